This design comes from an exercise in tuning for small area on the open sky130 flow, not from production work. RTL that was checked went through simulation tests only; none was proved equivalent to the original. The runs stand in the order in which they began. Some may have run side by side, so a run need not build on the results above it, and the first need not be the original design. Some runs may be left out. An edit can pass the tests and still lose a function that they never use. Function not checked in runs 2, 3, 9, 11, 17, 22, 24, 28, 30 and 31: the RTL went through the layout flow alone. The clock cells of runs 12 to 31 come from the design's own scripts or RTL, not from TritonCTS. The flow treats the clock pin as an ideal source. Dropping or thinning the clock tree relies on that and would not hold on a real chip.

$ cat flow/design.v
module Adder1(a_in, b_in, c_in, s_out, c_out);
  input   a_in, b_in, c_in;
  output  s_out, c_out;
  assign s_out = a_in ^ b_in ^ c_in;
  assign c_out = (a_in & b_in) | (b_in & c_in) | (c_in & a_in);
endmodule
module Adder6(a_in, b_in, s_out);
  input  [5:0] a_in, b_in;
  output [5:0] s_out;
  wire   [5:0] c_in;
  Adder1 add0(a_in[0], b_in[0], 1'b0, s_out[0], c_in[1]);
  Adder1 add1(a_in[1], b_in[1], c_in[1], s_out[1], c_in[2]);
  Adder1 add2(a_in[2], b_in[2], c_in[2], s_out[2], c_in[3]);
  Adder1 add3(a_in[3], b_in[3], c_in[3], s_out[3], c_in[4]);
  Adder1 add4(a_in[4], b_in[4], c_in[4], s_out[4], c_in[5]);
  Adder1 add5(a_in[5], b_in[5], c_in[5], s_out[5],   c_in[0]);
endmodule
module TwosCompliment(a_in, a_out);
  input  [5:0] a_in;
  output [5:0] a_out;
  Adder6 add(
    .a_in(~a_in),
    .b_in(6'b000001),
    .s_out(a_out)
  );
endmodule
module Multiplier(a_in, b_in, c_out);
  input  [5:0] a_in, b_in;
  output [11:0] c_out;
  reg [5:0] t;
  reg [11:0] accum;
  reg [11:0] sum;
  integer i;
  assign c_out = sum;
  always@(*) begin
    if (a_in[5] == 1) begin
      t = (~a_in) + 1;
    end
    else begin
      t = a_in;
    end
    accum = {{6{b_in[5]}}, b_in};
    sum = 0;
    for (i = 0; i < 6; i = i + 1) begin
      if (t[0] == 1) begin
        sum = sum + accum;
      end
      accum = accum << 1;
      t = t >> 1;
    end
	 if (a_in[5] == 1) begin
		sum = 1 + ~sum;
	 end
  end
endmodule
module Divider(a_in, b_in, c_out);
  input  [5:0] a_in, b_in;
  output [11:0] c_out;
  reg [5:0] quotient, remainder;
  assign c_out = {remainder, quotient};
  reg [5:0] accum;
  integer msb, i;
  always@(*) begin
    msb = 0;
    accum = 6'b0;
    if (a_in[5] | b_in[5] | b_in == 6'b0) begin
      remainder = 6'b0;
      quotient = 6'b0;
    end
    else begin
      if (b_in[4]) msb = 0;
      else if (b_in[3]) msb = 1;
      else if (b_in[2]) msb = 2;
      else if (b_in[1]) msb = 3;
      else if (b_in[0]) msb = 4;
      else msb = 0;
      accum = b_in << msb;
      remainder = a_in;
      quotient = 6'b0;
      for (i = 4; i >= 0; i = i - 1) begin
        if (i <= msb) begin
          if (remainder >= accum) begin
            remainder = remainder - accum;
            quotient = quotient + (1 << i);
          end
          accum = accum >> 1;
        end
      end
    end
  end
endmodule
module Mux1(a_in, b_in, s_in, s_out);
  parameter WIDTH = 1;
  input  [WIDTH-1:0] a_in, b_in;
  input  s_in;
  output [WIDTH-1:0] s_out;
  assign s_out = s_in ? b_in : a_in;
endmodule
module Mux2(a_in, b_in, c_in, d_in, s_in, s_out);
  parameter WIDTH = 1;
  input  [WIDTH-1:0] a_in, b_in, c_in, d_in;
  input  [1:0] s_in;
  output [WIDTH-1:0] s_out;
  wire   [WIDTH-1:0] mux00_out, mux01_out;
  Mux1 #(WIDTH) mux00 (
    .a_in(a_in),
    .b_in(b_in),
    .s_in(s_in[0]),
    .s_out(mux00_out)
  );
  Mux1 #(WIDTH) mux01 (
    .a_in(c_in),
    .b_in(d_in),
    .s_in(s_in[0]),
    .s_out(mux01_out)
  );
  Mux1 #(WIDTH) mux10 (
    .a_in(mux00_out),
    .b_in(mux01_out),
    .s_in(s_in[1]),
    .s_out(s_out)
  );
endmodule
module ALU(a_in, b_in, op_in, c_out, overflow);
  input  [5:0] a_in, b_in;
  input  [1:0] op_in;
  output [11:0] c_out;
  output overflow;
  wire  [5:0]  adder_out, suber_out;
  wire  [11:0] muler_out, diver_out;
  Adder6 adder(
    .a_in(a_in),
    .b_in(b_in),
    .s_out(adder_out)
  );
  wire  [5:0] tc_a_out;
  TwosCompliment tc(
    .a_in(b_in),
    .a_out(tc_a_out)
  );
  Adder6 suber(
    .a_in(a_in),
    .b_in(tc_a_out),
    .s_out(suber_out)
  );
  Multiplier muler(
    .a_in(a_in),
    .b_in(b_in),
    .c_out(muler_out)
  );
  Divider diver(
    .a_in(a_in),
    .b_in(b_in),
    .c_out(diver_out)
  );
  Mux2 #(12) muxResult (
    .a_in({6'b0, adder_out}),
    .b_in({6'b0, suber_out}),
    .c_in(muler_out),
    .d_in(diver_out),
    .s_in(op_in),
    .s_out(c_out)
  );
  Mux2 #(1) muxOverflow (
    .a_in((a_in[5] & b_in[5] & ~c_out[5])
        | (~a_in[5] & ~b_in[5] & c_out[5])),
    .b_in((a_in[5] & tc_a_out[5] & ~c_out[5])
        | (~a_in[5] & ~tc_a_out[5] & c_out[5])),
    .c_in(1'b0),
    .d_in(1'b0),
    .s_in(op_in),
    .s_out(overflow)
  );
endmodule
module Bin2dec(a_in , c_out);
  input [11:0] a_in;
  output [16:0] c_out;  
  reg [11:0] decnum;
  reg [16:0] result;
  assign c_out = result;
  always@(*) begin
    result = 17'b0;
    decnum = a_in;
    if (a_in[11]) begin
    	result[16] = 1;
    	decnum = 1 + ~decnum;
    end
    else begin
    	result[16] = 0;
    end
    result[3:0] = decnum % 10; decnum = decnum / 10;
    result[7:4] = decnum % 10; decnum = decnum / 10;
    result[11:8] = decnum % 10; decnum = decnum / 10;
    result[15:12] = decnum % 10; decnum = decnum / 10;
  end
endmodule
module Display7seg(a_in , s_out);
  input [11:0] a_in;
  output [39:0] s_out;  
  wire [16:0] c_out;
  Bin2dec bin2dec(
  	.a_in(a_in),
  	.c_out(c_out)
  );
  Seg7 seg7(
  	.c_in(c_out),
  	.s_out(s_out)
  );
endmodule
module Seg7_integer(a_in , s_out);
  input [3:0] a_in;
  output [7:0] s_out;
  reg [7:0] temp;
  assign s_out = temp;
  always @(*) begin
  	case (a_in)
  	  4'b0000: temp = 8'b00111111;
  	  4'b0001: temp = 8'b00000110;
  	  4'b0010: temp = 8'b01011011;
  	  4'b0011: temp = 8'b01001111;
  	  4'b0100: temp = 8'b01100110;
  	  4'b0101: temp = 8'b01101101;
  	  4'b0110: temp = 8'b01111101;
  	  4'b0111: temp = 8'b00100111;
  	  4'b1000: temp = 8'b01111111;
  	  4'b1001: temp = 8'b01101111;
  	  default: temp = 8'b00000000;
  	endcase
  end
endmodule
module Seg7_sign(a_in , s_out);
  input a_in;
  output [7:0] s_out;
  reg [7:0] temp;
  assign s_out = temp;
  always @(*) begin
  	if(a_in == 1) begin
  	    temp = 8'b01000000;
  	end
  	else begin
  		temp = 8'b00000000;
  	end
  end
endmodule
module Seg7(c_in , s_out);
  input [16:0] c_in;
  output [39:0] s_out;
  Seg7_sign seg7_1(
  	.a_in(c_in[16]),
  	.s_out(s_out[39:32])
  );
  Seg7_integer seg7_2(
  	.a_in(c_in[15:12]),
  	.s_out(s_out[31:24])
  );
  Seg7_integer seg7_3(
  	.a_in(c_in[11:8]),
  	.s_out(s_out[23:16])
  );
  Seg7_integer seg7_4(
  	.a_in(c_in[7:4]),
  	.s_out(s_out[15:8])
  );
  Seg7_integer seg7_5(
  	.a_in(c_in[3:0]),
  	.s_out(s_out[7:0])
  );
endmodule
module TopLevel(sw, ledr, ledg, seg7_out);
  input  [17:0] sw;
  output [17:0] ledr;
  output [8:0]  ledg;
  wire [5:0] a_in, b_in;
  wire [1:0] op_in;
  wire led_in;
  assign a_in = sw[17:12];
  assign b_in = sw[11: 6];
  assign op_in = sw[1:0];
  assign led_in = sw[2];
  wire [11:0] c_out;
  wire overflow_out;
  output wire [39:0] seg7_out;
  assign ledg[8] = overflow_out;
  assign ledg[7:0] = 8'b0;
  assign ledr[5:0] = 6'b0;
  ALU alu(
    .a_in(a_in),
    .b_in(b_in),
    .c_out(c_out),
    .op_in(op_in),
    .overflow(overflow_out)
  );
  Mux1 #(12) mux(
    .a_in({a_in, b_in}),
    .b_in(c_out),
    .s_in(led_in),
    .s_out(ledr[17:6])
  );
  wire [39:0] display7seg_out;
  assign  seg7_out = ~display7seg_out;
  wire [11:0] display7seg_in;
  assign display7seg_in = op_in[1] ? c_out : {{6{c_out[5]}}, c_out[5:0]};
  Display7seg display7seg(
    .a_in(display7seg_in),
    .s_out(display7seg_out)
  );
endmodule
module Lab1Top(clk, sw, ledr, ledg, seg7_out);
  input         clk;
  input  [17:0] sw;
  output reg [17:0] ledr;
  output reg [8:0]  ledg;
  output reg [39:0] seg7_out;
  reg  [17:0] sw_q;
  wire [17:0] ledr_d;
  wire [8:0]  ledg_d;
  wire [39:0] seg7_d;
  TopLevel core(
    .sw(sw_q),
    .ledr(ledr_d),
    .ledg(ledg_d),
    .seg7_out(seg7_d)
  );
  always @(posedge clk) begin
    sw_q     <= sw;
    ledr     <= ledr_d;
    ledg     <= ledg_d;
    seg7_out <= seg7_d;
  end
endmodule
$ cat flow/run.sh
#!/bin/bash
# synth_recipe.tcl (not shown) runs the flow's synth.tcl, then flattens the netlist and writes it again
# the make line also repeats each setting of config.mk as NAME=value (left out here)
make -C /OpenROAD-flow-scripts/flow DESIGN_CONFIG=/design/flow/config.mk WORK_HOME=/design/flow/orfs CLKGATE_MAP_FILE= SYNTH_SCRIPT=/design/flow/synth_recipe.tcl finish
$ cat flow/config.mk
export PLATFORM = sky130hd
export DESIGN_NAME = Lab1Top
export DESIGN_NICKNAME = Lab1Top
export VERILOG_FILES = /design/flow/design.v
export SDC_FILE = /design/flow/constraint.sdc
export NUM_CORES = 4
export LEC_CHECK = 0
export CAP_MARGIN = 20
export CORE_MARGIN = 2
export CORE_UTILIZATION = 40
export SLEW_MARGIN = 20
$ cat flow/constraint.sdc
create_clock -name core_clock -period 18.0 [get_ports {clk}]
set_input_delay 3.6000 -clock core_clock [delete_from_list [all_inputs] [get_ports {clk}]]
set_output_delay 3.6000 -clock core_clock [all_outputs]
set_load 0.01 [all_outputs]
==> flow_summary.yaml, run 1 <==
timing:
  clock_skew_ns: 0.0137
  fin_crit_ns: 17.01
  min_period_over_period: 0.945
  holdWs_ns: 0.758
  finalSetupTns_ns: 0
  setup_slack_ns: 0.995
  setup_viol: 0
  max_slew_margin: 0.269
  tightest_slew_ns: 1.09
  hold_viol: 0
  fmax_mhz: 58.8
  final_max_slew_viol_count: 0
critical_path:
  crit_end: "seg7_out[22]"
  critPathKind: "register to register"
  r2r_slack_ns: 0.99
  required_ns: 18.24
  slowest_stage: "dfxtp_1"
  cp-startpoint: "sw_q[9]"
  r2r-end: "seg7_out[22]"
  crit_arrival_ns: 17.25
  crit_top_cell: "ha_1"
  rr_startpoint: "sw_q[9]"
  endpoint_kind: "register"
  reg2regPathDepth: 70
  crit_path_max_incr_delay_ns: 0.49
  critical_path_peak_fanout: 17
  start_kind: "register"
routing:
  drt-total-wl_um: 31100
  num_vias: 10400
  viasPerCell: 5.83
  first_pass_iters: 5
  wire_per_inst_um: 17.4
  drtIter0Drc: 803
  drc: 0
  final_antenna_net_count: 0
synth:
  seq_area_frac_synth: 0.109
  netlist_area_um2: 10500
  ys_seq_elements: 57
  synth.avg_cell_area_um2: 7.60
  synth-main-ff-cell: "dfxtp_1"
  async_flop_share: 0
  synth_cells: 1378
  synth_edf_count: 0
  synth_cell_types: 133
  yosys_warnings: 6
clock_network:
  clk_latency_ns: 0.35
  cts_tree: "yes"
  cts_num_sinks: 57
  cts_buffers: 9
  path_clk_slew_ns: 0.07
  root_buffer: "clkbuf_16"
  clock_path_buffers: 2
  htreeDepth: 3
die:
  num_io_pins: 86
  die_w_um: 166
  initial_core_util: 0.404
  die_y_um: 166
  dieArea_um2: 27500
  core_um2: 25900
  num_rows: 59
placement:
  post-dp-hpwl_um: 24600
  portBuffers: 57
  pre_cts_ws_ns: 0.666
  place_congestion: 0.904
  dp_cells: 1769
flow_run:
  maxCapViolCount: 0
finish:
  stdcell_count: 1790
  area_growth_pct: 13.4
  drive_above_1_share: 0.127
  nNetsFinal: 1592
  diodes: 0
grt:
  grt_overflow: 0
  grt_start_max_net_pins: 30
  grt_pass1_vias: 9723
  grt_pass1_wl_um: 50300
  track_usage: 0.221
  antenna_found_initial: 0
worst_hold_path:
  min_path_type: "register to register"
status:
  status: "no timing/DRC/antenna violations"
worst min path at each step:
stage                       start       end  slack (ns)  cells after the start
after floorplan           sw_q[2]  ledr[17]        0.49                      1
after global placement    sw_q[8]   ledr[8]        0.76                      3
after detailed placement  sw_q[8]   ledr[8]        0.77                      3
after CTS                 sw_q[8]   ledr[8]        0.77                      3
after global routing      sw_q[8]   ledr[8]        0.79                      3
final                     sw_q[8]   ledr[8]        0.76                      3
flip-flops by register name (all words and copies together), names as in the netlist:
signal,count
seg7_out,29
sw_q,15
ledr,12
ledg,1
synthesized netlist by cell type (5+ instances only):
library cell	number	area, um2
nor3_1	31	155
xor2_1	18	158
and2_1	12	75.1
a32oi_1	6	52.6
o21ai_0	60	300
o21a_1	20	150
and3_1	15	93.8
xnor2_2	5	81.3
o31ai_1	20	150
ha_1	106	1330
inv_2	7	26.3
nor4_1	6	37.5
and4_1	6	52.6
xnor2_1	38	333
dfxtp_1	57	1140
nand4_1	15	93.8
a221oi_1	7	61.3
nand2b_1	15	93.8
nand3_1	33	165
fa_1	17	340
a21oi_1	98	490
nor2_1	147	552
nand2_1	117	439
inv_1	76	285
o211ai_1	12	90.1
o21ai_1	16	80.1
clkbuf_1	26	97.6
nor2b_1	17	106
mux2i_1	26	260
a311oi_1	5	43.8
o31a_1	7	61.3
o22ai_1	12	75.1
a211o_1	9	78.8
buf_4	29	218
or3_1	18	113
a221o_1	7	70.1
a21o_1	27	203
or2_2	10	62.6
a31oi_1	19	119
mux2_2	9	101
buf_2	13	65.1
a22oi_1	6	45.0
a211oi_1	21	158
placed cells by master, fill, tap and decap left out, types with 20 or more instances in the layout:
master / count
clkdlybuf4s50_1: 57
mux2i_1: 25
nor3_1: 31
a21o_1: 27
nand2_1: 117
dfxtp_1: 57
ha_1: 106
o21a_1: 20
nor2_1: 146
o21ai_0: 59
a21oi_1: 97
xnor2_1: 38
inv_1: 76
a211oi_1: 21
buf_4: 52
conb_1: 25
nand3_1: 33
critical path: cells and delay by family, from the launching register on:
| kind | cells | cell delay (ns) |
|---|---|---|
| adders and majority gates | 8 | 2.63 |
| and+or+nand+nor | 24 | 5.54 |
| AOI/OAI and AO/OA | 27 | 6.42 |
| muxes | 1 | 0.38 |
| buffers and inverters | 10 | 1.37 |
| DFF | 1 | 0.49 |
cell type report:
cell class	instances	area, um2
Fill cell	2593	14000
Multi-Input combinational cell	1187	8720
Sequential cell	57	1140
Timing Repair Buffer	110	966
Tap cell	335	419
Inverter	85	324
Clock buffer	9	225
Clock inverter	7	70.1
repair_timing:
action | CTS | global route
resized for setup | 0 | 12
endpoints found under the setup margin | 0 | 25
buffers inserted | 0 | 5
hold buffers | 0 | 0
kinds of logic (layout without fill, tap and decap cells):
group / count (synthesis) / after routing / synth area share
multiplexers: 40 / 40 / 0.0435
AO/OA/AOI/OAI: 449 / 449 / 0.318
other: 2 / 25 / 0.000717
buffers and inverters: 157 / 211 / 0.0709
adder cells (fa/ha/maj): 123 / 123 / 0.159
XOR/XNOR: 62 / 62 / 0.0572
AND/OR/NAND/NOR: 488 / 488 / 0.241
flip-flops: 57 / 57 / 0.109
routing by layer:
metal | vias to the layer above | routed length (um) | global-route usage
li1 | 5225 | - | -
met1 | 4912 | 14800 | 0.303
met2 | 266 | 14600 | 0.371
met3 | 36 | 1190 | 0.0222
met4 | 0 | 552 | 0.0582
met5 | - | 0 | 0
metrics by stage:
stage	util	cell area, um2
after global placement	0.443	11500
after CTS	0.455	11800
after detailed placement	0.443	11500
after floorplan	-	10600
final	0.458	11900
after global routing	0.458	11900
Power of run 1 is not shown: default switching activity piles up to over one toggle a cycle in this logic, so the estimate is an artifact.
==> run 2, diff against run 1 <==
==> flow/design.v (replaced) <==
module Lab1Top(clk, sw, ledr, ledg, seg7_out);
  input         clk;
  input  [17:0] sw;
  output [17:0] ledr;
  output [8:0]  ledg;
  output [39:0] seg7_out;
  reg [14:0] s1, s2;
  always @(posedge clk) begin
    s1 <= {sw[17:6], sw[2:0]};
    s2 <= s1;
  end
  wire [5:0] a = s2[14:9];
  wire [5:0] b = s2[8:3];
  wire show = s2[2];
  wire [1:0] op = s2[1:0];
  wire [5:0] bx = b ^ {6{op[0]}};
  wire [5:0] s = a + bx + op[0];
  wire bs = b[5] ^ (op[0] & (|b[4:0]));
  wire ovf = ~op[1] & (a[5] == bs) & (s[5] != a[5]);
  wire signed [11:0] p = $signed(a) * $signed(b);
  reg [4:0] q, r;
  reg [5:0] t;
  integer i;
  always @(*) begin
    r = 5'd0;
    q = 5'd0;
    for (i = 4; i >= 0; i = i - 1) begin
      t = {r, a[i]} - {1'b0, b[4:0]};
      q[i] = ~t[5];
      r = t[5] ? {r[3:0], a[i]} : t[4:0];
    end
  end
  wire dv = ~a[5] & ~b[5] & (|b[4:0]);
  wire [11:0] d = dv ? {1'b0, r, 1'b0, q} : 12'd0;
  reg [11:0] c;
  always @(*)
    case (op)
      2'b00, 2'b01: c = {6'd0, s};
      2'b10: c = p;
      default: c = d;
    endcase
  wire neg = op[1] ? (~op[0] & p[11]) : s[5];
  wire [11:0] v = op[1] ? c : {{6{s[5]}}, s};
  wire [10:0] m = neg ? -v[10:0] : v[10:0];
  reg [14:0] bcd;
  integer k;
  always @(*) begin
    bcd = 15'd0;
    for (k = 10; k >= 0; k = k - 1) begin
      if (bcd[3:0] >= 5) bcd[3:0] = bcd[3:0] + 3;
      if (bcd[7:4] >= 5) bcd[7:4] = bcd[7:4] + 3;
      if (bcd[11:8] >= 5) bcd[11:8] = bcd[11:8] + 3;
      bcd = {bcd[13:0], m[k]};
    end
  end
  function [6:0] seg;
    input [3:0] x;
    case (x)
      4'd0: seg = 7'h3f; 4'd1: seg = 7'h06; 4'd2: seg = 7'h5b; 4'd3: seg = 7'h4f;
      4'd4: seg = 7'h66; 4'd5: seg = 7'h6d; 4'd6: seg = 7'h7d; 4'd7: seg = 7'h27;
      4'd8: seg = 7'h7f; 4'd9: seg = 7'h6f; default: seg = 7'h00;
    endcase
  endfunction
  assign ledr = {show ? c : {a, b}, 6'd0};
  assign ledg = {ovf, 8'd0};
  assign seg7_out = ~{1'b0, neg, 6'd0,
                      1'b0, seg(bcd[15-3 +: 4] & 4'b0001),
                      1'b0, seg(bcd[11:8]),
                      1'b0, seg(bcd[7:4]),
                      1'b0, seg(bcd[3:0])};
endmodule
==> run 2 against run 1 <==
  * Maximum frequency decreased by 17%
  * Register-to-register slack improved by 17 ns
  * Critical path type is now register to output pin
  * First-iteration DRC count decreased by 59%
  * Clock skew decreased by 0.013 ns
  * Global-route usage increased by 0.62 points
  * Now fails the layout checks on negative setup slack
  * Cell count decreased by 8.8%
==> flow_summary.yaml, run 2 <==
status:
  status: "complete, but fails checks"
  violations: "negative setup slack"
synth:
  yosys_warnings: 2
  seq_area_frac_synth: 0.0776
  synth-main-ff-cell: "dfxtp_1"
  ys_top_cells_by_count: "ha_1, inv_1, nor2_1"
  synth_cell_types: 127
  synth_edf_count: 0
  synth.avg_cell_area_um2: 8.00
  netlist_area_um2: 7740
  yosysTopAreaCellShare: 0.142
  async_flop_share: 0
  yosysMostFrequentCell: "ha_1"
  synth_cells: 968
  ys_top_cells_by_area: "ha_1, fa_1, dfxtp_1, inv_1, nor2_1"
  ys_seq_elements: 30
  synth_top_area_cell: "ha_1"
clock_network:
  cts_num_sinks: 30
  path_clk_slew_ns: 0.04
  clock_path_buffers: 2
  clk_latency_ns: 0.26
  hold_buffers: 0
  htreeDepth: 2
  cts_tree: "yes"
  cts_buffers: 5
  root_buffer: "clkbuf_16"
timing:
  tightest_slew_ns: 0.871
  fmax_mhz: 49.0
  fin_crit_ns: 20.41
  clock_skew_ns: 0.000922
  rsz0062_at_grt: "true"
  max_slew_margin: 0.415
  final_max_slew_viol_count: 0
  setup_viol: 25
  min_period_over_period: 1.13
  setup_slack_ns: -2.41
  hold_viol: 0
critical_path:
  start_kind: "register"
  crit_path_max_incr_delay_ns: 0.54
  endpoint_kind: "output pin"
  critical_path_peak_fanout: 5
  crit_top_cell: "ha_4"
  crit_arrival_ns: 16.81
  required_ns: 14.40
  slowest_stage: "or4_4"
  reg2regPathDepth: 0
  path_delay_family: "simple AND/OR/NAND/NOR gates"
  cp.buffers_inverters: 14
  crit_cells: 94
  critPathKind: "register to output pin"
routing:
  drtIter0Drc: 328
  first_pass_iters: 5
  viasPerCell: 5.15
  final_antenna_net_count: 0
  num_vias: 8407
  drt-total-wl_um: 23600
  wire_per_inst_um: 14.5
  drc: 0
placement:
  portBuffers: 54
  place_congestion: 0.896
  postPlaceCellArea_um2: 11200
  post-dp-hpwl_um: 18300
die:
  initial_core_util: 0.411
  num_io_pins: 86
  num_rows: 50
  die_y_um: 143
  dieArea_um2: 20500
  die_w_um: 143
  core_um2: 18800
finish:
  area_growth_pct: 58.1
  multi_input_area_um2: 7580
  layout_commonest_cell: "buf_4"
  fin_area_um2: 12200
  nNetsFinal: 1510
  reg_top3: "s1 x15, s2 x15"
  drive_above_1_share: 0.471
  final_cell_mix: "buf_4, inv_1, nor2_1, ha_1, nand2_1"
  fillers: 1595
  diodes: 0
  ff_latch_area_um2: 604
worst_hold_path:
  min_path_type: "register to register"
  min_path_cells: 0
flow_run:
  maxCapViolCount: 0
grt:
  antenna_found_initial: 0
  track_usage: 0.227
  grt_pass1_wl_um: 38600
  grt_overflow: 0
  grt_start_max_net_pins: 23
  grt_pass1_vias: 8336
-- run 2: changes by cell type after synthesis, moves of 11 or more --
| cell | delta |
|---|---|
| nand3_1 | -15 |
| fa_1 | +14 |
| o21ai_1 | -11 |
| a21o_1 | -15 |
| nor2_1 | -64 |
| nand2_1 | -53 |
| o21ai_0 | -25 |
| clkbuf_1 | -20 |
| dfxtp_1 | -27 |
| ha_1 | -18 |
| a21oi_1 | -44 |
| a31oi_1 | -11 |
| buf_2 | -11 |
-- run 2: final timing paths --
kind	startpoint	slack (ns)	endpoint
setup / recovery	s2[6]	-2.41	seg7_out[9]
hold / removal	s1[11]	0.32	s2[11]
setup reg to reg	s1[0]	17.59	s2[0]
hold reg to reg	s1[11]	0.32	s2[11]
-- run 2: through the flow --
stage | setup slack, ns | cells | utilization | TNS (ns) | hold slack [ns]
2_1_floorplan | -2.47 | 995 | - | -45.10 | 0.310
3_3_place_gp | -2.67 | 1565 | 0.592 | -56.12 | 0.311
3_5_place_dp | -2.88 | 1565 | 0.592 | -61.91 | 0.312
4_1_cts | -2.36 | 1614 | 0.633 | -50.38 | 0.323
5_1_grt | -3.14 | 1632 | 0.650 | -69.07 | 0.330
6_report | -2.41 | 1632 | 0.650 | -50.79 | 0.322
-- run 2: area by class of cell --
type                            instances  share of cell area
Timing Repair Buffer                  423               0.265
Inverter                               90              0.0286
Clock buffer                            7              0.0108
Multi-Input combinational cell        822               0.619
Tap cell                              260              0.0266
Sequential cell                        30              0.0494
-- run 2: routing by layer --
metal  up-vias  share of wire  global-route usage  wire (um)
met1      3990           0.47               0.307      11200
met2       145           0.48               0.394      11400
li1       4242              -                   -          -
met4         0          0.015              0.0521        350
met5         -              0                   0          0
met3        30          0.030              0.0171        698
-- run 2: cells by family after synthesis --
family / count (synthesis) / share of synthesized area
AOI/OAI and AO/OA: 266 / 0.261
xor gates and xnor gates: 53 / 0.0619
adders and majority gates: 119 / 0.222
buffers and inverters: 143 / 0.0942
DFF: 30 / 0.0776
muxes: 37 / 0.0541
other: 2 / 0.000970
and+or+nand+nor: 318 / 0.228
-- run 2: timing repair --
item / CTS / global route
pin swaps: 72 / 55
gates resized for setup: 186 / 36
setup endpoints to repair: 25 / 25
setup buffers: 42 / 18
Power of run 2 is left out for the same reason.
==> run 3, diff against run 2 <==
--- a/flow/design.v
+++ b/flow/design.v
@@ -5,13 +5,10 @@
   output [8:0]  ledg;
   output [39:0] seg7_out;
-  reg [14:0] s1, s2;
-  always @(posedge clk) begin
-    s1 <= {sw[17:6], sw[2:0]};
-    s2 <= s1;
-  end
-  wire [5:0] a = s2[14:9];
-  wire [5:0] b = s2[8:3];
-  wire show = s2[2];
-  wire [1:0] op = s2[1:0];
+  reg [14:0] s1;
+  always @(posedge clk) s1 <= {sw[17:6], sw[2:0]};
+  wire [5:0] a = s1[14:9];
+  wire [5:0] b = s1[8:3];
+  wire show = s1[2];
+  wire [1:0] op = s1[1:0];
   wire [5:0] bx = b ^ {6{op[0]}};
   wire [5:0] s = a + bx + op[0];
@@ -43,4 +40,13 @@
   wire [11:0] v = op[1] ? c : {{6{s[5]}}, s};
   wire [10:0] m = neg ? -v[10:0] : v[10:0];
+  reg [11:0] ledr_q;
+  reg ovf_q, neg_q;
+  reg [10:0] m_q;
+  always @(posedge clk) begin
+    ledr_q <= show ? c : {a, b};
+    ovf_q <= ovf;
+    neg_q <= neg;
+    m_q <= m;
+  end
   reg [14:0] bcd;
   integer k;
@@ -51,5 +57,5 @@
       if (bcd[7:4] >= 5) bcd[7:4] = bcd[7:4] + 3;
       if (bcd[11:8] >= 5) bcd[11:8] = bcd[11:8] + 3;
-      bcd = {bcd[13:0], m[k]};
+      bcd = {bcd[13:0], m_q[k]};
     end
   end
@@ -62,8 +68,8 @@
     endcase
   endfunction
-  assign ledr = {show ? c : {a, b}, 6'd0};
-  assign ledg = {ovf, 8'd0};
-  assign seg7_out = ~{1'b0, neg, 6'd0,
-                      1'b0, seg(bcd[15-3 +: 4] & 4'b0001),
+  assign ledr = {ledr_q, 6'd0};
+  assign ledg = {ovf_q, 8'd0};
+  assign seg7_out = ~{1'b0, neg_q, 6'd0,
+                      1'b0, seg({3'd0, bcd[12]}),
                       1'b0, seg(bcd[11:8]),
                       1'b0, seg(bcd[7:4]),
==> run 3 against run 2 <==
  * Worst hold slack gained 0.30 ns
  * Cell count shrank 35%
  * Sequential share of layout area grew 5.9 points
  * Routed wire length shrank 44%
  * The run now finishes clean
  * Highest routed layer unchanged
  * Register-to-register slack lost 10 ns
  * Critical path depth shrank 52
  * Non-clock buffer count shrank 369
  * Design area shrank 40%
  * First-iteration DRC count shrank 46%
==> flow_summary.yaml, run 3 <==
status:
  status: "no timing/DRC/antenna violations"
grt:
  antenna_found_initial: 0
  grt_pass1_wl_um: 22400
  track_usage: 0.151
  grt_pass1_vias: 4942
  grt_overflow: 0
  grt_start_max_net_pins: 22
critical_path:
  slowest_stage: "clkdlybuf4s50_1"
  critPathKind: "register to output pin"
  critical_path_peak_fanout: 7
  crit_arrival_ns: 10.12
  start_kind: "register"
  crit_path_max_incr_delay_ns: 0.54
  endpoint_kind: "output pin"
  required_ns: 14.40
  crit_top_cell: "ha_1"
timing:
  fin_crit_ns: 13.72
  clock_skew_ns: 0.00748
  setup_viol: 0
  setup_slack_ns: 4.28
  min_period_over_period: 0.762
  finalSetupTns_ns: 0
  fmax_mhz: 72.9
  tightest_slew_ns: 0.766
  holdWs_ns: 0.621
  final_max_slew_viol_count: 0
  max_slew_margin: 0.489
  hold_viol: 0
  rsz0062_at_grt: "false"
synth:
  synthMuxAreaShare: 0.0981
  synth.avg_cell_area_um2: 8.37
  yosys.area_share.simple: 0.152
  yosysTopAreaCellShare: 0.185
  synth-main-ff-cell: "dfxtp_1"
  ys_top_cells_by_area: "ha_1, dfxtp_1, fa_1, inv_1, mux2i_1"
  seq_area_frac_synth: 0.121
  ys_top_cells_by_count: "ha_1, inv_1, nor2_1"
  netlist_area_um2: 6620
  synth_edf_count: 0
  yosys_warnings: 1
  synth-compound-area-share: 0.175
  synth_top_area_cell: "ha_1"
  synthAdderAreaFrac: 0.279
  yosysMostFrequentCell: "ha_1"
  synth_cell_types: 77
  synthXorXnorAreaFrac: 0.0743
  synth_top_family_by_area: "adder cells"
  async_flop_share: 0
  ys_seq_elements: 40
  synth_cells: 791
routing:
  drc: 0
  drt-total-wl_um: 13200
  wire_per_inst_um: 12.5
  final_antenna_net_count: 0
  viasPerCell: 4.91
  first_pass_iters: 4
  num_vias: 5191
  drtIter0Drc: 178
clock_network:
  cts_resized: 0
  clk_latency_ns: 0.29
  cts_tree: "yes"
  path_clk_slew_ns: 0.05
  htreeDepth: 2
  cts_setup_buffers: 0
  hold_buffers: 0
  cts_num_sinks: 40
  root_buffer: "clkbuf_16"
  clock_path_buffers: 2
  cts_buffers: 5
die:
  num_io_pins: 86
  die_w_um: 133
  num_rows: 47
  dieArea_um2: 17600
  die_y_um: 133
  core_um2: 16300
  initial_core_util: 0.405
finish:
  largest-register: "s1"
  layout_commonest_cell: "ha_1"
  final_cell_mix: "ha_1, inv_1, nor2_1, nand2_1, clkdlybuf4s50_1"
  reg_top3: "s1 x15, ledr_q x12, m_q x11"
  area_growth_pct: 11.7
  drive_above_1_share: 0.0741
  fin_area_um2: 7390
  diodes: 0
  ff_latch_area_um2: 801
  largest_register_ffs: 15
  multi_input_area_um2: 5260
  fillers: 1684
  nNetsFinal: 984
placement:
  portBuffers: 54
  post-dp-hpwl_um: 11100
  pre_cts_ws_ns: 4.57
  postPlaceCellArea_um2: 7250
  place_congestion: 0.832
worst_hold_path:
  min_path_type: "register to register"
flow_run:
  maxCapViolCount: 0
run 3: cell types whose count changed in the layout (fill, tap and decap cells not counted), moves of 11 or more:
| cell | delta |
|---|---|
| inv_1 | +18 |
| a21oi_2 | -14 |
| clkdlybuf4s50_1 | +25 |
| buf_4 | -356 |
| buf_6 | -15 |
| o21ai_0 | +11 |
| nor2b_1 | +15 |
| buf_2 | -23 |
| dfxtp_1 | +13 |
| ha_1 | +37 |
| nand3_1 | -12 |
| ha_4 | -24 |
| a21oi_1 | +11 |
run 3: cell families (layout without fill, tap and decap cells):
| group | count (synthesis) | count (layout) |
|---|---|---|
| compound gates | 170 | 170 |
| xor+xnor | 51 | 51 |
| fa+ha+maj | 129 | 129 |
| buf+inv | 141 | 160 |
| flops | 40 | 40 |
| mux | 55 | 55 |
| other cells | 2 | 29 |
| simple gates | 203 | 203 |
run 3: worst paths after layout:
kind | slack (ns) | from | depth (start not counted) | end
worst max-delay path | 4.28 | m_q[8] | 42 | seg7_out[5]
worst min-delay path | 0.62 | s1[6] | 2 | ledr_q[3]
worst max register to register | 7.33 | s1[4] | 47 | m_q[9]
worst min register to register | 0.62 | s1[6] | 2 | ledr_q[3]
run 3: area by class of cell:
| class | count | area share |
|---|---|---|
| timing repair buffer | 54 | 0.0731 |
| clock buffer | 8 | 0.0198 |
| sequential | 40 | 0.108 |
| inverter | 98 | 0.0498 |
| tap | 220 | 0.0372 |
| multi-input combinational | 637 | 0.712 |
run 3: metrics by stage:
stage	cells	utilization
finish	1057	0.452
global route	1057	0.452
CTS	1057	0.452
detailed placement	1049	0.443
global placement	1049	0.443
floorplan	818	-
run 3: metal layers:
layer	global-route usage	wire, um
met1	0.187	6010
met4	0.0341	189
met5	0	0
met2	0.284	6660
met3	0.0134	304
run 3: worst max-delay path, delay by kind of cell (launching register included):
family / cells / cell delay (ns)
buffers and inverters: 5 / 0.99
adder cells (fa/ha/maj): 10 / 2.49
AO/OA/AOI/OAI: 9 / 2.27
flip-flops: 1 / 0.34
AND/OR/NAND/NOR: 11 / 2.09
XOR/XNOR: 7 / 1.66
Power of run 3 is left out for the same reason.
==> run 4, diff against run 3 <==
==> flow/design.v (replaced) <==
module Lab1Top(clk, sw, ledr, ledg, seg7_out);
  input         clk;
  input  [17:0] sw;
  output [17:0] ledr;
  output [8:0]  ledg;
  output [39:0] seg7_out;
  reg [14:0] s1;
  always @(posedge clk) s1 <= {sw[17:6], sw[2:0]};
  wire [5:0] a = s1[14:9];
  wire [5:0] b = s1[8:3];
  wire show = s1[2];
  wire [1:0] op = s1[1:0];
  wire n170 = b[0] ^ op[0];
  wire n171 = a[0] ^ n170 ^ op[0];
  wire n172 = (a[0] & n170) | (a[0] & op[0]) | (n170 & op[0]);
  wire n173 = b[1] ^ op[0];
  wire n174 = a[1] ^ n173 ^ n172;
  wire n175 = (a[1] & n173) | (a[1] & n172) | (n173 & n172);
  wire n176 = b[2] ^ op[0];
  wire n177 = a[2] ^ n176 ^ n175;
  wire n178 = (a[2] & n176) | (a[2] & n175) | (n176 & n175);
  wire n179 = b[3] ^ op[0];
  wire n180 = a[3] ^ n179 ^ n178;
  wire n181 = (a[3] & n179) | (a[3] & n178) | (n179 & n178);
  wire n182 = b[4] ^ op[0];
  wire n183 = a[4] ^ n182 ^ n181;
  wire n184 = (a[4] & n182) | (a[4] & n181) | (n182 & n181);
  wire n185 = b[5] ^ op[0];
  wire n186 = a[5] ^ n185 ^ n184;
  wire [5:0] s = {n186, n183, n180, n177, n174, n171};
  wire bs = b[5] ^ (op[0] & (|b[4:0]));
  wire ovf = ~op[1] & ~(a[5] ^ bs) & (s[5] ^ a[5]);
  wire n1 = a[0] & b[0];
  wire n2 = a[1] & b[0];
  wire n3 = a[2] & b[0];
  wire n4 = a[3] & b[0];
  wire n5 = a[4] & b[0];
  wire n6 = ~(a[5] & b[0]);
  wire n7 = a[0] & b[1];
  wire n8 = a[1] & b[1];
  wire n9 = a[2] & b[1];
  wire n10 = a[3] & b[1];
  wire n11 = a[4] & b[1];
  wire n12 = ~(a[5] & b[1]);
  wire n13 = a[0] & b[2];
  wire n14 = a[1] & b[2];
  wire n15 = a[2] & b[2];
  wire n16 = a[3] & b[2];
  wire n17 = a[4] & b[2];
  wire n18 = ~(a[5] & b[2]);
  wire n19 = a[0] & b[3];
  wire n20 = a[1] & b[3];
  wire n21 = a[2] & b[3];
  wire n22 = a[3] & b[3];
  wire n23 = a[4] & b[3];
  wire n24 = ~(a[5] & b[3]);
  wire n25 = a[0] & b[4];
  wire n26 = a[1] & b[4];
  wire n27 = a[2] & b[4];
  wire n28 = a[3] & b[4];
  wire n29 = a[4] & b[4];
  wire n30 = ~(a[5] & b[4]);
  wire n31 = ~(a[0] & b[5]);
  wire n32 = ~(a[1] & b[5]);
  wire n33 = ~(a[2] & b[5]);
  wire n34 = ~(a[3] & b[5]);
  wire n35 = ~(a[4] & b[5]);
  wire n36 = a[5] & b[5];
  wire n37 = n2 ^ n7;
  wire n38 = n2 & n7;
  wire n39 = n3 ^ n8 ^ n13;
  wire n40 = (n3 & n8) | (n3 & n13) | (n8 & n13);
  wire n41 = n38 ^ n39;
  wire n42 = n38 & n39;
  wire n43 = n4 ^ n9 ^ n14;
  wire n44 = (n4 & n9) | (n4 & n14) | (n9 & n14);
  wire n45 = n19 ^ n40 ^ n43;
  wire n46 = (n19 & n40) | (n19 & n43) | (n40 & n43);
  wire n47 = n42 ^ n45;
  wire n48 = n42 & n45;
  wire n49 = n5 ^ n10 ^ n15;
  wire n50 = (n5 & n10) | (n5 & n15) | (n10 & n15);
  wire n51 = n20 ^ n25 ^ n44;
  wire n52 = (n20 & n25) | (n20 & n44) | (n25 & n44);
  wire n53 = n49 ^ n46 ^ n51;
  wire n54 = (n49 & n46) | (n49 & n51) | (n46 & n51);
  wire n55 = n48 ^ n53;
  wire n56 = n48 & n53;
  wire n57 = n6 ^ n11 ^ n16;
  wire n58 = (n6 & n11) | (n6 & n16) | (n11 & n16);
  wire n59 = n21 ^ n26 ^ n31;
  wire n60 = (n21 & n26) | (n21 & n31) | (n26 & n31);
  wire n61 = n50 ^ n57 ^ n59;
  wire n62 = (n50 & n57) | (n50 & n59) | (n57 & n59);
  wire n63 = n52 ^ n61 ^ n54;
  wire n64 = (n52 & n61) | (n52 & n54) | (n61 & n54);
  wire n65 = n56 ^ n63;
  wire n66 = n56 & n63;
  wire n67 = ~(n12 ^ n17);
  wire n68 = n12 | n17;
  wire n69 = n22 ^ n27 ^ n32;
  wire n70 = (n22 & n27) | (n22 & n32) | (n27 & n32);
  wire n71 = n58 ^ n60 ^ n67;
  wire n72 = (n58 & n60) | (n58 & n67) | (n60 & n67);
  wire n73 = n69 ^ n62 ^ n71;
  wire n74 = (n69 & n62) | (n69 & n71) | (n62 & n71);
  wire n75 = n73 ^ n64 ^ n66;
  wire n76 = (n73 & n64) | (n73 & n66) | (n64 & n66);
  wire n77 = n18 ^ n23 ^ n28;
  wire n78 = (n18 & n23) | (n18 & n28) | (n23 & n28);
  wire n79 = n33 ^ n68 ^ n70;
  wire n80 = (n33 & n68) | (n33 & n70) | (n68 & n70);
  wire n81 = n77 ^ n72 ^ n79;
  wire n82 = (n77 & n72) | (n77 & n79) | (n72 & n79);
  wire n83 = n74 ^ n81 ^ n76;
  wire n84 = (n74 & n81) | (n74 & n76) | (n81 & n76);
  wire n85 = n24 ^ n29 ^ n34;
  wire n86 = (n24 & n29) | (n24 & n34) | (n29 & n34);
  wire n87 = n78 ^ n85 ^ n80;
  wire n88 = (n78 & n85) | (n78 & n80) | (n85 & n80);
  wire n89 = n82 ^ n87 ^ n84;
  wire n90 = (n82 & n87) | (n82 & n84) | (n87 & n84);
  wire n91 = n30 ^ n35 ^ n86;
  wire n92 = (n30 & n35) | (n30 & n86) | (n35 & n86);
  wire n93 = n91 ^ n88 ^ n90;
  wire n94 = (n91 & n88) | (n91 & n90) | (n88 & n90);
  wire n95 = n36 ^ n92 ^ n94;
  wire n96 = (n36 & n92) | (n36 & n94) | (n92 & n94);
  wire n97 = ~n96;
  wire [11:0] p = {n97, n95, n93, n89, n83, n75, n65, n55, n47, n41, n37, n1};
  wire dv = ~a[5] & ~b[5] & (|b[4:0]);
  wire n99 = a[0] & dv;
  wire n100 = a[1] & dv;
  wire n101 = a[2] & dv;
  wire n102 = a[3] & dv;
  wire n103 = a[4] & dv;
  wire n104 = b[0] | ~dv;
  wire n105 = ~n104;
  wire n106 = ~(n103 ^ n105);
  wire n107 = n103 | n105;
  wire n108 = n107 & ~(b[1] | b[2] | b[3] | b[4]);
  wire n109 = n108 ? n106 : n103;
  wire n110 = ~n104;
  wire n111 = ~(n102 ^ n110);
  wire n112 = n102 | n110;
  wire n113 = ~b[1];
  wire n114 = n109 ^ n113 ^ n112;
  wire n115 = (n109 & n113) | (n109 & n112) | (n113 & n112);
  wire n116 = n115 & ~(b[2] | b[3] | b[4]);
  wire n117 = n116 ? n111 : n102;
  wire n118 = n116 ? n114 : n109;
  wire n119 = ~n104;
  wire n120 = ~(n101 ^ n119);
  wire n121 = n101 | n119;
  wire n122 = ~b[1];
  wire n123 = n117 ^ n122 ^ n121;
  wire n124 = (n117 & n122) | (n117 & n121) | (n122 & n121);
  wire n125 = ~b[2];
  wire n126 = n118 ^ n125 ^ n124;
  wire n127 = (n118 & n125) | (n118 & n124) | (n125 & n124);
  wire n128 = n127 & ~(b[3] | b[4]);
  wire n129 = n128 ? n120 : n101;
  wire n130 = n128 ? n123 : n117;
  wire n131 = n128 ? n126 : n118;
  wire n132 = ~n104;
  wire n133 = ~(n100 ^ n132);
  wire n134 = n100 | n132;
  wire n135 = ~b[1];
  wire n136 = n129 ^ n135 ^ n134;
  wire n137 = (n129 & n135) | (n129 & n134) | (n135 & n134);
  wire n138 = ~b[2];
  wire n139 = n130 ^ n138 ^ n137;
  wire n140 = (n130 & n138) | (n130 & n137) | (n138 & n137);
  wire n141 = ~b[3];
  wire n142 = n131 ^ n141 ^ n140;
  wire n143 = (n131 & n141) | (n131 & n140) | (n141 & n140);
  wire n144 = n143 & ~(b[4]);
  wire n145 = n144 ? n133 : n100;
  wire n146 = n144 ? n136 : n129;
  wire n147 = n144 ? n139 : n130;
  wire n148 = n144 ? n142 : n131;
  wire n149 = ~n104;
  wire n150 = ~(n99 ^ n149);
  wire n151 = n99 | n149;
  wire n152 = ~b[1];
  wire n153 = n145 ^ n152 ^ n151;
  wire n154 = (n145 & n152) | (n145 & n151) | (n152 & n151);
  wire n155 = ~b[2];
  wire n156 = n146 ^ n155 ^ n154;
  wire n157 = (n146 & n155) | (n146 & n154) | (n155 & n154);
  wire n158 = ~b[3];
  wire n159 = n147 ^ n158 ^ n157;
  wire n160 = (n147 & n158) | (n147 & n157) | (n158 & n157);
  wire n161 = ~b[4];
  wire n162 = n148 ^ n161 ^ n160;
  wire n163 = (n148 & n161) | (n148 & n160) | (n161 & n160);
  wire n164 = n163;
  wire n165 = n164 ? n150 : n99;
  wire n166 = n164 ? n153 : n145;
  wire n167 = n164 ? n156 : n146;
  wire n168 = n164 ? n159 : n147;
  wire n169 = n164 ? n162 : n148;
  wire [4:0] q = {n108, n116, n128, n144, n164};
  wire [4:0] r = {n169, n168, n167, n166, n165};
  wire [11:0] c = op[1] ? (op[0] ? {1'b0, r, 1'b0, q} : p) : {6'd0, s};
  wire [10:0] v = op[1] ? c[10:0] : {{5{s[5]}}, s};
  wire neg = op[1] ? (~op[0] & p[11]) : s[5];
  reg [10:0] m;
  reg nz;
  integer i;
  always @(*) begin
    nz = 1'b0;
    for (i = 0; i < 11; i = i + 1) begin
      m[i] = v[i] ^ (neg & nz);
      nz = nz | v[i];
    end
  end
  reg [11:0] ledr_q;
  reg ovf_q, neg_q;
  reg [10:0] m_q;
  always @(posedge clk) begin
    ledr_q <= show ? c : {a, b};
    ovf_q <= ovf;
    neg_q <= neg;
    m_q <= m;
  end
  function [3:0] add3;
    input [3:0] x;
    begin
      add3[3] = x[3] | (x[2] & x[0]) | (x[2] & x[1]);
      add3[2] = (x[2] & ~x[1] & ~x[0]) | (x[3] & x[0]);
      add3[1] = (~x[2] & x[1]) | (x[1] & x[0]) | (x[3] & ~x[0]);
      add3[0] = (~x[3] & ~x[2] & x[0]) | (x[2] & x[1] & ~x[0]) | (x[3] & ~x[0]);
    end
  endfunction
  reg [12:0] bcd;
  integer k;
  always @(*) begin
    bcd = 13'd0;
    for (k = 10; k >= 0; k = k - 1) begin
      bcd[3:0] = add3(bcd[3:0]);
      bcd[7:4] = add3(bcd[7:4]);
      bcd[11:8] = add3(bcd[11:8]);
      bcd = {bcd[11:0], m_q[k]};
    end
  end
  function [6:0] seg;
    input [3:0] x;
    begin
      seg[0] = x[3] | x[1] | (x[2] ~^ x[0]);
      seg[1] = ~x[2] | (x[1] ~^ x[0]);
      seg[2] = x[2] | ~x[1] | x[0];
      seg[3] = x[3] | (~x[2] & ~x[0]) | (x[1] & ~x[0]) | (~x[2] & x[1]) | (x[2] & ~x[1] & x[0]);
      seg[4] = ~x[0] & (~x[2] | x[1]);
      seg[5] = x[3] | x[2] | (~x[1] & ~x[0]);
      seg[6] = x[3] | (x[2] ^ x[1]) | (x[1] & ~x[0]);
    end
  endfunction
  assign ledr = {ledr_q, 6'd0};
  assign ledg = {ovf_q, 8'd0};
  assign seg7_out = ~{1'b0, neg_q, 6'd0,
                      1'b0, seg({3'd0, bcd[12]}),
                      1'b0, seg(bcd[11:8]),
                      1'b0, seg(bcd[7:4]),
                      1'b0, seg(bcd[3:0])};
endmodule
==> run 4 against run 3 <==
  * Utilization rose by 0.24 points
  * Die area fell by 17%
  * Critical path depth fell by 5
  * Critical path type is now register to register
  * Largest cell class unchanged
==> flow_summary.yaml, run 4 <==
timing:
  tightest_slew_ns: 1.04
  final_max_slew_viol_count: 0
  fmax_mhz: 93.0
  setup_slack_ns: 7.25
  setup_viol: 0
  clock_skew_ns: 0.00653
  min_period_over_period: 0.597
  rsz0062_at_grt: "false"
  finalSetupTns_ns: 0
  fin_crit_ns: 10.75
  hold_viol: 0
  max_slew_margin: 0.306
die:
  num_rows: 42
  die_y_um: 121
  die_w_um: 121
  initial_core_util: 0.412
  core_um2: 13300
  dieArea_um2: 14600
  num_io_pins: 86
critical_path:
  crit_arrival_ns: 10.90
  reg2regPathDepth: 37
  r2r_slack_ns: 7.25
  endpoint_kind: "register"
  r2r-end: "m_q[10]"
  path_delay_family: "adder cells"
  slowest_stage: "dfxtp_1"
  critPathKind: "register to register"
  cp-startpoint: "s1[4]"
  cp.buffers_inverters: 3
  start_kind: "register"
  rr_startpoint: "s1[4]"
  crit_top_cell: "fa_1"
  critical_path_peak_fanout: 13
  crit_path_max_incr_delay_ns: 0.82
  required_ns: 18.15
grt:
  grt_start_max_net_pins: 30
  antenna_found_initial: 0
  grt_pass1_wl_um: 22600
  grt_overflow: 0
  track_usage: 0.186
  grt_pass1_vias: 4685
finish:
  nNetsFinal: 773
  reg_top3: "s1 x15, ledr_q x12, m_q x11"
  layout_commonest_cell: "nand2_1"
  drive_above_1_share: 0.0710
  area_growth_pct: 10.3
  largest_register_ffs: 15
  fillers: 1314
  diodes: 0
  largest-register: "s1"
  ff_latch_area_um2: 801
  final_cell_mix: "nand2_1, clkdlybuf4s50_1, nor2_1, inv_1, dfxtp_1"
  stdcell_count: 866
  multi_input_area_um2: 4160
  fin_area_um2: 6040
clock_network:
  hold_buffers: 0
  cts_setup_buffers: 0
  cts_tree: "yes"
  clock_path_buffers: 2
  clk_latency_ns: 0.28
  cts_buffers: 5
  path_clk_slew_ns: 0.06
  cts_num_sinks: 40
  root_buffer: "clkbuf_16"
  htreeDepth: 2
  cts_resized: 0
routing:
  num_vias: 4831
  drtIter0Drc: 366
  first_pass_iters: 5
  final_antenna_net_count: 0
  drc: 0
  viasPerCell: 5.58
  wire_per_inst_um: 15.6
  drt-total-wl_um: 13500
placement:
  dp_cells: 858
  place_congestion: 0.887
  postPlaceCellArea_um2: 5900
  post-dp-hpwl_um: 10100
  portBuffers: 54
  pre_cts_ws_ns: 7.35
synth:
  synth_edf_count: 0
  ys_seq_elements: 40
  yosysMostFrequentCell: "nand2_1"
  synth.avg_cell_area_um2: 8.08
  async_flop_share: 0
  synth_cells: 678
  yosys_warnings: 1
  ys_top_cells_by_area: "dfxtp_1, fa_1, ha_1, buf_4, nand2_1"
  ys_top_cells_by_count: "nand2_1, nor2_1, inv_1"
  seq_area_frac_synth: 0.146
  yosysTopAreaCellShare: 0.146
  synth_top_area_cell: "dfxtp_1"
  synth-main-ff-cell: "dfxtp_1"
  netlist_area_um2: 5480
  synth_cell_types: 87
worst_hold_path:
  hold_end: "ledr_q[5]"
  min_path_type: "register to register"
  min_path_cells: 2
  hp-start: "s1[8]"
status:
  status: "no timing/DRC/antenna violations"
flow_run:
  maxCapViolCount: 0
==> run 4: changes by cell type in the layout (fill, tap and decap cells not counted), moves of 10 or more <==
| cell | delta |
|---|---|
| inv_1 | -50 |
| a21oi_1 | -20 |
| nor2_1 | -22 |
| ha_1 | -71 |
| o31ai_1 | +10 |
| mux2i_1 | -24 |
| xnor2_1 | -13 |
| and2_1 | +19 |
==> run 4: final cells by class <==
class / count / area share
clock buffers: 6 / 0.0230
clock inverters: 2 / 0.00166
inverters: 43 / 0.0267
multi-input cells: 543 / 0.688
flip-flops and latches: 40 / 0.132
well taps: 176 / 0.0364
repair buffers: 56 / 0.0919
==> run 4: worst register-to-register path, delay by kind of cell (launching register included) <==
family / cells / cell delay, ns
multiplexers: 3 / 0.79
AO/OA/AOI/OAI: 6 / 1.49
XOR/XNOR: 1 / 0.16
buffers and inverters: 3 / 0.22
adder cells (fa/ha/maj): 11 / 4.32
flip-flops: 1 / 0.82
AND/OR/NAND/NOR: 13 / 2.82
==> run 4: per-layer routing <==
metal,GRT usage,wire (um)
met1,0.239,5900
met2,0.331,6890
met3,0.0160,491
met4,0.0574,208
met5,0,0
==> run 4: kinds of logic after synthesis <==
logic type,after synthesis,synth area share
flip-flops,40,0.146
multiplexers,17,0.0336
AND/OR/NAND/NOR,245,0.244
other,2,0.00137
buffers and inverters,121,0.113
XOR/XNOR,26,0.0429
AO/OA/AOI/OAI,162,0.219
adder cells (fa/ha/maj),65,0.201
==> run 4: worst max-delay path by stage <==
stage,end,depth (start not counted)
after global routing,m_q[10],37
after detailed placement,m_q[10],37
after global placement,m_q[10],37
final,m_q[10],37
after CTS,m_q[10],37
after floorplan,m_q[10],40
==> run 4: metrics by stage <==
| step | hold WS (ns) | utilization |
|---|---|---|
| after detailed placement | 0.687 | 0.443 |
| after global routing | 0.752 | 0.455 |
| after global placement | 0.689 | 0.443 |
| after CTS | 0.692 | 0.455 |
| after floorplan | 0.538 | - |
| final | 0.689 | 0.455 |
Power of run 4 is left out for the same reason.
==> run 5, diff against run 4 <==
==> flow/flow/run.sh (new file) <==
#!/bin/bash
# Standard ORFS layout, with three changes to how the layout is made:
# port buffers are buf_1 cells, the clock tree uses small clock buffers
# without dummy loads, and constant outputs share the synthesized tie cells.
set -euo pipefail
export BUFFER_PORTS_ARGS="-buffer_cell sky130_fd_sc_hd__buf_1"
export CTS_ARGS="-sink_clustering_enable -repair_clock_nets -buf_list {sky130_fd_sc_hd__clkbuf_2 sky130_fd_sc_hd__clkbuf_4 sky130_fd_sc_hd__clkbuf_8} -dont_use_dummy_load"
export SKIP_REPAIR_TIE_FANOUT=1
bash standard.sh > make_flow.log 2>&1
==> flow/standard.sh (new file) <==
#!/bin/bash
# synth_recipe.tcl (not shown) runs the flow's synth.tcl, then flattens the netlist and writes it again
# the make line also repeats each setting of config.mk as NAME=value (left out here)
make -C /OpenROAD-flow-scripts/flow DESIGN_CONFIG=/design/flow/config.mk WORK_HOME=/design/flow/orfs CLKGATE_MAP_FILE= SYNTH_SCRIPT=/design/flow/synth_recipe.tcl "${@:-finish}"
removed: flow/run.sh
==> run 5 against run 4 <==
  * Clock-buffer cell count fell by 1
  * Sequential share of layout area rose by 1.2 points
  * Critical path depth did not move
  * First-iteration DRC count rose by 1.4%
  * Cell count fell by 3.3%
  * Routed wire length fell by 1.8%
  * Synthesized cell count did not move
  * Design area fell by 8.5%
  * Worst setup slack improved by 0.12 ns
  * Maximum frequency rose by 1.2%
  * Die area did not move
==> flow_summary.yaml, run 5 <==
status:
  status: "no timing/DRC/antenna violations"
timing:
  min_period_over_period: 0.590
  fin_crit_ns: 10.63
  fmax_mhz: 94.1
  rsz0062_at_grt: "false"
  finalSetupTns_ns: 0
  max_slew_margin: 0.315
  clock_skew_ns: 0.0197
  hold_viol: 0
  final_max_slew_viol_count: 0
  setup_viol: 0
  tightest_slew_ns: 1.03
finish:
  ff_latch_area_um2: 801
  nNetsFinal: 747
  diodes: 0
  drive_above_1_share: 0.0696
  area_growth_pct: 0.936
  largest_register_ffs: 15
  final_cell_mix: "nand2_1, buf_1, nor2_1, inv_1, dfxtp_1"
  layout_commonest_cell: "nand2_1"
  largest-register: "s1"
  fillers: 1380
  multi_input_area_um2: 4060
  reg_top3: "s1 x15, ledr_q x12, m_q x11"
clock_network:
  path_clk_slew_ns: 0.08
  cts_buffers: 5
  clock_path_buffers: 2
  htreeDepth: 2
  cts_setup_buffers: 0
  hold_buffers: 0
  cts_num_sinks: 40
  cts_resized: 0
  cts_tree: "yes"
  root_buffer: "clkbuf_8"
  clk_latency_ns: 0.30
synth:
  yosysTopAreaCellShare: 0.146
  yosysMostFrequentCell: "nand2_1"
  synth-main-ff-cell: "dfxtp_1"
  seq_area_frac_synth: 0.146
  async_flop_share: 0
  netlist_area_um2: 5480
  synth_top_area_cell: "dfxtp_1"
  ys_seq_elements: 40
  synth_edf_count: 0
  ys_top_cells_by_area: "dfxtp_1, fa_1, ha_1, buf_4, nand2_1"
  synth_cells: 678
  synth.avg_cell_area_um2: 8.08
  ys_top_cells_by_count: "nand2_1, nor2_1, inv_1"
  synth_cell_types: 87
  yosys_warnings: 1
grt:
  grt_overflow: 0
  track_usage: 0.185
  grt_start_max_net_pins: 30
  grt_pass1_wl_um: 22500
  antenna_found_initial: 0
  grt_pass1_vias: 4576
routing:
  drt-total-wl_um: 13300
  num_vias: 4797
  viasPerCell: 5.73
  first_pass_iters: 5
  drc: 0
  drtIter0Drc: 371
  final_antenna_net_count: 0
  wire_per_inst_um: 15.8
flow_run:
  maxCapViolCount: 0
placement:
  post-dp-hpwl_um: 9930
  portBuffers: 54
  place_congestion: 0.906
critical_path:
  critPathKind: "register to register"
  start_kind: "register"
  crit_arrival_ns: 10.80
  crit_top_cell: "fa_1"
  endpoint_kind: "register"
  slowest_stage: "dfxtp_1"
  cp-startpoint: "s1[5]"
  rr_startpoint: "s1[5]"
  critical_path_peak_fanout: 13
  required_ns: 18.17
  crit_path_max_incr_delay_ns: 0.83
die:
  num_io_pins: 86
  initial_core_util: 0.412
  core_um2: 13300
  die_w_um: 121
  dieArea_um2: 14600
  die_y_um: 121
  num_rows: 42
worst_hold_path:
  min_path_type: "register to register"
  hp-start: "s1[13]"
run 5: routing by layer:
metal	GRT usage	routed length [um]	up-vias
met3	0.0164	479	20
met5	0	0	-
li1	-	-	2330
met2	0.340	6880	130
met1	0.237	5790	2317
met4	0.0291	101	0
run 5: cell families after synthesis:
kind of cell | count (synthesis) | share of synthesized area
xor+xnor | 26 | 0.0429
buf+inv | 121 | 0.113
flops | 40 | 0.146
compound gates | 162 | 0.219
simple gates | 245 | 0.244
other cells | 2 | 0.00137
mux | 17 | 0.0336
fa+ha+maj | 65 | 0.201
run 5: worst max-delay path, delay by kind of cell, from the launching register on:
kind / cells / cell delay (ns)
multiplexers: 3 / 0.78
flip-flops: 1 / 0.83
adder cells (fa/ha/maj): 11 / 4.22
AND/OR/NAND/NOR: 13 / 2.77
XOR/XNOR: 1 / 0.14
AO/OA/AOI/OAI: 6 / 1.54
buffers and inverters: 3 / 0.22
run 5: worst paths after layout:
kind | depth (start not counted) | end | slack [ns]
setup reg to reg | 37 | m_q[10] | 7.37
hold / removal | 2 | ledr_q[10] | 0.72
setup / recovery | 37 | m_q[10] | 7.37
hold reg to reg | 2 | ledr_q[10] | 0.72
run 5: stage by stage:
| step | std cells | worst slack (ns) | utilization | cell area [um2] | hold slack [ns] |
|---|---|---|---|---|---|
| after detailed placement | 832 | 7.45 | 0.411 | 5460 | 0.683 |
| after CTS | 837 | 7.46 | 0.416 | 5530 | 0.682 |
| after global routing | 837 | 6.74 | 0.416 | 5530 | 0.731 |
| after floorplan | 678 | 8.58 | - | 5480 | 0.538 |
| final | 837 | 7.37 | 0.416 | 5530 | 0.715 |
| after global placement | 832 | 7.61 | 0.411 | 5460 | 0.674 |
run 5: area by class of cell:
type / count / share of cell area
Timing Repair Buffer: 56 / 0.0394
Inverter: 43 / 0.0292
Sequential cell: 40 / 0.145
Tap cell: 176 / 0.0398
Clock buffer: 5 / 0.0124
Multi-Input combinational cell: 517 / 0.734
Power of run 5 is left out for the same reason.
==> run 6, diff against run 5 <==
==> flow/flow/run.sh (replaced) <==
#!/bin/bash
# The standard ORFS layout (standard.sh) with these changes to how the
# layout is made:
# - synthesis runs the standard synthesis script, but Yosys's abc step uses
#   the area-oriented ABC script flow/area.abc, and half adders are left to
#   abc (the ha cells are added to DONT_USE_CELLS);
# - port buffers are buf_1 cells;
# - the clock tree uses small clock buffers and no dummy loads;
# - constant outputs share the synthesized tie cells.
# make's output goes to make_flow.log here; each step's log is in orfs/logs/.
set -euo pipefail
W=$PWD
sed "s#@ABC@#$W/flow/area.abc#; s#@FLOW_SYNTH@#$W/synth_recipe.tcl#" flow/synth.tcl.in > my_synth.tcl
sed "s#SYNTH_SCRIPT=[^ ]*#SYNTH_SCRIPT=$W/my_synth.tcl#" standard.sh > my_standard.sh
grep -q "SYNTH_SCRIPT=$W/my_synth.tcl" my_standard.sh
PLATFORM_DONT_USE=$(make -s -C "$FLOW_HOME" DESIGN_CONFIG="$W/config.mk" print-DONT_USE_CELLS | sed -n 's/^DONT_USE_CELLS: *//p')
echo "$PLATFORM_DONT_USE" | grep -q probe_p_8
export BUFFER_PORTS_ARGS="-buffer_cell sky130_fd_sc_hd__buf_1"
export CTS_ARGS="-sink_clustering_enable -repair_clock_nets -buf_list {sky130_fd_sc_hd__clkbuf_2 sky130_fd_sc_hd__clkbuf_4 sky130_fd_sc_hd__clkbuf_8} -dont_use_dummy_load"
export SKIP_REPAIR_TIE_FANOUT=1
bash my_standard.sh "DONT_USE_CELLS=$PLATFORM_DONT_USE sky130_fd_sc_hd__ha_1 sky130_fd_sc_hd__ha_2 sky130_fd_sc_hd__ha_4" finish > make_flow.log 2>&1
==> flow/flow/area.abc (new file) <==
strash
&get -n
&deepsyn -T 30
&put
dch -f
amap
topo
==> flow/flow/synth.tcl.in (new file) <==
# The standard synthesis (synth_recipe.tcl), with Yosys's abc step given the
# area-oriented script @ABC@ in place of the one ORFS picks.
proc abc {args} {
  set i [lsearch -exact $args -script]
  if { $i >= 0 } { lset args [expr { $i + 1 }] @ABC@ }
  yosys abc {*}$args
}
source @FLOW_SYNTH@
==> run 6 against run 5 <==
  * Critical path depth grew 14
  * Clock-buffer cell count is the same
  * Critical endpoint unchanged
  * Design area shrank 31%
  * Via count shrank 29%
  * Non-clock buffer count shrank 2
  * Critical path type unchanged
  * Die area shrank 32%
  * Worst hold slack lost 0.11 ns
  * Synthesized cell count shrank 27%
  * Global-route usage grew 0.85 points
  * Utilization grew 1.8 points
==> flow_summary.yaml, run 6 <==
synth:
  synth-main-ff-cell: "dfxtp_1"
  async_flop_share: 0
  ys_seq_elements: 40
  ys_top_cells_by_area: "dfxtp_1, fa_1, nor2_1, clkinv_1, buf_4"
  ys_top_cells_by_count: "nor2_1, clkinv_1, nand2_1"
  yosysMostFrequentCell: "nor2_1"
  synthXorXnorAreaFrac: 0.00240
  synth_edf_count: 0
  synth_top_family_by_area: "compound AO/OA/AOI/OAI gates"
  synth-compound-area-share: 0.225
  yosys.area_share.simple: 0.197
  seq_area_frac_synth: 0.220
  synth.avg_cell_area_um2: 7.39
  synth_cells: 493
  yosysTopAreaCellShare: 0.220
  synth_cell_types: 36
  netlist_area_um2: 3640
  synth_top_area_cell: "dfxtp_1"
  yosys_warnings: 1
  synthAdderAreaFrac: 0.209
  synthMuxAreaShare: 0
finish:
  final_cell_mix: "nor2_1, clkinv_1, buf_1, nand2_1, dfxtp_1"
  largest_register_ffs: 15
  stdcell_count: 627
  diodes: 0
  drive_above_1_share: 0.00963
  layout_commonest_cell: "nor2_1"
  reg_top3: "s1 x15, ledr_q x12, m_q x11"
  nNetsFinal: 578
  area_growth_pct: 4.36
  largest-register: "s1"
die:
  dieArea_um2: 9890
  num_rows: 34
  initial_core_util: 0.416
  die_w_um: 99.4
  core_um2: 8760
  num_io_pins: 86
  die_y_um: 99.4
timing:
  rsz0062_at_grt: "false"
  fmax_mhz: 86.3
  hold_viol: 0
  setup_viol: 0
  finalSetupTns_ns: 0
  fin_crit_ns: 11.59
  clock_skew_ns: 0.0125
  setup_slack_ns: 6.41
  final_max_slew_viol_count: 0
  tightest_slew_ns: 0.783
  max_slew_margin: 0.478
  min_period_over_period: 0.644
routing:
  viasPerCell: 5.44
  num_vias: 3408
  wire_per_inst_um: 14.7
  final_antenna_net_count: 0
  drt-total-wl_um: 9200
  drc: 0
  drtIter0Drc: 183
  first_pass_iters: 4
clock_network:
  htreeDepth: 2
  cts_tree: "yes"
  hold_buffers: 0
  cts_buffers: 5
  cts_num_sinks: 40
  path_clk_slew_ns: 0.06
  clock_path_buffers: 2
  root_buffer: "clkbuf_8"
  clk_latency_ns: 0.29
  cts_setup_buffers: 0
  cts_resized: 0
critical_path:
  critPathKind: "register to register"
  critical_path_peak_fanout: 8
  crit_path_max_incr_delay_ns: 0.64
  slowest_stage: "dfxtp_1"
  cp-startpoint: "s1[5]"
  endpoint_kind: "register"
  required_ns: 18.21
  start_kind: "register"
  rr_startpoint: "s1[5]"
  crit_top_cell: "nor2_1"
  crit_arrival_ns: 11.80
placement:
  post-dp-hpwl_um: 7480
  place_congestion: 0.947
  dp_cells: 622
  portBuffers: 54
  pre_cts_ws_ns: 6.51
grt:
  grt_pass1_wl_um: 15300
  grt_start_max_net_pins: 17
  grt_pass1_vias: 3344
  track_usage: 0.193
  antenna_found_initial: 0
  grt_overflow: 0
worst_hold_path:
  hp-start: "s1[1]"
  min_path_type: "register to register"
flow_run:
  maxCapViolCount: 0
status:
  status: "no timing/DRC/antenna violations"
## run 6: area by class of cell
class | count | area (um2)
tap | 108 | 135
sequential | 40 | 801
multi-input combinational | 346 | 2320
timing repair buffer | 54 | 203
clock buffer | 5 | 68.8
inverter | 74 | 278
fill | 948 | 4960
## run 6: critical path: cells and delay by family (launching register included)
| family | cells | cell delay [ns] |
|---|---|---|
| and+or+nand+nor | 26 | 4.59 |
| adders and majority gates | 10 | 3.83 |
| AOI/OAI and AO/OA | 8 | 1.26 |
| buffers and inverters | 6 | 1.07 |
| DFF | 1 | 0.64 |
| xor gates and xnor gates | 1 | 0.12 |
## run 6: metrics by stage
stage | hold slack (ns) | util | instance area (um2)
finish | 0.605 | 0.434 | 3800
CTS | 0.611 | 0.434 | 3800
floorplan | 0.503 | - | 3640
global route | 0.645 | 0.434 | 3800
global placement | 0.590 | 0.426 | 3730
detailed placement | 0.596 | 0.426 | 3730
## run 6: final timing paths
kind / cells past startpoint / endpoint / slack, ns
max reg2reg: 51 / m_q[10] / 6.41
min: 2 / ledr_q[9] / 0.60
max: 51 / m_q[10] / 6.41
min reg2reg: 2 / ledr_q[9] / 0.60
## run 6: layer usage
layer | up-vias | track usage | routed length, um | part of all wire
met5 | - | 0 | 0 | 0
met4 | 0 | 0.0706 | 254 | 0.028
met3 | 15 | 0.0295 | 514 | 0.056
met2 | 82 | 0.348 | 4670 | 0.51
met1 | 1613 | 0.232 | 3760 | 0.41
li1 | 1698 | - | - | -
## run 6: cells by family after synthesis
kind of cell               count (synthesis)
buffers and inverters                    107
xor gates and xnor gates                   1
DFF                                       40
adders and majority gates                 38
other                                      2
AOI/OAI and AO/OA                        132
and+or+nand+nor                          173
Power of run 6 is not shown: the default activity estimate is doubtful for this run.
==> run 7, diff against run 6 <==
--- a/flow/flow/run.sh
+++ b/flow/flow/run.sh
@@ -17,5 +17,5 @@
 echo "$PLATFORM_DONT_USE" | grep -q probe_p_8
 export BUFFER_PORTS_ARGS="-buffer_cell sky130_fd_sc_hd__buf_1"
-export CTS_ARGS="-sink_clustering_enable -repair_clock_nets -buf_list {sky130_fd_sc_hd__clkbuf_2 sky130_fd_sc_hd__clkbuf_4 sky130_fd_sc_hd__clkbuf_8} -dont_use_dummy_load"
+export CTS_ARGS="-repair_clock_nets -buf_list {sky130_fd_sc_hd__clkbuf_4} -dont_use_dummy_load"
 export SKIP_REPAIR_TIE_FANOUT=1
 bash my_standard.sh "DONT_USE_CELLS=$PLATFORM_DONT_USE sky130_fd_sc_hd__ha_1 sky130_fd_sc_hd__ha_2 sky130_fd_sc_hd__ha_4" finish > make_flow.log 2>&1
==> run 7 against run 6 <==
  * Still clean on timing, DRC and antenna
  * Non-clock buffer count is the same
  * Flip-flop and latch count unchanged
  * Cell count stayed put
  * Critical path type unchanged
  * Largest cell class unchanged
  * Highest routed layer unchanged
==> flow_summary.yaml, run 7 <==
die:
  initial_core_util: 0.416
  core_um2: 8760
  num_io_pins: 86
  dieArea_um2: 9890
  num_rows: 34
  die_y_um: 99.4
  die_w_um: 99.4
synth:
  synth-main-ff-cell: "dfxtp_1"
  synth_cells: 493
  synth_edf_count: 0
  ys_top_cells_by_count: "nor2_1, clkinv_1, nand2_1"
  yosysMostFrequentCell: "nor2_1"
  synth_cell_types: 36
  async_flop_share: 0
  seq_area_frac_synth: 0.220
  synth_top_area_cell: "dfxtp_1"
  synth.avg_cell_area_um2: 7.39
  netlist_area_um2: 3640
  ys_seq_elements: 40
  yosysTopAreaCellShare: 0.220
  yosys_warnings: 1
  ys_top_cells_by_area: "dfxtp_1, fa_1, nor2_1, clkinv_1, buf_4"
timing:
  clock_skew_ns: 0.0258
  setup_viol: 0
  max_slew_margin: 0.475
  min_period_over_period: 0.641
  fin_crit_ns: 11.53
  hold_viol: 0
  tightest_slew_ns: 0.787
  finalSetupTns_ns: 0
  rsz0062_at_grt: "false"
  final_max_slew_viol_count: 0
  fmax_mhz: 86.7
critical_path:
  crit_arrival_ns: 11.79
  endpoint_kind: "register"
  slowest_stage: "dfxtp_1"
  start_kind: "register"
  critical_path_peak_fanout: 8
  required_ns: 18.26
  rr_startpoint: "s1[5]"
  crit_path_max_incr_delay_ns: 0.64
  crit_top_cell: "nor2_1"
  cp-startpoint: "s1[5]"
  crit_end: "m_q[10]"
  critPathKind: "register to register"
  reg2regPathDepth: 51
  r2r-end: "m_q[10]"
  r2r_slack_ns: 6.47
routing:
  first_pass_iters: 5
  final_antenna_net_count: 0
  viasPerCell: 5.45
  drc: 0
  drtIter0Drc: 161
  wire_per_inst_um: 14.7
  drt-total-wl_um: 9200
  num_vias: 3418
grt:
  track_usage: 0.192
  grt_pass1_wl_um: 15300
  grt_overflow: 0
  grt_pass1_vias: 3345
  antenna_found_initial: 0
  grt_start_max_net_pins: 17
finish:
  area_growth_pct: 3.50
  reg_top3: "s1 x15, ledr_q x12, m_q x11"
  drive_above_1_share: 0.00963
  fillers: 954
  final_cell_mix: "nor2_1, clkinv_1, buf_1, nand2_1, dfxtp_1"
  nNetsFinal: 578
  layout_commonest_cell: "nor2_1"
  largest_register_ffs: 15
  diodes: 0
  largest-register: "s1"
clock_network:
  cts_num_sinks: 40
  cts_setup_buffers: 0
  cts_resized: 0
  hold_buffers: 0
  cts_buffers: 5
  path_clk_slew_ns: 0.09
  htreeDepth: 2
  root_buffer: "clkbuf_4"
  cts_tree: "yes"
  clock_path_buffers: 2
  clk_latency_ns: 0.35
placement:
  post-dp-hpwl_um: 7480
  place_congestion: 0.947
  portBuffers: 54
worst_hold_path:
  min_path_type: "register to register"
flow_run:
  maxCapViolCount: 0
status:
  status: "no timing/DRC/antenna violations"
==> run 7: cell counts after synthesis <==
No cell type changed its count.
==> run 7: kinds of logic (layout without fill, tap and decap cells) <==
family                     after synthesis  after routing  share of synthesized area
and+or+nand+nor                        173            173                      0.197
AOI/OAI and AO/OA                      132            132                      0.225
buffers and inverters                  107            133                      0.144
DFF                                     40             40                      0.220
adders and majority gates               38             38                      0.209
other                                    2              2                    0.00206
xor gates and xnor gates                 1              1                    0.00240
==> run 7: worst min-delay path by stage <==
| stage | slack [ns] | endpoint | start | depth (start not counted) |
|---|---|---|---|---|
| 2_1_floorplan | 0.50 | ledr_q[9] | s1[1] | 2 |
| 3_3_place_gp | 0.59 | ledr_q[9] | s1[1] | 2 |
| 3_5_place_dp | 0.60 | ledr_q[9] | s1[1] | 2 |
| 4_1_cts | 0.62 | ledr_q[9] | s1[1] | 2 |
| 5_1_grt | 0.65 | ledr_q[9] | s1[1] | 2 |
| 6_report | 0.61 | ledr_q[9] | s1[1] | 2 |
==> run 7: layer usage <==
| layer | GRT usage | part of all wire | wire length, um | vias to the layer above |
|---|---|---|---|---|
| li1 | - | - | - | 1701 |
| met1 | 0.232 | 0.42 | 3870 | 1620 |
| met2 | 0.348 | 0.51 | 4680 | 82 |
| met3 | 0.0295 | 0.044 | 404 | 15 |
| met4 | 0.0674 | 0.027 | 250 | 0 |
| met5 | 0 | 0 | 0 | - |
==> run 7: worst max-delay path: cells and delay by family (launching register included) <==
kind | cells | cell delay, ns
xor+xnor | 1 | 0.12
buf+inv | 6 | 1.06
fa+ha+maj | 10 | 3.83
simple gates | 26 | 4.56
flops | 1 | 0.64
compound gates | 8 | 1.24
==> run 7: final cells by class <==
| cell class | count | area, um2 | share of cell area |
|---|---|---|---|
| sequential | 40 | 801 | 0.212 |
| clock buffer | 5 | 37.5 | 0.00995 |
| inverter | 74 | 278 | 0.0737 |
| multi-input combinational | 346 | 2320 | 0.614 |
| timing repair buffer | 54 | 203 | 0.0537 |
| tap | 108 | 135 | 0.0358 |
==> run 7: per-stage QoR <==
stage,instance area [um2],util,std cells,setup WS (ns),hold WS (ns)
4_1_cts,3770,0.430,627,6.46,0.616
3_3_place_gp,3730,0.426,622,6.73,0.590
5_1_grt,3770,0.430,627,5.27,0.651
2_1_floorplan,3640,-,493,8.34,0.503
6_report,3770,0.430,627,6.47,0.613
3_5_place_dp,3730,0.426,622,6.51,0.596
Power of run 7 is not shown: the default activity estimate is doubtful for this run.
==> run 8, diff against run 7 <==
--- a/flow/flow/run.sh
+++ b/flow/flow/run.sh
@@ -17,5 +17,5 @@
 echo "$PLATFORM_DONT_USE" | grep -q probe_p_8
 export BUFFER_PORTS_ARGS="-buffer_cell sky130_fd_sc_hd__buf_1"
-export CTS_ARGS="-repair_clock_nets -buf_list {sky130_fd_sc_hd__clkbuf_4} -dont_use_dummy_load"
+export CTS_ARGS="-sink_clustering_enable -sink_clustering_size 40 -sink_clustering_max_diameter 200 -repair_clock_nets -buf_list {sky130_fd_sc_hd__clkbuf_4 sky130_fd_sc_hd__clkbuf_8} -dont_use_dummy_load"
 export SKIP_REPAIR_TIE_FANOUT=1
 bash my_standard.sh "DONT_USE_CELLS=$PLATFORM_DONT_USE sky130_fd_sc_hd__ha_1 sky130_fd_sc_hd__ha_2 sky130_fd_sc_hd__ha_4" finish > make_flow.log 2>&1
==> run 8 against run 7 <==
  * Still clean on timing, DRC and antenna
  * Die area unchanged
  * Global-route usage is 0.059 points higher
  * Sequential share of layout area shrank 0.17 points
  * Cell count did not move
  * Area after synthesis did not move
  * Via count shrank 0.29%
  * Maximum frequency decreased by 0.54%
  * Clock-buffer cell count is the same
  * Non-clock buffer count stayed put
  * First-iteration DRC count up 14%
  * Clock skew fell by 0.013 ns
  * Critical endpoint unchanged
==> flow_summary.yaml, run 8 <==
critical_path:
  start_kind: "register"
  endpoint_kind: "register"
  critPathKind: "register to register"
  crit_arrival_ns: 11.80
  r2r-end: "m_q[10]"
  crit_top_cell: "nor2_1"
  required_ns: 18.21
  reg2regPathDepth: 51
  slowest_stage: "dfxtp_1"
  r2r_slack_ns: 6.41
  rr_startpoint: "s1[5]"
  critical_path_peak_fanout: 8
  path_delay_family: "simple AND/OR/NAND/NOR gates"
  crit_path_max_incr_delay_ns: 0.64
  cp.buffers_inverters: 6
clock_network:
  cts_num_sinks: 40
  htreeDepth: 2
  path_clk_slew_ns: 0.06
  clk_latency_ns: 0.29
  cts_setup_buffers: 0
  cts_resized: 0
  root_buffer: "clkbuf_8"
  cts_tree: "yes"
  cts_buffers: 5
  clock_path_buffers: 2
  hold_buffers: 0
grt:
  grt_pass1_wl_um: 15300
  grt_start_max_net_pins: 17
  grt_pass1_vias: 3344
  grt_overflow: 0
  antenna_found_initial: 0
  track_usage: 0.193
synth:
  async_flop_share: 0
  netlist_area_um2: 3640
  ys_seq_elements: 40
  yosys_warnings: 1
  synth-main-ff-cell: "dfxtp_1"
  yosysTopAreaCellShare: 0.220
  ys_top_cells_by_area: "dfxtp_1, fa_1, nor2_1, clkinv_1, buf_4"
  yosysMostFrequentCell: "nor2_1"
  synth_cell_types: 36
  synth.avg_cell_area_um2: 7.39
  synth_edf_count: 0
  synth_cells: 493
  synth_top_area_cell: "dfxtp_1"
  ys_top_cells_by_count: "nor2_1, clkinv_1, nand2_1"
  seq_area_frac_synth: 0.220
routing:
  viasPerCell: 5.44
  drc: 0
  drtIter0Drc: 183
  num_vias: 3408
  drt-total-wl_um: 9200
  wire_per_inst_um: 14.7
  final_antenna_net_count: 0
  first_pass_iters: 4
die:
  core_um2: 8760
  die_y_um: 99.4
  num_io_pins: 86
  num_rows: 34
  initial_core_util: 0.416
  dieArea_um2: 9890
  die_w_um: 99.4
finish:
  ff_latch_area_um2: 801
  largest-register: "s1"
  final_cell_mix: "nor2_1, clkinv_1, buf_1, nand2_1, dfxtp_1"
  reg_top3: "s1 x15, ledr_q x12, m_q x11"
  multi_input_area_um2: 2320
  diodes: 0
  drive_above_1_share: 0.00963
  area_growth_pct: 4.36
  layout_commonest_cell: "nor2_1"
  fillers: 948
  nNetsFinal: 578
  largest_register_ffs: 15
status:
  status: "no timing/DRC/antenna violations"
timing:
  finalSetupTns_ns: 0
  fmax_mhz: 86.3
  min_period_over_period: 0.644
  final_max_slew_viol_count: 0
  setup_viol: 0
  hold_viol: 0
  tightest_slew_ns: 0.783
  rsz0062_at_grt: "false"
  max_slew_margin: 0.478
  clock_skew_ns: 0.0125
  fin_crit_ns: 11.59
placement:
  place_congestion: 0.947
  portBuffers: 54
  post-dp-hpwl_um: 7480
worst_hold_path:
  min_path_type: "register to register"
  hp-start: "s1[1]"
  hold_end: "ledr_q[9]"
  min_path_cells: 2
flow_run:
  maxCapViolCount: 0
## run 8: cell counts after synthesis
No cell type changed its count.
## run 8: logic make-up after synthesis
family / after synthesis / share of synthesized area
AND/OR/NAND/NOR: 173 / 0.197
other: 2 / 0.00206
AO/OA/AOI/OAI: 132 / 0.225
XOR/XNOR: 1 / 0.00240
flip-flops: 40 / 0.220
buffers and inverters: 107 / 0.144
adder cells (fa/ha/maj): 38 / 0.209
## run 8: cell type report
class                   instances  share of cell area
clock buffers                   5              0.0181
inverters                      74              0.0731
multi-input cells             346               0.609
flip-flops and latches         40               0.211
well taps                     108              0.0355
repair buffers                 54              0.0533
## run 8: routing by layer
metal | up-vias | wire [um] | GRT usage
met2 | 82 | 4670 | 0.348
li1 | 1698 | - | -
met4 | 0 | 254 | 0.0706
met1 | 1613 | 3760 | 0.232
met5 | - | 0 | 0
met3 | 15 | 514 | 0.0295
## run 8: worst max-delay path by stage
stage / startpoint / to / slack (ns) / cells past startpoint
floorplan: s1[5] / m_q[10] / 8.34 / 51
global route: s1[5] / m_q[10] / 5.27 / 51
detailed placement: s1[5] / m_q[10] / 6.51 / 51
finish: s1[5] / m_q[10] / 6.41 / 51
CTS: s1[5] / m_q[10] / 6.46 / 51
global placement: s1[5] / m_q[10] / 6.73 / 51
## run 8: worst register-to-register path, delay by kind of cell, from the launching register on
kind | cells | cell delay [ns]
flip-flops | 1 | 0.64
adder cells (fa/ha/maj) | 10 | 3.84
AND/OR/NAND/NOR | 26 | 4.59
XOR/XNOR | 1 | 0.12
AO/OA/AOI/OAI | 8 | 1.26
buffers and inverters | 6 | 1.07
## run 8: metrics by stage
stage                     cells  hold WS [ns]  worst slack [ns]  instance area, um2   util
after CTS                   627         0.611              6.46                3800  0.434
after global placement      622         0.590              6.73                3730  0.426
after floorplan             493         0.503              8.34                3640      -
after global routing        627         0.645              5.27                3800  0.434
after detailed placement    622         0.596              6.51                3730  0.426
final                       627         0.605              6.41                3800  0.434
Power of run 8 is not shown: the default activity estimate is doubtful for this run.
==> run 9, diff against run 8 <==
--- a/flow/design.v
+++ b/flow/design.v
@@ -11,24 +11,4 @@
   wire show = s1[2];
   wire [1:0] op = s1[1:0];
-  wire n170 = b[0] ^ op[0];
-  wire n171 = a[0] ^ n170 ^ op[0];
-  wire n172 = (a[0] & n170) | (a[0] & op[0]) | (n170 & op[0]);
-  wire n173 = b[1] ^ op[0];
-  wire n174 = a[1] ^ n173 ^ n172;
-  wire n175 = (a[1] & n173) | (a[1] & n172) | (n173 & n172);
-  wire n176 = b[2] ^ op[0];
-  wire n177 = a[2] ^ n176 ^ n175;
-  wire n178 = (a[2] & n176) | (a[2] & n175) | (n176 & n175);
-  wire n179 = b[3] ^ op[0];
-  wire n180 = a[3] ^ n179 ^ n178;
-  wire n181 = (a[3] & n179) | (a[3] & n178) | (n179 & n178);
-  wire n182 = b[4] ^ op[0];
-  wire n183 = a[4] ^ n182 ^ n181;
-  wire n184 = (a[4] & n182) | (a[4] & n181) | (n182 & n181);
-  wire n185 = b[5] ^ op[0];
-  wire n186 = a[5] ^ n185 ^ n184;
-  wire [5:0] s = {n186, n183, n180, n177, n174, n171};
-  wire bs = b[5] ^ (op[0] & (|b[4:0]));
-  wire ovf = ~op[1] & ~(a[5] ^ bs) & (s[5] ^ a[5]);
   wire n1 = a[0] & b[0];
   wire n2 = a[1] & b[0];
@@ -180,27 +160,36 @@
   wire n147 = n144 ? n139 : n130;
   wire n148 = n144 ? n142 : n131;
-  wire n149 = ~n104;
-  wire n150 = ~(n99 ^ n149);
-  wire n151 = n99 | n149;
-  wire n152 = ~b[1];
-  wire n153 = n145 ^ n152 ^ n151;
-  wire n154 = (n145 & n152) | (n145 & n151) | (n152 & n151);
-  wire n155 = ~b[2];
-  wire n156 = n146 ^ n155 ^ n154;
-  wire n157 = (n146 & n155) | (n146 & n154) | (n155 & n154);
-  wire n158 = ~b[3];
-  wire n159 = n147 ^ n158 ^ n157;
-  wire n160 = (n147 & n158) | (n147 & n157) | (n158 & n157);
-  wire n161 = ~b[4];
-  wire n162 = n148 ^ n161 ^ n160;
-  wire n163 = (n148 & n161) | (n148 & n160) | (n161 & n160);
-  wire n164 = n163;
-  wire n165 = n164 ? n150 : n99;
-  wire n166 = n164 ? n153 : n145;
-  wire n167 = n164 ? n156 : n146;
-  wire n168 = n164 ? n159 : n147;
-  wire n169 = n164 ? n162 : n148;
-  wire [4:0] q = {n108, n116, n128, n144, n164};
-  wire [4:0] r = {n169, n168, n167, n166, n165};
+  wire n149 = op[1] ? n99 : a[0];
+  wire n150 = op[1] ? n145 : a[1];
+  wire n151 = op[1] ? n146 : a[2];
+  wire n152 = op[1] ? n147 : a[3];
+  wire n153 = op[1] ? n148 : a[4];
+  wire n154 = op[1] ? (~b[0] & dv) : (b[0] ^ op[0]);
+  wire n155 = b[1] ^ op[0];
+  wire n156 = b[2] ^ op[0];
+  wire n157 = b[3] ^ op[0];
+  wire n158 = b[4] ^ op[0];
+  wire n159 = b[5] ^ op[0];
+  wire n160 = n149 ^ n154 ^ op[0];
+  wire n161 = (n149 & n154) | (n149 & op[0]) | (n154 & op[0]);
+  wire n162 = n150 ^ n155 ^ n161;
+  wire n163 = (n150 & n155) | (n150 & n161) | (n155 & n161);
+  wire n164 = n151 ^ n156 ^ n163;
+  wire n165 = (n151 & n156) | (n151 & n163) | (n156 & n163);
+  wire n166 = n152 ^ n157 ^ n165;
+  wire n167 = (n152 & n157) | (n152 & n165) | (n157 & n165);
+  wire n168 = n153 ^ n158 ^ n167;
+  wire n169 = (n153 & n158) | (n153 & n167) | (n158 & n167);
+  wire n170 = a[5] ^ n159 ^ n169;
+  wire n171 = n169 ? n160 : n99;
+  wire n172 = n169 ? n162 : n145;
+  wire n173 = n169 ? n164 : n146;
+  wire n174 = n169 ? n166 : n147;
+  wire n175 = n169 ? n168 : n148;
+  wire [4:0] q = {n108, n116, n128, n144, n169};
+  wire [4:0] r = {n175, n174, n173, n172, n171};
+  wire [5:0] s = {n170, n168, n166, n164, n162, n160};
+  wire bs = b[5] ^ (op[0] & (|b[4:0]));
+  wire ovf = ~op[1] & ~(a[5] ^ bs) & (s[5] ^ a[5]);
   wire [11:0] c = op[1] ? (op[0] ? {1'b0, r, 1'b0, q} : p) : {6'd0, s};
   wire [10:0] v = op[1] ? c[10:0] : {{5{s[5]}}, s};
@@ -225,22 +214,28 @@
     m_q <= m;
   end
-  function [3:0] add3;
-    input [3:0] x;
+  function [3:0] dd;
+    input [3:0] d;
+    reg c;
     begin
-      add3[3] = x[3] | (x[2] & x[0]) | (x[2] & x[1]);
-      add3[2] = (x[2] & ~x[1] & ~x[0]) | (x[3] & x[0]);
-      add3[1] = (~x[2] & x[1]) | (x[1] & x[0]) | (x[3] & ~x[0]);
-      add3[0] = (~x[3] & ~x[2] & x[0]) | (x[2] & x[1] & ~x[0]) | (x[3] & ~x[0]);
+      c = d[3] | (d[2] & d[1]) | (d[2] & d[0]);
+      dd[3] = c;
+      dd[0] = d[0] ^ c;
+      dd[1] = c ? ((d[1] & d[0]) | (d[3] & ~d[0])) : d[1];
+      dd[2] = (d[2] & ~d[1] & ~d[0]) | (d[3] & d[0]);
     end
   endfunction
-  reg [12:0] bcd;
+  reg [3:0] du, dt, dh, cu, ct, ch;
+  reg th;
   integer k;
   always @(*) begin
-    bcd = 13'd0;
+    du = 4'd0; dt = 4'd0; dh = 4'd0; th = 1'b0;
     for (k = 10; k >= 0; k = k - 1) begin
-      bcd[3:0] = add3(bcd[3:0]);
-      bcd[7:4] = add3(bcd[7:4]);
-      bcd[11:8] = add3(bcd[11:8]);
-      bcd = {bcd[11:0], m_q[k]};
+      cu = dd(du);
+      ct = dd(dt);
+      ch = dd(dh);
+      du = {cu[2:0], m_q[k]};
+      dt = {ct[2:0], cu[3]};
+      dh = {ch[2:0], ct[3]};
+      th = th | ch[3];
     end
   end
@@ -260,7 +255,7 @@
   assign ledg = {ovf_q, 8'd0};
   assign seg7_out = ~{1'b0, neg_q, 6'd0,
-                      1'b0, seg({3'd0, bcd[12]}),
-                      1'b0, seg(bcd[11:8]),
-                      1'b0, seg(bcd[7:4]),
-                      1'b0, seg(bcd[3:0])};
+                      1'b0, seg({3'd0, th}),
+                      1'b0, seg(dh),
+                      1'b0, seg(dt),
+                      1'b0, seg(du)};
 endmodule
--- a/flow/flow/run.sh
+++ b/flow/flow/run.sh
@@ -17,5 +17,5 @@
 echo "$PLATFORM_DONT_USE" | grep -q probe_p_8
 export BUFFER_PORTS_ARGS="-buffer_cell sky130_fd_sc_hd__buf_1"
-export CTS_ARGS="-sink_clustering_enable -sink_clustering_size 40 -sink_clustering_max_diameter 200 -repair_clock_nets -buf_list {sky130_fd_sc_hd__clkbuf_4 sky130_fd_sc_hd__clkbuf_8} -dont_use_dummy_load"
+export CTS_ARGS="-sink_clustering_enable -repair_clock_nets -buf_list {sky130_fd_sc_hd__clkbuf_2 sky130_fd_sc_hd__clkbuf_4 sky130_fd_sc_hd__clkbuf_8} -dont_use_dummy_load"
 export SKIP_REPAIR_TIE_FANOUT=1
 bash my_standard.sh "DONT_USE_CELLS=$PLATFORM_DONT_USE sky130_fd_sc_hd__ha_1 sky130_fd_sc_hd__ha_2 sky130_fd_sc_hd__ha_4" finish > make_flow.log 2>&1
==> run 9 against run 8 <==
  * Still clean on timing, DRC and antenna
  * Design area shrank 0.46%
  * Utilization shrank 0.20 points
  * Register-to-register slack lost 1.8 ns
  * Global-route usage shrank 0.33 points
  * Worst hold slack lost 0.0076 ns
  * Die area shrank 0.46%
==> flow_summary.yaml, run 9 <==
die:
  die_y_um: 99.2
  dieArea_um2: 9840
  initial_core_util: 0.414
  die_w_um: 99.2
  core_um2: 8760
  num_rows: 34
  num_io_pins: 86
synth:
  yosysMostFrequentCell: "nor2_1"
  yosys_warnings: 1
  ys_top_cells_by_count: "nor2_1, clkinv_1, dfxtp_1"
  synth_cells: 510
  ys_seq_elements: 40
  synth_edf_count: 0
  yosysTopAreaCellShare: 0.221
  synthAdderAreaFrac: 0.188
  netlist_area_um2: 3630
  ys_top_cells_by_area: "dfxtp_1, fa_1, nor2_1, clkinv_1, buf_4"
  async_flop_share: 0
  synthXorXnorAreaFrac: 0.00242
  synth_cell_types: 35
  synthMuxAreaShare: 0
  synth_top_area_cell: "dfxtp_1"
  seq_area_frac_synth: 0.221
  yosys.area_share.simple: 0.244
  synth-compound-area-share: 0.202
  synth.avg_cell_area_um2: 7.11
  synth_top_family_by_area: "simple AND/OR/NAND/NOR gates"
  synth-main-ff-cell: "dfxtp_1"
critical_path:
  critical_path_peak_fanout: 9
  endpoint_kind: "register"
  start_kind: "register"
  crit_path_max_incr_delay_ns: 0.77
  required_ns: 18.17
  crit_top_cell: "nor2_1"
  slowest_stage: "a211oi_1"
  crit_arrival_ns: 13.59
  reg2regPathDepth: 62
  critPathKind: "register to register"
clock_network:
  cts_resized: 0
  cts_tree: "yes"
  hold_buffers: 0
  clock_path_buffers: 2
  root_buffer: "clkbuf_8"
  cts_buffers: 5
  cts_num_sinks: 40
  path_clk_slew_ns: 0.08
  clk_latency_ns: 0.29
  cts_setup_buffers: 0
  htreeDepth: 2
finish:
  largest-register: "s1"
  final_cell_mix: "nor2_1, clkinv_1, buf_1, dfxtp_1, nand2_1"
  fin_util: 0.432
  largest_register_ffs: 15
  reg_top3: "s1 x15, ledr_q x12, m_q x11"
  diodes: 0
  stdcell_count: 644
  nNetsFinal: 591
  drive_above_1_share: 0.00933
  area_growth_pct: 4.38
  layout_commonest_cell: "nor2_1"
grt:
  track_usage: 0.190
  antenna_found_initial: 0
  grtUsageMet1: 0.262
  grt_overflow: 0
  grt_start_max_net_pins: 19
  top_usage_layer: "met2"
  met2_usage: 0.319
  grt_pass1_vias: 3341
  met3_usage: 0.0288
  grt_pass1_wl_um: 15400
routing:
  drt-total-wl_um: 8670
  first_pass_iters: 4
  viasPerCell: 5.26
  drtIter0Drc: 171
  num_vias: 3390
  drc: 0
  wire_per_inst_um: 13.5
  final_antenna_net_count: 0
timing:
  fin_crit_ns: 13.42
  finalSetupTns_ns: 0
  rsz0062_at_grt: "false"
  setup_slack_ns: 4.58
  fmax_mhz: 74.5
  setup_viol: 0
  hold_viol: 0
  final_max_slew_viol_count: 0
  min_period_over_period: 0.746
  clock_skew_ns: 0.0246
  tightest_slew_ns: 0.909
  max_slew_margin: 0.390
worst_hold_path:
  min_path_type: "register to register"
  min_path_cells: 1
flow_run:
  maxCapViolCount: 0
placement:
  post-dp-hpwl_um: 7120
  place_congestion: 0.916
  portBuffers: 54
  pre_cts_ws_ns: 4.69
  dp_cells: 639
status:
  status: "no timing/DRC/antenna violations"
-- run 9: layout make-up --
cell class                 instances  area [um2]
sequential                        40         801
multi-input combinational        367        2310
inverter                          70         263
tap                              108         135
fill                             959        4980
clock buffer                       5        68.8
timing repair buffer              54         203
-- run 9: metal layers --
| metal | vias up | wire [um] |
|---|---|---|
| met3 | 10 | 448 |
| met2 | 82 | 4100 |
| met1 | 1579 | 4030 |
| met4 | 0 | 99 |
| li1 | 1719 | - |
| met5 | - | 0 |
-- run 9: path summary, 6_finish.rpt --
kind	from	end	slack, ns
setup reg to reg	s1[5]	m_q[10]	4.58
hold / removal	s1[2]	ledr_q[2]	0.60
setup / recovery	s1[5]	m_q[10]	4.58
hold reg to reg	s1[2]	ledr_q[2]	0.60
-- run 9: metrics by stage --
| stage | instance area (um2) | hold slack [ns] |
|---|---|---|
| after floorplan | 3630 | 0.500 |
| after global placement | 3720 | 0.583 |
| after detailed placement | 3720 | 0.584 |
| after CTS | 3780 | 0.602 |
| after global routing | 3780 | 0.635 |
| final | 3780 | 0.597 |
-- run 9: cells by family after synthesis --
logic type | Yosys count
simple gates | 212
compound gates | 118
buf+inv | 103
flops | 40
fa+ha+maj | 34
other cells | 2
xor+xnor | 1
-- run 9: worst max-delay path, delay by kind of cell (launching register included) --
family                     cells  cell delay (ns)
AOI/OAI and AO/OA              9             2.06
xor gates and xnor gates       1             0.11
adders and majority gates      8             2.93
buffers and inverters          9             1.55
DFF                            1             0.56
and+or+nand+nor               35             6.08
Power of run 9 is not shown: default switching activity piles up to over one toggle a cycle in this logic, so the estimate is an artifact.
==> run 10, diff against run 9 <==
==> flow/design.v: back to that of run 4 <==
--- a/flow/flow/run.sh
+++ b/flow/flow/run.sh
@@ -17,5 +17,5 @@
 echo "$PLATFORM_DONT_USE" | grep -q probe_p_8
 export BUFFER_PORTS_ARGS="-buffer_cell sky130_fd_sc_hd__buf_1"
-export CTS_ARGS="-sink_clustering_enable -repair_clock_nets -buf_list {sky130_fd_sc_hd__clkbuf_2 sky130_fd_sc_hd__clkbuf_4 sky130_fd_sc_hd__clkbuf_8} -dont_use_dummy_load"
+export CTS_ARGS="-sink_clustering_enable -sink_clustering_size 40 -sink_clustering_max_diameter 300 -sink_buffer_max_cap_derate 1.0 -repair_clock_nets -buf_list {sky130_fd_sc_hd__clkbuf_4 sky130_fd_sc_hd__clkbuf_8} -dont_use_dummy_load"
 export SKIP_REPAIR_TIE_FANOUT=1
 bash my_standard.sh "DONT_USE_CELLS=$PLATFORM_DONT_USE sky130_fd_sc_hd__ha_1 sky130_fd_sc_hd__ha_2 sky130_fd_sc_hd__ha_4" finish > make_flow.log 2>&1
==> run 10 against run 9 <==
  * Non-clock buffer count did not move
  * Still clean
  * Die area rose by 0.46%
  * Worst hold slack improved by 0.015 ns
  * Register-to-register slack improved by 1.9 ns
  * Global-route usage rose by 0.27 points
  * Via count increased by 0.83%
  * Worst setup slack improved by 1.9 ns
  * Routed wire length is 6.1% higher
==> flow_summary.yaml, run 10 <==
flow_run:
  maxCapViolCount: 0
grt:
  grt_pass1_wl_um: 15300
  track_usage: 0.192
  top_usage_layer: "met2"
  grt_start_max_net_pins: 17
  grt_overflow: 0
  met3_usage: 0.0295
  met2_usage: 0.348
  grtUsageMet1: 0.232
  grt_pass1_vias: 3345
  antenna_found_initial: 0
critical_path:
  critPathKind: "register to register"
  reg2regPathDepth: 51
  crit_top_cell: "nor2_1"
  start_kind: "register"
  critical_path_peak_fanout: 8
  endpoint_kind: "register"
  cp-startpoint: "s1[5]"
  r2r_slack_ns: 6.47
  crit_end: "m_q[10]"
  crit_path_max_incr_delay_ns: 0.64
  required_ns: 18.26
  slowest_stage: "dfxtp_1"
  crit_arrival_ns: 11.79
  rr_startpoint: "s1[5]"
  r2r-end: "m_q[10]"
clock_network:
  root_buffer: "clkbuf_4"
  htreeDepth: 2
  cts_resized: 0
  clk_latency_ns: 0.35
  cts_num_sinks: 40
  clock_path_buffers: 2
  cts_buffers: 5
  hold_buffers: 0
  cts_tree: "yes"
  path_clk_slew_ns: 0.09
  cts_setup_buffers: 0
synth:
  netlist_area_um2: 3640
  ys_top_cells_by_area: "dfxtp_1, fa_1, nor2_1, clkinv_1, buf_4"
  synth.avg_cell_area_um2: 7.39
  synth_cells: 493
  seq_area_frac_synth: 0.220
  yosysMostFrequentCell: "nor2_1"
  synth_top_area_cell: "dfxtp_1"
  synth_edf_count: 0
  synth_cell_types: 36
  ys_top_cells_by_count: "nor2_1, clkinv_1, nand2_1"
  synth-main-ff-cell: "dfxtp_1"
  yosysTopAreaCellShare: 0.220
  ys_seq_elements: 40
  yosys_warnings: 1
  async_flop_share: 0
routing:
  wire_per_inst_um: 14.7
  viasPerCell: 5.45
  first_pass_iters: 5
  drtIter0Drc: 161
  drt-total-wl_um: 9200
  num_vias: 3418
  final_antenna_net_count: 0
  drc: 0
timing:
  final_max_slew_viol_count: 0
  rsz0062_at_grt: "false"
  setup_viol: 0
  finalSetupTns_ns: 0
  hold_viol: 0
  fmax_mhz: 86.7
  clock_skew_ns: 0.0258
  tightest_slew_ns: 0.787
  min_period_over_period: 0.641
  max_slew_margin: 0.475
  fin_crit_ns: 11.53
finish:
  diodes: 0
  final_cell_mix: "nor2_1, clkinv_1, buf_1, nand2_1, dfxtp_1"
  layout_commonest_cell: "nor2_1"
  largest_register_ffs: 15
  nNetsFinal: 578
  area_growth_pct: 3.50
  drive_above_1_share: 0.00963
  reg_top3: "s1 x15, ledr_q x12, m_q x11"
  largest-register: "s1"
die:
  core_um2: 8760
  die_y_um: 99.4
  num_rows: 34
  dieArea_um2: 9890
  initial_core_util: 0.416
  die_w_um: 99.4
  num_io_pins: 86
worst_hold_path:
  min_path_type: "register to register"
  hp-start: "s1[1]"
  min_path_cells: 2
placement:
  portBuffers: 54
  post-dp-hpwl_um: 7480
  place_congestion: 0.947
status:
  status: "no timing/DRC/antenna violations"
run 10: worst min path at each step:
stage	end	slack [ns]
4_1_cts	ledr_q[9]	0.62
2_1_floorplan	ledr_q[9]	0.50
5_1_grt	ledr_q[9]	0.65
6_report	ledr_q[9]	0.61
3_5_place_dp	ledr_q[9]	0.60
3_3_place_gp	ledr_q[9]	0.59
run 10: cells by family (layout without fill, tap and decap cells):
logic type               count (synthesis)  count (layout)  share of synthesized area
AO/OA/AOI/OAI                          132             132                      0.225
XOR/XNOR                                 1               1                    0.00240
adder cells (fa/ha/maj)                 38              38                      0.209
buffers and inverters                  107             133                      0.144
flip-flops                              40              40                      0.220
other                                    2               2                    0.00206
AND/OR/NAND/NOR                        173             173                      0.197
run 10: per-stage QoR:
step	setup WS, ns	utilization	hold WS (ns)	instance area, um2	std cells
4_1_cts	6.46	0.430	0.616	3770	627
5_1_grt	5.27	0.430	0.651	3770	627
6_report	6.47	0.430	0.613	3770	627
3_3_place_gp	6.73	0.426	0.590	3730	622
3_5_place_dp	6.51	0.426	0.596	3730	622
2_1_floorplan	8.34	-	0.503	3640	493
run 10: cell type report:
type / count / area (um2)
Inverter: 74 / 278
Multi-Input combinational cell: 346 / 2320
Timing Repair Buffer: 54 / 203
Tap cell: 108 / 135
Fill cell: 954 / 4990
Sequential cell: 40 / 801
Clock buffer: 5 / 37.5
run 10: per-layer routing:
layer	up-vias	wire, um
met5	-	0
met3	15	404
li1	1701	-
met1	1620	3870
met4	0	250
met2	82	4680
run 10: critical path, delay by kind of cell, from the launching register on:
kind / cells / cell delay, ns
simple gates: 26 / 4.56
buf+inv: 6 / 1.06
fa+ha+maj: 10 / 3.83
compound gates: 8 / 1.24
xor+xnor: 1 / 0.12
flops: 1 / 0.64
Power of run 10 is not shown: the default activity estimate is doubtful for this run.
==> run 11, diff against run 10 <==
==> flow/design.v: back to that of run 9 <==
--- a/flow/flow/run.sh
+++ b/flow/flow/run.sh
@@ -3,6 +3,6 @@
 # layout is made:
 # - synthesis runs the standard synthesis script, but Yosys's abc step uses
-#   the area-oriented ABC script flow/area.abc, and half adders are left to
-#   abc (the ha cells are added to DONT_USE_CELLS);
+#   the area-oriented ABC script flow/area.abc, and half and full adders are left to
+#   abc (the ha and fa cells are added to DONT_USE_CELLS);
 # - port buffers are buf_1 cells;
 # - the clock tree uses small clock buffers and no dummy loads;
@@ -17,5 +17,5 @@
 echo "$PLATFORM_DONT_USE" | grep -q probe_p_8
 export BUFFER_PORTS_ARGS="-buffer_cell sky130_fd_sc_hd__buf_1"
-export CTS_ARGS="-sink_clustering_enable -sink_clustering_size 40 -sink_clustering_max_diameter 300 -sink_buffer_max_cap_derate 1.0 -repair_clock_nets -buf_list {sky130_fd_sc_hd__clkbuf_4 sky130_fd_sc_hd__clkbuf_8} -dont_use_dummy_load"
+export CTS_ARGS="-sink_clustering_enable -repair_clock_nets -buf_list {sky130_fd_sc_hd__clkbuf_2 sky130_fd_sc_hd__clkbuf_4 sky130_fd_sc_hd__clkbuf_8} -dont_use_dummy_load"
 export SKIP_REPAIR_TIE_FANOUT=1
-bash my_standard.sh "DONT_USE_CELLS=$PLATFORM_DONT_USE sky130_fd_sc_hd__ha_1 sky130_fd_sc_hd__ha_2 sky130_fd_sc_hd__ha_4" finish > make_flow.log 2>&1
+bash my_standard.sh "DONT_USE_CELLS=$PLATFORM_DONT_USE sky130_fd_sc_hd__ha_1 sky130_fd_sc_hd__ha_2 sky130_fd_sc_hd__ha_4 sky130_fd_sc_hd__fa_1 sky130_fd_sc_hd__fa_2 sky130_fd_sc_hd__fa_4" finish > make_flow.log 2>&1
==> run 11 against run 10 <==
  * Die area is 2.2% lower
  * Global-route usage up 0.15 points
  * Design area is 1.2% lower
  * Clock-buffer cell count unchanged
  * Routed wire length is 1.0% higher
  * Area after synthesis down 2.3%
  * Register-to-register slack gained 1.3 ns
  * Utilization shrank 0.11 points
  * Sequential share of layout area up 0.26 points
  * Via count grew 14%
  * First-iteration DRC count is 48% higher
  * Flip-flop and latch count did not move
  * Critical endpoint is now seg7_out[14]
==> flow_summary.yaml, run 11 <==
routing:
  drt-total-wl_um: 9290
  num_vias: 3906
  viasPerCell: 5.28
  drc: 0
  first_pass_iters: 6
  wire_per_inst_um: 12.6
  final_antenna_net_count: 0
  drtIter0Drc: 238
critical_path:
  reg2regPathDepth: 60
  crit_cells: 45
  crit_path_max_incr_delay_ns: 0.52
  critical_path_peak_fanout: 6
  crit_top_cell: "clkinv_1"
  rr_startpoint: "s1[7]"
  r2r_slack_ns: 7.75
  start_kind: "register"
  r2r-end: "m_q[9]"
  endpoint_kind: "output pin"
  cp-startpoint: "m_q[8]"
  crit_end: "seg7_out[14]"
  path_delay_family: "compound AO/OA/AOI/OAI gates"
  crit_arrival_ns: 8.50
  critPathKind: "register to output pin"
  slowest_stage: "o21ai_0"
  required_ns: 14.40
  cp.buffers_inverters: 12
die:
  dieArea_um2: 9670
  core_um2: 8680
  initial_core_util: 0.410
  num_rows: 34
  die_w_um: 98.3
  num_io_pins: 86
  die_y_um: 98.3
timing:
  hold_viol: 0
  tightest_slew_ns: 0.682
  final_max_slew_viol_count: 0
  fmax_mhz: 82.6
  min_period_over_period: 0.672
  max_slew_margin: 0.544
  rsz0062_at_grt: "false"
  clock_skew_ns: 0.0122
  setup_viol: 0
  fin_crit_ns: 12.10
  finalSetupTns_ns: 0
synth:
  synth_cell_types: 33
  synth.avg_cell_area_um2: 5.88
  synth_edf_count: 0
  seq_area_frac_synth: 0.225
  async_flop_share: 0
  yosysMostFrequentCell: "nor2_1"
  ys_top_cells_by_area: "dfxtp_1, nor2_1, o21ai_0, nand2_1, a21oi_1"
  synth_top_area_cell: "dfxtp_1"
  yosys_warnings: 1
  ys_seq_elements: 40
  netlist_area_um2: 3560
  ys_top_cells_by_count: "nor2_1, nand2_1, o21ai_0"
  synth_cells: 605
  synth-main-ff-cell: "dfxtp_1"
  yosysTopAreaCellShare: 0.225
finish:
  nNetsFinal: 653
  final_cell_mix: "nor2_1, nand2_1, o21ai_0, clkinv_1, a21oi_1"
  reg_top3: "s1 x15, ledr_q x12, m_q x11"
  largest_register_ffs: 15
  diodes: 0
  drive_above_1_share: 0.00949
  area_growth_pct: 4.68
  fillers: 967
  largest-register: "s1"
  layout_commonest_cell: "nor2_1"
grt:
  grt_pass1_vias: 3479
  track_usage: 0.194
  antenna_found_initial: 0
  grt_overflow: 0
  grt_start_max_net_pins: 21
  grt_pass1_wl_um: 15600
clock_network:
  cts_tree: "yes"
  cts_num_sinks: 40
  root_buffer: "clkbuf_8"
  cts_resized: 0
  cts_setup_buffers: 0
  path_clk_slew_ns: 0.07
  cts_buffers: 5
  clk_latency_ns: 0.30
  hold_buffers: 0
  htreeDepth: 2
  clock_path_buffers: 2
flow_run:
  maxCapViolCount: 0
placement:
  place_congestion: 0.925
  portBuffers: 54
  post-dp-hpwl_um: 7420
status:
  status: "no timing/DRC/antenna violations"
worst_hold_path:
  min_path_type: "register to register"
==> run 11: cell types whose count changed after synthesis, sizes merged, moves of 5 or more <==
cell / delta
a211oi: -5
a21oi: +27
clkinv: -11
fa: -38
nand2: +41
nor2: +40
o21a: +7
o21ai: +44
or2: +8
==> run 11: how the worst min path moves through the flow <==
stage                start        end  slack, ns  cells past startpoint
floorplan           s1[12]  ledr_q[9]       0.51                      2
detailed placement   s1[2]  ledr_q[2]       0.61                      1
global route         s1[2]  ledr_q[2]       0.67                      1
CTS                  s1[2]  ledr_q[2]       0.63                      1
finish               s1[2]  ledr_q[2]       0.62                      1
global placement     s1[2]  ledr_q[0]       0.60                      1
==> run 11: through the flow <==
step	worst slack, ns	hold slack (ns)	cell area [um2]	utilization	instances
after floorplan	7.22	0.510	3560	-	605
after global placement	6.50	0.602	3660	0.421	735
after detailed placement	6.28	0.607	3660	0.421	735
after CTS	5.94	0.626	3720	0.429	740
after global routing	4.61	0.665	3720	0.429	740
final	5.90	0.625	3720	0.429	740
==> run 11: area by class of cell <==
| type | instances | area (um2) | area share |
|---|---|---|---|
| Multi-Input combinational cell | 469 | 2270 | 0.610 |
| Sequential cell | 40 | 801 | 0.215 |
| Inverter | 63 | 236 | 0.0635 |
| Timing Repair Buffer | 55 | 210 | 0.0564 |
| Tap cell | 108 | 135 | 0.0363 |
| Clock buffer | 5 | 68.8 | 0.0185 |
==> run 11: worst reg2reg max path, delay by kind of cell, from the launching register on <==
family	cells	cell delay, ns
compound gates	22	3.81
xor+xnor	2	0.36
buf+inv	7	1.10
flops	1	0.39
simple gates	29	4.49
==> run 11: cell families (layout without fill, tap and decap cells) <==
group / count (synthesis) / in the layout / synth area share
AOI/OAI and AO/OA: 203 / 203 / 0.329
xor gates and xnor gates: 2 / 2 / 0.00492
buffers and inverters: 96 / 123 / 0.136
DFF: 40 / 40 / 0.225
other: 2 / 2 / 0.00211
and+or+nand+nor: 262 / 262 / 0.303
==> run 11: layer usage <==
metal,vias up,wire [um],part of all wire,track usage
li1,2113,-,-,-
met3,12,474,0.051,0.0279
met1,1672,4630,0.50,0.276
met2,109,4060,0.44,0.309
met5,-,0,0,0
met4,0,129,0.014,0.0495
Power of run 11 is not shown: the default activity estimate is doubtful for this run.
==> run 12, diff against run 11 <==
--- a/flow/design.v
+++ b/flow/design.v
@@ -222,5 +222,5 @@
       dd[0] = d[0] ^ c;
       dd[1] = c ? ((d[1] & d[0]) | (d[3] & ~d[0])) : d[1];
-      dd[2] = (d[2] & ~d[1] & ~d[0]) | (d[3] & d[0]);
+      dd[2] = (~c & d[2]) | (d[3] & d[0]);
     end
   endfunction
--- a/flow/flow/run.sh
+++ b/flow/flow/run.sh
@@ -6,5 +6,7 @@
 #   abc (the ha and fa cells are added to DONT_USE_CELLS);
 # - port buffers are buf_1 cells;
-# - the clock tree uses small clock buffers and no dummy loads;
+# - the clock tree is one level of clock buffers, one per group of nearby
+#   registers
+#   (flow/pre_cts.tcl, run before the CTS step, which it then skips);
 # - constant outputs share the synthesized tie cells.
 # make's output goes to make_flow.log here; each step's log is in orfs/logs/.
@@ -17,5 +19,7 @@
 echo "$PLATFORM_DONT_USE" | grep -q probe_p_8
 export BUFFER_PORTS_ARGS="-buffer_cell sky130_fd_sc_hd__buf_1"
-export CTS_ARGS="-sink_clustering_enable -repair_clock_nets -buf_list {sky130_fd_sc_hd__clkbuf_2 sky130_fd_sc_hd__clkbuf_4 sky130_fd_sc_hd__clkbuf_8} -dont_use_dummy_load"
+export PRE_CTS_TCL=$W/flow/pre_cts.tcl
+export CLOCK_BUFFER_CELL=${CLOCK_BUFFER_CELL:-sky130_fd_sc_hd__clkbuf_4}
+export CLOCK_CLUSTERS=${CLOCK_CLUSTERS:-4}
 export SKIP_REPAIR_TIE_FANOUT=1
 bash my_standard.sh "DONT_USE_CELLS=$PLATFORM_DONT_USE sky130_fd_sc_hd__ha_1 sky130_fd_sc_hd__ha_2 sky130_fd_sc_hd__ha_4 sky130_fd_sc_hd__fa_1 sky130_fd_sc_hd__fa_2 sky130_fd_sc_hd__fa_4" finish > make_flow.log 2>&1
==> flow/flow/pre_cts.tcl (new file) <==
# Clock tree: the registers are split into CLOCK_CLUSTERS groups by position
# (k-means); one clock buffer (CLOCK_BUFFER_CELL), placed at the centre of its
# group, drives each group, and the clock port drives only these buffers.
# The standard CTS command is then skipped.
set block [ord::get_db_block]
set k $::env(CLOCK_CLUSTERS)
set regs {}
foreach inst [$block getInsts] {
  if { [string match "*dfxtp*" [[$inst getMaster] getName]] } {
    set box [$inst getBBox]
    lappend regs [list $inst [expr { ([$box xMin] + [$box xMax]) / 2.0 }] \
      [expr { ([$box yMin] + [$box yMax]) / 2.0 }]]
  }
}
# k-means, started from registers spread along the sorted x order
set sorted [lsort -real -index 1 $regs]
set n [llength $sorted]
set centres {}
for { set i 0 } { $i < $k } { incr i } {
  set r [lindex $sorted [expr { int(($i + 0.5) * $n / $k) }]]
  lappend centres [list [lindex $r 1] [lindex $r 2]]
}
for { set iter 0 } { $iter < 50 } { incr iter } {
  set groups [lrepeat $k {}]
  foreach r $regs {
    set best 0
    set bd 1e30
    for { set i 0 } { $i < $k } { incr i } {
      lassign [lindex $centres $i] cx cy
      set d [expr { abs([lindex $r 1] - $cx) + abs([lindex $r 2] - $cy) }]
      if { $d < $bd } { set bd $d; set best $i }
    }
    lset groups $best [concat [lindex $groups $best] [list $r]]
  }
  set new {}
  for { set i 0 } { $i < $k } { incr i } {
    set g [lindex $groups $i]
    if { [llength $g] == 0 } { lappend new [lindex $centres $i]; continue }
    set sx 0.0
    set sy 0.0
    foreach r $g { set sx [expr { $sx + [lindex $r 1] }]; set sy [expr { $sy + [lindex $r 2] }] }
    lappend new [list [expr { $sx / [llength $g] }] [expr { $sy / [llength $g] }]]
  }
  set centres $new
}
set dbu [$block getDefUnits]
set clk [$block findNet clk]
for { set i 0 } { $i < $k } { incr i } {
  set g [lindex $groups $i]
  if { [llength $g] == 0 } { continue }
  set pins {}
  foreach r $g { lappend pins [get_pins -of_objects [get_cells [[lindex $r 0] getName]] -filter "name == CLK"] }
  lassign [lindex $centres $i] cx cy
  puts "Clock buffer $i for [llength $g] registers at ([expr { $cx / $dbu }], [expr { $cy / $dbu }])"
  insert_buffer -buffer_cell $::env(CLOCK_BUFFER_CELL) -net clk -load_pins $pins \
    -buffer_name clkbuf_regs_$i -net_name clk_regs_$i \
    -location [list [expr { $cx / $dbu }] [expr { $cy / $dbu }]]
}
foreach inst [$block getInsts] {
  if { [string match "clkbuf_regs_*" [$inst getName]] } {
    foreach it [$inst getITerms] {
      if { [$it getNet] != "NULL" && [[$it getNet] getName] ni {VPWR VGND} } {
        [$it getNet] setSigType CLOCK
      }
    }
  }
}
proc clock_tree_synthesis { args } {
  puts "clock_tree_synthesis skipped: the clock buffers are already in place"
}
==> run 12 against run 11 <==
  * Critical path type unchanged
  * Register-to-register slack better by 0.02 ns
  * Flip-flop and latch count unchanged
  * Clock skew increased by 0.0097 ns
  * Sequential share of layout area up 0.43 points
  * Worst setup slack better by 0.56 ns
  * Critical endpoint is now seg7_out[4]
  * Largest cell class unchanged
  * Via count is 0.87% lower
  * Utilization is 0.63 points lower
  * Still clean
==> flow_summary.yaml, run 12 <==
placement:
  post-dp-hpwl_um: 7240
  portBuffers: 54
  dp_cells: 734
  place_congestion: 0.864
  postPlaceCellArea_um2: 3620
finish:
  multi_input_area_um2: 2270
  fillers: 967
  fin_area_um2: 3650
  nNetsFinal: 651
  reg_top3: "s1 x15, ledr_q x12, m_q x11"
  largest_register_ffs: 15
  stdcell_count: 739
  final_cell_mix: "nor2_1, nand2_1, o21ai_0, a21oi_1, clkinv_1"
  fin_util: 0.423
  layout_commonest_cell: "nor2_1"
  largest-register: "s1"
  ff_latch_area_um2: 801
  area_growth_pct: 3.69
  drive_above_1_share: 0.00794
timing:
  clock_skew_ns: 0.0219
  min_period_over_period: 0.642
  max_slew_margin: 0.536
  hold_viol: 0
  setup_viol: 0
  rsz0062_at_grt: "false"
  fmax_mhz: 86.6
  finalSetupTns_ns: 0
  fin_crit_ns: 11.55
  tightest_slew_ns: 0.688
  final_max_slew_viol_count: 0
synth:
  synth-main-ff-cell: "dfxtp_1"
  yosys_warnings: 1
  async_flop_share: 0
  ys_seq_elements: 40
  netlist_area_um2: 3520
  synth_cell_types: 34
  yosysMostFrequentCell: "nor2_1"
  seq_area_frac_synth: 0.227
  synth_edf_count: 0
  synth_cells: 604
  synth_top_area_cell: "dfxtp_1"
  yosysTopAreaCellShare: 0.227
  ys_top_cells_by_count: "nor2_1, nand2_1, o21ai_0"
  synth.avg_cell_area_um2: 5.83
  ys_top_cells_by_area: "dfxtp_1, nor2_1, o21ai_0, nand2_1, a21oi_1"
die:
  die_y_um: 97.8
  dieArea_um2: 9570
  num_io_pins: 86
  num_rows: 34
  initial_core_util: 0.408
  die_w_um: 97.8
  core_um2: 8640
grt:
  grt_pass1_wl_um: 15300
  track_usage: 0.184
  grt_overflow: 0
  grt_start_max_net_pins: 20
  antenna_found_initial: 1
  grt_pass1_vias: 3409
routing:
  drc: 0
  drtIter0Drc: 180
  viasPerCell: 5.24
  final_antenna_net_count: 0
  num_vias: 3872
  drt-total-wl_um: 9010
  wire_per_inst_um: 12.2
  first_pass_iters: 5
status:
  status: "no timing/DRC/antenna violations"
critical_path:
  critPathKind: "register to output pin"
  start_kind: "register"
  endpoint_kind: "output pin"
  required_ns: 14.40
  critical_path_peak_fanout: 6
  crit_arrival_ns: 7.95
  r2r_slack_ns: 7.77
  crit_path_max_incr_delay_ns: 0.45
  slowest_stage: "o21ai_0"
worst_hold_path:
  min_path_type: "register to register"
clock_network:
  clk_latency_ns: 0.17
  hold_buffers: 0
  path_clk_slew_ns: 0.11
  cts_setup_buffers: 0
  cts_resized: 0
flow_run:
  maxCapViolCount: 0
==> run 12: path summary, 6_finish.rpt <==
kind                start     endpoint  depth (start not counted)
hold reg to reg     s1[2]    ledr_q[2]                          1
setup / recovery  m_q[10]  seg7_out[4]                         41
setup reg to reg    s1[5]       m_q[9]                         58
hold / removal      s1[2]    ledr_q[2]                          1
==> run 12: cells by family after synthesis <==
kind of cell	count (synthesis)	share of synthesized area
xor+xnor	2	0.00497
simple gates	275	0.317
buf+inv	88	0.129
other cells	2	0.00213
flops	40	0.227
compound gates	197	0.320
==> run 12: metrics by stage <==
stage               worst slack (ns)  hold slack [ns]
floorplan                       7.75            0.480
global placement                7.00            0.558
detailed placement              6.73            0.548
CTS                             6.67            0.548
global route                    5.11            0.587
finish                          6.45            0.565
==> run 12: metal layers <==
layer / routed length, um / track usage / up-vias
met5: 0 / 0 / -
met4: 187 / 0.0342 / 0
met3: 441 / 0.0115 / 16
met2: 4030 / 0.315 / 106
met1: 4360 / 0.258 / 1650
li1: - / - / 2100
==> run 12: worst max-delay path: cells and delay by family, from the launching register on <==
family	cells	cell delay [ns]
compound gates	16	3.48
simple gates	14	2.20
buf+inv	11	1.69
flops	1	0.41
==> run 12: cell type report, clock buffers not listed <==
cell class | instances | share of cell area
flip-flops and latches | 40 | 0.219
repair buffers | 55 | 0.0576
well taps | 108 | 0.0370
multi-input cells | 476 | 0.621
inverters | 55 | 0.0565
diodes | 1 | 0.000685
Power of run 12 is not shown: the default activity estimate is doubtful for this run.
==> run 13, diff against run 12 <==
--- a/flow/flow/run.sh
+++ b/flow/flow/run.sh
@@ -20,6 +20,6 @@
 export BUFFER_PORTS_ARGS="-buffer_cell sky130_fd_sc_hd__buf_1"
 export PRE_CTS_TCL=$W/flow/pre_cts.tcl
-export CLOCK_BUFFER_CELL=${CLOCK_BUFFER_CELL:-sky130_fd_sc_hd__clkbuf_4}
-export CLOCK_CLUSTERS=${CLOCK_CLUSTERS:-4}
+export CLOCK_BUFFER_CELL=${CLOCK_BUFFER_CELL:-sky130_fd_sc_hd__clkbuf_8}
+export CLOCK_CLUSTERS=${CLOCK_CLUSTERS:-3}
 export SKIP_REPAIR_TIE_FANOUT=1
 bash my_standard.sh "DONT_USE_CELLS=$PLATFORM_DONT_USE sky130_fd_sc_hd__ha_1 sky130_fd_sc_hd__ha_2 sky130_fd_sc_hd__ha_4 sky130_fd_sc_hd__fa_1 sky130_fd_sc_hd__fa_2 sky130_fd_sc_hd__fa_4" finish > make_flow.log 2>&1
==> run 13 against run 12 <==
  * Synthesized cell count did not move
  * Via count grew 0.49%
  * Design area is 0.24% higher
  * Still clean
==> flow_summary.yaml, run 13 <==
finish:
  fin_util: 0.424
  final_cell_mix: "nor2_1, nand2_1, o21ai_0, a21oi_1, clkinv_1"
  drive_above_1_share: 0.00636
  nNetsFinal: 650
  diodes: 0
  largest_register_ffs: 15
  area_growth_pct: 3.94
  layout_commonest_cell: "nor2_1"
  largest-register: "s1"
  reg_top3: "s1 x15, ledr_q x12, m_q x11"
  fillers: 967
grt:
  antenna_found_initial: 0
  track_usage: 0.184
  grt_start_max_net_pins: 20
  grt_pass1_vias: 3390
  grt_overflow: 0
  grt_pass1_wl_um: 15300
placement:
  portBuffers: 54
  place_congestion: 0.864
  pre_cts_ws_ns: 6.73
  post-dp-hpwl_um: 7240
synth:
  yosysTopAreaCellShare: 0.227
  yosys_warnings: 1
  synth-main-ff-cell: "dfxtp_1"
  netlist_area_um2: 3520
  ys_top_cells_by_count: "nor2_1, nand2_1, o21ai_0"
  async_flop_share: 0
  ys_top_cells_by_area: "dfxtp_1, nor2_1, o21ai_0, nand2_1, a21oi_1"
  ys_seq_elements: 40
  synth.avg_cell_area_um2: 5.83
  yosysMostFrequentCell: "nor2_1"
  synth_cells: 604
  synth_edf_count: 0
  seq_area_frac_synth: 0.227
  synth_cell_types: 34
  synth_top_area_cell: "dfxtp_1"
critical_path:
  slowest_stage: "o21ai_0"
  start_kind: "register"
  r2r-end: "m_q[9]"
  endpoint_kind: "output pin"
  reg2regPathDepth: 55
  crit_arrival_ns: 7.93
  critPathKind: "register to output pin"
  r2r_slack_ns: 7.80
  crit_path_max_incr_delay_ns: 0.45
  crit_end: "seg7_out[4]"
  cp-startpoint: "m_q[10]"
  critical_path_peak_fanout: 6
  rr_startpoint: "s1[5]"
  required_ns: 14.40
flow_run:
  maxCapViolCount: 0
die:
  die_y_um: 97.8
  num_io_pins: 86
  initial_core_util: 0.408
  dieArea_um2: 9570
  num_rows: 34
  core_um2: 8640
  die_w_um: 97.8
timing:
  min_period_over_period: 0.640
  fin_crit_ns: 11.53
  clock_skew_ns: 0.0230
  fmax_mhz: 86.8
  finalSetupTns_ns: 0
  holdWs_ns: 0.577
  tightest_slew_ns: 0.699
  rsz0062_at_grt: "false"
  hold_viol: 0
  setup_slack_ns: 6.47
  setup_viol: 0
  max_slew_margin: 0.529
  final_max_slew_viol_count: 0
worst_hold_path:
  hp-start: "s1[2]"
  min_path_type: "register to register"
routing:
  drt-total-wl_um: 9070
  viasPerCell: 5.28
  first_pass_iters: 5
  wire_per_inst_um: 12.3
  drtIter0Drc: 164
  num_vias: 3891
  drc: 0
  final_antenna_net_count: 0
clock_network:
  clk_latency_ns: 0.15
  cts_setup_buffers: 0
  hold_buffers: 0
  path_clk_slew_ns: 0.09
  cts_resized: 0
status:
  status: "no timing/DRC/antenna violations"
## run 13: changes by cell type in the layout (fill, tap and decap cells not counted), sizes merged
cell    before  now
clkbuf       4    3
diode        1    0
## run 13: worst min-delay path by stage
stage,depth (start not counted),slack [ns],end
2_1_floorplan,1,0.48,ledr_q[1]
3_3_place_gp,1,0.56,ledr_q[1]
3_5_place_dp,1,0.55,ledr_q[1]
4_1_cts,1,0.55,ledr_q[1]
5_1_grt,1,0.59,ledr_q[1]
6_report,1,0.58,ledr_q[1]
## run 13: cell families after synthesis
logic type,count (synthesis),synth area share
AO/OA/AOI/OAI,197,0.320
flip-flops,40,0.227
XOR/XNOR,2,0.00497
other,2,0.00213
AND/OR/NAND/NOR,275,0.317
buffers and inverters,88,0.129
## run 13: cell type report, clock buffers not listed
type	count	area, um2	area share
timing repair buffer	55	210	0.0574
tap	108	135	0.0369
sequential	40	801	0.219
multi-input combinational	476	2270	0.619
inverter	55	206	0.0564
## run 13: metrics by stage
| step | cell area, um2 | cells |
|---|---|---|
| after floorplan | 3520 | 604 |
| after global placement | 3620 | 734 |
| after detailed placement | 3620 | 734 |
| after CTS | 3660 | 737 |
| after global routing | 3660 | 737 |
| final | 3660 | 737 |
## run 13: routing by layer
layer | GRT usage | wire, um | up-vias
met2 | 0.318 | 4070 | 117
met4 | 0.0353 | 189 | 0
met3 | 0.0107 | 430 | 13
met5 | 0 | 0 | -
met1 | 0.256 | 4380 | 1664
li1 | - | - | 2097
## run 13: worst max-delay path: cells and delay by family (launching register included)
kind,cells,cell delay (ns)
compound gates,16,3.48
simple gates,14,2.20
buf+inv,11,1.69
flops,1,0.40
Power of run 13 is not shown: the default activity estimate is doubtful for this run.
==> run 14, diff against run 13 <==
==> flow/flow/area.abc (replaced) <==
strash
dc2
&get -n
&deepsyn -T 30
&put
dch -f
amap
topo
==> run 14 against run 13 <==
  * Critical endpoint is now seg7_out[6]
  * Worst hold slack better by 0.057 ns
  * Via count is 1.6% lower
  * Synthesized cell count shrank 0.50%
  * Register-to-register slack improved by 0.19 ns
  * Still clean
  * Utilization down 0.23 points
  * Die area is 0.82% lower
  * Area after synthesis is 0.85% lower
  * Maximum frequency up 6.5%
==> flow_summary.yaml, run 14 <==
status:
  status: "no timing/DRC/antenna violations"
routing:
  num_vias: 3830
  wire_per_inst_um: 12.5
  first_pass_iters: 5
  final_antenna_net_count: 0
  dr_wl_met2_um: 3990
  viasPerCell: 5.23
  met3_length_um: 525
  top_layer: "met4"
  met1_length_um: 4560
  drtIter0Drc: 220
  drc: 0
  drt-total-wl_um: 9170
worst_hold_path:
  min_path_type: "register to register"
grt:
  track_usage: 0.190
  grt_pass1_wl_um: 15600
  grt_overflow: 0
  antenna_found_initial: 0
  grt_start_max_net_pins: 19
  grt_pass1_vias: 3330
clock_network:
  cts_resized: 0
  clk_latency_ns: 0.15
  cts_setup_buffers: 0
  path_clk_slew_ns: 0.09
  hold_buffers: 0
timing:
  setup_slack_ns: 7.18
  max_slew_margin: 0.503
  holdWs_ns: 0.634
  final_max_slew_viol_count: 0
  fin_crit_ns: 10.82
  finalSetupTns_ns: 0
  hold_viol: 0
  min_period_over_period: 0.601
  setup_viol: 0
  tightest_slew_ns: 0.738
  clock_skew_ns: 0.0258
  rsz0062_at_grt: "false"
  fmax_mhz: 92.4
die:
  die_w_um: 97.4
  num_rows: 34
  num_io_pins: 86
  dieArea_um2: 9490
  core_um2: 8590
  initial_core_util: 0.406
  die_y_um: 97.4
synth:
  synth_top_area_cell: "dfxtp_1"
  synth_cell_types: 30
  async_flop_share: 0
  yosys_warnings: 1
  yosysTopAreaCellShare: 0.229
  synth_edf_count: 0
  synthAdderAreaFrac: 0
  yosys.area_share.simple: 0.311
  synth-main-ff-cell: "dfxtp_1"
  synth_top_family_by_area: "compound AO/OA/AOI/OAI gates"
  synthXorXnorAreaFrac: 0
  synth.avg_cell_area_um2: 5.81
  synth-compound-area-share: 0.325
  ys_seq_elements: 40
  netlist_area_um2: 3490
  ys_top_cells_by_area: "dfxtp_1, nor2_1, o21ai_0, a21oi_1, nand2_1"
  yosysMostFrequentCell: "nor2_1"
  synthMuxAreaShare: 0
  synth_cells: 601
  seq_area_frac_synth: 0.229
  ys_top_cells_by_count: "nor2_1, o21ai_0, nand2_1"
critical_path:
  critPathKind: "register to output pin"
  critical_path_peak_fanout: 6
  required_ns: 14.40
  start_kind: "register"
  crit_path_max_incr_delay_ns: 0.49
  slowest_stage: "o21ai_0"
  endpoint_kind: "output pin"
  crit_top_cell: "nor2_1"
  crit_arrival_ns: 7.22
finish:
  final_cell_mix: "nor2_1, o21ai_0, nand2_1, a21oi_1, clkinv_1"
  diodes: 0
  nNetsFinal: 646
  fin_area_um2: 3620
  area_growth_pct: 3.76
  largest-register: "s1"
  drive_above_1_share: 0.00480
  reg_top3: "s1 x15, ledr_q x12, m_q x11"
  largest_register_ffs: 15
  fillers: 950
  layout_commonest_cell: "nor2_1"
placement:
  portBuffers: 54
  pre_cts_ws_ns: 7.46
  place_congestion: 0.892
  post-dp-hpwl_um: 7510
  postPlaceCellArea_um2: 3580
flow_run:
  maxCapViolCount: 0
[run 14: changes by cell type in the layout (fill, tap and decap cells not counted), moves of 4 or more]
cell,change
nor2_1,+4
or2_0,-4
nand2_1,-6
o32ai_1,+6
nor3_1,+7
[run 14: cell families after synthesis]
kind of cell / after synthesis
compound gates: 198
buf+inv: 91
flops: 40
other cells: 2
simple gates: 270
[run 14: path summary, 6_finish.rpt]
path | from | depth (start not counted) | to | slack [ns]
min | s1[14] | 2 | ledr_q[11] | 0.63
min reg2reg | s1[14] | 2 | ledr_q[11] | 0.63
max reg2reg | s1[7] | 62 | m_q[9] | 7.99
max | m_q[10] | 39 | seg7_out[6] | 7.18
[run 14: critical path: cells and delay by family (launching register included)]
family | cells | cell delay [ns]
AO/OA/AOI/OAI | 16 | 3.28
flip-flops | 1 | 0.45
buffers and inverters | 8 | 1.36
AND/OR/NAND/NOR | 15 | 2.01
[run 14: final cells by class, clock buffers not listed]
class / instances / area [um2] / area share
well taps: 108 / 135 / 0.0373
repair buffers: 54 / 203 / 0.0559
multi-input cells: 470 / 2230 / 0.614
flip-flops and latches: 40 / 801 / 0.221
inverters: 58 / 218 / 0.0601
[run 14: metal layers]
metal  vias to the layer above  global-route usage
li1                       2073                   -
met1                      1631               0.285
met2                       117               0.309
met3                         9             0.00935
met4                         0              0.0267
met5                         -                   0
[run 14: stage by stage]
step	instances	util
floorplan	601	-
global placement	730	0.417
detailed placement	730	0.417
CTS	733	0.422
global route	733	0.422
finish	733	0.422
Power of run 14 is not shown: the default activity estimate is doubtful for this run.
==> run 15, diff against run 14 <==
==> flow/design.v (replaced) <==
module Lab1Top(clk, sw, ledr, ledg, seg7_out);
  input         clk;
  input  [17:0] sw;
  output [17:0] ledr;
  output [8:0]  ledg;
  output [39:0] seg7_out;
  reg [14:0] s1;
  always @(posedge clk) s1 <= {sw[17:6], sw[2:0]};
  wire [5:0] a = s1[14:9];
  wire [5:0] b = s1[8:3];
  wire show = s1[2];
  wire [1:0] op = s1[1:0];
  wire n1 = b[0] ^ 1'b0;
  wire n2 = (b[1] & ~b[0] & ~1'b0) | (~b[1] & b[0] & 1'b0);
  wire n3 = ((n1 & a[0]) | (n2 & 1'b0)) ^ b[1];
  wire n4 = ((n1 & a[1]) | (n2 & a[0])) ^ b[1];
  wire n5 = ((n1 & a[2]) | (n2 & a[1])) ^ b[1];
  wire n6 = ((n1 & a[3]) | (n2 & a[2])) ^ b[1];
  wire n7 = ((n1 & a[4]) | (n2 & a[3])) ^ b[1];
  wire n8 = ((n1 & a[5]) | (n2 & a[4])) ^ b[1];
  wire n9 = ((n1 & a[5]) | (n2 & a[5])) ^ b[1];
  wire n10 = ~n9;
  wire n11 = b[2] ^ b[1];
  wire n12 = (b[3] & ~b[2] & ~b[1]) | (~b[3] & b[2] & b[1]);
  wire n13 = ((n11 & a[0]) | (n12 & 1'b0)) ^ b[3];
  wire n14 = ((n11 & a[1]) | (n12 & a[0])) ^ b[3];
  wire n15 = ((n11 & a[2]) | (n12 & a[1])) ^ b[3];
  wire n16 = ((n11 & a[3]) | (n12 & a[2])) ^ b[3];
  wire n17 = ((n11 & a[4]) | (n12 & a[3])) ^ b[3];
  wire n18 = ((n11 & a[5]) | (n12 & a[4])) ^ b[3];
  wire n19 = ((n11 & a[5]) | (n12 & a[5])) ^ b[3];
  wire n20 = ~n19;
  wire n21 = b[4] ^ b[3];
  wire n22 = (b[5] & ~b[4] & ~b[3]) | (~b[5] & b[4] & b[3]);
  wire n23 = ((n21 & a[0]) | (n22 & 1'b0)) ^ b[5];
  wire n24 = ((n21 & a[1]) | (n22 & a[0])) ^ b[5];
  wire n25 = ((n21 & a[2]) | (n22 & a[1])) ^ b[5];
  wire n26 = ((n21 & a[3]) | (n22 & a[2])) ^ b[5];
  wire n27 = ((n21 & a[4]) | (n22 & a[3])) ^ b[5];
  wire n28 = ((n21 & a[5]) | (n22 & a[4])) ^ b[5];
  wire n29 = ((n21 & a[5]) | (n22 & a[5])) ^ b[5];
  wire n30 = ~n29;
  wire n31 = b[1] ^ n3;
  wire n32 = b[1] & n3;
  wire n33 = n4 ^ n32;
  wire n34 = n4 & n32;
  wire n35 = b[3] ^ n5 ^ n13;
  wire n36 = (b[3] & n5) | (b[3] & n13) | (n5 & n13);
  wire n37 = n35 ^ n34;
  wire n38 = n35 & n34;
  wire n39 = n6 ^ n14 ^ n36;
  wire n40 = (n6 & n14) | (n6 & n36) | (n14 & n36);
  wire n41 = n39 ^ n38;
  wire n42 = n39 & n38;
  wire n43 = b[5] ^ n7 ^ n15;
  wire n44 = (b[5] & n7) | (b[5] & n15) | (n7 & n15);
  wire n45 = n23 ^ n43 ^ n40;
  wire n46 = (n23 & n43) | (n23 & n40) | (n43 & n40);
  wire n47 = n45 ^ n42;
  wire n48 = n45 & n42;
  wire n49 = n8 ^ n16 ^ n24;
  wire n50 = (n8 & n16) | (n8 & n24) | (n16 & n24);
  wire n51 = n44 ^ n49 ^ n46;
  wire n52 = (n44 & n49) | (n44 & n46) | (n49 & n46);
  wire n53 = n51 ^ n48;
  wire n54 = n51 & n48;
  wire n55 = ~(n10 ^ n17);
  wire n56 = n10 | n17;
  wire n57 = n25 ^ n50 ^ n55;
  wire n58 = (n25 & n50) | (n25 & n55) | (n50 & n55);
  wire n59 = n57 ^ n52 ^ n54;
  wire n60 = (n57 & n52) | (n57 & n54) | (n52 & n54);
  wire n61 = ~(n18 ^ n26);
  wire n62 = n18 | n26;
  wire n63 = n56 ^ n61 ^ n58;
  wire n64 = (n56 & n61) | (n56 & n58) | (n61 & n58);
  wire n65 = n63 ^ n60;
  wire n66 = n63 & n60;
  wire n67 = n20 ^ n27 ^ n62;
  wire n68 = (n20 & n27) | (n20 & n62) | (n27 & n62);
  wire n69 = n67 ^ n64 ^ n66;
  wire n70 = (n67 & n64) | (n67 & n66) | (n64 & n66);
  wire n71 = ~(n28 ^ n68);
  wire n72 = n28 | n68;
  wire n73 = n71 ^ n70;
  wire n74 = n71 & n70;
  wire n75 = n30 ^ n72 ^ n74;
  wire n76 = (n30 & n72) | (n30 & n74) | (n72 & n74);
  wire n77 = ~n76;
  wire [11:0] p = {n77, n75, n73, n69, n65, n59, n53, n47, n41, n37, n33, n31};
  wire dv = ~a[5] & ~b[5] & (|b[4:0]);
  wire n79 = a[0] & dv;
  wire n80 = a[1] & dv;
  wire n81 = a[2] & dv;
  wire n82 = a[3] & dv;
  wire n83 = a[4] & dv;
  wire n84 = b[0] | ~dv;
  wire n85 = ~n84;
  wire n86 = ~(n83 ^ n85);
  wire n87 = n83 | n85;
  wire n88 = n87 & ~(b[1] | b[2] | b[3] | b[4]);
  wire n89 = n88 ? n86 : n83;
  wire n90 = ~n84;
  wire n91 = ~(n82 ^ n90);
  wire n92 = n82 | n90;
  wire n93 = ~b[1];
  wire n94 = n89 ^ n93 ^ n92;
  wire n95 = (n89 & n93) | (n89 & n92) | (n93 & n92);
  wire n96 = n95 & ~(b[2] | b[3] | b[4]);
  wire n97 = n96 ? n91 : n82;
  wire n98 = n96 ? n94 : n89;
  wire n99 = ~n84;
  wire n100 = ~(n81 ^ n99);
  wire n101 = n81 | n99;
  wire n102 = ~b[1];
  wire n103 = n97 ^ n102 ^ n101;
  wire n104 = (n97 & n102) | (n97 & n101) | (n102 & n101);
  wire n105 = ~b[2];
  wire n106 = n98 ^ n105 ^ n104;
  wire n107 = (n98 & n105) | (n98 & n104) | (n105 & n104);
  wire n108 = n107 & ~(b[3] | b[4]);
  wire n109 = n108 ? n100 : n81;
  wire n110 = n108 ? n103 : n97;
  wire n111 = n108 ? n106 : n98;
  wire n112 = ~n84;
  wire n113 = ~(n80 ^ n112);
  wire n114 = n80 | n112;
  wire n115 = ~b[1];
  wire n116 = n109 ^ n115 ^ n114;
  wire n117 = (n109 & n115) | (n109 & n114) | (n115 & n114);
  wire n118 = ~b[2];
  wire n119 = n110 ^ n118 ^ n117;
  wire n120 = (n110 & n118) | (n110 & n117) | (n118 & n117);
  wire n121 = ~b[3];
  wire n122 = n111 ^ n121 ^ n120;
  wire n123 = (n111 & n121) | (n111 & n120) | (n121 & n120);
  wire n124 = n123 & ~(b[4]);
  wire n125 = n124 ? n113 : n80;
  wire n126 = n124 ? n116 : n109;
  wire n127 = n124 ? n119 : n110;
  wire n128 = n124 ? n122 : n111;
  wire n129 = op[1] ? n79 : a[0];
  wire n130 = op[1] ? n125 : a[1];
  wire n131 = op[1] ? n126 : a[2];
  wire n132 = op[1] ? n127 : a[3];
  wire n133 = op[1] ? n128 : a[4];
  wire n134 = op[1] ? (~b[0] & dv) : (b[0] ^ op[0]);
  wire n135 = b[1] ^ op[0];
  wire n136 = b[2] ^ op[0];
  wire n137 = b[3] ^ op[0];
  wire n138 = b[4] ^ op[0];
  wire n139 = b[5] ^ op[0];
  wire n140 = n129 ^ n134 ^ op[0];
  wire n141 = (n129 & n134) | (n129 & op[0]) | (n134 & op[0]);
  wire n142 = n130 ^ n135 ^ n141;
  wire n143 = (n130 & n135) | (n130 & n141) | (n135 & n141);
  wire n144 = n131 ^ n136 ^ n143;
  wire n145 = (n131 & n136) | (n131 & n143) | (n136 & n143);
  wire n146 = n132 ^ n137 ^ n145;
  wire n147 = (n132 & n137) | (n132 & n145) | (n137 & n145);
  wire n148 = n133 ^ n138 ^ n147;
  wire n149 = (n133 & n138) | (n133 & n147) | (n138 & n147);
  wire n150 = a[5] ^ n139 ^ n149;
  wire n151 = n149 ? n140 : n79;
  wire n152 = n149 ? n142 : n125;
  wire n153 = n149 ? n144 : n126;
  wire n154 = n149 ? n146 : n127;
  wire n155 = n149 ? n148 : n128;
  wire [4:0] q = {n88, n96, n108, n124, n149};
  wire [4:0] r = {n155, n154, n153, n152, n151};
  wire [5:0] s = {n150, n148, n146, n144, n142, n140};
  wire bs = b[5] ^ (op[0] & (|b[4:0]));
  wire ovf = ~op[1] & ~(a[5] ^ bs) & (s[5] ^ a[5]);
  wire [11:0] c = op[1] ? (op[0] ? {1'b0, r, 1'b0, q} : p) : {6'd0, s};
  wire [10:0] v = op[1] ? c[10:0] : {{5{s[5]}}, s};
  wire neg = op[1] ? (~op[0] & p[11]) : s[5];
  reg [10:0] m;
  reg nz;
  integer i;
  always @(*) begin
    nz = 1'b0;
    for (i = 0; i < 11; i = i + 1) begin
      m[i] = v[i] ^ (neg & nz);
      nz = nz | v[i];
    end
  end
  reg [11:0] ledr_q;
  reg ovf_q, neg_q;
  reg [10:0] m_q;
  always @(posedge clk) begin
    ledr_q <= show ? c : {a, b};
    ovf_q <= ovf;
    neg_q <= neg;
    m_q <= m;
  end
  function [3:0] dd;
    input [3:0] d;
    reg c;
    begin
      c = d[3] | (d[2] & d[1]) | (d[2] & d[0]);
      dd[3] = c;
      dd[0] = d[0] ^ c;
      dd[1] = c ? ((d[1] & d[0]) | (d[3] & ~d[0])) : d[1];
      dd[2] = (~c & d[2]) | (d[3] & d[0]);
    end
  endfunction
  reg [3:0] du, dt, dh, cu, ct, ch;
  reg th;
  integer k;
  always @(*) begin
    du = 4'd0; dt = 4'd0; dh = 4'd0; th = 1'b0;
    for (k = 10; k >= 0; k = k - 1) begin
      cu = dd(du);
      ct = dd(dt);
      ch = dd(dh);
      du = {cu[2:0], m_q[k]};
      dt = {ct[2:0], cu[3]};
      dh = {ch[2:0], ct[3]};
      th = th | ch[3];
    end
  end
  function [6:0] seg;
    input [3:0] x;
    begin
      seg[0] = x[3] | x[1] | (x[2] ~^ x[0]);
      seg[1] = ~x[2] | (x[1] ~^ x[0]);
      seg[2] = x[2] | ~x[1] | x[0];
      seg[3] = x[3] | (~x[2] & ~x[0]) | (x[1] & ~x[0]) | (~x[2] & x[1]) | (x[2] & ~x[1] & x[0]);
      seg[4] = ~x[0] & (~x[2] | x[1]);
      seg[5] = x[3] | x[2] | (~x[1] & ~x[0]);
      seg[6] = x[3] | (x[2] ^ x[1]) | (x[1] & ~x[0]);
    end
  endfunction
  assign ledr = {ledr_q, 6'd0};
  assign ledg = {ovf_q, 8'd0};
  assign seg7_out = ~{1'b0, neg_q, 6'd0,
                      1'b0, seg({3'd0, th}),
                      1'b0, seg(dh),
                      1'b0, seg(dt),
                      1'b0, seg(du)};
endmodule
==> run 15 against run 14 <==
  * Synthesized cell count down 4.2%
  * Clock skew shrank 0.012 ns
  * Via count increased by 0.42%
  * Global-route usage increased by 0.31 points
  * Flip-flop and latch count did not move
  * Routed wire length is 3.0% higher
  * Area after synthesis decreased by 1.1%
  * Critical path depth decreased by 1
==> flow_summary.yaml, run 15 <==
status:
  status: "no timing/DRC/antenna violations"
routing:
  viasPerCell: 5.46
  wire_per_inst_um: 13.4
  final_antenna_net_count: 0
  first_pass_iters: 5
  num_vias: 3846
  drtIter0Drc: 285
  drt-total-wl_um: 9440
  drc: 0
timing:
  setup_slack_ns: 6.84
  rsz0062_at_grt: "false"
  max_slew_margin: 0.424
  min_period_over_period: 0.620
  hold_viol: 0
  clock_skew_ns: 0.0136
  tightest_slew_ns: 0.855
  finalSetupTns_ns: 0
  fin_crit_ns: 11.16
  final_max_slew_viol_count: 0
  fmax_mhz: 89.6
  setup_viol: 0
synth:
  synth_edf_count: 0
  async_flop_share: 0
  synth_cells: 576
  seq_area_frac_synth: 0.232
  ys_top_cells_by_area: "dfxtp_1, nor2_1, a21oi_1, o21ai_0, buf_4"
  synth_top_area_cell: "dfxtp_1"
  synth-main-ff-cell: "dfxtp_1"
  yosysTopAreaCellShare: 0.232
  netlist_area_um2: 3450
  yosys_warnings: 1
  synth_cell_types: 32
  yosysMostFrequentCell: "nor2_1"
  synth.avg_cell_area_um2: 6.00
  ys_top_cells_by_count: "nor2_1, a21oi_1, clkinv_1"
  ys_seq_elements: 40
placement:
  place_congestion: 0.957
  pre_cts_ws_ns: 7.16
  portBuffers: 54
  post-dp-hpwl_um: 7560
  postPlaceCellArea_um2: 3540
critical_path:
  r2r-end: "m_q[9]"
  critPathKind: "register to output pin"
  crit_path_max_incr_delay_ns: 0.68
  start_kind: "register"
  reg2regPathDepth: 56
  endpoint_kind: "output pin"
  r2r_slack_ns: 7.64
  rr_startpoint: "s1[4]"
  slowest_stage: "o21ai_0"
  critical_path_peak_fanout: 9
  required_ns: 14.40
  crit_top_cell: "clkinv_1"
  crit_arrival_ns: 7.56
clock_network:
  path_clk_slew_ns: 0.09
  clk_latency_ns: 0.15
  hold_buffers: 0
  cts_setup_buffers: 0
  cts_resized: 0
finish:
  drive_above_1_share: 0.00500
  nNetsFinal: 621
  largest_register_ffs: 15
  final_cell_mix: "nor2_1, a21oi_1, clkinv_1, o21ai_0, buf_1"
  ff_latch_area_um2: 801
  reg_top3: "s1 x15, ledr_q x12, m_q x11"
  layout_commonest_cell: "nor2_1"
  area_growth_pct: 3.70
  multi_input_area_um2: 2190
  largest-register: "s1"
  diodes: 0
  fin_area_um2: 3580
  fillers: 911
worst_hold_path:
  hold_end: "ledr_q[4]"
  hp-start: "s1[7]"
  min_path_cells: 2
  min_path_type: "register to register"
die:
  dieArea_um2: 9390
  die_y_um: 96.9
  core_um2: 8300
  num_rows: 33
  initial_core_util: 0.416
  num_io_pins: 86
  die_w_um: 96.9
grt:
  grt_overflow: 0
  grt_pass1_vias: 3215
  grt_start_max_net_pins: 19
  antenna_found_initial: 0
  track_usage: 0.193
  grt_pass1_wl_um: 15700
flow_run:
  maxCapViolCount: 0
-- run 15: cell count changes in the layout (fill, tap and decap cells not counted), moves of 6 or more --
cell,previous run,this run
o22ai_1,19,39
o21ai_0,77,55
nand2_1,74,52
or2_0,6,12
nor2_1,159,148
-- run 15: area by class of cell, clock buffers not listed --
cell class / count / area share
inverters: 56 / 0.0587
repair buffers: 54 / 0.0566
well taps: 105 / 0.0367
multi-input cells: 447 / 0.613
flip-flops and latches: 40 / 0.224
-- run 15: logic make-up (layout without fill, tap and decap cells) --
logic type             Yosys count  count (layout)  share of synthesized area
and+or+nand+nor                241             241                      0.287
AOI/OAI and AO/OA              204             204                      0.347
buffers and inverters           89             113                      0.133
DFF                             40              40                      0.232
other                            2               2                    0.00217
-- run 15: metrics by stage --
step / instances / utilization / hold WS (ns)
detailed placement: 702 / 0.427 / 0.586
CTS: 705 / 0.431 / 0.585
global route: 705 / 0.431 / 0.594
floorplan: 576 / - / 0.479
finish: 705 / 0.431 / 0.585
global placement: 702 / 0.427 / 0.583
-- run 15: metal layers --
| layer | vias to the layer above | routed length [um] | global-route usage |
|---|---|---|---|
| met2 | 145 | 4000 | 0.307 |
| met3 | 13 | 669 | 0.0166 |
| li1 | 2039 | - | - |
| met4 | 0 | 105 | 0.0184 |
| met1 | 1649 | 4660 | 0.295 |
| met5 | - | 0 | 0 |
-- run 15: worst max path at each step --
| stage | startpoint | to | slack [ns] |
|---|---|---|---|
| global route | m_q[10] | seg7_out[6] | 5.76 |
| CTS | m_q[10] | seg7_out[6] | 7.10 |
| detailed placement | m_q[10] | seg7_out[6] | 7.16 |
| global placement | m_q[10] | seg7_out[6] | 7.33 |
| finish | m_q[10] | seg7_out[6] | 6.84 |
| floorplan | m_q[10] | seg7_out[6] | 8.15 |
-- run 15: worst max-delay path: cells and delay by family, from the launching register on --
| family | cells | cell delay (ns) |
|---|---|---|
| AO/OA/AOI/OAI | 16 | 4.21 |
| flip-flops | 1 | 0.39 |
| AND/OR/NAND/NOR | 13 | 1.48 |
| buffers and inverters | 9 | 1.36 |
Power of run 15 is left out: the tool's default activity adds up to more than one toggle a clock period on the data nets, which glitch-free logic cannot reach.
==> run 16, diff against run 15 <==
--- a/flow/design.v
+++ b/flow/design.v
@@ -5,10 +5,13 @@
   output [8:0]  ledg;
   output [39:0] seg7_out;
-  reg [14:0] s1;
-  always @(posedge clk) s1 <= {sw[17:6], sw[2:0]};
-  wire [5:0] a = s1[14:9];
-  wire [5:0] b = s1[8:3];
-  wire show = s1[2];
-  wire [1:0] op = s1[1:0];
+  reg [14:0] s1, s2;
+  always @(posedge clk) begin
+    s1 <= {sw[17:6], sw[2:0]};
+    s2 <= s1;
+  end
+  wire [5:0] a = s2[14:9];
+  wire [5:0] b = s2[8:3];
+  wire show = s2[2];
+  wire [1:0] op = s2[1:0];
   wire n1 = b[0] ^ 1'b0;
   wire n2 = (b[1] & ~b[0] & ~1'b0) | (~b[1] & b[0] & 1'b0);
@@ -185,13 +188,8 @@
     end
   end
-  reg [11:0] ledr_q;
-  reg ovf_q, neg_q;
-  reg [10:0] m_q;
-  always @(posedge clk) begin
-    ledr_q <= show ? c : {a, b};
-    ovf_q <= ovf;
-    neg_q <= neg;
-    m_q <= m;
-  end
+  wire [11:0] ledr_q = show ? c : {a, b};
+  wire ovf_q = ovf;
+  wire neg_q = neg;
+  wire [10:0] m_q = m;
   function [3:0] dd;
     input [3:0] d;
==> run 16 against run 15 <==
  * Global-route usage rose by 2.3 points
  * Area after synthesis fell by 4.8%
  * Cell count rose by 2.0%
  * Utilization rose by 2.2 points
  * Design area rose by 2.5%
  * Critical endpoint is now seg7_out[10]
  * Maximum frequency fell by 32%
  * Synthesized cell count fell by 0.17%
  * Flip-flop and latch count fell by 10
  * Still clean
  * Via count rose by 3.5%
  * Die area fell by 4.6%
  * Highest routed layer unchanged
==> flow_summary.yaml, run 16 <==
clock_network:
  path_clk_slew_ns: 0.07
  hold_buffers: 0
  clk_latency_ns: 0.13
die:
  num_rows: 33
  die_y_um: 94.7
  initial_core_util: 0.406
  core_um2: 8090
  dieArea_um2: 8960
  num_io_pins: 86
  die_w_um: 94.7
finish:
  final_cell_mix: "nor2_1, clkinv_1, a21oi_1, o21ai_0"
  reg_top3: "s1 x15, s2 x15"
  drive_above_1_share: 0.0782
  area_growth_pct: 11.7
  stdcell_count: 719
  nNetsFinal: 635
  diodes: 0
  layout_commonest_cell: "nor2_1"
placement:
  dp_cells: 712
  pre_cts_ws_ns: 0.570
  post-dp-hpwl_um: 7670
  place_congestion: 0.928
  portBuffers: 54
timing:
  fin_crit_ns: 16.34
  setup_slack_ns: 1.66
  rsz0062_at_grt: "false"
  tightest_slew_ns: 0.719
  max_slew_margin: 0.515
  fmax_mhz: 61.2
  setup_viol: 0
  hold_viol: 0
  clock_skew_ns: 0.00458
  min_period_over_period: 0.908
  finalSetupTns_ns: 0
  final_max_slew_viol_count: 0
grt:
  grt_overflow: 0
  track_usage: 0.216
  grt_start_max_net_pins: 17
  antenna_found_initial: 0
  grt_pass1_wl_um: 16100
  grt_pass1_vias: 3548
worst_hold_path:
  min_path_cells: 0
  min_path_type: "register to register"
synth:
  yosys_warnings: 1
  synth_cell_types: 37
  async_flop_share: 0
  synth_top_area_cell: "dfxtp_1"
  ys_top_cells_by_count: "nor2_1, clkinv_1, a21oi_1"
  yosysTopAreaCellShare: 0.183
  ys_top_cells_by_area: "dfxtp_1, nor2_1, a21oi_1, o21ai_0, clkinv_1"
  yosysMostFrequentCell: "nor2_1"
  synth-main-ff-cell: "dfxtp_1"
  synth_edf_count: 0
  ys_seq_elements: 30
  synth.avg_cell_area_um2: 5.72
  synth_cells: 575
  seq_area_frac_synth: 0.183
  netlist_area_um2: 3290
flow_run:
  maxCapViolCount: 0
status:
  status: "no timing/DRC/antenna violations"
critical_path:
  required_ns: 14.40
  start_kind: "register"
  crit_path_max_incr_delay_ns: 0.55
  crit_end: "seg7_out[10]"
  slowest_stage: "dfxtp_1"
  crit_arrival_ns: 12.74
  endpoint_kind: "output pin"
  critPathKind: "register to output pin"
  crit_top_cell: "nor2_1"
  cp-startpoint: "s2[4]"
  reg2regPathDepth: 0
  r2r-end: "s2[12]"
  rr_startpoint: "s1[12]"
  r2r_slack_ns: 17.60
  critical_path_peak_fanout: 10
routing:
  final_antenna_net_count: 0
  drtIter0Drc: 301
  wire_per_inst_um: 13.6
  viasPerCell: 5.54
  drt-total-wl_um: 9750
  num_vias: 3981
  drc: 0
  first_pass_iters: 5
==> run 16: changes by cell type after synthesis, sizes merged, moves of 4 or more <==
cell    previous run  this run
o21ai             55        60
dfxtp             40        30
nor3              12        19
clkinv            56        71
nand3              2         6
nor2             148       137
o22ai             39        26
==> run 16: worst min-delay path by stage <==
stage / startpoint / to / slack [ns]
after floorplan: s1[0] / s2[0] / 0.31
after global placement: s1[9] / s2[9] / 0.31
after detailed placement: s1[2] / s2[2] / 0.31
after CTS: s1[2] / s2[2] / 0.31
after global routing: s1[6] / s2[6] / 0.33
final: s1[6] / s2[6] / 0.32
==> run 16: metrics by stage <==
stage                     hold WS (ns)  utilization  area, um2
after floorplan                  0.310            -       3290
after global placement           0.311        0.427       3460
after detailed placement         0.312        0.427       3460
after CTS                        0.312        0.432       3500
after global routing             0.327        0.454       3670
final                            0.321        0.454       3670
==> run 16: final cells by class, clock buffers not listed <==
type                       count  area [um2]
fill                         893        4420
multi-input combinational    441        2300
timing repair buffer          69         315
inverter                      71         278
sequential                    30         606
tap                          105         131
==> run 16: cell families after synthesis <==
logic type                share of synthesized area
other                                       0.00228
buffers and inverters                         0.156
DFF                                           0.183
xor gates and xnor gates                    0.00267
AOI/OAI and AO/OA                             0.348
and+or+nand+nor                               0.308
==> run 16: per-layer routing <==
metal / vias to the layer above / wire length [um] / GRT usage
li1: 2056 / - / -
met1: 1734 / 4570 / 0.310
met2: 170 / 4270 / 0.361
met3: 21 / 718 / 0.0136
met4: 0 / 189 / 0.0350
met5: - / 0 / 0
==> run 16: timing repair <==
action,CTS,global route
resized for setup,0,40
setup buffers,0,4
setup endpoints to repair,0,21
==> run 16: critical path: cells and delay by family (launching register included) <==
kind	cells	cell delay (ns)
AO/OA/AOI/OAI	26	4.72
buffers and inverters	10	1.39
flip-flops	1	0.55
AND/OR/NAND/NOR	52	5.90
Power of run 16 is not shown: the default activity estimate is doubtful for this run.
==> run 17, diff against run 16 <==
--- a/flow/design.v
+++ b/flow/design.v
@@ -176,16 +176,22 @@
   wire ovf = ~op[1] & ~(a[5] ^ bs) & (s[5] ^ a[5]);
   wire [11:0] c = op[1] ? (op[0] ? {1'b0, r, 1'b0, q} : p) : {6'd0, s};
-  wire [10:0] v = op[1] ? c[10:0] : {{5{s[5]}}, s};
   wire neg = op[1] ? (~op[0] & p[11]) : s[5];
-  reg [10:0] m;
-  reg nz;
+  reg [10:0] mp;
+  reg [5:0] ms;
+  reg nzp, nzs;
   integer i;
   always @(*) begin
-    nz = 1'b0;
+    nzp = 1'b0;
+    nzs = 1'b0;
     for (i = 0; i < 11; i = i + 1) begin
-      m[i] = v[i] ^ (neg & nz);
-      nz = nz | v[i];
+      mp[i] = p[i] ^ (p[11] & nzp);
+      nzp = nzp | p[i];
+    end
+    for (i = 0; i < 6; i = i + 1) begin
+      ms[i] = s[i] ^ (s[5] & nzs);
+      nzs = nzs | s[i];
     end
   end
+  wire [10:0] m = op[1] ? (op[0] ? {r, 1'b0, q} : mp) : {5'd0, ms};
   wire [11:0] ledr_q = show ? c : {a, b};
   wire ovf_q = ovf;
==> run 17 against run 16 <==
  * Still clean
  * Routed wire length is 2.0% lower
  * Global-route usage shrank 1.2 points
  * Register-to-register slack hardly changed
==> flow_summary.yaml, run 17 <==
synth:
  seq_area_frac_synth: 0.179
  ys_top_cells_by_count: "nor2_1, a21oi_1, nand2_1, o21ai_0, clkinv_1"
  synth_cell_types: 33
  synth_edf_count: 0
  netlist_area_um2: 3360
  ys_top_cells_by_area: "dfxtp_1, nor2_1, a21oi_1, o21ai_0, buf_4"
  yosysTopAreaCellShare: 0.179
  yosys_warnings: 1
  yosysMostFrequentCell: "nor2_1"
  async_flop_share: 0
  synth.avg_cell_area_um2: 5.71
  synth_top_area_cell: "dfxtp_1"
  synth-main-ff-cell: "dfxtp_1"
  ys_seq_elements: 30
  synth_cells: 589
critical_path:
  crit_path_max_incr_delay_ns: 0.46
  slowest_stage: "dfxtp_1"
  critical_path_peak_fanout: 9
  critPathKind: "register to output pin"
  required_ns: 14.40
  cp-startpoint: "s2[5]"
  start_kind: "register"
  endpoint_kind: "output pin"
  rr_startpoint: "s1[13]"
  crit_arrival_ns: 12.98
finish:
  fillers: 880
  layout_commonest_cell: "nor2_1"
  final_cell_mix: "nor2_1, nand2_1, a21oi_1, clkinv_1, o21ai_0"
  drive_above_1_share: 0.0498
  area_growth_pct: 8.00
  reg_top3: "s1 x15, s2 x15"
  nNetsFinal: 643
  diodes: 0
clock_network:
  clk_latency_ns: 0.13
  path_clk_slew_ns: 0.07
timing:
  setup_viol: 0
  max_slew_margin: 0.392
  tightest_slew_ns: 0.911
  fmax_mhz: 60.3
  holdWs_ns: 0.327
  fin_crit_ns: 16.58
  min_period_over_period: 0.921
  clock_skew_ns: 0.00650
  hold_viol: 0
  final_max_slew_viol_count: 0
worst_hold_path:
  min_path_type: "register to register"
  hp-start: "s1[3]"
grt:
  grt_pass1_vias: 3431
  track_usage: 0.204
  antenna_found_initial: 0
  grt_pass1_wl_um: 15500
  grt_overflow: 0
  grt_start_max_net_pins: 25
routing:
  wire_per_inst_um: 13.1
  drc: 0
  viasPerCell: 5.63
  final_antenna_net_count: 0
  drtIter0Drc: 304
  num_vias: 4093
  first_pass_iters: 5
  drt-total-wl_um: 9560
placement:
  post-dp-hpwl_um: 7390
  portBuffers: 54
  place_congestion: 0.933
die:
  core_um2: 8180
  dieArea_um2: 9150
  num_io_pins: 86
  die_w_um: 95.7
  die_y_um: 95.7
  num_rows: 33
  initial_core_util: 0.411
status:
  status: "no timing/DRC/antenna violations"
flow_run:
  maxCapViolCount: 0
[run 17: cell count changes after synthesis, moves of 4 or more]
cell,delta
a21oi_1,+7
clkinv_1,-7
nand2_1,+12
nor2b_1,-7
nor3_1,-5
o21a_1,+5
o21ai_0,+6
o22ai_1,+11
o32ai_1,+4
or2_0,-4
[run 17: through the flow]
step           setup TNS, ns  area, um2  setup WS, ns  utilization  instances
2_1_floorplan              0       3360          2.34            -        589
3_3_place_gp               0       3500          1.05        0.428        722
3_5_place_dp               0       3500         0.625        0.428        722
4_1_cts                    0       3540         0.531        0.433        725
5_1_grt              -0.0425       3630       -0.0174        0.444        727
6_report                   0       3630          1.42        0.444        727
[run 17: kinds of logic after synthesis]
group	count (synthesis)	synth area share
flip-flops	30	0.179
AO/OA/AOI/OAI	223	0.389
buffers and inverters	97	0.145
AND/OR/NAND/NOR	237	0.284
other	2	0.00223
[run 17: final timing paths]
kind	cells past startpoint	slack, ns	to
min	0	0.33	s2[3]
min reg2reg	0	0.33	s2[3]
max reg2reg	0	17.60	s2[13]
max	81	1.42	seg7_out[6]
[run 17: area by class of cell, clock buffers not listed]
cell class	instances	area [um2]	share of cell area
Multi-Input combinational cell	462	2340	0.645
Sequential cell	30	601	0.165
Timing Repair Buffer	63	270	0.0745
Inverter	64	244	0.0672
Tap cell	105	131	0.0362
[run 17: worst max-delay path, delay by kind of cell, from the launching register on]
kind / cells / cell delay (ns)
AO/OA/AOI/OAI: 29 / 5.39
AND/OR/NAND/NOR: 35 / 4.46
buffers and inverters: 17 / 2.48
flip-flops: 1 / 0.46
[run 17: per-layer routing]
metal / up-vias / GRT usage / part of all wire
li1: 2123 / - / -
met1: 1793 / 0.299 / 0.47
met2: 159 / 0.326 / 0.44
met3: 18 / 0.00791 / 0.064
met4: 0 / 0.0500 / 0.025
met5: - / 0 / 0
[run 17: what timing repair did]
item                                    in CTS  in global routing
endpoints found under the setup margin       0                 21
gates resized for setup                      0                 26
hold buffers                                 0                  0
buffers inserted                             0                  2
Power of run 17 is not shown: the default activity estimate is doubtful for this run.
==> run 18, diff against run 17 <==
--- a/flow/design.v
+++ b/flow/design.v
@@ -176,22 +176,16 @@
   wire ovf = ~op[1] & ~(a[5] ^ bs) & (s[5] ^ a[5]);
   wire [11:0] c = op[1] ? (op[0] ? {1'b0, r, 1'b0, q} : p) : {6'd0, s};
+  wire [10:0] v = op[1] ? c[10:0] : {{5{s[5]}}, s};
   wire neg = op[1] ? (~op[0] & p[11]) : s[5];
-  reg [10:0] mp;
-  reg [5:0] ms;
-  reg nzp, nzs;
+  reg [10:0] m;
+  reg nz;
   integer i;
   always @(*) begin
-    nzp = 1'b0;
-    nzs = 1'b0;
+    nz = 1'b0;
     for (i = 0; i < 11; i = i + 1) begin
-      mp[i] = p[i] ^ (p[11] & nzp);
-      nzp = nzp | p[i];
-    end
-    for (i = 0; i < 6; i = i + 1) begin
-      ms[i] = s[i] ^ (s[5] & nzs);
-      nzs = nzs | s[i];
+      m[i] = v[i] ^ (neg & nz);
+      nz = nz | v[i];
     end
   end
-  wire [10:0] m = op[1] ? (op[0] ? {r, 1'b0, q} : mp) : {5'd0, ms};
   wire [11:0] ledr_q = show ? c : {a, b};
   wire ovf_q = ovf;
--- a/flow/config.mk
+++ b/flow/config.mk
@@ -9,3 +9,4 @@
 export CORE_MARGIN = 2
 export CORE_UTILIZATION = 40
+export SETUP_SLACK_MARGIN = -0.8
 export SLEW_MARGIN = 20
==> run 18 against run 17 <==
  * Still clean on timing, DRC and antenna
  * Register-to-register slack barely moved
  * Worst hold slack got worse by 0.0051 ns
  * Sequential share of layout area rose by 0.14 points
  * First-iteration DRC count fell by 12%
  * Global-route usage rose by 1.2 points
  * Critical endpoint is now seg7_out[10]
==> flow_summary.yaml, run 18 <==
clock_network:
  path_clk_slew_ns: 0.06
  clk_latency_ns: 0.13
  hold_buffers: 0
critical_path:
  endpoint_kind: "output pin"
  required_ns: 14.40
  r2r-end: "s2[12]"
  crit_path_max_incr_delay_ns: 0.48
  crit_arrival_ns: 13.44
  start_kind: "register"
  cp.buffers_inverters: 11
  r2r_slack_ns: 17.60
  critical_path_peak_fanout: 11
  slowest_stage: "dfxtp_2"
  reg2regPathDepth: 0
  crit_top_cell: "nor2_1"
  critPathKind: "register to output pin"
  rr_startpoint: "s1[12]"
  path_delay_family: "compound AO/OA/AOI/OAI gates"
die:
  num_io_pins: 86
  core_um2: 8090
  dieArea_um2: 8960
  die_w_um: 94.7
  num_rows: 33
  die_y_um: 94.7
  initial_core_util: 0.406
synth:
  synth.avg_cell_area_um2: 5.72
  synthMuxAreaShare: 0
  ys_top_cells_by_area: "dfxtp_1, nor2_1, a21oi_1, o21ai_0, clkinv_1"
  yosys.area_share.simple: 0.308
  synth_top_area_cell: "dfxtp_1"
  ys_seq_elements: 30
  seq_area_frac_synth: 0.183
  synth-main-ff-cell: "dfxtp_1"
  synth_cells: 575
  synthAdderAreaFrac: 0
  yosys_warnings: 1
  netlist_area_um2: 3290
  async_flop_share: 0
  synthXorXnorAreaFrac: 0.00266
  ys_top_cells_by_count: "nor2_1, clkinv_1, a21oi_1"
  yosysTopAreaCellShare: 0.183
  synth_edf_count: 0
  synth_cell_types: 37
  synth_top_family_by_area: "compound AO/OA/AOI/OAI gates"
  synth-compound-area-share: 0.348
  yosysMostFrequentCell: "nor2_1"
routing:
  drc: 0
  drtIter0Drc: 267
  met3_length_um: 749
  num_vias: 4034
  final_antenna_net_count: 0
  top_layer: "met4"
  wire_per_inst_um: 13.5
  dr_wl_met2_um: 4300
  viasPerCell: 5.61
  drt-total-wl_um: 9720
  first_pass_iters: 5
  met1_length_um: 4530
timing:
  max_slew_margin: 0.506
  fmax_mhz: 58.7
  fin_crit_ns: 17.04
  holdWs_ns: 0.321
  min_period_over_period: 0.947
  tightest_slew_ns: 0.732
  setup_viol: 0
  clock_skew_ns: 0.00412
  hold_viol: 0
  final_max_slew_viol_count: 0
worst_hold_path:
  min_path_cells: 0
  hp-start: "s1[6]"
  min_path_type: "register to register"
  hold_end: "s2[6]"
grt:
  grt_overflow: 0
  track_usage: 0.216
  antenna_found_initial: 0
  grt_pass1_vias: 3548
  grt_start_max_net_pins: 17
  grt_pass1_wl_um: 16100
finish:
  multi_input_area_um2: 2240
  nNetsFinal: 635
  area_growth_pct: 9.71
  ff_latch_area_um2: 602
  drive_above_1_share: 0.0603
  diodes: 0
  fillers: 900
  stdcell_count: 719
  final_cell_mix: "nor2_1, clkinv_1, a21oi_1, o21ai_0"
  layout_commonest_cell: "nor2_1"
  reg_top3: "s1 x15, s2 x15"
placement:
  portBuffers: 54
  place_congestion: 0.928
  dp_cells: 712
  post-dp-hpwl_um: 7670
status:
  status: "no timing/DRC/antenna violations"
flow_run:
  maxCapViolCount: 0
-- run 18: changes by cell type after synthesis, sizes merged, moves of 5 or more --
cell,delta
nor3,+5
o21ai,-6
o22ai,-11
nor2b,+7
nand2,-12
clkinv,+7
o21a,-5
a21oi,-7
-- run 18: routing by layer --
layer,GRT usage,up-vias
li1,-,2051
met1,0.310,1779
met2,0.361,186
met3,0.0136,18
met4,0.0350,0
met5,0,-
-- run 18: kinds of logic after synthesis --
| group | after synthesis |
|---|---|
| buffers and inverters | 104 |
| other | 2 |
| and+or+nand+nor | 243 |
| xor gates and xnor gates | 1 |
| AOI/OAI and AO/OA | 195 |
| DFF | 30 |
-- run 18: how the worst max path moves through the flow --
| stage | endpoint | cells after the start | from | slack (ns) |
|---|---|---|---|---|
| after floorplan | seg7_out[10] | 79 | s2[6] | 1.84 |
| after global placement | seg7_out[10] | 82 | s2[4] | 0.99 |
| after detailed placement | seg7_out[9] | 84 | s2[4] | 0.57 |
| after CTS | seg7_out[9] | 86 | s2[4] | 0.47 |
| after global routing | seg7_out[10] | 84 | s2[3] | -0.85 |
| final | seg7_out[10] | 82 | s2[3] | 0.96 |
-- run 18: timing repair --
item	in CTS	in global routing
gates resized for setup	0	21
endpoints found under the setup margin	0	21
setup buffers	0	4
-- run 18: final cells by class, clock buffers not listed --
class | instances | area share
Multi-Input combinational cell | 441 | 0.622
Timing Repair Buffer | 69 | 0.0874
Tap cell | 105 | 0.0364
Inverter | 71 | 0.0760
Sequential cell | 30 | 0.167
-- run 18: metrics by stage --
stage               setup TNS (ns)  cell area [um2]  setup WS (ns)  utilization
CTS                              0             3500          0.473        0.432
global route                -11.12             3610         -0.846        0.446
detailed placement               0             3460          0.570        0.427
finish                           0             3610          0.961        0.446
global placement                 0             3460          0.991        0.427
floorplan                        0             3290           1.84            -
Power of run 18 is not shown: the default activity estimate is doubtful for this run.
==> run 19, diff against run 18 <==
--- a/flow/flow/run.sh
+++ b/flow/flow/run.sh
@@ -23,3 +23,4 @@
 export CLOCK_CLUSTERS=${CLOCK_CLUSTERS:-3}
 export SKIP_REPAIR_TIE_FANOUT=1
+export REMOVE_ABC_BUFFERS=1
 bash my_standard.sh "DONT_USE_CELLS=$PLATFORM_DONT_USE sky130_fd_sc_hd__ha_1 sky130_fd_sc_hd__ha_2 sky130_fd_sc_hd__ha_4 sky130_fd_sc_hd__fa_1 sky130_fd_sc_hd__fa_2 sky130_fd_sc_hd__fa_4" finish > make_flow.log 2>&1
--- a/flow/config.mk
+++ b/flow/config.mk
@@ -9,4 +9,5 @@
 export CORE_MARGIN = 2
 export CORE_UTILIZATION = 40
-export SETUP_SLACK_MARGIN = -0.8
+export GPL_TIMING_DRIVEN = 0
+export SETUP_SLACK_MARGIN = -1.0
 export SLEW_MARGIN = 20
==> run 19 against run 18 <==
  * Worst setup slack worse by 0.29 ns
  * Sequential share of layout area is 0.26 points higher
  * Area after synthesis did not move
  * Cell count down 1.8%
  * First-iteration DRC count rose by 23%
  * Critical path depth is 1 higher
  * Largest cell class unchanged
  * Highest routed layer unchanged
==> flow_summary.yaml, run 19 <==
status:
  status: "no timing/DRC/antenna violations"
die:
  dieArea_um2: 8960
  num_io_pins: 86
  core_um2: 8090
  initial_core_util: 0.406
  die_w_um: 94.7
  num_rows: 33
  die_y_um: 94.7
synth:
  synthXorXnorAreaFrac: 0.00266
  seq_area_frac_synth: 0.183
  synth-main-ff-cell: "dfxtp_1"
  yosysMostFrequentCell: "nor2_1"
  synthMuxAreaShare: 0
  synth_top_area_cell: "dfxtp_1"
  synth_edf_count: 0
  yosysTopAreaCellShare: 0.183
  yosys_warnings: 1
  ys_seq_elements: 30
  synth_top_family_by_area: "compound AO/OA/AOI/OAI gates"
  yosys.area_share.simple: 0.308
  netlist_area_um2: 3290
  ys_top_cells_by_count: "nor2_1, clkinv_1, a21oi_1"
  async_flop_share: 0
  synth.avg_cell_area_um2: 5.72
  synth-compound-area-share: 0.348
  synthAdderAreaFrac: 0
  synth_cell_types: 37
  ys_top_cells_by_area: "dfxtp_1, nor2_1, a21oi_1, o21ai_0, clkinv_1"
  synth_cells: 575
routing:
  viasPerCell: 5.56
  drt-total-wl_um: 9620
  wire_per_inst_um: 13.6
  drc: 0
  first_pass_iters: 5
  drtIter0Drc: 329
  num_vias: 3927
  final_antenna_net_count: 0
timing:
  fmax_mhz: 57.7
  tightest_slew_ns: 0.986
  holdWs_ns: 0.326
  max_slew_margin: 0.338
  setup_slack_ns: 0.674
  final_max_slew_viol_count: 0
  clock_skew_ns: 0.000343
  fin_crit_ns: 17.33
  setup_viol: 0
  min_period_over_period: 0.963
  hold_viol: 0
critical_path:
  cp-startpoint: "s2[6]"
  cp.buffers_inverters: 8
  crit_arrival_ns: 13.73
  r2r_slack_ns: 17.60
  reg2regPathDepth: 0
  critPathKind: "register to output pin"
  endpoint_kind: "output pin"
  required_ns: 14.40
  crit_path_max_incr_delay_ns: 0.42
  path_delay_family: "simple AND/OR/NAND/NOR gates"
  critical_path_peak_fanout: 13
  start_kind: "register"
  crit_top_cell: "nor2_1"
  r2r-end: "s2[4]"
  rr_startpoint: "s1[4]"
  slowest_stage: "dfxtp_2"
worst_hold_path:
  min_path_type: "register to register"
  min_path_cells: 0
  hp-start: "s1[2]"
  hold_end: "s2[2]"
grt:
  grt_overflow: 0
  grt_start_max_net_pins: 17
  antenna_found_initial: 0
  top_usage_layer: "met2"
  grt_pass1_vias: 3257
  met2_usage: 0.339
  grt_pass1_wl_um: 15300
  met3_usage: 0.0152
  grtUsageMet1: 0.296
  track_usage: 0.206
finish:
  final_cell_mix: "nor2_1, clkinv_1, a21oi_1, o21ai_0"
  reg_top3: "s1 x15, s2 x15"
  diodes: 0
  fin_area_um2: 3560
  fillers: 909
  area_growth_pct: 8.26
  layout_commonest_cell: "nor2_1"
  drive_above_1_share: 0.0483
  nNetsFinal: 622
placement:
  portBuffers: 54
  place_congestion: 0.925
  postPlaceCellArea_um2: 3370
  pre_cts_ws_ns: -0.883
  post-dp-hpwl_um: 7680
clock_network:
  clk_latency_ns: 0.12
  path_clk_slew_ns: 0.07
  hold_buffers: 0
flow_run:
  maxCapViolCount: 0
## run 19: timing repair
action,in CTS,in global routing
resized for setup,0,32
setup buffers,0,2
setup endpoints to repair,0,21
## run 19: cells by family after synthesis
kind of cell    count (synthesis)
compound gates                195
xor+xnor                        1
simple gates                  243
flops                          30
buf+inv                       104
other cells                     2
## run 19: through the flow
| stage | setup TNS (ns) | instances | util |
|---|---|---|---|
| 2_1_floorplan | 0 | 542 | - |
| 3_3_place_gp | -7.21 | 701 | 0.417 |
| 3_5_place_dp | -9.99 | 701 | 0.417 |
| 4_1_cts | -11.40 | 704 | 0.422 |
| 5_1_grt | -12.72 | 706 | 0.440 |
| 6_report | 0 | 706 | 0.440 |
## run 19: metal layers
layer,part of all wire,up-vias
met1,0.46,1741
met4,0.021,0
li1,-,2029
met2,0.44,142
met3,0.074,15
met5,0,-
## run 19: area by class of cell, clock buffers not listed
cell class	instances	area, um2	share of cell area
multi-input cells	441	2290	0.645
flip-flops and latches	30	603	0.169
inverters	71	270	0.0759
repair buffers	56	218	0.0612
well taps	105	131	0.0369
## run 19: worst max path at each step
stage	endpoint	depth (start not counted)
floorplan	seg7_out[10]	81
detailed placement	seg7_out[10]	81
finish	seg7_out[10]	83
global placement	seg7_out[10]	80
global route	seg7_out[10]	83
CTS	seg7_out[10]	81
Power of run 19 is not shown: the default activity estimate is doubtful for this run.
==> run 20, diff against run 19 <==
--- a/flow/flow/run.sh
+++ b/flow/flow/run.sh
@@ -23,4 +23,3 @@
 export CLOCK_CLUSTERS=${CLOCK_CLUSTERS:-3}
 export SKIP_REPAIR_TIE_FANOUT=1
-export REMOVE_ABC_BUFFERS=1
 bash my_standard.sh "DONT_USE_CELLS=$PLATFORM_DONT_USE sky130_fd_sc_hd__ha_1 sky130_fd_sc_hd__ha_2 sky130_fd_sc_hd__ha_4 sky130_fd_sc_hd__fa_1 sky130_fd_sc_hd__fa_2 sky130_fd_sc_hd__fa_4" finish > make_flow.log 2>&1
--- a/flow/config.mk
+++ b/flow/config.mk
@@ -9,5 +9,4 @@
 export CORE_MARGIN = 2
 export CORE_UTILIZATION = 40
-export GPL_TIMING_DRIVEN = 0
 export SETUP_SLACK_MARGIN = -1.0
 export SLEW_MARGIN = 20
==> run 20 against run 19 <==
  * Flip-flop and latch count unchanged
  * Critical endpoint unchanged
  * Area after synthesis unchanged
  * Critical path type unchanged
  * Still clean
  * Clock skew is 0.0040 ns higher
  * First-iteration DRC count rose by 15%
==> flow_summary.yaml, run 20 <==
status:
  status: "no timing/DRC/antenna violations"
grt:
  track_usage: 0.216
  grt_overflow: 0
  grt_pass1_wl_um: 16100
  grt_pass1_vias: 3548
  antenna_found_initial: 0
  grt_start_max_net_pins: 17
critical_path:
  cp.buffers_inverters: 10
  crit_arrival_ns: 13.56
  endpoint_kind: "output pin"
  required_ns: 14.40
  critPathKind: "register to output pin"
  path_delay_family: "compound AO/OA/AOI/OAI gates"
  start_kind: "register"
  crit_top_cell: "nor2_1"
  crit_path_max_incr_delay_ns: 0.49
  slowest_stage: "dfxtp_1"
  critical_path_peak_fanout: 12
worst_hold_path:
  min_path_type: "register to register"
finish:
  fin_util: 0.438
  reg_top3: "s1 x15, s2 x15"
  area_growth_pct: 7.84
  final_cell_mix: "nor2_1, clkinv_1, a21oi_1, o21ai_0"
  layout_commonest_cell: "nor2_1"
  diodes: 0
  drive_above_1_share: 0.0443
  nNetsFinal: 631
synth:
  yosys_warnings: 1
  synth_cell_types: 37
  netlist_area_um2: 3290
  synth_top_area_cell: "dfxtp_1"
  synth.avg_cell_area_um2: 5.72
  ys_top_cells_by_area: "dfxtp_1, nor2_1, a21oi_1, o21ai_0, clkinv_1"
  seq_area_frac_synth: 0.183
  ys_top_cells_by_count: "nor2_1, clkinv_1, a21oi_1"
  yosysMostFrequentCell: "nor2_1"
  ys_seq_elements: 30
  synth-main-ff-cell: "dfxtp_1"
  async_flop_share: 0
  synth_cells: 575
  synth_edf_count: 0
  yosysTopAreaCellShare: 0.183
clock_network:
  path_clk_slew_ns: 0.06
  hold_buffers: 0
  clk_latency_ns: 0.13
routing:
  wire_per_inst_um: 13.4
  final_antenna_net_count: 0
  drtIter0Drc: 377
  num_vias: 3979
  viasPerCell: 5.57
  drt-total-wl_um: 9600
  drc: 0
  first_pass_iters: 8
flow_run:
  maxCapViolCount: 0
placement:
  pre_cts_ws_ns: 0.570
  portBuffers: 54
  post-dp-hpwl_um: 7670
  place_congestion: 0.928
die:
  core_um2: 8090
  die_w_um: 94.7
  num_io_pins: 86
  die_y_um: 94.7
  dieArea_um2: 8960
  num_rows: 33
  initial_core_util: 0.406
timing:
  holdWs_ns: 0.321
  setup_viol: 0
  final_max_slew_viol_count: 0
  min_period_over_period: 0.953
  hold_viol: 0
  fin_crit_ns: 17.16
  fmax_mhz: 58.3
  setup_slack_ns: 0.843
  max_slew_margin: 0.522
  finalSetupTns_ns: 0
  tightest_slew_ns: 0.699
  clock_skew_ns: 0.00439
-- run 20: repair_timing --
| item | CTS | global route |
|---|---|---|
| buffers inserted | 0 | 0 |
| gates resized for setup | 0 | 14 |
| setup endpoints to repair | 0 | 19 |
-- run 20: final timing paths --
check / slack (ns) / start / endpoint / cells after the start
worst max-delay path: 0.84 / s2[13] / seg7_out[10] / 82
worst min-delay path: 0.32 / s1[6] / s2[6] / 0
worst max register to register: 17.60 / s1[12] / s2[12] / 0
worst min register to register: 0.32 / s1[6] / s2[6] / 0
-- run 20: through the flow --
step / instance area, um2 / std cells
floorplan: 3290 / 575
global placement: 3460 / 712
detailed placement: 3460 / 712
CTS: 3500 / 715
global route: 3540 / 715
finish: 3540 / 715
-- run 20: kinds of logic (layout without fill, tap and decap cells) --
| family | after synthesis | after routing | share of synthesized area |
|---|---|---|---|
| AOI/OAI and AO/OA | 195 | 195 | 0.348 |
| buffers and inverters | 104 | 139 | 0.156 |
| xor gates and xnor gates | 1 | 1 | 0.00267 |
| DFF | 30 | 30 | 0.183 |
| and+or+nand+nor | 243 | 243 | 0.308 |
| other | 2 | 2 | 0.00228 |
-- run 20: area by class of cell, clock buffers not listed --
class / instances / area [um2]
Multi-Input combinational cell: 441 / 2220
Fill cell: 905 / 4550
Inverter: 71 / 267
Tap cell: 105 / 131
Timing Repair Buffer: 65 / 285
Sequential cell: 30 / 602
-- run 20: metal layers --
metal	vias to the layer above	track usage	wire, um
met3	15	0.0136	754
met1	1759	0.310	4470
met2	164	0.361	4230
met5	-	0	0
li1	2041	-	-
met4	0	0.0350	139
Power of run 20 is not shown: the default activity estimate is doubtful for this run.
==> run 21, diff against run 20 <==
--- a/flow/flow/run.sh
+++ b/flow/flow/run.sh
@@ -23,3 +23,4 @@
 export CLOCK_CLUSTERS=${CLOCK_CLUSTERS:-3}
 export SKIP_REPAIR_TIE_FANOUT=1
+export GPL_KEEP_OVERFLOW=0
 bash my_standard.sh "DONT_USE_CELLS=$PLATFORM_DONT_USE sky130_fd_sc_hd__ha_1 sky130_fd_sc_hd__ha_2 sky130_fd_sc_hd__ha_4 sky130_fd_sc_hd__fa_1 sky130_fd_sc_hd__fa_2 sky130_fd_sc_hd__fa_4" finish > make_flow.log 2>&1
==> run 21 against run 20 <==
  * Still clean on timing, DRC and antenna
  * Critical path depth grew 1
  * Register-to-register slack is essentially flat
  * Design area about the same
  * Sequential share of layout area barely moved
  * Global-route usage shrank 0.78 points
  * Area after synthesis did not move
  * Synthesized cell count unchanged
  * Critical path type unchanged
  * Highest routed layer unchanged
==> flow_summary.yaml, run 21 <==
timing:
  final_max_slew_viol_count: 0
  hold_viol: 0
  clock_skew_ns: 0.000633
  fin_crit_ns: 17.19
  setup_viol: 0
  min_period_over_period: 0.955
  fmax_mhz: 58.2
  max_slew_margin: 0.371
  tightest_slew_ns: 0.943
  setup_slack_ns: 0.813
finish:
  layout_commonest_cell: "nor2_1"
  drive_above_1_share: 0.0466
  diodes: 0
  multi_input_area_um2: 2290
  area_growth_pct: 7.88
  final_cell_mix: "nor2_1, clkinv_1, a21oi_1, o21ai_0"
  nNetsFinal: 622
  fillers: 895
  ff_latch_area_um2: 603
  reg_top3: "s1 x15, s2 x15"
grt:
  grt_pass1_vias: 3331
  grt_overflow: 0
  grt_pass1_wl_um: 15500
  grt_start_max_net_pins: 17
  track_usage: 0.208
  antenna_found_initial: 0
clock_network:
  clk_latency_ns: 0.13
  path_clk_slew_ns: 0.06
critical_path:
  path_delay_family: "compound AO/OA/AOI/OAI gates"
  endpoint_kind: "output pin"
  crit_end: "seg7_out[10]"
  critPathKind: "register to output pin"
  r2r_slack_ns: 17.60
  rr_startpoint: "s1[14]"
  r2r-end: "s2[14]"
  reg2regPathDepth: 0
  crit_arrival_ns: 13.59
  cp.buffers_inverters: 9
  slowest_stage: "a221oi_4"
  cp-startpoint: "s2[6]"
  crit_top_cell: "nor2_1"
  crit_path_max_incr_delay_ns: 0.43
  critical_path_peak_fanout: 13
  crit_cells: 83
  required_ns: 14.40
  start_kind: "register"
routing:
  drtIter0Drc: 340
  first_pass_iters: 5
  viasPerCell: 5.54
  drc: 0
  drt-total-wl_um: 9520
  final_antenna_net_count: 0
  num_vias: 3911
  wire_per_inst_um: 13.5
placement:
  post-dp-hpwl_um: 7380
  place_congestion: 0.914
  pre_cts_ws_ns: -0.499
  portBuffers: 54
die:
  die_y_um: 94.7
  dieArea_um2: 8960
  num_io_pins: 86
  initial_core_util: 0.406
  die_w_um: 94.7
  core_um2: 8090
  num_rows: 33
synth:
  synth-main-ff-cell: "dfxtp_1"
  yosysTopAreaCellShare: 0.183
  seq_area_frac_synth: 0.183
  synth-compound-area-share: 0.348
  synthXorXnorAreaFrac: 0.00266
  synth_top_area_cell: "dfxtp_1"
  synthAdderAreaFrac: 0
  yosys.area_share.simple: 0.308
  async_flop_share: 0
  netlist_area_um2: 3290
  synthMuxAreaShare: 0
  synth_cells: 575
  ys_top_cells_by_count: "nor2_1, clkinv_1, a21oi_1"
  synth_edf_count: 0
  synth_cell_types: 37
  yosysMostFrequentCell: "nor2_1"
  ys_top_cells_by_area: "dfxtp_1, nor2_1, a21oi_1, o21ai_0, clkinv_1"
  synth_top_family_by_area: "compound AO/OA/AOI/OAI gates"
  ys_seq_elements: 30
  synth.avg_cell_area_um2: 5.72
  yosys_warnings: 1
status:
  status: "no timing/DRC/antenna violations"
flow_run:
  maxCapViolCount: 0
worst_hold_path:
  min_path_type: "register to register"
## run 21: cell counts after synthesis
Identical to the previous run, type by type.
## run 21: kinds of logic after synthesis
group | after synthesis
XOR/XNOR | 1
AND/OR/NAND/NOR | 243
buffers and inverters | 104
AO/OA/AOI/OAI | 195
other | 2
flip-flops | 30
## run 21: what timing repair did
item,4_1_cts,5_1_grt
buffers inserted,0,2
resized for setup,0,29
setup endpoints to repair,0,21
endpoints found under the hold margin,0,0
hold buffers,0,0
## run 21: worst min-delay path by stage
| stage | start | endpoint | slack, ns | cells past startpoint |
|---|---|---|---|---|
| floorplan | s1[0] | s2[0] | 0.31 | 0 |
| global placement | s1[3] | s2[3] | 0.31 | 0 |
| detailed placement | s1[0] | s2[0] | 0.31 | 0 |
| CTS | s1[0] | s2[0] | 0.31 | 0 |
| global route | s1[7] | s2[7] | 0.33 | 0 |
| finish | s1[12] | s2[12] | 0.33 | 0 |
## run 21: layout make-up, clock buffers not listed
class                      instances  area share
sequential                        30       0.170
tap                              105      0.0371
multi-input combinational        441       0.645
inverter                          71      0.0752
timing repair buffer              56      0.0614
## run 21: stage by stage
| step | utilization | instances | TNS, ns | instance area (um2) | hold WS (ns) |
|---|---|---|---|---|---|
| final | 0.438 | 706 | 0 | 3550 | 0.325 |
| after global routing | 0.438 | 706 | -14.67 | 3550 | 0.331 |
| after CTS | 0.422 | 704 | -4.53 | 3410 | 0.312 |
| after detailed placement | 0.417 | 701 | -3.80 | 3370 | 0.312 |
| after global placement | 0.417 | 701 | -0.452 | 3370 | 0.310 |
| after floorplan | - | 575 | 0 | 3290 | 0.310 |
## run 21: layer usage
metal  global-route usage  wire length [um]  vias to the layer above
li1                     -                 -                     2018
met2                0.335              4100                      183
met3               0.0128               830                       22
met4               0.0314               180                        0
met5                    0                 0                        -
met1                0.310              4410                     1688
Power of run 21 is not shown: the default activity estimate is doubtful for this run.
==> run 22, diff against run 21 <==
--- a/flow/design.v
+++ b/flow/design.v
@@ -176,16 +176,22 @@
   wire ovf = ~op[1] & ~(a[5] ^ bs) & (s[5] ^ a[5]);
   wire [11:0] c = op[1] ? (op[0] ? {1'b0, r, 1'b0, q} : p) : {6'd0, s};
-  wire [10:0] v = op[1] ? c[10:0] : {{5{s[5]}}, s};
   wire neg = op[1] ? (~op[0] & p[11]) : s[5];
-  reg [10:0] m;
-  reg nz;
+  reg [10:0] mp;
+  reg [5:0] ms;
+  reg nzp, nzs;
   integer i;
   always @(*) begin
-    nz = 1'b0;
+    nzp = 1'b0;
+    nzs = 1'b0;
     for (i = 0; i < 11; i = i + 1) begin
-      m[i] = v[i] ^ (neg & nz);
-      nz = nz | v[i];
+      mp[i] = p[i] ^ (p[11] & nzp);
+      nzp = nzp | p[i];
+    end
+    for (i = 0; i < 6; i = i + 1) begin
+      ms[i] = s[i] ^ (s[5] & nzs);
+      nzs = nzs | s[i];
     end
   end
+  wire [10:0] m = op[1] ? (op[0] ? {r, 1'b0, q} : mp) : {5'd0, ms};
   wire [11:0] ledr_q = show ? c : {a, b};
   wire ovf_q = ovf;
--- a/flow/flow/run.sh
+++ b/flow/flow/run.sh
@@ -21,6 +21,5 @@
 export PRE_CTS_TCL=$W/flow/pre_cts.tcl
 export CLOCK_BUFFER_CELL=${CLOCK_BUFFER_CELL:-sky130_fd_sc_hd__clkbuf_8}
-export CLOCK_CLUSTERS=${CLOCK_CLUSTERS:-3}
+export CLOCK_CLUSTERS=${CLOCK_CLUSTERS:-2}
 export SKIP_REPAIR_TIE_FANOUT=1
-export GPL_KEEP_OVERFLOW=0
 bash my_standard.sh "DONT_USE_CELLS=$PLATFORM_DONT_USE sky130_fd_sc_hd__ha_1 sky130_fd_sc_hd__ha_2 sky130_fd_sc_hd__ha_4 sky130_fd_sc_hd__fa_1 sky130_fd_sc_hd__fa_2 sky130_fd_sc_hd__fa_4" finish > make_flow.log 2>&1
==> run 22 against run 21 <==
  * Still clean
  * Worst setup slack got worse by 0.027 ns
  * Via count rose by 4.6%
  * Area after synthesis up 2.2%
  * Synthesized cell count up 2.4%
  * Global-route usage shrank 0.48 points
  * Design area shrank 0.14%
  * Clock skew grew 0.012 ns
==> flow_summary.yaml, run 22 <==
die:
  die_w_um: 95.7
  initial_core_util: 0.411
  num_io_pins: 86
  dieArea_um2: 9150
  num_rows: 33
  core_um2: 8180
  die_y_um: 95.7
critical_path:
  endpoint_kind: "output pin"
  cp-startpoint: "s2[5]"
  reg2regPathDepth: 0
  start_kind: "register"
  critical_path_peak_fanout: 9
  crit_path_max_incr_delay_ns: 0.44
  crit_top_cell: "nor2_1"
  crit_arrival_ns: 13.61
  r2r_slack_ns: 17.60
  r2r-end: "s2[1]"
  required_ns: 14.40
  crit_end: "seg7_out[13]"
  slowest_stage: "dfxtp_1"
  rr_startpoint: "s1[1]"
  critPathKind: "register to output pin"
grt:
  grt_start_max_net_pins: 25
  antenna_found_initial: 0
  grt_pass1_wl_um: 15500
  grt_overflow: 0
  track_usage: 0.203
  grt_pass1_vias: 3413
clock_network:
  hold_buffers: 0
  clk_latency_ns: 0.15
  path_clk_slew_ns: 0.09
  cts_setup_buffers: 0
finish:
  final_cell_mix: "nor2_1, a21oi_1, nand2_1, clkinv_1, o21ai_0"
  fin_util: 0.433
  fillers: 889
  drive_above_1_share: 0.0194
  diodes: 0
  reg_top3: "s1 x15, s2 x15"
  area_growth_pct: 5.36
  layout_commonest_cell: "nor2_1"
  nNetsFinal: 640
timing:
  hold_viol: 0
  min_period_over_period: 0.956
  final_max_slew_viol_count: 0
  setup_viol: 0
  tightest_slew_ns: 0.861
  holdWs_ns: 0.315
  max_slew_margin: 0.425
  clock_skew_ns: 0.0129
  fin_crit_ns: 17.21
  fmax_mhz: 58.1
synth:
  synth-main-ff-cell: "dfxtp_1"
  ys_seq_elements: 30
  yosysTopAreaCellShare: 0.179
  synth_cell_types: 33
  async_flop_share: 0
  yosysMostFrequentCell: "nor2_1"
  synth.avg_cell_area_um2: 5.71
  synth_cells: 589
  synth_edf_count: 0
  yosys_warnings: 1
  ys_top_cells_by_count: "nor2_1, a21oi_1, nand2_1, o21ai_0, clkinv_1"
  synth_top_area_cell: "dfxtp_1"
  ys_top_cells_by_area: "dfxtp_1, nor2_1, a21oi_1, o21ai_0, buf_4"
  seq_area_frac_synth: 0.179
  netlist_area_um2: 3360
routing:
  viasPerCell: 5.65
  drtIter0Drc: 309
  drc: 0
  first_pass_iters: 4
  final_antenna_net_count: 0
  num_vias: 4089
  wire_per_inst_um: 13.0
  drt-total-wl_um: 9440
status:
  status: "no timing/DRC/antenna violations"
placement:
  post-dp-hpwl_um: 7390
  portBuffers: 54
  place_congestion: 0.933
worst_hold_path:
  min_path_type: "register to register"
flow_run:
  maxCapViolCount: 0
[run 22: cell count changes after synthesis, sizes merged, moves of 6 or more]
cell    change
nand2      +12
o21ai       +6
nor2b       -7
a21oi       +7
o22ai      +11
clkinv      -7
[run 22: kinds of logic after synthesis]
kind of cell	count (synthesis)	share of synthesized area
other	2	0.00223
DFF	30	0.179
AOI/OAI and AO/OA	223	0.389
and+or+nand+nor	237	0.284
buffers and inverters	97	0.145
[run 22: worst min-delay path by stage]
stage / start / to / slack, ns / cells past startpoint
global route: s1[5] / s2[5] / 0.33 / 0
floorplan: s1[0] / s2[0] / 0.31 / 0
detailed placement: s1[12] / s2[12] / 0.31 / 0
CTS: s1[12] / s2[12] / 0.31 / 0
global placement: s1[6] / s2[6] / 0.31 / 0
finish: s1[5] / s2[5] / 0.32 / 0
[run 22: final cells by class, clock buffers not listed]
| class | count | area, um2 | share of cell area |
|---|---|---|---|
| multi-input combinational | 462 | 2290 | 0.646 |
| timing repair buffer | 61 | 255 | 0.0721 |
| sequential | 30 | 601 | 0.170 |
| inverter | 64 | 240 | 0.0678 |
| tap | 105 | 131 | 0.0371 |
[run 22: what timing repair did]
item / 4_1_cts / 5_1_grt
hold endpoints to repair: 0 / 0
setup endpoints to repair: 0 / 15
gates resized for setup: 0 / 10
[run 22: stage by stage]
stage          cell area (um2)  TNS [ns]  std cells  worst slack (ns)
3_3_place_gp              3500         0        722              1.05
6_report                  3540         0        724             0.786
5_1_grt                   3540     -8.76        724            -0.960
2_1_floorplan             3360         0        589              2.34
4_1_cts                   3530         0        724             0.531
3_5_place_dp              3500         0        722             0.625
[run 22: worst max-delay path, delay by kind of cell, from the launching register on]
family,cells,cell delay [ns]
AO/OA/AOI/OAI,28,5.45
buffers and inverters,16,2.62
flip-flops,1,0.44
AND/OR/NAND/NOR,36,4.89
[run 22: routing by layer]
metal  GRT usage  up-vias  share of wire
met4      0.0488        0          0.024
met3     0.00632       18          0.063
met1       0.301     1793           0.47
met5           0        -              0
met2       0.325      158           0.44
li1            -     2120              -
Power of run 22 is not shown: the default activity estimate is doubtful for this run.
==> run 23, diff against run 22 <==
--- a/flow/design.v
+++ b/flow/design.v
@@ -176,22 +176,16 @@
   wire ovf = ~op[1] & ~(a[5] ^ bs) & (s[5] ^ a[5]);
   wire [11:0] c = op[1] ? (op[0] ? {1'b0, r, 1'b0, q} : p) : {6'd0, s};
+  wire [10:0] v = op[1] ? c[10:0] : {{5{s[5]}}, s};
   wire neg = op[1] ? (~op[0] & p[11]) : s[5];
-  reg [10:0] mp;
-  reg [5:0] ms;
-  reg nzp, nzs;
+  reg [10:0] m;
+  reg nz;
   integer i;
   always @(*) begin
-    nzp = 1'b0;
-    nzs = 1'b0;
+    nz = 1'b0;
     for (i = 0; i < 11; i = i + 1) begin
-      mp[i] = p[i] ^ (p[11] & nzp);
-      nzp = nzp | p[i];
-    end
-    for (i = 0; i < 6; i = i + 1) begin
-      ms[i] = s[i] ^ (s[5] & nzs);
-      nzs = nzs | s[i];
+      m[i] = v[i] ^ (neg & nz);
+      nz = nz | v[i];
     end
   end
-  wire [10:0] m = op[1] ? (op[0] ? {r, 1'b0, q} : mp) : {5'd0, ms};
   wire [11:0] ledr_q = show ? c : {a, b};
   wire ovf_q = ovf;
==> run 23 against run 22 <==
  * Still clean on timing, DRC and antenna
  * Register-to-register slack about the same
  * Maximum frequency hardly changed
  * Flip-flop and latch count unchanged
  * Via count fell by 2.9%
  * Design area is 0.28% lower
  * Cell count decreased by 1.4%
  * Critical path depth up 2
  * First-iteration DRC count up 0.32%
  * Critical path type unchanged
==> flow_summary.yaml, run 23 <==
synth:
  ys_top_cells_by_count: "nor2_1, clkinv_1, a21oi_1"
  yosysTopAreaCellShare: 0.183
  synth_edf_count: 0
  synth.avg_cell_area_um2: 5.72
  yosysMostFrequentCell: "nor2_1"
  yosys_warnings: 1
  synth_top_area_cell: "dfxtp_1"
  seq_area_frac_synth: 0.183
  ys_seq_elements: 30
  ys_top_cells_by_area: "dfxtp_1, nor2_1, a21oi_1, o21ai_0, clkinv_1"
  synth_cell_types: 37
  async_flop_share: 0
  synth-main-ff-cell: "dfxtp_1"
  synth_cells: 575
  netlist_area_um2: 3290
grt:
  track_usage: 0.216
  grt_start_max_net_pins: 17
  met3_usage: 0.0128
  antenna_found_initial: 0
  grtUsageMet1: 0.309
  grt_pass1_wl_um: 16100
  grt_pass1_vias: 3531
  top_usage_layer: "met2"
  met2_usage: 0.361
  grt_overflow: 0
timing:
  min_period_over_period: 0.956
  fin_crit_ns: 17.20
  fmax_mhz: 58.1
  clock_skew_ns: 0.000574
  final_max_slew_viol_count: 0
  setup_viol: 0
  max_slew_margin: 0.518
  tightest_slew_ns: 0.715
  hold_viol: 0
  finalSetupTns_ns: 0
critical_path:
  reg2regPathDepth: 0
  cp-startpoint: "s2[13]"
  slowest_stage: "dfxtp_1"
  path_delay_family: "compound AO/OA/AOI/OAI gates"
  rr_startpoint: "s1[12]"
  crit_path_max_incr_delay_ns: 0.49
  r2r_slack_ns: 17.60
  crit_top_cell: "nor2_1"
  endpoint_kind: "output pin"
  crit_arrival_ns: 13.60
  r2r-end: "s2[12]"
  critical_path_peak_fanout: 12
  critPathKind: "register to output pin"
  start_kind: "register"
  required_ns: 14.40
  cp.buffers_inverters: 10
finish:
  nNetsFinal: 630
  drive_above_1_share: 0.0427
  final_cell_mix: "nor2_1, clkinv_1, a21oi_1, o21ai_0"
  reg_top3: "s1 x15, s2 x15"
  area_growth_pct: 7.42
  layout_commonest_cell: "nor2_1"
  diodes: 0
  stdcell_count: 714
routing:
  viasPerCell: 5.56
  drtIter0Drc: 310
  drt-total-wl_um: 9650
  wire_per_inst_um: 13.5
  drc: 0
  num_vias: 3970
  first_pass_iters: 8
  final_antenna_net_count: 0
worst_hold_path:
  min_path_cells: 0
  hold_end: "s2[3]"
  hp-start: "s1[3]"
  min_path_type: "register to register"
placement:
  portBuffers: 54
  dp_cells: 712
  post-dp-hpwl_um: 7670
  place_congestion: 0.928
die:
  core_um2: 8090
  initial_core_util: 0.406
  num_io_pins: 86
  die_y_um: 94.7
  die_w_um: 94.7
  num_rows: 33
  dieArea_um2: 8960
status:
  status: "no timing/DRC/antenna violations"
flow_run:
  maxCapViolCount: 0
clock_network:
  path_clk_slew_ns: 0.08
  clk_latency_ns: 0.14
  cts_setup_buffers: 0
run 23: worst max path at each step:
stage,to,depth (start not counted)
finish,seg7_out[10],82
global route,seg7_out[10],84
CTS,seg7_out[9],86
detailed placement,seg7_out[9],84
global placement,seg7_out[10],82
floorplan,seg7_out[10],79
run 23: metal layers:
layer / share of wire / vias up
met4: 0.019 / 0
met1: 0.47 / 1746
met5: 0 / -
met2: 0.43 / 167
li1: - / 2036
met3: 0.079 / 21
run 23: area by class of cell, clock buffers not listed:
class / instances / area, um2
fill: 909 / 4560
timing repair buffer: 65 / 285
sequential: 30 / 602
multi-input combinational: 441 / 2220
inverter: 71 / 267
tap: 105 / 131
run 23: logic make-up after synthesis:
kind of cell,share of synthesized area
simple gates,0.308
other cells,0.00228
flops,0.183
xor+xnor,0.00267
compound gates,0.348
buf+inv,0.156
run 23: what timing repair did:
action,4_1_cts,5_1_grt
hold buffers,0,0
gates resized for setup,0,14
setup endpoints to repair,0,19
run 23: through the flow:
stage / hold WS (ns) / utilization / cell area [um2] / setup slack (ns)
5_1_grt: 0.343 / 0.436 / 3530 / -1.07
3_3_place_gp: 0.311 / 0.427 / 3460 / 0.991
4_1_cts: 0.312 / 0.430 / 3480 / 0.473
2_1_floorplan: 0.310 / - / 3290 / 1.84
3_5_place_dp: 0.312 / 0.427 / 3460 / 0.570
6_report: 0.328 / 0.436 / 3530 / 0.801
Power of run 23 is not shown: the default activity estimate is doubtful for this run.
==> run 24, diff against run 23 <==
--- a/flow/design.v
+++ b/flow/design.v
@@ -14,40 +14,40 @@
   wire show = s2[2];
   wire [1:0] op = s2[1:0];
-  wire n1 = b[0] ^ 1'b0;
-  wire n2 = (b[1] & ~b[0] & ~1'b0) | (~b[1] & b[0] & 1'b0);
-  wire n3 = ((n1 & a[0]) | (n2 & 1'b0)) ^ b[1];
-  wire n4 = ((n1 & a[1]) | (n2 & a[0])) ^ b[1];
-  wire n5 = ((n1 & a[2]) | (n2 & a[1])) ^ b[1];
-  wire n6 = ((n1 & a[3]) | (n2 & a[2])) ^ b[1];
-  wire n7 = ((n1 & a[4]) | (n2 & a[3])) ^ b[1];
-  wire n8 = ((n1 & a[5]) | (n2 & a[4])) ^ b[1];
-  wire n9 = ((n1 & a[5]) | (n2 & a[5])) ^ b[1];
+  wire n1 = a[0] ^ 1'b0;
+  wire n2 = (a[1] & ~a[0] & ~1'b0) | (~a[1] & a[0] & 1'b0);
+  wire n3 = ((n1 & b[0]) | (n2 & 1'b0)) ^ a[1];
+  wire n4 = ((n1 & b[1]) | (n2 & b[0])) ^ a[1];
+  wire n5 = ((n1 & b[2]) | (n2 & b[1])) ^ a[1];
+  wire n6 = ((n1 & b[3]) | (n2 & b[2])) ^ a[1];
+  wire n7 = ((n1 & b[4]) | (n2 & b[3])) ^ a[1];
+  wire n8 = ((n1 & b[5]) | (n2 & b[4])) ^ a[1];
+  wire n9 = ((n1 & b[5]) | (n2 & b[5])) ^ a[1];
   wire n10 = ~n9;
-  wire n11 = b[2] ^ b[1];
-  wire n12 = (b[3] & ~b[2] & ~b[1]) | (~b[3] & b[2] & b[1]);
-  wire n13 = ((n11 & a[0]) | (n12 & 1'b0)) ^ b[3];
-  wire n14 = ((n11 & a[1]) | (n12 & a[0])) ^ b[3];
-  wire n15 = ((n11 & a[2]) | (n12 & a[1])) ^ b[3];
-  wire n16 = ((n11 & a[3]) | (n12 & a[2])) ^ b[3];
-  wire n17 = ((n11 & a[4]) | (n12 & a[3])) ^ b[3];
-  wire n18 = ((n11 & a[5]) | (n12 & a[4])) ^ b[3];
-  wire n19 = ((n11 & a[5]) | (n12 & a[5])) ^ b[3];
+  wire n11 = a[2] ^ a[1];
+  wire n12 = (a[3] & ~a[2] & ~a[1]) | (~a[3] & a[2] & a[1]);
+  wire n13 = ((n11 & b[0]) | (n12 & 1'b0)) ^ a[3];
+  wire n14 = ((n11 & b[1]) | (n12 & b[0])) ^ a[3];
+  wire n15 = ((n11 & b[2]) | (n12 & b[1])) ^ a[3];
+  wire n16 = ((n11 & b[3]) | (n12 & b[2])) ^ a[3];
+  wire n17 = ((n11 & b[4]) | (n12 & b[3])) ^ a[3];
+  wire n18 = ((n11 & b[5]) | (n12 & b[4])) ^ a[3];
+  wire n19 = ((n11 & b[5]) | (n12 & b[5])) ^ a[3];
   wire n20 = ~n19;
-  wire n21 = b[4] ^ b[3];
-  wire n22 = (b[5] & ~b[4] & ~b[3]) | (~b[5] & b[4] & b[3]);
-  wire n23 = ((n21 & a[0]) | (n22 & 1'b0)) ^ b[5];
-  wire n24 = ((n21 & a[1]) | (n22 & a[0])) ^ b[5];
-  wire n25 = ((n21 & a[2]) | (n22 & a[1])) ^ b[5];
-  wire n26 = ((n21 & a[3]) | (n22 & a[2])) ^ b[5];
-  wire n27 = ((n21 & a[4]) | (n22 & a[3])) ^ b[5];
-  wire n28 = ((n21 & a[5]) | (n22 & a[4])) ^ b[5];
-  wire n29 = ((n21 & a[5]) | (n22 & a[5])) ^ b[5];
+  wire n21 = a[4] ^ a[3];
+  wire n22 = (a[5] & ~a[4] & ~a[3]) | (~a[5] & a[4] & a[3]);
+  wire n23 = ((n21 & b[0]) | (n22 & 1'b0)) ^ a[5];
+  wire n24 = ((n21 & b[1]) | (n22 & b[0])) ^ a[5];
+  wire n25 = ((n21 & b[2]) | (n22 & b[1])) ^ a[5];
+  wire n26 = ((n21 & b[3]) | (n22 & b[2])) ^ a[5];
+  wire n27 = ((n21 & b[4]) | (n22 & b[3])) ^ a[5];
+  wire n28 = ((n21 & b[5]) | (n22 & b[4])) ^ a[5];
+  wire n29 = ((n21 & b[5]) | (n22 & b[5])) ^ a[5];
   wire n30 = ~n29;
-  wire n31 = b[1] ^ n3;
-  wire n32 = b[1] & n3;
+  wire n31 = a[1] ^ n3;
+  wire n32 = a[1] & n3;
   wire n33 = n4 ^ n32;
   wire n34 = n4 & n32;
-  wire n35 = b[3] ^ n5 ^ n13;
-  wire n36 = (b[3] & n5) | (b[3] & n13) | (n5 & n13);
+  wire n35 = a[3] ^ n5 ^ n13;
+  wire n36 = (a[3] & n5) | (a[3] & n13) | (n5 & n13);
   wire n37 = n35 ^ n34;
   wire n38 = n35 & n34;
@@ -56,6 +56,6 @@
   wire n41 = n39 ^ n38;
   wire n42 = n39 & n38;
-  wire n43 = b[5] ^ n7 ^ n15;
-  wire n44 = (b[5] & n7) | (b[5] & n15) | (n7 & n15);
+  wire n43 = a[5] ^ n7 ^ n15;
+  wire n44 = (a[5] & n7) | (a[5] & n15) | (n7 & n15);
   wire n45 = n23 ^ n43 ^ n40;
   wire n46 = (n23 & n43) | (n23 & n40) | (n43 & n40);
==> run 24 against run 23 <==
  * Sequential share of layout area fell by 2.2 points
  * Register-to-register slack is essentially flat
  * Maximum frequency is 0.43% lower
  * Utilization grew 8.8 points
  * Still clean
  * Worst hold slack worse by 0.0088 ns
  * Clock skew rose by 0.015 ns
  * Design area increased by 15%
  * Area after synthesis is 1.5% lower
  * First-iteration DRC count shrank 14%
  * Routed wire length rose by 3.4%
==> flow_summary.yaml, run 24 <==
worst_hold_path:
  hold_end: "s2[4]"
  min_path_cells: 0
  min_path_type: "register to register"
  hp-start: "s1[4]"
synth:
  synth_edf_count: 0
  ys_top_cells_by_area: "dfxtp_1, nor2_1, o21ai_0, a21oi_1, buf_4"
  yosys_warnings: 1
  yosysMostFrequentCell: "nor2_1"
  ys_top_cells_by_count: "nor2_1, o21ai_0, a21oi_1"
  synth.avg_cell_area_um2: 5.69
  netlist_area_um2: 3240
  ys_seq_elements: 30
  synth-main-ff-cell: "dfxtp_1"
  synth_cells: 569
  async_flop_share: 0
  yosysTopAreaCellShare: 0.185
  seq_area_frac_synth: 0.185
  synth_cell_types: 34
  synth_top_area_cell: "dfxtp_1"
finish:
  area_growth_pct: 25.7
  stdcell_count: 787
  reg_top3: "s1 x15, s2 x15"
  fillers: 844
  nNetsFinal: 706
  drive_above_1_share: 0.150
  final_cell_mix: "nor2_1, buf_4, o21ai_0, a21oi_1, nand2_1"
  diodes: 0
  layout_commonest_cell: "nor2_1"
critical_path:
  slowest_stage: "dfxtp_1"
  crit_path_max_incr_delay_ns: 0.47
  crit_top_cell: "nor2_1"
  rr_startpoint: "s1[1]"
  endpoint_kind: "output pin"
  critical_path_peak_fanout: 6
  cp.buffers_inverters: 11
  r2r-end: "s2[1]"
  start_kind: "register"
  required_ns: 14.40
  cp-startpoint: "s2[7]"
  r2r_slack_ns: 17.60
  reg2regPathDepth: 0
  path_delay_family: "compound AO/OA/AOI/OAI gates"
  crit_arrival_ns: 13.67
  critPathKind: "register to output pin"
routing:
  final_antenna_net_count: 0
  num_vias: 4114
  viasPerCell: 5.23
  first_pass_iters: 5
  drc: 0
  drtIter0Drc: 268
  wire_per_inst_um: 12.7
  drt-total-wl_um: 9970
placement:
  place_congestion: 0.988
  dp_cells: 785
  portBuffers: 54
  post-dp-hpwl_um: 8080
grt:
  grt_pass1_wl_um: 16100
  track_usage: 0.218
  antenna_found_initial: 0
  grt_start_max_net_pins: 18
  grt_pass1_vias: 3466
  grt_overflow: 0
clock_network:
  clk_latency_ns: 0.15
  cts_setup_buffers: 0
  path_clk_slew_ns: 0.10
die:
  num_io_pins: 86
  die_w_um: 94.0
  die_y_um: 94.0
  initial_core_util: 0.417
  dieArea_um2: 8830
  core_um2: 7770
  num_rows: 32
timing:
  min_period_over_period: 0.960
  setup_viol: 0
  fmax_mhz: 57.9
  max_slew_margin: 0.613
  tightest_slew_ns: 0.579
  clock_skew_ns: 0.0155
  final_max_slew_viol_count: 0
  hold_viol: 0
  fin_crit_ns: 17.27
  holdWs_ns: 0.320
status:
  status: "no timing/DRC/antenna violations"
flow_run:
  maxCapViolCount: 0
[run 24: logic make-up after synthesis]
kind of cell,share of synthesized area
AOI/OAI and AO/OA,0.382
buffers and inverters,0.145
DFF,0.185
other,0.00232
and+or+nand+nor,0.285
[run 24: repair_timing]
item / CTS / global route
resized for setup: 0 / 18
setup endpoints to repair: 0 / 21
hold buffers: 0 / 0
[run 24: worst max path at each step]
| stage | slack, ns | to | cells past startpoint |
|---|---|---|---|
| floorplan | 0.25 | seg7_out[14] | 92 |
| global route | -0.95 | seg7_out[6] | 92 |
| detailed placement | 0.34 | seg7_out[14] | 93 |
| global placement | 0.59 | seg7_out[6] | 93 |
| finish | 0.73 | seg7_out[14] | 94 |
| CTS | 0.23 | seg7_out[6] | 93 |
[run 24: final cells by class, clock buffers not listed]
cell class / instances / area [um2] / area share
inverter: 59 / 221 / 0.0544
multi-input combinational: 447 / 2190 / 0.538
sequential: 30 / 604 / 0.148
tap: 102 / 128 / 0.0314
timing repair buffer: 147 / 901 / 0.221
[run 24: per-stage QoR]
step / cell area (um2) / utilization / TNS [ns] / worst slack, ns
after global placement: 4020 / 0.517 / 0 / 0.594
after CTS: 4050 / 0.521 / 0 / 0.229
after detailed placement: 4020 / 0.517 / 0 / 0.342
final: 4070 / 0.524 / 0 / 0.726
after global routing: 4070 / 0.524 / -10.58 / -0.952
after floorplan: 3240 / - / 0 / 0.249
[run 24: metal layers]
metal  routed length (um)  vias to the layer above  share of wire  GRT usage
met5                    0                        -              0          0
met4                  141                        0          0.014     0.0362
met3                  576                       13          0.058    0.00722
met2                 4520                      142           0.45      0.367
met1                 4730                     1780           0.47      0.314
li1                     -                     2179              -          -
Power of run 24 is not shown: default switching activity piles up to over one toggle a cycle in this logic, so the estimate is an artifact.
==> run 25, diff against run 24 <==
==> flow/design.v: back to that of run 16 <==
--- a/flow/config.mk
+++ b/flow/config.mk
@@ -8,5 +8,5 @@
 export CAP_MARGIN = 20
 export CORE_MARGIN = 2
-export CORE_UTILIZATION = 40
+export CORE_UTILIZATION = 65
 export SETUP_SLACK_MARGIN = -1.0
 export SLEW_MARGIN = 20
==> run 25 against run 24 <==
  * Register-to-register slack got worse by 0.02 ns
  * Cell count decreased by 14%
  * Critical path depth decreased by 8
==> flow_summary.yaml, run 25 <==
finish:
  drive_above_1_share: 0.0411
  layout_commonest_cell: "nor2_1"
  reg_top3: "s1 x15, s2 x15"
  diodes: 0
  fillers: 439
  stdcell_count: 676
  area_growth_pct: 6.05
  nNetsFinal: 630
  final_cell_mix: "nor2_1, clkinv_1, a21oi_1, o21ai_0"
synth:
  seq_area_frac_synth: 0.183
  synthXorXnorAreaFrac: 0.00266
  synth_top_family_by_area: "compound AO/OA/AOI/OAI gates"
  synth_cell_types: 37
  synth-main-ff-cell: "dfxtp_1"
  synth_cells: 575
  yosysMostFrequentCell: "nor2_1"
  async_flop_share: 0
  ys_top_cells_by_count: "nor2_1, clkinv_1, a21oi_1"
  yosys.area_share.simple: 0.308
  ys_top_cells_by_area: "dfxtp_1, nor2_1, a21oi_1, o21ai_0, clkinv_1"
  synth_edf_count: 0
  synth.avg_cell_area_um2: 5.72
  synth_top_area_cell: "dfxtp_1"
  synth-compound-area-share: 0.348
  yosys_warnings: 1
  synthMuxAreaShare: 0
  netlist_area_um2: 3290
  ys_seq_elements: 30
  yosysTopAreaCellShare: 0.183
  synthAdderAreaFrac: 0
timing:
  clock_skew_ns: 0.00915
  min_period_over_period: 0.968
  hold_viol: 0
  setup_viol: 0
  finalSetupTns_ns: 0
  tightest_slew_ns: 0.981
  final_max_slew_viol_count: 0
  fin_crit_ns: 17.42
  fmax_mhz: 57.4
  max_slew_margin: 0.341
grt:
  grt_pass1_wl_um: 15000
  antenna_found_initial: 0
  grt_pass1_vias: 3299
  track_usage: 0.334
  grt_overflow: 0
  grt_start_max_net_pins: 17
placement:
  place_congestion: 0.991
  post-dp-hpwl_um: 7520
  portBuffers: 54
  dp_cells: 674
critical_path:
  endpoint_kind: "output pin"
  crit_top_cell: "nor2_1"
  cp.buffers_inverters: 11
  critical_path_peak_fanout: 7
  crit_arrival_ns: 13.82
  critPathKind: "register to output pin"
  slowest_stage: "dfxtp_1"
  crit_path_max_incr_delay_ns: 0.38
  required_ns: 14.40
  path_delay_family: "simple AND/OR/NAND/NOR gates"
  start_kind: "register"
routing:
  drt-total-wl_um: 9580
  drc: 0
  wire_per_inst_um: 14.2
  viasPerCell: 6.05
  num_vias: 4091
  final_antenna_net_count: 0
  first_pass_iters: 6
  drtIter0Drc: 363
die:
  dieArea_um2: 5640
  initial_core_util: 0.687
  num_io_pins: 86
  core_um2: 4790
  num_rows: 25
  die_y_um: 75.1
  die_w_um: 75.1
clock_network:
  clk_latency_ns: 0.15
  hold_buffers: 0
  path_clk_slew_ns: 0.09
worst_hold_path:
  min_path_type: "register to register"
flow_run:
  maxCapViolCount: 0
status:
  status: "no timing/DRC/antenna violations"
-- run 25: through the flow --
| stage | instance area, um2 | setup WS (ns) | hold slack, ns | util |
|---|---|---|---|---|
| after floorplan | 3290 | 1.84 | 0.310 | - |
| after CTS | 3440 | 0.519 | 0.313 | 0.718 |
| after global placement | 3410 | 1.16 | 0.310 | 0.712 |
| final | 3490 | 0.577 | 0.329 | 0.728 |
| after detailed placement | 3410 | 0.610 | 0.313 | 0.712 |
| after global routing | 3490 | -0.997 | 0.338 | 0.728 |
-- run 25: cells by family (layout without fill, tap and decap cells) --
family	Yosys count	count (layout)
AO/OA/AOI/OAI	195	195
buffers and inverters	104	138
XOR/XNOR	1	1
flip-flops	30	30
AND/OR/NAND/NOR	243	243
other	2	2
-- run 25: metal layers --
metal | part of all wire | GRT usage
met3 | 0.10 | 0.0549
met2 | 0.44 | 0.541
met4 | 0.027 | 0.0853
met1 | 0.43 | 0.462
met5 | 0 | 0
-- run 25: final timing paths --
| kind | from | end | slack [ns] | cells after the start |
|---|---|---|---|---|
| max reg2reg | s1[13] | s2[13] | 17.58 | 0 |
| min | s1[3] | s2[3] | 0.33 | 0 |
| max | s2[7] | seg7_out[10] | 0.58 | 86 |
| min reg2reg | s1[3] | s2[3] | 0.33 | 0 |
-- run 25: cell type report, clock buffers not listed --
type	instances	area, um2	area share
multi-input cells	441	2220	0.636
flip-flops and latches	30	602	0.173
repair buffers	65	285	0.0818
inverters	71	270	0.0775
well taps	67	83.8	0.0240
-- run 25: repair_timing --
item                       CTS  global route
buffers inserted             0             0
resized for setup            0            14
setup endpoints to repair    0            17
Power of run 25 is not shown: the default activity estimate is doubtful for this run.
==> run 26, diff against run 25 <==
==> flow/flow/area.abc (replaced) <==
strash
dc2
&get -n
&deepsyn -T 30
&put
dch -f
amap -m
topo
--- a/flow/config.mk
+++ b/flow/config.mk
@@ -8,5 +8,5 @@
 export CAP_MARGIN = 20
 export CORE_MARGIN = 2
-export CORE_UTILIZATION = 65
+export CORE_UTILIZATION = 40
 export SETUP_SLACK_MARGIN = -1.0
 export SLEW_MARGIN = 20
==> run 26 against run 25 <==
  * Clock skew down 0.0083 ns
  * Design area increased by 2.2%
  * Synthesized cell count decreased by 0.52%
  * Register-to-register slack barely moved
  * Cell count is 5.5% higher
  * Global-route usage shrank 12 points
  * Die area rose by 59%
  * Critical endpoint unchanged
  * Highest routed layer unchanged
==> flow_summary.yaml, run 26 <==
grt:
  grt_overflow: 0
  grtUsageMet1: 0.299
  track_usage: 0.209
  top_usage_layer: "met2"
  grt_pass1_vias: 3390
  grt_start_max_net_pins: 17
  antenna_found_initial: 0
  met2_usage: 0.342
  met3_usage: 0.0208
  grt_pass1_wl_um: 15500
critical_path:
  crit_top_cell: "nor2_1"
  crit_arrival_ns: 13.44
  critical_path_peak_fanout: 5
  slowest_stage: "a221oi_4"
  rr_startpoint: "s1[1]"
  endpoint_kind: "output pin"
  start_kind: "register"
  crit_path_max_incr_delay_ns: 0.37
  r2r_slack_ns: 17.59
  critPathKind: "register to output pin"
  required_ns: 14.40
  reg2regPathDepth: 0
  r2r-end: "s2[1]"
finish:
  final_cell_mix: "nor2_1, clkinv_1, o21ai_0, nand2_1, buf_1"
  nNetsFinal: 629
  reg_top3: "s1 x15, s2 x15"
  fin_util: 0.440
  fin_area_um2: 3560
  drive_above_1_share: 0.0428
  area_growth_pct: 7.96
  layout_commonest_cell: "nor2_1"
  diodes: 0
synth:
  netlist_area_um2: 3300
  synth_cell_types: 34
  synth_edf_count: 0
  yosysTopAreaCellShare: 0.182
  ys_top_cells_by_area: "dfxtp_1, nor2_1, o21ai_0, clkinv_1, a21oi_1"
  synth_cells: 572
  synth_top_area_cell: "dfxtp_1"
  ys_seq_elements: 30
  synth-main-ff-cell: "dfxtp_1"
  yosys_warnings: 1
  yosysMostFrequentCell: "nor2_1"
  synth.avg_cell_area_um2: 5.77
  seq_area_frac_synth: 0.182
  async_flop_share: 0
  ys_top_cells_by_count: "nor2_1, clkinv_1, o21ai_0"
die:
  die_w_um: 94.8
  core_um2: 8090
  initial_core_util: 0.408
  dieArea_um2: 8990
  num_io_pins: 86
  die_y_um: 94.8
  num_rows: 33
clock_network:
  path_clk_slew_ns: 0.08
  clk_latency_ns: 0.14
  cts_setup_buffers: 0
worst_hold_path:
  min_path_type: "register to register"
  hp-start: "s1[13]"
  hold_end: "s2[13]"
  min_path_cells: 0
routing:
  viasPerCell: 5.47
  final_antenna_net_count: 0
  num_vias: 3903
  drc: 0
  drt-total-wl_um: 9510
  drtIter0Drc: 414
  first_pass_iters: 6
  wire_per_inst_um: 13.3
timing:
  finalSetupTns_ns: 0
  max_slew_margin: 0.275
  hold_viol: 0
  clock_skew_ns: 0.000858
  tightest_slew_ns: 1.07
  final_max_slew_viol_count: 0
  holdWs_ns: 0.332
  setup_viol: 0
  fmax_mhz: 58.7
  min_period_over_period: 0.947
  fin_crit_ns: 17.04
placement:
  post-dp-hpwl_um: 7670
  place_congestion: 0.973
  postPlaceCellArea_um2: 3480
  portBuffers: 54
status:
  status: "no timing/DRC/antenna violations"
flow_run:
  maxCapViolCount: 0
==> run 26: changes by cell type in the layout (fill, tap and decap cells not counted), moves of 3 or more <==
| cell | delta |
|---|---|
| nand2_1 | +10 |
| o22ai_1 | +3 |
| o21ai_0 | +8 |
| nor2b_1 | +5 |
| nor2_1 | -25 |
| nand3_1 | +4 |
| o21a_1 | +5 |
| a21oi_1 | -13 |
| nor3_1 | +3 |
==> run 26: critical path: cells and delay by family, from the launching register on <==
kind,cells,cell delay [ns]
AND/OR/NAND/NOR,34,4.42
flip-flops,1,0.33
buffers and inverters,13,1.70
AO/OA/AOI/OAI,36,6.82
==> run 26: layout make-up, clock buffers not listed <==
cell class | count | area, um2
repair buffers | 67 | 300
multi-input cells | 436 | 2220
inverters | 73 | 278
flip-flops and latches | 30 | 604
well taps | 105 | 131
fillers | 907 | 4530
==> run 26: routing by layer <==
layer / routed length, um / up-vias
met5: 0 / -
met4: 191 / 0
met3: 713 / 17
met2: 4160 / 165
met1: 4440 / 1672
li1: - / 2049
==> run 26: per-stage QoR <==
step	setup WS (ns)	instances
after floorplan	1.01	572
after global placement	0.828	711
after detailed placement	0.559	711
after CTS	0.500	713
after global routing	-0.978	713
final	0.959	713
==> run 26: worst max path at each step <==
stage / start / endpoint / slack (ns) / cells past startpoint
global route: s2[6] / seg7_out[10] / -0.98 / 83
global placement: s2[5] / seg7_out[10] / 0.83 / 83
floorplan: s2[6] / seg7_out[10] / 1.01 / 82
finish: s2[6] / seg7_out[10] / 0.96 / 83
detailed placement: s2[5] / seg7_out[10] / 0.56 / 83
CTS: s2[5] / seg7_out[10] / 0.50 / 83
==> run 26: logic make-up (layout without fill, tap and decap cells) <==
family,count (synthesis),in the layout,synth area share
AND/OR/NAND/NOR,234,234,0.298
other,2,2,0.00228
AO/OA/AOI/OAI,199,199,0.356
buffers and inverters,106,142,0.158
XOR/XNOR,1,1,0.00266
flip-flops,30,30,0.182
==> run 26: repair_timing <==
action / 4_1_cts / 5_1_grt
gates resized for setup: 0 / 16
endpoints found under the setup margin: 0 / 21
hold buffers: 0 / 0
Power of run 26 is not shown: the default activity estimate is doubtful for this run.
==> run 27, diff against run 26 <==
==> flow/flow/area.abc (replaced) <==
strash
&get -n
&deepsyn -T 30
&put
dch -f
amap
topo
==> run 27 against run 26 <==
  * Still clean on timing, DRC and antenna
  * Synthesized cell count is 2.6% lower
  * Via count rose by 9.8%
  * Flip-flop and latch count unchanged
  * Die area decreased by 2.3%
  * Worst hold slack lost 0.0081 ns
  * Cell count rose by 11%
  * First-iteration DRC count decreased by 19%
  * Critical path depth rose by 19
  * Area after synthesis decreased by 2.4%
==> flow_summary.yaml, run 27 <==
status:
  status: "no timing/DRC/antenna violations"
routing:
  drtIter0Drc: 336
  viasPerCell: 5.40
  drt-total-wl_um: 10500
  drc: 0
  final_antenna_net_count: 0
  num_vias: 4284
  first_pass_iters: 5
  wire_per_inst_um: 13.2
finish:
  area_growth_pct: 32.5
  diodes: 0
  layout_commonest_cell: "nor2_1"
  nNetsFinal: 712
  drive_above_1_share: 0.201
  final_cell_mix: "nor2_1, buf_4, clkinv_1, buf_1"
  reg_top3: "s1 x15, s2 x15"
synth:
  yosysMostFrequentCell: "nor2_1"
  synth_top_area_cell: "dfxtp_1"
  synth.avg_cell_area_um2: 5.78
  netlist_area_um2: 3220
  synth_cells: 557
  ys_top_cells_by_area: "dfxtp_1, nor2_1, o21ai_0, a21oi_1, buf_4"
  ys_seq_elements: 30
  ys_top_cells_by_count: "nor2_1, clkinv_1, o21ai_0"
  synth-main-ff-cell: "dfxtp_1"
  seq_area_frac_synth: 0.187
  yosys_warnings: 1
  yosysTopAreaCellShare: 0.187
  synth_edf_count: 0
  synth_cell_types: 38
  async_flop_share: 0
grt:
  antenna_found_initial: 0
  grt_pass1_vias: 3799
  grt_overflow: 0
  grt_pass1_wl_um: 17000
  track_usage: 0.229
  grt_start_max_net_pins: 17
placement:
  portBuffers: 54
  place_congestion: 0.977
  post-dp-hpwl_um: 8510
critical_path:
  cp-startpoint: "s2[4]"
  crit_end: "seg7_out[13]"
  r2r_slack_ns: 17.59
  crit_arrival_ns: 13.91
  critical_path_peak_fanout: 6
  reg2regPathDepth: 0
  rr_startpoint: "s1[13]"
  start_kind: "register"
  required_ns: 14.40
  critPathKind: "register to output pin"
  r2r-end: "s2[13]"
  crit_top_cell: "nor2_1"
  crit_path_max_incr_delay_ns: 0.42
  endpoint_kind: "output pin"
  slowest_stage: "dfxtp_2"
clock_network:
  path_clk_slew_ns: 0.09
  clk_latency_ns: 0.15
  hold_buffers: 0
flow_run:
  maxCapViolCount: 0
timing:
  fmax_mhz: 57.1
  final_max_slew_viol_count: 0
  holdWs_ns: 0.323
  hold_viol: 0
  fin_crit_ns: 17.51
  max_slew_margin: 0.497
  clock_skew_ns: 0.00471
  setup_viol: 0
  min_period_over_period: 0.973
  tightest_slew_ns: 0.746
die:
  die_w_um: 93.7
  initial_core_util: 0.414
  die_y_um: 93.7
  num_io_pins: 86
  num_rows: 32
  core_um2: 7770
  dieArea_um2: 8780
worst_hold_path:
  hp-start: "s1[4]"
  min_path_type: "register to register"
==> run 27: changes by cell type after synthesis, sizes merged, moves of 6 or more <==
cell,before,now
nor2,112,155
nand2,64,45
clkinv,73,61
o21ai,69,57
nand3,10,2
o21a,10,3
a21o,0,6
o32ai,1,7
==> run 27: cell type report, clock buffers not listed <==
type	instances	area (um2)
multi-input combinational	433	2240
timing repair buffer	165	1040
fill	835	3500
sequential	30	603
inverter	61	229
tap	102	128
==> run 27: cell families (layout without fill, tap and decap cells) <==
family	after synthesis	in the layout	synth area share
other	2	2	0.00233
DFF	30	30	0.187
AOI/OAI and AO/OA	192	192	0.362
and+or+nand+nor	239	239	0.301
buffers and inverters	94	228	0.148
==> run 27: stage by stage <==
stage | TNS, ns | instance area, um2 | cells | util | setup slack, ns
after detailed placement | 0 | 4120 | 789 | 0.530 | 0.0884
after global routing | -17.44 | 4260 | 793 | 0.549 | -1.14
after global placement | 0 | 4120 | 789 | 0.530 | 0.289
after CTS | -0.0293 | 4150 | 791 | 0.534 | -0.0293
after floorplan | 0 | 3220 | 557 | - | 0.198
final | 0 | 4260 | 793 | 0.549 | 0.492
==> run 27: repair_timing <==
item                                    CTS  global route
endpoints found under the setup margin    0            21
gates resized for setup                   0            34
setup buffers                             0             2
==> run 27: worst min path at each step <==
stage,endpoint,slack (ns),depth (start not counted)
CTS,s2[5],0.31,0
detailed placement,s2[5],0.31,0
global placement,s2[9],0.31,0
floorplan,s2[0],0.31,0
global route,s2[6],0.34,0
finish,s2[4],0.32,0
==> run 27: critical path, delay by kind of cell, from the launching register on <==
| kind | cells | cell delay, ns |
|---|---|---|
| AND/OR/NAND/NOR | 51 | 5.93 |
| AO/OA/AOI/OAI | 35 | 5.45 |
| buffers and inverters | 16 | 1.92 |
| flip-flops | 1 | 0.42 |
==> run 27: routing by layer <==
| layer | share of wire | vias to the layer above | GRT usage | wire [um] |
|---|---|---|---|---|
| li1 | - | 2201 | - | - |
| met1 | 0.46 | 1862 | 0.331 | 4830 |
| met2 | 0.44 | 201 | 0.382 | 4640 |
| met3 | 0.080 | 20 | 0.0169 | 834 |
| met4 | 0.014 | 0 | 0.0350 | 144 |
| met5 | 0 | - | 0 | 0 |
Power of run 27 is not shown: the default activity estimate is doubtful for this run.
==> run 28, diff against run 27 <==
==> flow/design.v (replaced) <==
module Lab1Top(clk, sw, ledr, ledg, seg7_out);
  input         clk;
  input  [17:0] sw;
  output [17:0] ledr;
  output [8:0]  ledg;
  output [39:0] seg7_out;
  reg [14:0] s1, s2;
  always @(posedge clk) begin
    s1 <= {sw[17:6], sw[2:0]};
    s2 <= s1;
  end
  wire [5:0] a = s2[14:9];
  wire [5:0] b = s2[8:3];
  wire show = s2[2];
  wire [1:0] op = s2[1:0];
  wire n1 = a[0] & b[0];
  wire n2 = a[1] & b[0];
  wire n3 = a[2] & b[0];
  wire n4 = a[3] & b[0];
  wire n5 = a[4] & b[0];
  wire n6 = ~(a[5] & b[0]);
  wire n7 = a[0] & b[1];
  wire n8 = a[1] & b[1];
  wire n9 = a[2] & b[1];
  wire n10 = a[3] & b[1];
  wire n11 = a[4] & b[1];
  wire n12 = ~(a[5] & b[1]);
  wire n13 = a[0] & b[2];
  wire n14 = a[1] & b[2];
  wire n15 = a[2] & b[2];
  wire n16 = a[3] & b[2];
  wire n17 = a[4] & b[2];
  wire n18 = ~(a[5] & b[2]);
  wire n19 = a[0] & b[3];
  wire n20 = a[1] & b[3];
  wire n21 = a[2] & b[3];
  wire n22 = a[3] & b[3];
  wire n23 = a[4] & b[3];
  wire n24 = ~(a[5] & b[3]);
  wire n25 = a[0] & b[4];
  wire n26 = a[1] & b[4];
  wire n27 = a[2] & b[4];
  wire n28 = a[3] & b[4];
  wire n29 = a[4] & b[4];
  wire n30 = ~(a[5] & b[4]);
  wire n31 = ~(a[0] & b[5]);
  wire n32 = ~(a[1] & b[5]);
  wire n33 = ~(a[2] & b[5]);
  wire n34 = ~(a[3] & b[5]);
  wire n35 = ~(a[4] & b[5]);
  wire n36 = a[5] & b[5];
  wire n37 = n2 ^ n7;
  wire n38 = n2 & n7;
  wire n39 = n3 ^ n8 ^ n13;
  wire n40 = (n3 & n8) | (n3 & n13) | (n8 & n13);
  wire n41 = n38 ^ n39;
  wire n42 = n38 & n39;
  wire n43 = n4 ^ n9 ^ n14;
  wire n44 = (n4 & n9) | (n4 & n14) | (n9 & n14);
  wire n45 = n19 ^ n40 ^ n43;
  wire n46 = (n19 & n40) | (n19 & n43) | (n40 & n43);
  wire n47 = n42 ^ n45;
  wire n48 = n42 & n45;
  wire n49 = n5 ^ n10 ^ n15;
  wire n50 = (n5 & n10) | (n5 & n15) | (n10 & n15);
  wire n51 = n20 ^ n25 ^ n44;
  wire n52 = (n20 & n25) | (n20 & n44) | (n25 & n44);
  wire n53 = n49 ^ n46 ^ n51;
  wire n54 = (n49 & n46) | (n49 & n51) | (n46 & n51);
  wire n55 = n48 ^ n53;
  wire n56 = n48 & n53;
  wire n57 = n6 ^ n11 ^ n16;
  wire n58 = (n6 & n11) | (n6 & n16) | (n11 & n16);
  wire n59 = n21 ^ n26 ^ n31;
  wire n60 = (n21 & n26) | (n21 & n31) | (n26 & n31);
  wire n61 = n50 ^ n57 ^ n59;
  wire n62 = (n50 & n57) | (n50 & n59) | (n57 & n59);
  wire n63 = n52 ^ n61 ^ n54;
  wire n64 = (n52 & n61) | (n52 & n54) | (n61 & n54);
  wire n65 = n56 ^ n63;
  wire n66 = n56 & n63;
  wire n67 = ~(n12 ^ n17);
  wire n68 = n12 | n17;
  wire n69 = n22 ^ n27 ^ n32;
  wire n70 = (n22 & n27) | (n22 & n32) | (n27 & n32);
  wire n71 = n58 ^ n60 ^ n67;
  wire n72 = (n58 & n60) | (n58 & n67) | (n60 & n67);
  wire n73 = n69 ^ n62 ^ n71;
  wire n74 = (n69 & n62) | (n69 & n71) | (n62 & n71);
  wire n75 = n73 ^ n64 ^ n66;
  wire n76 = (n73 & n64) | (n73 & n66) | (n64 & n66);
  wire n77 = n18 ^ n23 ^ n28;
  wire n78 = (n18 & n23) | (n18 & n28) | (n23 & n28);
  wire n79 = n33 ^ n68 ^ n70;
  wire n80 = (n33 & n68) | (n33 & n70) | (n68 & n70);
  wire n81 = n77 ^ n72 ^ n79;
  wire n82 = (n77 & n72) | (n77 & n79) | (n72 & n79);
  wire n83 = n74 ^ n81 ^ n76;
  wire n84 = (n74 & n81) | (n74 & n76) | (n81 & n76);
  wire n85 = n24 ^ n29 ^ n34;
  wire n86 = (n24 & n29) | (n24 & n34) | (n29 & n34);
  wire n87 = n78 ^ n85 ^ n80;
  wire n88 = (n78 & n85) | (n78 & n80) | (n85 & n80);
  wire n89 = n82 ^ n87 ^ n84;
  wire n90 = (n82 & n87) | (n82 & n84) | (n87 & n84);
  wire n91 = n30 ^ n35 ^ n86;
  wire n92 = (n30 & n35) | (n30 & n86) | (n35 & n86);
  wire n93 = n91 ^ n88 ^ n90;
  wire n94 = (n91 & n88) | (n91 & n90) | (n88 & n90);
  wire n95 = n36 ^ n92 ^ n94;
  wire n96 = (n36 & n92) | (n36 & n94) | (n92 & n94);
  wire n97 = ~n96;
  wire [11:0] p = {n97, n95, n93, n89, n83, n75, n65, n55, n47, n41, n37, n1};
  wire dv = ~a[5] & ~b[5] & (|b[4:0]);
  wire n99 = a[0] & dv;
  wire n100 = a[1] & dv;
  wire n101 = a[2] & dv;
  wire n102 = a[3] & dv;
  wire n103 = a[4] & dv;
  wire n104 = b[0] | ~dv;
  wire n105 = ~n104;
  wire n106 = ~(n103 ^ n105);
  wire n107 = n103 | n105;
  wire n108 = n107 & ~(b[1] | b[2] | b[3] | b[4]);
  wire n109 = n108 ? n106 : n103;
  wire n110 = ~n104;
  wire n111 = ~(n102 ^ n110);
  wire n112 = n102 | n110;
  wire n113 = ~b[1];
  wire n114 = n109 ^ n113 ^ n112;
  wire n115 = (n109 & n113) | (n109 & n112) | (n113 & n112);
  wire n116 = n115 & ~(b[2] | b[3] | b[4]);
  wire n117 = n116 ? n111 : n102;
  wire n118 = n116 ? n114 : n109;
  wire n119 = ~n104;
  wire n120 = ~(n101 ^ n119);
  wire n121 = n101 | n119;
  wire n122 = ~b[1];
  wire n123 = n117 ^ n122 ^ n121;
  wire n124 = (n117 & n122) | (n117 & n121) | (n122 & n121);
  wire n125 = ~b[2];
  wire n126 = n118 ^ n125 ^ n124;
  wire n127 = (n118 & n125) | (n118 & n124) | (n125 & n124);
  wire n128 = n127 & ~(b[3] | b[4]);
  wire n129 = n128 ? n120 : n101;
  wire n130 = n128 ? n123 : n117;
  wire n131 = n128 ? n126 : n118;
  wire n132 = ~n104;
  wire n133 = ~(n100 ^ n132);
  wire n134 = n100 | n132;
  wire n135 = ~b[1];
  wire n136 = n129 ^ n135 ^ n134;
  wire n137 = (n129 & n135) | (n129 & n134) | (n135 & n134);
  wire n138 = ~b[2];
  wire n139 = n130 ^ n138 ^ n137;
  wire n140 = (n130 & n138) | (n130 & n137) | (n138 & n137);
  wire n141 = ~b[3];
  wire n142 = n131 ^ n141 ^ n140;
  wire n143 = (n131 & n141) | (n131 & n140) | (n141 & n140);
  wire n144 = n143 & ~(b[4]);
  wire n145 = n144 ? n133 : n100;
  wire n146 = n144 ? n136 : n129;
  wire n147 = n144 ? n139 : n130;
  wire n148 = n144 ? n142 : n131;
  wire n149 = op[1] ? n99 : a[0];
  wire n150 = op[1] ? n145 : a[1];
  wire n151 = op[1] ? n146 : a[2];
  wire n152 = op[1] ? n147 : a[3];
  wire n153 = op[1] ? n148 : a[4];
  wire n154 = op[1] ? (~b[0] & dv) : (b[0] ^ op[0]);
  wire n155 = b[1] ^ op[0];
  wire n156 = b[2] ^ op[0];
  wire n157 = b[3] ^ op[0];
  wire n158 = b[4] ^ op[0];
  wire n159 = b[5] ^ op[0];
  wire n160 = n149 ^ n154 ^ op[0];
  wire n161 = (n149 & n154) | (n149 & op[0]) | (n154 & op[0]);
  wire n162 = n150 ^ n155 ^ n161;
  wire n163 = (n150 & n155) | (n150 & n161) | (n155 & n161);
  wire n164 = n151 ^ n156 ^ n163;
  wire n165 = (n151 & n156) | (n151 & n163) | (n156 & n163);
  wire n166 = n152 ^ n157 ^ n165;
  wire n167 = (n152 & n157) | (n152 & n165) | (n157 & n165);
  wire n168 = n153 ^ n158 ^ n167;
  wire n169 = (n153 & n158) | (n153 & n167) | (n158 & n167);
  wire n170 = a[5] ^ n159 ^ n169;
  wire n171 = n169 ? n160 : n99;
  wire n172 = n169 ? n162 : n145;
  wire n173 = n169 ? n164 : n146;
  wire n174 = n169 ? n166 : n147;
  wire n175 = n169 ? n168 : n148;
  wire [4:0] q = {n108, n116, n128, n144, n169};
  wire [4:0] r = {n175, n174, n173, n172, n171};
  wire [5:0] s = {n170, n168, n166, n164, n162, n160};
  wire bs = b[5] ^ (op[0] & (|b[4:0]));
  wire ovf = ~op[1] & ~(a[5] ^ bs) & (s[5] ^ a[5]);
  wire [11:0] c = op[1] ? (op[0] ? {1'b0, r, 1'b0, q} : p) : {6'd0, s};
  wire [10:0] v = op[1] ? c[10:0] : {{5{s[5]}}, s};
  wire neg = op[1] ? (~op[0] & p[11]) : s[5];
  reg [10:0] m;
  reg nz;
  integer i;
  always @(*) begin
    nz = 1'b0;
    for (i = 0; i < 11; i = i + 1) begin
      m[i] = v[i] ^ (neg & nz);
      nz = nz | v[i];
    end
  end
  wire [11:0] ledr_q = show ? c : {a, b};
  wire ovf_q = ovf;
  wire neg_q = neg;
  wire [10:0] m_q = m;
  function [3:0] dd;
    input [3:0] d;
    reg c;
    begin
      c = d[3] | (d[2] & d[1]) | (d[2] & d[0]);
      dd[3] = c;
      dd[0] = d[0] ^ c;
      dd[1] = c ? ((d[1] & d[0]) | (d[3] & ~d[0])) : d[1];
      dd[2] = (~c & d[2]) | (d[3] & d[0]);
    end
  endfunction
  reg [3:0] du, dt, dh, cu, ct, ch;
  reg th;
  integer k;
  always @(*) begin
    du = 4'd0; dt = 4'd0; dh = 4'd0; th = 1'b0;
    for (k = 10; k >= 0; k = k - 1) begin
      cu = dd(du);
      ct = dd(dt);
      ch = dd(dh);
      du = {cu[2:0], m_q[k]};
      dt = {ct[2:0], cu[3]};
      dh = {ch[2:0], ct[3]};
      th = th | ch[3];
    end
  end
  function [6:0] seg;
    input [3:0] x;
    begin
      seg[0] = x[3] | x[1] | (x[2] ~^ x[0]);
      seg[1] = ~x[2] | (x[1] ~^ x[0]);
      seg[2] = x[2] | ~x[1] | x[0];
      seg[3] = x[3] | (~x[2] & ~x[0]) | (x[1] & ~x[0]) | (~x[2] & x[1]) | (x[2] & ~x[1] & x[0]);
      seg[4] = ~x[0] & (~x[2] | x[1]);
      seg[5] = x[3] | x[2] | (~x[1] & ~x[0]);
      seg[6] = x[3] | (x[2] ^ x[1]) | (x[1] & ~x[0]);
    end
  endfunction
  assign ledr = {ledr_q, 6'd0};
  assign ledg = {ovf_q, 8'd0};
  assign seg7_out = ~{1'b0, neg_q, 6'd0,
                      1'b0, seg({3'd0, th}),
                      1'b0, seg(dh),
                      1'b0, seg(dt),
                      1'b0, seg(du)};
endmodule
==> flow/flow/area.abc (replaced) <==
strash
dc2
&get -n
&deepsyn -T 30
&put
dch -f
amap
topo
==> run 28 against run 27 <==
  * Via count is 4.3% lower
  * Critical path depth is 3 lower
  * Utilization is 5.2 points lower
  * Die area is 1.7% higher
  * Global-route usage is 2.3 points lower
  * Clock skew is 0.0040 ns lower
  * Largest cell class unchanged
  * Maximum frequency is 2.0% higher
  * Sequential share of layout area is 0.82 points higher
  * Routed wire length is 11% lower
  * Design area is 5.7% lower
==> flow_summary.yaml, run 28 <==
status:
  status: "no timing/DRC/antenna violations"
synth:
  synth_top_area_cell: "dfxtp_1"
  ys_top_cells_by_area: "dfxtp_1, nor2_1, o21ai_0, nand2_1, a21oi_1"
  yosysTopAreaCellShare: 0.183
  synth_edf_count: 0
  async_flop_share: 0
  synth-main-ff-cell: "dfxtp_1"
  seq_area_frac_synth: 0.183
  synth_cells: 582
  synth.avg_cell_area_um2: 5.63
  ys_top_cells_by_count: "nor2_1, o21ai_0, nand2_1"
  synth_cell_types: 32
  yosys_warnings: 1
  yosysMostFrequentCell: "nor2_1"
  ys_seq_elements: 30
  netlist_area_um2: 3280
critical_path:
  required_ns: 14.40
  slowest_stage: "dfxtp_1"
  r2r-end: "s2[1]"
  endpoint_kind: "output pin"
  reg2regPathDepth: 0
  crit_top_cell: "nor2_1"
  r2r_slack_ns: 17.60
  critical_path_peak_fanout: 5
  rr_startpoint: "s1[1]"
  crit_arrival_ns: 13.57
  cp-startpoint: "s2[8]"
  start_kind: "register"
  crit_path_max_incr_delay_ns: 0.39
  critPathKind: "register to output pin"
  crit_end: "seg7_out[13]"
grt:
  track_usage: 0.206
  grt_pass1_vias: 3428
  grt_overflow: 0
  antenna_found_initial: 0
  grt_start_max_net_pins: 17
  grt_pass1_wl_um: 15500
placement:
  place_congestion: 0.924
  post-dp-hpwl_um: 7620
  portBuffers: 54
  postPlaceCellArea_um2: 3930
routing:
  num_vias: 4100
  drtIter0Drc: 321
  final_antenna_net_count: 0
  viasPerCell: 5.22
  first_pass_iters: 5
  drt-total-wl_um: 9350
  drc: 0
  wire_per_inst_um: 11.9
timing:
  final_max_slew_viol_count: 0
  hold_viol: 0
  setup_viol: 0
  min_period_over_period: 0.954
  fmax_mhz: 58.2
  clock_skew_ns: 0.000741
  fin_crit_ns: 17.17
die:
  die_w_um: 94.5
  num_rows: 33
  dieArea_um2: 8930
  initial_core_util: 0.405
  die_y_um: 94.5
  num_io_pins: 86
  core_um2: 8090
finish:
  reg_top3: "s1 x15, s2 x15"
  nNetsFinal: 702
  final_cell_mix: "nor2_1, nand2_1, buf_4, o21ai_0, buf_1"
  layout_commonest_cell: "nor2_1"
  area_growth_pct: 22.8
  ff_latch_area_um2: 602
  drive_above_1_share: 0.138
  diodes: 0
  fin_area_um2: 4020
  multi_input_area_um2: 2310
  fillers: 862
clock_network:
  clk_latency_ns: 0.14
  hold_buffers: 0
  path_clk_slew_ns: 0.08
flow_run:
  maxCapViolCount: 0
worst_hold_path:
  min_path_type: "register to register"
  hp-start: "s1[7]"
  min_path_cells: 0
[run 28: cell types whose count changed in the layout (fill, tap and decap cells not counted), moves of 3 or more]
| cell | delta |
|---|---|
| o21ai_0 | +19 |
| a21o_1 | -4 |
| nor2_1 | -8 |
| o22ai_1 | -7 |
| o21a_1 | +12 |
| nand2_1 | +34 |
| a221oi_1 | -4 |
| o32ai_1 | -4 |
| nor4_1 | +4 |
| clkinv_1 | -11 |
| buf_4 | -35 |
| a21oi_1 | +3 |
| o21ai_1 | +8 |
| nor3_2 | -4 |
[run 28: through the flow]
stage | instances | setup TNS (ns) | hold slack [ns] | utilization | setup slack (ns)
2_1_floorplan | 582 | 0 | 0.310 | - | 0.677
3_3_place_gp | 783 | 0 | 0.311 | 0.485 | 0.804
3_5_place_dp | 783 | 0 | 0.312 | 0.485 | 0.478
4_1_cts | 785 | 0 | 0.312 | 0.488 | 0.343
5_1_grt | 786 | -13.70 | 0.340 | 0.497 | -1.01
6_report | 786 | 0 | 0.329 | 0.497 | 0.828
[run 28: what timing repair did]
action | in CTS | in global routing
buffers inserted | 0 | 1
setup endpoints to repair | 0 | 21
gates resized for setup | 0 | 32
[run 28: layout make-up, clock buffers not listed]
class	instances	area share
inverters	48	0.0448
flip-flops and latches	30	0.150
multi-input cells	471	0.574
repair buffers	130	0.192
well taps	105	0.0327
[run 28: kinds of logic (layout without fill, tap and decap cells)]
group / count (synthesis) / after routing / synth area share
and+or+nand+nor: 265 / 265 / 0.328
AOI/OAI and AO/OA: 203 / 203 / 0.353
buffers and inverters: 81 / 180 / 0.131
DFF: 30 / 30 / 0.183
other: 2 / 2 / 0.00229
xor gates and xnor gates: 1 / 1 / 0.00267
[run 28: worst max-delay path, delay by kind of cell, from the launching register on]
kind | cells | cell delay, ns
buffers and inverters | 9 | 1.21
DFF | 1 | 0.39
AOI/OAI and AO/OA | 40 | 6.34
and+or+nand+nor | 50 | 5.48
[run 28: metal layers]
layer | wire length, um | part of all wire | up-vias | GRT usage
met2 | 4050 | 0.43 | 143 | 0.338
met4 | 113 | 0.012 | 0 | 0.0278
met5 | 0 | 0 | - | 0
met3 | 621 | 0.066 | 9 | 0.0136
li1 | - | - | 2181 | -
met1 | 4570 | 0.49 | 1767 | 0.305
[run 28: worst min-delay path by stage]
stage	end	slack, ns
after floorplan	s2[0]	0.31
after global placement	s2[7]	0.31
after detailed placement	s2[12]	0.31
after CTS	s2[12]	0.31
after global routing	s2[0]	0.34
final	s2[7]	0.33
Power of run 28 is not shown: default switching activity piles up to over one toggle a cycle in this logic, so the estimate is an artifact.
==> run 29, diff against run 28 <==
==> flow/design.v: back to that of run 16 <==
--- a/flow/config.mk
+++ b/flow/config.mk
@@ -9,4 +9,4 @@
 export CORE_MARGIN = 2
 export CORE_UTILIZATION = 40
-export SETUP_SLACK_MARGIN = -1.0
+export SETUP_SLACK_MARGIN = -1.15
 export SLEW_MARGIN = 20
==> run 29 against run 28 <==
  * Sequential share of layout area rose by 2.1 points
  * Routed wire length is 2.6% higher
  * Die area grew 0.33%
  * Design area fell by 12%
  * Critical path depth shrank 14
==> flow_summary.yaml, run 29 <==
status:
  status: "no timing/DRC/antenna violations"
synth:
  yosysTopAreaCellShare: 0.183
  synth_top_area_cell: "dfxtp_1"
  synth_edf_count: 0
  async_flop_share: 0
  ys_top_cells_by_count: "nor2_1, clkinv_1, a21oi_1"
  synth_cell_types: 37
  yosys_warnings: 1
  netlist_area_um2: 3290
  synth.avg_cell_area_um2: 5.72
  seq_area_frac_synth: 0.183
  synth-main-ff-cell: "dfxtp_1"
  synth_cells: 575
  ys_top_cells_by_area: "dfxtp_1, nor2_1, a21oi_1, o21ai_0, clkinv_1"
  ys_seq_elements: 30
  yosysMostFrequentCell: "nor2_1"
die:
  dieArea_um2: 8960
  num_rows: 33
  num_io_pins: 86
  die_w_um: 94.7
  die_y_um: 94.7
  core_um2: 8090
  initial_core_util: 0.406
clock_network:
  cts_setup_buffers: 0
  clk_latency_ns: 0.14
  hold_buffers: 0
  path_clk_slew_ns: 0.08
timing:
  setup_slack_ns: 0.709
  hold_viol: 0
  fmax_mhz: 57.8
  final_max_slew_viol_count: 0
  tightest_slew_ns: 0.714
  finalSetupTns_ns: 0
  max_slew_margin: 0.518
  min_period_over_period: 0.961
  clock_skew_ns: 0.000574
  setup_viol: 0
  fin_crit_ns: 17.29
critical_path:
  cp-startpoint: "s2[4]"
  crit_path_max_incr_delay_ns: 0.43
  crit_arrival_ns: 13.69
  slowest_stage: "dfxtp_1"
  endpoint_kind: "output pin"
  crit_top_cell: "nor2_1"
  critPathKind: "register to output pin"
  reg2regPathDepth: 0
  r2r-end: "s2[12]"
  r2r_slack_ns: 17.60
  required_ns: 14.40
  critical_path_peak_fanout: 10
  start_kind: "register"
  rr_startpoint: "s1[12]"
finish:
  reg_top3: "s1 x15, s2 x15"
  nNetsFinal: 630
  final_cell_mix: "nor2_1, clkinv_1, a21oi_1, o21ai_0"
  drive_above_1_share: 0.0378
  area_growth_pct: 7.23
  layout_commonest_cell: "nor2_1"
  diodes: 0
placement:
  place_congestion: 0.928
  portBuffers: 54
  pre_cts_ws_ns: 0.570
  post-dp-hpwl_um: 7670
routing:
  drtIter0Drc: 307
  drt-total-wl_um: 9590
  num_vias: 3977
  drc: 0
  wire_per_inst_um: 13.4
  viasPerCell: 5.57
  final_antenna_net_count: 0
  first_pass_iters: 7
grt:
  grt_start_max_net_pins: 17
  grt_pass1_vias: 3531
  track_usage: 0.216
  grt_pass1_wl_um: 16100
  antenna_found_initial: 0
  grt_overflow: 0
flow_run:
  maxCapViolCount: 0
worst_hold_path:
  min_path_type: "register to register"
  hp-start: "s1[3]"
  min_path_cells: 0
  hold_end: "s2[3]"
[run 29: critical path: cells and delay by family (launching register included)]
kind	cells	cell delay (ns)
simple gates	49	6.16
buf+inv	11	1.68
compound gates	25	5.21
flops	1	0.43
[run 29: per-layer routing]
metal / vias to the layer above / track usage / part of all wire
met2: 143 / 0.361 / 0.44
met1: 1778 / 0.309 / 0.48
met4: 0 / 0.0338 / 0.019
li1: 2037 / - / -
met5: - / 0 / 0
met3: 19 / 0.0128 / 0.065
[run 29: area by class of cell, clock buffers not listed]
class                   count  area (um2)
inverters                  71         267
fillers                   912        4570
multi-input cells         441        2210
well taps                 105         131
flip-flops and latches     30         602
repair buffers             65         285
[run 29: kinds of logic after synthesis]
kind of cell	Yosys count	share of synthesized area
DFF	30	0.183
xor gates and xnor gates	1	0.00267
and+or+nand+nor	243	0.308
buffers and inverters	104	0.156
AOI/OAI and AO/OA	195	0.348
other	2	0.00228
[run 29: what timing repair did]
item,4_1_cts,5_1_grt
setup endpoints to repair,0,17
endpoints found under the hold margin,0,0
gates resized for setup,0,11
[run 29: worst max path at each step]
stage / endpoint / slack [ns] / cells after the start
3_3_place_gp: seg7_out[10] / 0.99 / 82
4_1_cts: seg7_out[9] / 0.47 / 86
6_report: seg7_out[10] / 0.71 / 85
5_1_grt: seg7_out[10] / -1.19 / 85
2_1_floorplan: seg7_out[10] / 1.84 / 79
3_5_place_dp: seg7_out[9] / 0.57 / 84
[run 29: through the flow]
stage / std cells / hold slack, ns / util / area (um2)
final: 714 / 0.328 / 0.436 / 3520
after global routing: 714 / 0.343 / 0.436 / 3520
after CTS: 714 / 0.312 / 0.430 / 3480
after detailed placement: 712 / 0.312 / 0.427 / 3460
after global placement: 712 / 0.311 / 0.427 / 3460
after floorplan: 575 / 0.310 / - / 3290
Power of run 29 is not shown: the default activity estimate is doubtful for this run.
==> run 30, diff against run 29 <==
--- a/flow/design.v
+++ b/flow/design.v
@@ -44,51 +44,51 @@
   wire n29 = ((n21 & a[5]) | (n22 & a[5])) ^ b[5];
   wire n30 = ~n29;
-  wire n31 = b[1] ^ n3;
-  wire n32 = b[1] & n3;
-  wire n33 = n4 ^ n32;
-  wire n34 = n4 & n32;
-  wire n35 = b[3] ^ n5 ^ n13;
-  wire n36 = (b[3] & n5) | (b[3] & n13) | (n5 & n13);
-  wire n37 = n35 ^ n34;
-  wire n38 = n35 & n34;
-  wire n39 = n6 ^ n14 ^ n36;
-  wire n40 = (n6 & n14) | (n6 & n36) | (n14 & n36);
-  wire n41 = n39 ^ n38;
-  wire n42 = n39 & n38;
-  wire n43 = b[5] ^ n7 ^ n15;
-  wire n44 = (b[5] & n7) | (b[5] & n15) | (n7 & n15);
-  wire n45 = n23 ^ n43 ^ n40;
-  wire n46 = (n23 & n43) | (n23 & n40) | (n43 & n40);
-  wire n47 = n45 ^ n42;
-  wire n48 = n45 & n42;
-  wire n49 = n8 ^ n16 ^ n24;
-  wire n50 = (n8 & n16) | (n8 & n24) | (n16 & n24);
-  wire n51 = n44 ^ n49 ^ n46;
-  wire n52 = (n44 & n49) | (n44 & n46) | (n49 & n46);
-  wire n53 = n51 ^ n48;
-  wire n54 = n51 & n48;
-  wire n55 = ~(n10 ^ n17);
-  wire n56 = n10 | n17;
-  wire n57 = n25 ^ n50 ^ n55;
-  wire n58 = (n25 & n50) | (n25 & n55) | (n50 & n55);
-  wire n59 = n57 ^ n52 ^ n54;
-  wire n60 = (n57 & n52) | (n57 & n54) | (n52 & n54);
-  wire n61 = ~(n18 ^ n26);
-  wire n62 = n18 | n26;
-  wire n63 = n56 ^ n61 ^ n58;
-  wire n64 = (n56 & n61) | (n56 & n58) | (n61 & n58);
-  wire n65 = n63 ^ n60;
-  wire n66 = n63 & n60;
-  wire n67 = n20 ^ n27 ^ n62;
-  wire n68 = (n20 & n27) | (n20 & n62) | (n27 & n62);
-  wire n69 = n67 ^ n64 ^ n66;
-  wire n70 = (n67 & n64) | (n67 & n66) | (n64 & n66);
-  wire n71 = ~(n28 ^ n68);
-  wire n72 = n28 | n68;
-  wire n73 = n71 ^ n70;
-  wire n74 = n71 & n70;
-  wire n75 = n30 ^ n72 ^ n74;
-  wire n76 = (n30 & n72) | (n30 & n74) | (n72 & n74);
-  wire n77 = ~n76;
+  wire n31 = n3 ^ b[1];
+  wire n32 = n3 & b[1];
+  wire n33 = n32 ^ n4;
+  wire n34 = n32 & n4;
+  wire n35 = n34 ^ n13 ^ n5;
+  wire n36 = (n34 & n13) | (n34 & n5) | (n13 & n5);
+  wire n37 = n35 ^ b[3];
+  wire n38 = n35 & b[3];
+  wire n39 = n38 ^ n36 ^ n14;
+  wire n40 = (n38 & n36) | (n38 & n14) | (n36 & n14);
+  wire n41 = n39 ^ n6;
+  wire n42 = n39 & n6;
+  wire n43 = n42 ^ n40 ^ n23;
+  wire n44 = (n42 & n40) | (n42 & n23) | (n40 & n23);
+  wire n45 = n43 ^ n15 ^ n7;
+  wire n46 = (n43 & n15) | (n43 & n7) | (n15 & n7);
+  wire n47 = n45 ^ b[5];
+  wire n48 = n45 & b[5];
+  wire n49 = n48 ^ n46 ^ n44;
+  wire n50 = (n48 & n46) | (n48 & n44) | (n46 & n44);
+  wire n51 = n49 ^ n24 ^ n16;
+  wire n52 = (n49 & n24) | (n49 & n16) | (n24 & n16);
+  wire n53 = n51 ^ n8;
+  wire n54 = n51 & n8;
+  wire n55 = n54 ^ n52 ^ n50;
+  wire n56 = (n54 & n52) | (n54 & n50) | (n52 & n50);
+  wire n57 = n55 ^ n25 ^ n17;
+  wire n58 = (n55 & n25) | (n55 & n17) | (n25 & n17);
+  wire n59 = ~(n57 ^ n10);
+  wire n60 = n57 | n10;
+  wire n61 = n60 ^ n58 ^ n56;
+  wire n62 = (n60 & n58) | (n60 & n56) | (n58 & n56);
+  wire n63 = n61 ^ n26 ^ n18;
+  wire n64 = (n61 & n26) | (n61 & n18) | (n26 & n18);
+  wire n65 = n63 ^ 1;
+  wire n66 = n63 & 1;
+  wire n67 = n66 ^ n64 ^ n62;
+  wire n68 = (n66 & n64) | (n66 & n62) | (n64 & n62);
+  wire n69 = n67 ^ n27 ^ n20;
+  wire n70 = (n67 & n27) | (n67 & n20) | (n27 & n20);
+  wire n71 = n70 ^ n68 ^ n28;
+  wire n72 = (n70 & n68) | (n70 & n28) | (n68 & n28);
+  wire n73 = n71 ^ 1;
+  wire n74 = n71 & 1;
+  wire n75 = n74 ^ n72 ^ n30;
+  wire n76 = (n74 & n72) | (n74 & n30) | (n72 & n30);
+  wire n77 = n76 ^ 1;
   wire [11:0] p = {n77, n75, n73, n69, n65, n59, n53, n47, n41, n37, n33, n31};
   wire dv = ~a[5] & ~b[5] & (|b[4:0]);
--- a/flow/config.mk
+++ b/flow/config.mk
@@ -9,4 +9,4 @@
 export CORE_MARGIN = 2
 export CORE_UTILIZATION = 40
-export SETUP_SLACK_MARGIN = -1.15
+export SETUP_SLACK_MARGIN = -1.0
 export SLEW_MARGIN = 20
==> run 30 against run 29 <==
  * Still clean on timing, DRC and antenna
  * Die area fell by 1.1%
  * Cell count up 4.9%
  * Maximum frequency increased by 0.38%
  * Area after synthesis shrank 1.2%
  * Utilization grew 6.8 points
  * Critical path depth rose by 1
  * Sequential share of layout area shrank 1.6 points
  * Worst setup slack better by 0.066 ns
  * Routed wire length grew 1.5%
  * Critical endpoint is now seg7_out[0]
==> flow_summary.yaml, run 30 <==
status:
  status: "no timing/DRC/antenna violations"
timing:
  fmax_mhz: 58.1
  setup_viol: 0
  fin_crit_ns: 17.23
  clock_skew_ns: 0.0274
  final_max_slew_viol_count: 0
  hold_viol: 0
  max_slew_margin: 0.432
  min_period_over_period: 0.957
  tightest_slew_ns: 0.845
synth:
  ys_top_cells_by_area: "dfxtp_1, nor2_1, o21ai_0, a21oi_1, o22ai_1"
  seq_area_frac_synth: 0.185
  synth_cell_types: 30
  synth_cells: 567
  yosys_warnings: 1
  synth-main-ff-cell: "dfxtp_1"
  yosysTopAreaCellShare: 0.185
  ys_top_cells_by_count: "nor2_1, o21ai_0, a21oi_1"
  synth.avg_cell_area_um2: 5.73
  ys_seq_elements: 30
  yosysMostFrequentCell: "nor2_1"
  async_flop_share: 0
  synth_top_area_cell: "dfxtp_1"
  netlist_area_um2: 3250
  synth_edf_count: 0
die:
  die_y_um: 94.1
  num_rows: 32
  core_um2: 7810
  num_io_pins: 86
  initial_core_util: 0.416
  die_w_um: 94.1
  dieArea_um2: 8860
critical_path:
  critical_path_peak_fanout: 6
  crit_arrival_ns: 13.63
  critPathKind: "register to output pin"
  crit_top_cell: "nor2_1"
  required_ns: 14.40
  slowest_stage: "or3_1"
  crit_path_max_incr_delay_ns: 0.40
  endpoint_kind: "output pin"
  start_kind: "register"
routing:
  first_pass_iters: 5
  viasPerCell: 5.46
  wire_per_inst_um: 13.0
  num_vias: 4086
  drt-total-wl_um: 9730
  drc: 0
  final_antenna_net_count: 0
  drtIter0Drc: 244
grt:
  grt_overflow: 0
  antenna_found_initial: 0
  met2_usage: 0.357
  top_usage_layer: "met2"
  grtUsageMet1: 0.306
  met3_usage: 0.00963
  track_usage: 0.212
  grt_start_max_net_pins: 20
  grt_pass1_wl_um: 15700
  grt_pass1_vias: 3530
finish:
  diodes: 0
  layout_commonest_cell: "nor2_1"
  nNetsFinal: 668
  fillers: 857
  ff_latch_area_um2: 607
  reg_top3: "s1 x15, s2 x15"
  multi_input_area_um2: 2320
  fin_area_um2: 3930
  final_cell_mix: "nor2_1, nand2_1, buf_4, clkinv_1, buf_1"
  drive_above_1_share: 0.144
  area_growth_pct: 20.9
worst_hold_path:
  min_path_type: "register to register"
placement:
  portBuffers: 54
  place_congestion: 0.956
  postPlaceCellArea_um2: 3730
  post-dp-hpwl_um: 7790
clock_network:
  hold_buffers: 0
  clk_latency_ns: 0.16
  path_clk_slew_ns: 0.10
flow_run:
  maxCapViolCount: 0
run 30: cell types whose count changed after synthesis, sizes merged, moves of 5 or more:
cell    previous run  this run
o22ai             26        41
o21ai             60        69
clkinv            71        58
nor3              19        13
o22a               1         6
run 30: worst max-delay path, delay by kind of cell, from the launching register on:
family,cells,cell delay (ns)
simple gates,39,5.05
compound gates,34,6.20
buf+inv,13,1.83
flops,1,0.38
run 30: final timing paths:
kind / cells past startpoint / slack (ns) / startpoint / to
setup / recovery: 86 / 0.77 / s2[7] / seg7_out[0]
hold / removal: 0 / 0.30 / s1[7] / s2[7]
setup reg to reg: 0 / 17.59 / s1[14] / s2[14]
hold reg to reg: 0 / 0.30 / s1[7] / s2[7]
run 30: cell families (layout without fill, tap and decap cells):
| logic type | after synthesis | count (layout) | synth area share |
|---|---|---|---|
| buf+inv | 91 | 171 | 0.143 |
| other cells | 2 | 2 | 0.00231 |
| compound gates | 211 | 211 | 0.375 |
| flops | 30 | 30 | 0.185 |
| simple gates | 233 | 233 | 0.295 |
run 30: repair_timing:
item,CTS,global route
buffers inserted,0,5
setup endpoints to repair,0,21
resized for setup,0,60
hold endpoints to repair,0,0
run 30: routing by layer:
layer | vias up | wire length (um)
li1 | 2123 | -
met1 | 1813 | 4560
met2 | 134 | 4460
met3 | 16 | 578
met4 | 0 | 141
met5 | - | 0
run 30: metrics by stage:
step                      hold WS (ns)  utilization  setup TNS, ns  setup slack (ns)  std cells
after detailed placement         0.313        0.478         -0.318            -0.125        743
after CTS                        0.313        0.481          -1.03            -0.267        745
after floorplan                  0.310            -          -1.81            -0.413        567
after global placement           0.310        0.478              0             0.390        743
after global routing             0.300        0.503         -13.73             -1.07        749
final                            0.299        0.503              0             0.775        749
run 30: layout make-up, clock buffers not listed:
| class | count | area share |
|---|---|---|
| flip-flops and latches | 30 | 0.155 |
| multi-input cells | 446 | 0.590 |
| repair buffers | 111 | 0.161 |
| inverters | 58 | 0.0554 |
| well taps | 102 | 0.0325 |
Power of run 30 is not shown: default switching activity piles up to over one toggle a cycle in this logic, so the estimate is an artifact.
==> run 31, diff against run 30 <==
--- a/flow/design.v
+++ b/flow/design.v
@@ -46,49 +46,49 @@
   wire n31 = n3 ^ b[1];
   wire n32 = n3 & b[1];
-  wire n33 = n32 ^ n4;
-  wire n34 = n32 & n4;
-  wire n35 = n34 ^ n13 ^ n5;
-  wire n36 = (n34 & n13) | (n34 & n5) | (n13 & n5);
-  wire n37 = n35 ^ b[3];
-  wire n38 = n35 & b[3];
-  wire n39 = n38 ^ n36 ^ n14;
-  wire n40 = (n38 & n36) | (n38 & n14) | (n36 & n14);
-  wire n41 = n39 ^ n6;
-  wire n42 = n39 & n6;
-  wire n43 = n42 ^ n40 ^ n23;
-  wire n44 = (n42 & n40) | (n42 & n23) | (n40 & n23);
-  wire n45 = n43 ^ n15 ^ n7;
-  wire n46 = (n43 & n15) | (n43 & n7) | (n15 & n7);
-  wire n47 = n45 ^ b[5];
-  wire n48 = n45 & b[5];
-  wire n49 = n48 ^ n46 ^ n44;
-  wire n50 = (n48 & n46) | (n48 & n44) | (n46 & n44);
-  wire n51 = n49 ^ n24 ^ n16;
-  wire n52 = (n49 & n24) | (n49 & n16) | (n24 & n16);
-  wire n53 = n51 ^ n8;
-  wire n54 = n51 & n8;
-  wire n55 = n54 ^ n52 ^ n50;
-  wire n56 = (n54 & n52) | (n54 & n50) | (n52 & n50);
-  wire n57 = n55 ^ n25 ^ n17;
-  wire n58 = (n55 & n25) | (n55 & n17) | (n25 & n17);
-  wire n59 = ~(n57 ^ n10);
-  wire n60 = n57 | n10;
-  wire n61 = n60 ^ n58 ^ n56;
-  wire n62 = (n60 & n58) | (n60 & n56) | (n58 & n56);
-  wire n63 = n61 ^ n26 ^ n18;
-  wire n64 = (n61 & n26) | (n61 & n18) | (n26 & n18);
-  wire n65 = n63 ^ 1;
-  wire n66 = n63 & 1;
-  wire n67 = n66 ^ n64 ^ n62;
-  wire n68 = (n66 & n64) | (n66 & n62) | (n64 & n62);
-  wire n69 = n67 ^ n27 ^ n20;
-  wire n70 = (n67 & n27) | (n67 & n20) | (n27 & n20);
-  wire n71 = n70 ^ n68 ^ n28;
-  wire n72 = (n70 & n68) | (n70 & n28) | (n68 & n28);
-  wire n73 = n71 ^ 1;
-  wire n74 = n71 & 1;
-  wire n75 = n74 ^ n72 ^ n30;
-  wire n76 = (n74 & n72) | (n74 & n30) | (n72 & n30);
-  wire n77 = n76 ^ 1;
+  wire n33 = n4 ^ n32;
+  wire n34 = n4 & n32;
+  wire n35 = n5 ^ n13 ^ b[3];
+  wire n36 = (n5 & n13) | (n5 & b[3]) | (n13 & b[3]);
+  wire n37 = n34 ^ n35;
+  wire n38 = n34 & n35;
+  wire n39 = n6 ^ n14 ^ n36;
+  wire n40 = (n6 & n14) | (n6 & n36) | (n14 & n36);
+  wire n41 = n38 ^ n39;
+  wire n42 = n38 & n39;
+  wire n43 = n7 ^ n15 ^ n23;
+  wire n44 = (n7 & n15) | (n7 & n23) | (n15 & n23);
+  wire n45 = b[5] ^ n40 ^ n42;
+  wire n46 = (b[5] & n40) | (b[5] & n42) | (n40 & n42);
+  wire n47 = n43 ^ n45;
+  wire n48 = n43 & n45;
+  wire n49 = n8 ^ n16 ^ n24;
+  wire n50 = (n8 & n16) | (n8 & n24) | (n16 & n24);
+  wire n51 = n44 ^ n46 ^ n48;
+  wire n52 = (n44 & n46) | (n44 & n48) | (n46 & n48);
+  wire n53 = n49 ^ n51;
+  wire n54 = n49 & n51;
+  wire n55 = ~(n10 ^ n17);
+  wire n56 = n10 | n17;
+  wire n57 = n25 ^ n50 ^ n52;
+  wire n58 = (n25 & n50) | (n25 & n52) | (n50 & n52);
+  wire n59 = n54 ^ n55 ^ n57;
+  wire n60 = (n54 & n55) | (n54 & n57) | (n55 & n57);
+  wire n61 = ~(n18 ^ n26);
+  wire n62 = n18 | n26;
+  wire n63 = n56 ^ n58 ^ n60;
+  wire n64 = (n56 & n58) | (n56 & n60) | (n58 & n60);
+  wire n65 = n61 ^ n63;
+  wire n66 = n61 & n63;
+  wire n67 = n20 ^ n27 ^ n62;
+  wire n68 = (n20 & n27) | (n20 & n62) | (n27 & n62);
+  wire n69 = n64 ^ n66 ^ n67;
+  wire n70 = (n64 & n66) | (n64 & n67) | (n66 & n67);
+  wire n71 = ~(n28 ^ n68);
+  wire n72 = n28 | n68;
+  wire n73 = n70 ^ n71;
+  wire n74 = n70 & n71;
+  wire n75 = n30 ^ n72 ^ n74;
+  wire n76 = (n30 & n72) | (n30 & n74) | (n72 & n74);
+  wire n77 = ~n76;
   wire [11:0] p = {n77, n75, n73, n69, n65, n59, n53, n47, n41, n37, n33, n31};
   wire dv = ~a[5] & ~b[5] & (|b[4:0]);
==> run 31 against run 30 <==
  * Still clean on timing, DRC and antenna
  * Register-to-register slack about the same
  * Area after synthesis down 0.62%
  * Synthesized cell count decreased by 0.53%
  * Design area is 2.2% higher
  * Global-route usage rose by 1.0 points
  * Routed wire length rose by 2.5%
  * Worst setup slack better by 0.099 ns
  * Maximum frequency grew 0.58%
  * Via count grew 0.22%
  * First-iteration DRC count is 21% higher
  * Utilization increased by 1.4 points
  * Critical endpoint is now seg7_out[14]
==> flow_summary.yaml, run 31 <==
timing:
  setup_viol: 0
  fin_crit_ns: 17.13
  fmax_mhz: 58.4
  clock_skew_ns: 0.00706
  min_period_over_period: 0.951
  final_max_slew_viol_count: 0
  finalSetupTns_ns: 0
  max_slew_margin: 0.501
  hold_viol: 0
  tightest_slew_ns: 0.730
finish:
  reg_top3: "s1 x15, s2 x15"
  diodes: 0
  nNetsFinal: 685
  layout_commonest_cell: "nor2_1"
  final_cell_mix: "nor2_1, buf_4, nand2_1, clkinv_1, a21oi_1"
  area_growth_pct: 24.4
  drive_above_1_share: 0.158
synth:
  synthAdderAreaFrac: 0
  yosys_warnings: 1
  yosys.area_share.simple: 0.283
  synth-compound-area-share: 0.378
  synth_cell_types: 32
  async_flop_share: 0
  synth-main-ff-cell: "dfxtp_1"
  synth_edf_count: 0
  synth_top_area_cell: "dfxtp_1"
  seq_area_frac_synth: 0.186
  synth_top_family_by_area: "compound AO/OA/AOI/OAI gates"
  ys_top_cells_by_area: "dfxtp_1, nor2_1, o21ai_0, a21oi_1, buf_4"
  synth_cells: 564
  ys_seq_elements: 30
  ys_top_cells_by_count: "nor2_1, o21ai_0, clkinv_1"
  yosysMostFrequentCell: "nor2_1"
  yosysTopAreaCellShare: 0.186
  synthMuxAreaShare: 0
  synth.avg_cell_area_um2: 5.72
  synthXorXnorAreaFrac: 0
  netlist_area_um2: 3230
critical_path:
  path_delay_family: "compound AO/OA/AOI/OAI gates"
  crit_top_cell: "nor2_1"
  r2r_slack_ns: 17.60
  crit_arrival_ns: 13.53
  crit_path_max_incr_delay_ns: 0.32
  rr_startpoint: "s1[8]"
  slowest_stage: "dfxtp_1"
  endpoint_kind: "output pin"
  start_kind: "register"
  r2r-end: "s2[8]"
  critPathKind: "register to output pin"
  required_ns: 14.40
  reg2regPathDepth: 0
  cp.buffers_inverters: 13
  critical_path_peak_fanout: 12
worst_hold_path:
  hp-start: "s1[5]"
  min_path_type: "register to register"
  min_path_cells: 0
  hold_end: "s2[5]"
die:
  dieArea_um2: 8810
  die_w_um: 93.8
  die_y_um: 93.8
  num_io_pins: 86
  num_rows: 32
  initial_core_util: 0.416
  core_um2: 7770
routing:
  viasPerCell: 5.35
  drtIter0Drc: 296
  drt-total-wl_um: 9970
  first_pass_iters: 5
  wire_per_inst_um: 13.0
  num_vias: 4095
  final_antenna_net_count: 0
  drc: 0
placement:
  place_congestion: 0.929
  post-dp-hpwl_um: 8030
  portBuffers: 54
grt:
  grt_pass1_vias: 3505
  track_usage: 0.222
  grt_start_max_net_pins: 17
  top_usage_layer: "met2"
  grt_overflow: 0
  grtUsageMet1: 0.344
  met3_usage: 0.0112
  met2_usage: 0.349
  antenna_found_initial: 0
  grt_pass1_wl_um: 16300
clock_network:
  path_clk_slew_ns: 0.09
  hold_buffers: 0
  clk_latency_ns: 0.15
flow_run:
  maxCapViolCount: 0
status:
  status: "no timing/DRC/antenna violations"
-- run 31: changes by cell type after synthesis, moves of 3 or more --
cell      before  now
nor3_1        13    8
or2_0         10    7
clkinv_1      58   64
o22a_1         6    3
nor2_1       135  127
nand2_1       57   62
o21ai_0       69   72
o211ai_1       1    4
o22ai_1       41   37
o21a_1         7    3
or3_1          3    0
-- run 31: logic make-up (layout without fill, tap and decap cells) --
| group | after synthesis | count (layout) |
|---|---|---|
| AOI/OAI and AO/OA | 211 | 211 |
| other | 2 | 2 |
| buffers and inverters | 97 | 197 |
| and+or+nand+nor | 224 | 224 |
| DFF | 30 | 30 |
-- run 31: layout make-up, clock buffers not listed --
| type | instances | area [um2] |
|---|---|---|
| fillers | 840 | 3750 |
| multi-input cells | 437 | 2240 |
| repair buffers | 131 | 781 |
| flip-flops and latches | 30 | 602 |
| inverters | 64 | 240 |
| well taps | 102 | 128 |
-- run 31: layer usage --
layer | vias up | share of wire | wire, um
met1 | 1770 | 0.49 | 4880
li1 | 2150 | - | -
met5 | - | 0 | 0
met2 | 164 | 0.42 | 4160
met3 | 11 | 0.083 | 832
met4 | 0 | 0.010 | 101
-- run 31: timing repair --
item | in CTS | in global routing
setup buffers | 0 | 2
gates resized for setup | 0 | 46
setup endpoints to repair | 0 | 21
-- run 31: worst max-delay path by stage --
stage | startpoint | endpoint | cells after the start
final | s2[4] | seg7_out[14] | 98
after global routing | s2[5] | seg7_out[6] | 105
after CTS | s2[5] | seg7_out[14] | 98
after detailed placement | s2[5] | seg7_out[14] | 98
after global placement | s2[5] | seg7_out[14] | 98
after floorplan | s2[4] | seg7_out[6] | 100
-- run 31: stage by stage --
stage	hold WS [ns]	cells	area (um2)	utilization	setup WS (ns)
CTS	0.312	764	3900	0.502	-0.193
global route	0.324	766	4020	0.517	-1.08
global placement	0.310	762	3870	0.499	0.235
detailed placement	0.312	762	3870	0.499	-0.0568
floorplan	0.310	564	3230	-	-0.272
finish	0.319	766	4020	0.517	0.874
Power of run 31 is left out for the same reason.

==> re-timing with driven ports <==
In the flow no input, the clock included, has a driving cell. The finished layouts below were timed again as built, in two steps.
Step 1 sets driving cells, clkbuf_16 on the clock port and buf_2 on the other inputs (assumed; they add their load-dependent delay and slew).
Step 2, shift: input delay + t, output delay - t, t = (earliest + latest rising clock arrival at the registers) / 2. This alone moves slack from input paths to output paths.
a / b / c = ideal / step 1 / step 2; a / b = the first two.
| run | shift t [ns] | slack for setup (ns) | slew at the worst register clock pin (ns) |
|---|---|---|---|
| run 1 | 0.399 | 0.995 / 0.995 / 0.995 | 0.07 / 0.07 |
| run 2 | 0.287 | -2.406 / -2.429 / -2.142 | 0.04 / 0.04 |
| run 3 | 0.317 | 4.279 / 4.244 / 4.561 | 0.06 / 0.06 |
| run 4 | 0.316 | 7.249 / 7.249 / 7.249 | 0.06 / 0.06 |
| run 5 | 0.312 | 7.372 / 7.372 / 7.372 | 0.08 / 0.08 |
| run 6 | 0.318 | 6.407 / 6.407 / 6.407 | 0.08 / 0.08 |
| run 7 | 0.368 | 6.470 / 6.470 / 6.470 | 0.12 / 0.12 |
| run 8 | 0.318 | 6.407 / 6.407 / 6.407 | 0.08 / 0.08 |
| run 9 | 0.310 | 4.576 / 4.576 / 4.576 | 0.08 / 0.08 |
| run 10 | 0.368 | 6.470 / 6.470 / 6.470 | 0.12 / 0.12 |
| run 11 | 0.325 | 5.896 / 5.864 / 6.189 | 0.07 / 0.07 |
| run 12 | 0.210 | 6.452 / 6.399 / 6.609 | 0.11 / 0.11 |
| run 13 | 0.199 | 6.473 / 6.415 / 6.614 | 0.09 / 0.09 |
| run 14 | 0.198 | 7.180 / 7.124 / 7.321 | 0.10 / 0.10 |
| run 15 | 0.192 | 6.837 / 6.788 / 6.980 | 0.09 / 0.09 |
| run 16 | 0.167 | 1.665 / 1.623 / 1.790 | 0.07 / 0.07 |
| run 17 | 0.168 | 1.425 / 1.383 / 1.551 | 0.07 / 0.07 |
| run 18 | 0.166 | 0.961 / 0.920 / 1.086 | 0.06 / 0.06 |
| run 19 | 0.166 | 0.674 / 0.634 / 0.800 | 0.07 / 0.07 |
| run 20 | 0.167 | 0.843 / 0.802 / 0.969 | 0.06 / 0.07 |
| run 21 | 0.169 | 0.813 / 0.771 / 0.940 | 0.06 / 0.06 |
| run 22 | 0.180 | 0.786 / 0.748 / 0.928 | 0.09 / 0.09 |
| run 23 | 0.175 | 0.801 / 0.767 / 0.942 | 0.08 / 0.08 |
| run 24 | 0.182 | 0.726 / 0.689 / 0.871 | 0.10 / 0.10 |
| run 25 | 0.177 | 0.577 / 0.542 / 0.720 | 0.09 / 0.09 |
| run 26 | 0.173 | 0.959 / 0.927 / 1.100 | 0.08 / 0.08 |
| run 27 | 0.179 | 0.492 / 0.457 / 0.636 | 0.09 / 0.09 |
| run 28 | 0.169 | 0.828 / 0.800 / 0.969 | 0.08 / 0.08 |
| run 29 | 0.175 | 0.709 / 0.675 / 0.850 | 0.08 / 0.08 |
| run 30 | 0.176 | 0.775 / 0.744 / 0.920 | 0.10 / 0.10 |
| run 31 | 0.173 | 0.874 / 0.843 / 1.016 | 0.09 / 0.09 |
